This design comes from an exercise in tuning for small area on the open sky130 flow, not from production work.
RTL that was checked went through simulation tests only; none was proved equivalent to the original.
The runs stand in the order in which they began. Some may have run side by side, so a run need not build on the results above it, and the first need not be the original design.
Some runs may be left out. An edit can pass the tests and still lose a function that they never use.
No functional check of the RTL was part of runs 1 and 3.
The clock cells of runs 9 to 15 come from the design's own scripts or RTL, not from TritonCTS.
The clock input has no modelled driver; a real chip could not lean on it and would need a root buffer or a full tree.

File: flow/design.v
module audio_clock_regeneration_packet (
	clk_pixel,
	clk_audio,
	reset,
	clk_audio_counter_wrap,
	header,
	sub
);
	parameter real VIDEO_RATE = 25.2E6;
	parameter signed [31:0] AUDIO_RATE = 48e3;
	input wire clk_pixel;
	input wire clk_audio;
	input wire reset;
	output reg clk_audio_counter_wrap;
	output wire [23:0] header;
	output wire [223:0] sub;
	function automatic signed [19:0] sv2v_cast_20_signed;
		input reg signed [19:0] inp;
		sv2v_cast_20_signed = inp;
	endfunction
	localparam [19:0] N = ((AUDIO_RATE % 125) == 0 ? sv2v_cast_20_signed((16 * AUDIO_RATE) / 125) : ((AUDIO_RATE % 225) == 0 ? sv2v_cast_20_signed((196 * AUDIO_RATE) / 225) : sv2v_cast_20_signed((AUDIO_RATE * 16) / 125)));
	localparam signed [31:0] CLK_AUDIO_COUNTER_WIDTH = $clog2(N / 128);
	function automatic [CLK_AUDIO_COUNTER_WIDTH - 1:0] sv2v_cast_C773D;
		input reg [CLK_AUDIO_COUNTER_WIDTH - 1:0] inp;
		sv2v_cast_C773D = inp;
	endfunction
	localparam [CLK_AUDIO_COUNTER_WIDTH - 1:0] CLK_AUDIO_COUNTER_END = sv2v_cast_C773D((N / 128) - 1);
	function automatic signed [CLK_AUDIO_COUNTER_WIDTH - 1:0] sv2v_cast_C773D_signed;
		input reg signed [CLK_AUDIO_COUNTER_WIDTH - 1:0] inp;
		sv2v_cast_C773D_signed = inp;
	endfunction
	reg [CLK_AUDIO_COUNTER_WIDTH - 1:0] clk_audio_counter;
	reg internal_clk_audio_counter_wrap;
	always @(posedge clk_audio)
		if (reset) begin
			clk_audio_counter <= sv2v_cast_C773D_signed(0);
			internal_clk_audio_counter_wrap <= 1'd0;
		end
		else if (clk_audio_counter == CLK_AUDIO_COUNTER_END) begin
			clk_audio_counter <= sv2v_cast_C773D_signed(0);
			internal_clk_audio_counter_wrap <= !internal_clk_audio_counter_wrap;
		end
		else
			clk_audio_counter <= clk_audio_counter + 1'd1;
	reg [1:0] clk_audio_counter_wrap_synchronizer_chain;
	always @(posedge clk_pixel) clk_audio_counter_wrap_synchronizer_chain <= reset ? 2'd0 : {internal_clk_audio_counter_wrap, clk_audio_counter_wrap_synchronizer_chain[1]};
	function automatic signed [31:0] sv2v_cast_32_signed;
		input reg signed [31:0] inp;
		sv2v_cast_32_signed = inp;
	endfunction
	localparam signed [31:0] CYCLE_TIME_STAMP_COUNTER_WIDTH = 18;
	reg [19:0] cycle_time_stamp;
	function automatic signed [CYCLE_TIME_STAMP_COUNTER_WIDTH - 1:0] sv2v_cast_CB977_signed;
		input reg signed [CYCLE_TIME_STAMP_COUNTER_WIDTH - 1:0] inp;
		sv2v_cast_CB977_signed = inp;
	endfunction
	reg [CYCLE_TIME_STAMP_COUNTER_WIDTH - 1:0] cycle_time_stamp_counter;
	function automatic signed [(20 - CYCLE_TIME_STAMP_COUNTER_WIDTH) - 1:0] sv2v_cast_3BF55_signed;
		input reg signed [(20 - CYCLE_TIME_STAMP_COUNTER_WIDTH) - 1:0] inp;
		sv2v_cast_3BF55_signed = inp;
	endfunction
	always @(posedge clk_pixel)
		if (reset) begin
			cycle_time_stamp_counter <= sv2v_cast_CB977_signed(0);
			cycle_time_stamp <= 20'd0;
			clk_audio_counter_wrap <= 1'b0;
		end
		else if (clk_audio_counter_wrap_synchronizer_chain[1] ^ clk_audio_counter_wrap_synchronizer_chain[0]) begin
			cycle_time_stamp_counter <= sv2v_cast_CB977_signed(0);
			cycle_time_stamp <= {sv2v_cast_3BF55_signed(0), cycle_time_stamp_counter + sv2v_cast_CB977_signed(1)};
			clk_audio_counter_wrap <= !clk_audio_counter_wrap;
		end
		else
			cycle_time_stamp_counter <= cycle_time_stamp_counter + sv2v_cast_CB977_signed(1);
	assign header = 24'h000001;
	genvar _gv_i_1;
	generate
		for (_gv_i_1 = 0; _gv_i_1 < 4; _gv_i_1 = _gv_i_1 + 1) begin : same_packet
			localparam i = _gv_i_1;
			assign sub[i * 56+:56] = {N[7:0], N[15:8], 4'd0, N[19:16], cycle_time_stamp[7:0], cycle_time_stamp[15:8], 4'd0, cycle_time_stamp[19:16], 8'd0};
		end
	endgenerate
endmodule
module audio_info_frame (
	header,
	sub
);
	parameter [2:0] AUDIO_CHANNEL_COUNT = 3'd1;
	parameter [7:0] CHANNEL_ALLOCATION = 8'h00;
	parameter [0:0] DOWN_MIX_INHIBITED = 1'b0;
	parameter [3:0] LEVEL_SHIFT_VALUE = 4'd0;
	parameter [1:0] LOW_FREQUENCY_EFFECTS_PLAYBACK_LEVEL = 2'b00;
	output wire [23:0] header;
	output wire [223:0] sub;
	localparam [3:0] AUDIO_CODING_TYPE = 4'd0;
	localparam [2:0] SAMPLING_FREQUENCY = 3'd0;
	localparam [1:0] SAMPLE_SIZE = 2'd0;
	localparam [4:0] LENGTH = 5'd10;
	localparam [7:0] VERSION = 8'd1;
	localparam [6:0] TYPE = 7'd4;
	assign header = {3'b000, LENGTH, VERSION, 1'b1, TYPE};
	wire [7:0] packet_bytes [27:0];
	assign packet_bytes[0] = 8'd1 + ~(((((((header[23:16] + header[15:8]) + header[7:0]) + packet_bytes[5]) + packet_bytes[4]) + packet_bytes[3]) + packet_bytes[2]) + packet_bytes[1]);
	assign packet_bytes[1] = {AUDIO_CODING_TYPE, 1'b0, AUDIO_CHANNEL_COUNT};
	assign packet_bytes[2] = {3'd0, SAMPLING_FREQUENCY, SAMPLE_SIZE};
	assign packet_bytes[3] = 8'd0;
	assign packet_bytes[4] = CHANNEL_ALLOCATION;
	assign packet_bytes[5] = {DOWN_MIX_INHIBITED, LEVEL_SHIFT_VALUE, 1'b0, LOW_FREQUENCY_EFFECTS_PLAYBACK_LEVEL};
	genvar _gv_i_1;
	generate
		for (_gv_i_1 = 6; _gv_i_1 < 28; _gv_i_1 = _gv_i_1 + 1) begin : pb_reserved
			localparam i = _gv_i_1;
			assign packet_bytes[i] = 8'd0;
		end
		for (_gv_i_1 = 0; _gv_i_1 < 4; _gv_i_1 = _gv_i_1 + 1) begin : pb_to_sub
			localparam i = _gv_i_1;
			assign sub[i * 56+:56] = {packet_bytes[6 + (i * 7)], packet_bytes[5 + (i * 7)], packet_bytes[4 + (i * 7)], packet_bytes[3 + (i * 7)], packet_bytes[2 + (i * 7)], packet_bytes[1 + (i * 7)], packet_bytes[0 + (i * 7)]};
		end
	endgenerate
endmodule
module audio_sample_packet (
	frame_counter,
	valid_bit,
	user_data_bit,
	audio_sample_word,
	audio_sample_word_present,
	header,
	sub
);
	parameter [0:0] GRADE = 1'b0;
	parameter [0:0] SAMPLE_WORD_TYPE = 1'b0;
	parameter [0:0] COPYRIGHT_NOT_ASSERTED = 1'b1;
	parameter [2:0] PRE_EMPHASIS = 3'b000;
	parameter [1:0] MODE = 2'b00;
	parameter [7:0] CATEGORY_CODE = 8'd0;
	parameter [3:0] SOURCE_NUMBER = 4'd0;
	parameter [3:0] SAMPLING_FREQUENCY = 4'b0000;
	parameter [1:0] CLOCK_ACCURACY = 2'b00;
	parameter [3:0] WORD_LENGTH = 0;
	parameter [3:0] ORIGINAL_SAMPLING_FREQUENCY = 4'b0000;
	parameter [0:0] LAYOUT = 1'b0;
	input wire [7:0] frame_counter;
	input wire [7:0] valid_bit;
	input wire [7:0] user_data_bit;
	input wire [191:0] audio_sample_word;
	input wire [3:0] audio_sample_word_present;
	output wire [23:0] header;
	output reg [223:0] sub;
	wire [3:0] CHANNEL_LEFT = 4'd1;
	wire [3:0] CHANNEL_RIGHT = 4'd2;
	localparam [7:0] CHANNEL_STATUS_LENGTH = 8'd192;
	wire [191:0] channel_status_left;
	assign channel_status_left = {152'd0, ORIGINAL_SAMPLING_FREQUENCY, WORD_LENGTH, 2'b00, CLOCK_ACCURACY, SAMPLING_FREQUENCY, CHANNEL_LEFT, SOURCE_NUMBER, CATEGORY_CODE, MODE, PRE_EMPHASIS, COPYRIGHT_NOT_ASSERTED, SAMPLE_WORD_TYPE, GRADE};
	wire [CHANNEL_STATUS_LENGTH - 1:0] channel_status_right;
	assign channel_status_right = {152'd0, ORIGINAL_SAMPLING_FREQUENCY, WORD_LENGTH, 2'b00, CLOCK_ACCURACY, SAMPLING_FREQUENCY, CHANNEL_RIGHT, SOURCE_NUMBER, CATEGORY_CODE, MODE, PRE_EMPHASIS, COPYRIGHT_NOT_ASSERTED, SAMPLE_WORD_TYPE, GRADE};
	assign header[19:12] = {7'b0000000, LAYOUT};
	assign header[7:0] = 8'd2;
	wire [1:0] parity_bit [3:0];
	reg [7:0] aligned_frame_counter [3:0];
	genvar _gv_i_1;
	function automatic [7:0] sv2v_cast_8;
		input reg [7:0] inp;
		sv2v_cast_8 = inp;
	endfunction
	generate
		for (_gv_i_1 = 0; _gv_i_1 < 4; _gv_i_1 = _gv_i_1 + 1) begin : sample_based_assign
			localparam i = _gv_i_1;
			always @(*) begin
				if (sv2v_cast_8(frame_counter + i) >= CHANNEL_STATUS_LENGTH)
					aligned_frame_counter[i] = sv2v_cast_8((frame_counter + i) - CHANNEL_STATUS_LENGTH);
				else
					aligned_frame_counter[i] = sv2v_cast_8(frame_counter + i);
			end
			assign header[20 + i] = (aligned_frame_counter[i] == 8'd0) && audio_sample_word_present[i];
			assign header[8 + i] = audio_sample_word_present[i];
			assign parity_bit[i][0] = ^{channel_status_left[aligned_frame_counter[i]], user_data_bit[i * 2], valid_bit[i * 2], audio_sample_word[(i * 2) * 24+:24]};
			assign parity_bit[i][1] = ^{channel_status_right[aligned_frame_counter[i]], user_data_bit[(i * 2) + 1], valid_bit[(i * 2) + 1], audio_sample_word[((i * 2) + 1) * 24+:24]};
			always @(*) begin
				if (audio_sample_word_present[i])
					sub[i * 56+:56] = {parity_bit[i][1], channel_status_right[aligned_frame_counter[i]], user_data_bit[(i * 2) + 1], valid_bit[(i * 2) + 1], parity_bit[i][0], channel_status_left[aligned_frame_counter[i]], user_data_bit[i * 2], valid_bit[i * 2], audio_sample_word[((i * 2) + 1) * 24+:24], audio_sample_word[(i * 2) * 24+:24]};
				else
					sub[i * 56+:56] = 56'd0;
			end
		end
	endgenerate
endmodule
module auxiliary_video_information_info_frame (
	header,
	sub
);
	parameter [1:0] VIDEO_FORMAT = 2'b00;
	parameter [0:0] ACTIVE_FORMAT_INFO_PRESENT = 1'b0;
	parameter [1:0] BAR_INFO = 2'b00;
	parameter [1:0] SCAN_INFO = 2'b00;
	parameter [1:0] COLORIMETRY = 2'b00;
	parameter [1:0] PICTURE_ASPECT_RATIO = 2'b00;
	parameter [3:0] ACTIVE_FORMAT_ASPECT_RATIO = 4'b1000;
	parameter [0:0] IT_CONTENT = 1'b0;
	parameter [2:0] EXTENDED_COLORIMETRY = 3'b000;
	parameter [1:0] RGB_QUANTIZATION_RANGE = 2'b00;
	parameter [1:0] NON_UNIFORM_PICTURE_SCALING = 2'b00;
	parameter signed [31:0] VIDEO_ID_CODE = 4;
	parameter [1:0] YCC_QUANTIZATION_RANGE = 2'b00;
	parameter [1:0] CONTENT_TYPE = 2'b00;
	parameter [3:0] PIXEL_REPETITION = 4'b0000;
	output wire [23:0] header;
	output wire [223:0] sub;
	localparam [4:0] LENGTH = 5'd13;
	localparam [7:0] VERSION = 8'd2;
	localparam [6:0] TYPE = 7'd2;
	assign header = {3'b000, LENGTH, VERSION, 1'b1, TYPE};
	wire [7:0] packet_bytes [27:0];
	assign packet_bytes[0] = 8'd1 + ~(((((((((((((((header[23:16] + header[15:8]) + header[7:0]) + packet_bytes[13]) + packet_bytes[12]) + packet_bytes[11]) + packet_bytes[10]) + packet_bytes[9]) + packet_bytes[8]) + packet_bytes[7]) + packet_bytes[6]) + packet_bytes[5]) + packet_bytes[4]) + packet_bytes[3]) + packet_bytes[2]) + packet_bytes[1]);
	assign packet_bytes[1] = {1'b0, VIDEO_FORMAT, ACTIVE_FORMAT_INFO_PRESENT, BAR_INFO, SCAN_INFO};
	assign packet_bytes[2] = {COLORIMETRY, PICTURE_ASPECT_RATIO, ACTIVE_FORMAT_ASPECT_RATIO};
	assign packet_bytes[3] = {IT_CONTENT, EXTENDED_COLORIMETRY, RGB_QUANTIZATION_RANGE, NON_UNIFORM_PICTURE_SCALING};
	function automatic signed [6:0] sv2v_cast_7_signed;
		input reg signed [6:0] inp;
		sv2v_cast_7_signed = inp;
	endfunction
	assign packet_bytes[4] = {1'b0, sv2v_cast_7_signed(VIDEO_ID_CODE)};
	assign packet_bytes[5] = {YCC_QUANTIZATION_RANGE, CONTENT_TYPE, PIXEL_REPETITION};
	genvar _gv_i_1;
	generate
		if (BAR_INFO != 2'b00) begin : genblk1
			assign packet_bytes[6] = 8'hff;
			assign packet_bytes[7] = 8'hff;
			assign packet_bytes[8] = 8'h00;
			assign packet_bytes[9] = 8'h00;
			assign packet_bytes[10] = 8'hff;
			assign packet_bytes[11] = 8'hff;
			assign packet_bytes[12] = 8'h00;
			assign packet_bytes[13] = 8'h00;
		end
		else begin : genblk1
			assign packet_bytes[6] = 8'h00;
			assign packet_bytes[7] = 8'h00;
			assign packet_bytes[8] = 8'h00;
			assign packet_bytes[9] = 8'h00;
			assign packet_bytes[10] = 8'h00;
			assign packet_bytes[11] = 8'h00;
			assign packet_bytes[12] = 8'h00;
			assign packet_bytes[13] = 8'h00;
		end
		for (_gv_i_1 = 14; _gv_i_1 < 28; _gv_i_1 = _gv_i_1 + 1) begin : pb_reserved
			localparam i = _gv_i_1;
			assign packet_bytes[i] = 8'd0;
		end
		for (_gv_i_1 = 0; _gv_i_1 < 4; _gv_i_1 = _gv_i_1 + 1) begin : pb_to_sub
			localparam i = _gv_i_1;
			assign sub[i * 56+:56] = {packet_bytes[6 + (i * 7)], packet_bytes[5 + (i * 7)], packet_bytes[4 + (i * 7)], packet_bytes[3 + (i * 7)], packet_bytes[2 + (i * 7)], packet_bytes[1 + (i * 7)], packet_bytes[0 + (i * 7)]};
		end
	endgenerate
endmodule
module source_product_description_info_frame (
	header,
	sub
);
	parameter [63:0] VENDOR_NAME = 0;
	parameter [127:0] PRODUCT_DESCRIPTION = 0;
	parameter [7:0] SOURCE_DEVICE_INFORMATION = 0;
	output wire [23:0] header;
	output wire [223:0] sub;
	localparam [4:0] LENGTH = 5'd25;
	localparam [7:0] VERSION = 8'd1;
	localparam [6:0] TYPE = 7'd3;
	assign header = {3'b000, LENGTH, VERSION, 1'b1, TYPE};
	wire [7:0] packet_bytes [27:0];
	assign packet_bytes[0] = 8'd1 + ~((((((((((((((((((((((((((header[23:16] + header[15:8]) + header[7:0]) + packet_bytes[24]) + packet_bytes[23]) + packet_bytes[22]) + packet_bytes[21]) + packet_bytes[20]) + packet_bytes[19]) + packet_bytes[18]) + packet_bytes[17]) + packet_bytes[16]) + packet_bytes[15]) + packet_bytes[14]) + packet_bytes[13]) + packet_bytes[12]) + packet_bytes[11]) + packet_bytes[10]) + packet_bytes[9]) + packet_bytes[8]) + packet_bytes[7]) + packet_bytes[6]) + packet_bytes[5]) + packet_bytes[4]) + packet_bytes[3]) + packet_bytes[2]) + packet_bytes[1]);
	wire signed [7:0] vendor_name [0:7];
	wire signed [7:0] product_description [0:15];
	genvar _gv_i_1;
	generate
		for (_gv_i_1 = 0; _gv_i_1 < 8; _gv_i_1 = _gv_i_1 + 1) begin : vendor_to_bytes
			localparam i = _gv_i_1;
			assign vendor_name[i] = VENDOR_NAME[((8 - i) * 8) - 1:(7 - i) * 8];
		end
		for (_gv_i_1 = 0; _gv_i_1 < 16; _gv_i_1 = _gv_i_1 + 1) begin : product_to_bytes
			localparam i = _gv_i_1;
			assign product_description[i] = PRODUCT_DESCRIPTION[((16 - i) * 8) - 1:(15 - i) * 8];
		end
		for (_gv_i_1 = 1; _gv_i_1 < 9; _gv_i_1 = _gv_i_1 + 1) begin : pb_vendor
			localparam i = _gv_i_1;
			assign packet_bytes[i] = (vendor_name[i - 1] == 8'h30 ? 8'h00 : vendor_name[i - 1]);
		end
		for (_gv_i_1 = 9; _gv_i_1 < LENGTH; _gv_i_1 = _gv_i_1 + 1) begin : pb_product
			localparam i = _gv_i_1;
			assign packet_bytes[i] = (product_description[i - 9] == 8'h30 ? 8'h00 : product_description[i - 9]);
		end
	endgenerate
	assign packet_bytes[LENGTH] = SOURCE_DEVICE_INFORMATION;
	generate
		for (_gv_i_1 = 26; _gv_i_1 < 28; _gv_i_1 = _gv_i_1 + 1) begin : pb_reserved
			localparam i = _gv_i_1;
			assign packet_bytes[i] = 8'd0;
		end
		for (_gv_i_1 = 0; _gv_i_1 < 4; _gv_i_1 = _gv_i_1 + 1) begin : pb_to_sub
			localparam i = _gv_i_1;
			assign sub[i * 56+:56] = {packet_bytes[6 + (i * 7)], packet_bytes[5 + (i * 7)], packet_bytes[4 + (i * 7)], packet_bytes[3 + (i * 7)], packet_bytes[2 + (i * 7)], packet_bytes[1 + (i * 7)], packet_bytes[0 + (i * 7)]};
		end
	endgenerate
endmodule
module packet_assembler (
	clk_pixel,
	reset,
	data_island_period,
	header,
	sub,
	packet_data,
	counter
);
	input wire clk_pixel;
	input wire reset;
	input wire data_island_period;
	input wire [23:0] header;
	input wire [223:0] sub;
	output wire [8:0] packet_data;
	output reg [4:0] counter;
	always @(posedge clk_pixel)
		if (reset)
			counter <= 5'd0;
		else if (data_island_period)
			counter <= counter + 5'd1;
	wire [5:0] counter_t2 = {counter, 1'b0};
	wire [5:0] counter_t2_p1 = {counter, 1'b1};
	reg [39:0] parity;
	wire [63:0] bch [3:0];
	assign bch[0] = {parity[0+:8], sub[0+:56]};
	assign bch[1] = {parity[8+:8], sub[56+:56]};
	assign bch[2] = {parity[16+:8], sub[112+:56]};
	assign bch[3] = {parity[24+:8], sub[168+:56]};
	wire [31:0] bch4 = {parity[32+:8], header};
	assign packet_data = {bch[3][counter_t2_p1], bch[2][counter_t2_p1], bch[1][counter_t2_p1], bch[0][counter_t2_p1], bch[3][counter_t2], bch[2][counter_t2], bch[1][counter_t2], bch[0][counter_t2], bch4[counter]};
	function automatic [7:0] next_ecc;
		input [7:0] ecc;
		input [7:0] next_bch_bit;
		next_ecc = (ecc >> 1) ^ (ecc[0] ^ next_bch_bit ? 8'b10000011 : 8'd0);
	endfunction
	wire [7:0] parity_next [4:0];
	wire [31:0] parity_next_next;
	genvar _gv_i_1;
	generate
		for (_gv_i_1 = 0; _gv_i_1 < 5; _gv_i_1 = _gv_i_1 + 1) begin : parity_calc
			localparam i = _gv_i_1;
			if (i == 4) begin : genblk1
				assign parity_next[i] = next_ecc(parity[i * 8+:8], header[counter]);
			end
			else begin : genblk1
				assign parity_next[i] = next_ecc(parity[i * 8+:8], sub[(i * 56) + counter_t2]);
				assign parity_next_next[i * 8+:8] = next_ecc(parity_next[i], sub[(i * 56) + counter_t2_p1]);
			end
		end
	endgenerate
	always @(posedge clk_pixel)
		if (reset)
			parity <= 40'h0000000000;
		else if (data_island_period) begin
			if (counter < 5'd28) begin
				parity[0+:32] <= parity_next_next;
				if (counter < 5'd24)
					parity[32+:8] <= parity_next[4];
			end
			else if (counter == 5'd31)
				parity <= 40'h0000000000;
		end
		else
			parity <= 40'h0000000000;
endmodule
module packet_picker (
	clk_pixel,
	clk_audio,
	reset,
	video_field_end,
	packet_enable,
	packet_pixel_counter,
	audio_sample_word,
	header,
	sub
);
	parameter signed [31:0] VIDEO_ID_CODE = 4;
	parameter real VIDEO_RATE = 0;
	parameter [0:0] IT_CONTENT = 1'b0;
	parameter signed [31:0] AUDIO_BIT_WIDTH = 0;
	parameter signed [31:0] AUDIO_RATE = 0;
	parameter [63:0] VENDOR_NAME = 0;
	parameter [127:0] PRODUCT_DESCRIPTION = 0;
	parameter [7:0] SOURCE_DEVICE_INFORMATION = 0;
	input wire clk_pixel;
	input wire clk_audio;
	input wire reset;
	input wire video_field_end;
	input wire packet_enable;
	input wire [4:0] packet_pixel_counter;
	input wire [(2 * AUDIO_BIT_WIDTH) - 1:0] audio_sample_word;
	output wire [23:0] header;
	output wire [223:0] sub;
	reg [7:0] packet_type;
	wire [23:0] headers [255:0];
	wire [223:0] subs [255:0];
	assign header = headers[packet_type];
	assign sub[0+:56] = subs[packet_type][0+:56];
	assign sub[56+:56] = subs[packet_type][56+:56];
	assign sub[112+:56] = subs[packet_type][112+:56];
	assign sub[168+:56] = subs[packet_type][168+:56];
	assign headers[0] = 24'h000000;
	assign subs[0][0+:56] = 56'd0;
	assign subs[0][56+:56] = 56'd0;
	assign subs[0][112+:56] = 56'd0;
	assign subs[0][168+:56] = 56'd0;
	genvar _gv_u;
	generate
		for (_gv_u = 3; _gv_u < 256; _gv_u = _gv_u + 1) begin : unused_packet_types
			if ((_gv_u < 130) || (_gv_u > 132)) begin : tie
				assign headers[_gv_u] = 24'd0;
				assign subs[_gv_u] = 224'd0;
			end
		end
	endgenerate
	wire clk_audio_counter_wrap;
	audio_clock_regeneration_packet #(
		.VIDEO_RATE(VIDEO_RATE),
		.AUDIO_RATE(AUDIO_RATE)
	) audio_clock_regeneration_packet(
		.clk_pixel(clk_pixel),
		.clk_audio(clk_audio),
		.reset(reset),
		.clk_audio_counter_wrap(clk_audio_counter_wrap),
		.header(headers[1]),
		.sub(subs[1])
	);
	localparam [3:0] SAMPLING_FREQUENCY = (AUDIO_RATE == 32000 ? 4'b0011 : (AUDIO_RATE == 44100 ? 4'b0000 : (AUDIO_RATE == 88200 ? 4'b1000 : (AUDIO_RATE == 176400 ? 4'b1100 : (AUDIO_RATE == 48000 ? 4'b0010 : (AUDIO_RATE == 96000 ? 4'b1010 : (AUDIO_RATE == 192000 ? 4'b1110 : 4'bxxxx)))))));
	localparam signed [31:0] AUDIO_BIT_WIDTH_COMPARATOR = (AUDIO_BIT_WIDTH < 20 ? 20 : (AUDIO_BIT_WIDTH == 20 ? 25 : (AUDIO_BIT_WIDTH < 24 ? 24 : (AUDIO_BIT_WIDTH == 24 ? 29 : -1))));
	function automatic signed [2:0] sv2v_cast_3_signed;
		input reg signed [2:0] inp;
		sv2v_cast_3_signed = inp;
	endfunction
	localparam [2:0] WORD_LENGTH = sv2v_cast_3_signed(AUDIO_BIT_WIDTH_COMPARATOR - AUDIO_BIT_WIDTH);
	localparam [0:0] WORD_LENGTH_LIMIT = (AUDIO_BIT_WIDTH <= 20 ? 1'b0 : 1'b1);
	reg [(2 * AUDIO_BIT_WIDTH) - 1:0] audio_sample_word_transfer;
	reg audio_sample_word_transfer_control;
	always @(posedge clk_audio) begin
		audio_sample_word_transfer <= audio_sample_word;
		audio_sample_word_transfer_control <= reset ? 1'd0 : !audio_sample_word_transfer_control;
	end
	reg [1:0] audio_sample_word_transfer_control_synchronizer_chain;
	always @(posedge clk_pixel) audio_sample_word_transfer_control_synchronizer_chain <= reset ? 2'd0 : {audio_sample_word_transfer_control, audio_sample_word_transfer_control_synchronizer_chain[1]};
	reg sample_buffer_current;
	reg [1:0] samples_remaining;
	reg [191:0] audio_sample_word_buffer [1:0];
	reg [(2 * AUDIO_BIT_WIDTH) - 1:0] audio_sample_word_transfer_mux;
	always @(*) begin
		if (audio_sample_word_transfer_control_synchronizer_chain[0] ^ audio_sample_word_transfer_control_synchronizer_chain[1])
			audio_sample_word_transfer_mux = audio_sample_word_transfer;
		else
			audio_sample_word_transfer_mux = {audio_sample_word_buffer[sample_buffer_current][(((samples_remaining * 2) + 1) * 24) + (23 >= (24 - AUDIO_BIT_WIDTH) ? 23 : (23 + (23 >= (24 - AUDIO_BIT_WIDTH) ? 0 + AUDIO_BIT_WIDTH : (24 - AUDIO_BIT_WIDTH) - 22)) - 1)-:(23 >= (24 - AUDIO_BIT_WIDTH) ? 0 + AUDIO_BIT_WIDTH : (24 - AUDIO_BIT_WIDTH) - 22)], audio_sample_word_buffer[sample_buffer_current][((samples_remaining * 2) * 24) + (23 >= (24 - AUDIO_BIT_WIDTH) ? 23 : (23 + (23 >= (24 - AUDIO_BIT_WIDTH) ? 0 + AUDIO_BIT_WIDTH : (24 - AUDIO_BIT_WIDTH) - 22)) - 1)-:(23 >= (24 - AUDIO_BIT_WIDTH) ? 0 + AUDIO_BIT_WIDTH : (24 - AUDIO_BIT_WIDTH) - 22)]};
	end
	reg sample_buffer_used;
	reg sample_buffer_ready;
	function automatic signed [(24 - AUDIO_BIT_WIDTH) - 1:0] sv2v_cast_C9FA5_signed;
		input reg signed [(24 - AUDIO_BIT_WIDTH) - 1:0] inp;
		sv2v_cast_C9FA5_signed = inp;
	endfunction
	always @(posedge clk_pixel) begin
		if (sample_buffer_used)
			sample_buffer_ready <= 1'b0;
		if (reset) begin
			samples_remaining <= 2'd0;
			sample_buffer_ready <= 1'b0;
			sample_buffer_current <= 1'b0;
		end
		else if (audio_sample_word_transfer_control_synchronizer_chain[0] ^ audio_sample_word_transfer_control_synchronizer_chain[1]) begin
			audio_sample_word_buffer[sample_buffer_current][(samples_remaining * 2) * 24+:24] <= {audio_sample_word_transfer_mux[0+:AUDIO_BIT_WIDTH], sv2v_cast_C9FA5_signed(0)};
			audio_sample_word_buffer[sample_buffer_current][((samples_remaining * 2) + 1) * 24+:24] <= {audio_sample_word_transfer_mux[AUDIO_BIT_WIDTH+:AUDIO_BIT_WIDTH], sv2v_cast_C9FA5_signed(0)};
			if (samples_remaining == 2'd3) begin
				samples_remaining <= 2'd0;
				sample_buffer_ready <= 1'b1;
				sample_buffer_current <= !sample_buffer_current;
			end
			else
				samples_remaining <= samples_remaining + 1'd1;
		end
	end
	reg [191:0] audio_sample_word_packet;
	reg [3:0] audio_sample_word_present_packet;
	reg [7:0] frame_counter;
	wire signed [31:0] k;
	always @(posedge clk_pixel)
		if (reset)
			frame_counter <= 8'd0;
		else if ((packet_pixel_counter == 5'd31) && (packet_type == 8'h02)) begin
			frame_counter = frame_counter + 8'd4;
			if (frame_counter >= 8'd192)
				frame_counter = frame_counter - 8'd192;
		end
	audio_sample_packet #(
		.SAMPLING_FREQUENCY(SAMPLING_FREQUENCY),
		.WORD_LENGTH({WORD_LENGTH[0], WORD_LENGTH[1], WORD_LENGTH[2], WORD_LENGTH_LIMIT})
	) audio_sample_packet(
		.frame_counter(frame_counter),
		.valid_bit(8'b00000000),
		.user_data_bit(8'b00000000),
		.audio_sample_word(audio_sample_word_packet),
		.audio_sample_word_present(audio_sample_word_present_packet),
		.header(headers[2]),
		.sub(subs[2])
	);
	function automatic signed [6:0] sv2v_cast_7_signed;
		input reg signed [6:0] inp;
		sv2v_cast_7_signed = inp;
	endfunction
	auxiliary_video_information_info_frame #(
		.VIDEO_ID_CODE(sv2v_cast_7_signed(VIDEO_ID_CODE)),
		.IT_CONTENT(IT_CONTENT)
	) auxiliary_video_information_info_frame(
		.header(headers[130]),
		.sub(subs[130])
	);
	source_product_description_info_frame #(
		.VENDOR_NAME(VENDOR_NAME),
		.PRODUCT_DESCRIPTION(PRODUCT_DESCRIPTION),
		.SOURCE_DEVICE_INFORMATION(SOURCE_DEVICE_INFORMATION)
	) source_product_description_info_frame(
		.header(headers[131]),
		.sub(subs[131])
	);
	audio_info_frame audio_info_frame(
		.header(headers[132]),
		.sub(subs[132])
	);
	reg audio_info_frame_sent;
	reg auxiliary_video_information_info_frame_sent;
	reg source_product_description_info_frame_sent;
	reg last_clk_audio_counter_wrap;
	always @(posedge clk_pixel) begin
		if (sample_buffer_used)
			sample_buffer_used <= 1'b0;
		if (reset) begin
			sample_buffer_used <= 1'b0;
			last_clk_audio_counter_wrap <= 1'b0;
		end
		if (reset || video_field_end) begin
			audio_info_frame_sent <= 1'b0;
			auxiliary_video_information_info_frame_sent <= 1'b0;
			source_product_description_info_frame_sent <= 1'b0;
			packet_type <= 8'd0;
		end
		else if (packet_enable) begin
			if (last_clk_audio_counter_wrap ^ clk_audio_counter_wrap) begin
				packet_type <= 8'd1;
				last_clk_audio_counter_wrap <= clk_audio_counter_wrap;
			end
			else if (sample_buffer_ready) begin
				packet_type <= 8'd2;
				audio_sample_word_packet <= audio_sample_word_buffer[!sample_buffer_current];
				audio_sample_word_present_packet <= 4'b1111;
				sample_buffer_used <= 1'b1;
			end
			else if (!audio_info_frame_sent) begin
				packet_type <= 8'h84;
				audio_info_frame_sent <= 1'b1;
			end
			else if (!auxiliary_video_information_info_frame_sent) begin
				packet_type <= 8'h82;
				auxiliary_video_information_info_frame_sent <= 1'b1;
			end
			else if (!source_product_description_info_frame_sent) begin
				packet_type <= 8'h83;
				source_product_description_info_frame_sent <= 1'b1;
			end
			else
				packet_type <= 8'd0;
		end
	end
endmodule
module tmds_channel (
	clk_pixel,
	video_data,
	data_island_data,
	control_data,
	mode,
	tmds
);
	parameter signed [31:0] CN = 0;
	input wire clk_pixel;
	input wire [7:0] video_data;
	input wire [3:0] data_island_data;
	input wire [1:0] control_data;
	input wire [2:0] mode;
	output reg [9:0] tmds;
	reg signed [4:0] acc;
	reg [8:0] q_m;
	reg [9:0] q_out;
	wire [9:0] video_coding;
	assign video_coding = q_out;
	reg [3:0] N1D;
	reg signed [4:0] N1q_m07;
	reg signed [4:0] N0q_m07;
	always @(*) begin
		N1D = ((((((video_data[0] + video_data[1]) + video_data[2]) + video_data[3]) + video_data[4]) + video_data[5]) + video_data[6]) + video_data[7];
		case (((((((q_m[0] + q_m[1]) + q_m[2]) + q_m[3]) + q_m[4]) + q_m[5]) + q_m[6]) + q_m[7])
			4'b0000: N1q_m07 = 5'sd0;
			4'b0001: N1q_m07 = 5'sd1;
			4'b0010: N1q_m07 = 5'sd2;
			4'b0011: N1q_m07 = 5'sd3;
			4'b0100: N1q_m07 = 5'sd4;
			4'b0101: N1q_m07 = 5'sd5;
			4'b0110: N1q_m07 = 5'sd6;
			4'b0111: N1q_m07 = 5'sd7;
			4'b1000: N1q_m07 = 5'sd8;
			default: N1q_m07 = 5'sd0;
		endcase
		N0q_m07 = 5'sd8 - N1q_m07;
	end
	reg signed [4:0] acc_add;
	integer i;
	always @(*) begin
		if ((N1D > 4'd4) || ((N1D == 4'd4) && (video_data[0] == 1'd0))) begin
			q_m[0] = video_data[0];
			for (i = 0; i < 7; i = i + 1)
				q_m[i + 1] = q_m[i] ~^ video_data[i + 1];
			q_m[8] = 1'b0;
		end
		else begin
			q_m[0] = video_data[0];
			for (i = 0; i < 7; i = i + 1)
				q_m[i + 1] = q_m[i] ^ video_data[i + 1];
			q_m[8] = 1'b1;
		end
		if ((acc == 5'sd0) || (N1q_m07 == N0q_m07)) begin
			if (q_m[8]) begin
				acc_add = N1q_m07 - N0q_m07;
				q_out = {~q_m[8], q_m[8], q_m[7:0]};
			end
			else begin
				acc_add = N0q_m07 - N1q_m07;
				q_out = {~q_m[8], q_m[8], ~q_m[7:0]};
			end
		end
		else if (((acc > 5'sd0) && (N1q_m07 > N0q_m07)) || ((acc < 5'sd0) && (N1q_m07 < N0q_m07))) begin
			q_out = {1'b1, q_m[8], ~q_m[7:0]};
			acc_add = (N0q_m07 - N1q_m07) + (q_m[8] ? 5'sd2 : 5'sd0);
		end
		else begin
			q_out = {1'b0, q_m[8], q_m[7:0]};
			acc_add = (N1q_m07 - N0q_m07) - (~q_m[8] ? 5'sd2 : 5'sd0);
		end
	end
	always @(posedge clk_pixel) acc <= (mode != 3'd1 ? 5'sd0 : acc + acc_add);
	reg [9:0] control_coding;
	always @(*) begin
		(* full_case, parallel_case *)
		case (control_data)
			2'b00: control_coding = 10'b1101010100;
			2'b01: control_coding = 10'b0010101011;
			2'b10: control_coding = 10'b0101010100;
			2'b11: control_coding = 10'b1010101011;
		endcase
	end
	reg [9:0] terc4_coding;
	always @(*) begin
		(* full_case, parallel_case *)
		case (data_island_data)
			4'b0000: terc4_coding = 10'b1010011100;
			4'b0001: terc4_coding = 10'b1001100011;
			4'b0010: terc4_coding = 10'b1011100100;
			4'b0011: terc4_coding = 10'b1011100010;
			4'b0100: terc4_coding = 10'b0101110001;
			4'b0101: terc4_coding = 10'b0100011110;
			4'b0110: terc4_coding = 10'b0110001110;
			4'b0111: terc4_coding = 10'b0100111100;
			4'b1000: terc4_coding = 10'b1011001100;
			4'b1001: terc4_coding = 10'b0100111001;
			4'b1010: terc4_coding = 10'b0110011100;
			4'b1011: terc4_coding = 10'b1011000110;
			4'b1100: terc4_coding = 10'b1010001110;
			4'b1101: terc4_coding = 10'b1001110001;
			4'b1110: terc4_coding = 10'b0101100011;
			4'b1111: terc4_coding = 10'b1011000011;
		endcase
	end
	wire [9:0] video_guard_band;
	generate
		if ((CN == 0) || (CN == 2)) begin : genblk1
			assign video_guard_band = 10'b1011001100;
		end
		else begin : genblk1
			assign video_guard_band = 10'b0100110011;
		end
	endgenerate
	wire [9:0] data_guard_band;
	generate
		if ((CN == 1) || (CN == 2)) begin : genblk2
			assign data_guard_band = 10'b0100110011;
		end
		else begin : genblk2
			assign data_guard_band = (control_data == 2'b00 ? 10'b1010001110 : (control_data == 2'b01 ? 10'b1001110001 : (control_data == 2'b10 ? 10'b0101100011 : 10'b1011000011)));
		end
	endgenerate
	always @(posedge clk_pixel)
		case (mode)
			3'd0: tmds <= control_coding;
			3'd1: tmds <= video_coding;
			3'd2: tmds <= video_guard_band;
			3'd3: tmds <= terc4_coding;
			3'd4: tmds <= data_guard_band;
		endcase
endmodule
module hdmi (
	clk_pixel,
	clk_audio,
	reset,
	rgb,
	audio_sample_word,
	tmds,
	cx,
	cy,
	frame_width,
	frame_height,
	screen_width,
	screen_height
);
	parameter signed [31:0] VIDEO_ID_CODE = 1;
	parameter [0:0] IT_CONTENT = 1'b1;
	parameter signed [31:0] BIT_WIDTH = (VIDEO_ID_CODE < 4 ? 10 : (VIDEO_ID_CODE == 4 ? 11 : 12));
	parameter signed [31:0] BIT_HEIGHT = (VIDEO_ID_CODE == 16 ? 11 : 10);
	parameter [0:0] DVI_OUTPUT = 1'b0;
	parameter real VIDEO_REFRESH_RATE = 59.94;
	parameter signed [31:0] AUDIO_RATE = 44100;
	parameter signed [31:0] AUDIO_BIT_WIDTH = 16;
	parameter [63:0] VENDOR_NAME = {"Unknown", 8'd0};
	parameter [127:0] PRODUCT_DESCRIPTION = {"FPGA", 96'd0};
	parameter [7:0] SOURCE_DEVICE_INFORMATION = 8'h00;
	parameter signed [31:0] START_X = 0;
	parameter signed [31:0] START_Y = 0;
	input wire clk_pixel;
	input wire clk_audio;
	input wire reset;
	input wire [23:0] rgb;
	input wire [(2 * AUDIO_BIT_WIDTH) - 1:0] audio_sample_word;
	output wire [29:0] tmds;
	output reg [BIT_WIDTH - 1:0] cx;
	output reg [BIT_HEIGHT - 1:0] cy;
	output wire [BIT_WIDTH - 1:0] frame_width;
	output wire [BIT_HEIGHT - 1:0] frame_height;
	output wire [BIT_WIDTH - 1:0] screen_width;
	output wire [BIT_HEIGHT - 1:0] screen_height;
	localparam signed [31:0] NUM_CHANNELS = 3;
	reg hsync;
	reg vsync;
	wire [BIT_WIDTH - 1:0] hsync_pulse_start;
	wire [BIT_WIDTH - 1:0] hsync_pulse_size;
	wire [BIT_HEIGHT - 1:0] vsync_pulse_start;
	wire [BIT_HEIGHT - 1:0] vsync_pulse_size;
	wire invert;
	generate
		case (VIDEO_ID_CODE)
			1: begin : genblk1
				assign frame_width = 800;
				assign frame_height = 525;
				assign screen_width = 640;
				assign screen_height = 480;
				assign hsync_pulse_start = 16;
				assign hsync_pulse_size = 96;
				assign vsync_pulse_start = 10;
				assign vsync_pulse_size = 2;
				assign invert = 1;
			end
			2, 3: begin : genblk1
				assign frame_width = 858;
				assign frame_height = 525;
				assign screen_width = 720;
				assign screen_height = 480;
				assign hsync_pulse_start = 16;
				assign hsync_pulse_size = 62;
				assign vsync_pulse_start = 9;
				assign vsync_pulse_size = 6;
				assign invert = 1;
			end
			4: begin : genblk1
				assign frame_width = 1650;
				assign frame_height = 750;
				assign screen_width = 1280;
				assign screen_height = 720;
				assign hsync_pulse_start = 110;
				assign hsync_pulse_size = 40;
				assign vsync_pulse_start = 5;
				assign vsync_pulse_size = 5;
				assign invert = 0;
			end
			16, 34: begin : genblk1
				assign frame_width = 2200;
				assign frame_height = 1125;
				assign screen_width = 1920;
				assign screen_height = 1080;
				assign hsync_pulse_start = 88;
				assign hsync_pulse_size = 44;
				assign vsync_pulse_start = 4;
				assign vsync_pulse_size = 5;
				assign invert = 0;
			end
			17, 18: begin : genblk1
				assign frame_width = 864;
				assign frame_height = 625;
				assign screen_width = 720;
				assign screen_height = 576;
				assign hsync_pulse_start = 12;
				assign hsync_pulse_size = 64;
				assign vsync_pulse_start = 5;
				assign vsync_pulse_size = 5;
				assign invert = 1;
			end
			19: begin : genblk1
				assign frame_width = 1980;
				assign frame_height = 750;
				assign screen_width = 1280;
				assign screen_height = 720;
				assign hsync_pulse_start = 440;
				assign hsync_pulse_size = 40;
				assign vsync_pulse_start = 5;
				assign vsync_pulse_size = 5;
				assign invert = 0;
			end
			95, 105, 97, 107: begin : genblk1
				assign frame_width = 4400;
				assign frame_height = 2250;
				assign screen_width = 3840;
				assign screen_height = 2160;
				assign hsync_pulse_start = 176;
				assign hsync_pulse_size = 88;
				assign vsync_pulse_start = 8;
				assign vsync_pulse_size = 10;
				assign invert = 0;
			end
		endcase
	endgenerate
	always @(*) begin
		hsync <= invert ^ ((cx >= (screen_width + hsync_pulse_start)) && (cx < ((screen_width + hsync_pulse_start) + hsync_pulse_size)));
		if (cy == (screen_height + vsync_pulse_start))
			vsync <= invert ^ (cx >= (screen_width + hsync_pulse_start));
		else if (cy == ((screen_height + vsync_pulse_start) + vsync_pulse_size))
			vsync <= invert ^ (cx < (screen_width + hsync_pulse_start));
		else
			vsync <= invert ^ ((cy >= (screen_height + vsync_pulse_start)) && (cy < ((screen_height + vsync_pulse_start) + vsync_pulse_size)));
	end
	localparam real VIDEO_RATE = (VIDEO_ID_CODE == 1 ? 25.2E6 : ((VIDEO_ID_CODE == 2) || (VIDEO_ID_CODE == 3) ? 27.027E6 : (VIDEO_ID_CODE == 4 ? 74.25E6 : (VIDEO_ID_CODE == 16 ? 148.5E6 : ((VIDEO_ID_CODE == 17) || (VIDEO_ID_CODE == 18) ? 27E6 : (VIDEO_ID_CODE == 19 ? 74.25E6 : (VIDEO_ID_CODE == 34 ? 74.25E6 : ((((VIDEO_ID_CODE == 95) || (VIDEO_ID_CODE == 105)) || (VIDEO_ID_CODE == 97)) || (VIDEO_ID_CODE == 107) ? 594E6 : 0)))))))) * ((VIDEO_REFRESH_RATE == 59.94) || (VIDEO_REFRESH_RATE == 29.97) ? 1000.0 / 1001.0 : 1);
	function automatic signed [BIT_WIDTH - 1:0] sv2v_cast_AA29A_signed;
		input reg signed [BIT_WIDTH - 1:0] inp;
		sv2v_cast_AA29A_signed = inp;
	endfunction
	function automatic signed [BIT_HEIGHT - 1:0] sv2v_cast_FE860_signed;
		input reg signed [BIT_HEIGHT - 1:0] inp;
		sv2v_cast_FE860_signed = inp;
	endfunction
	always @(posedge clk_pixel)
		if (reset) begin
			cx <= sv2v_cast_AA29A_signed(START_X);
			cy <= sv2v_cast_FE860_signed(START_Y);
		end
		else begin
			cx <= (cx == (frame_width - 1'b1) ? sv2v_cast_AA29A_signed(0) : cx + 1'b1);
			cy <= (cx == (frame_width - 1'b1) ? (cy == (frame_height - 1'b1) ? sv2v_cast_FE860_signed(0) : cy + 1'b1) : cy);
		end
	reg video_data_period;
	always @(posedge clk_pixel)
		if (reset)
			video_data_period <= 0;
		else
			video_data_period <= (cx < screen_width) && (cy < screen_height);
	reg [2:0] mode;
	reg [23:0] video_data;
	reg [5:0] control_data;
	reg [11:0] data_island_data;
	function automatic signed [4:0] sv2v_cast_5_signed;
		input reg signed [4:0] inp;
		sv2v_cast_5_signed = inp;
	endfunction
	function automatic [4:0] sv2v_cast_5;
		input reg [4:0] inp;
		sv2v_cast_5 = inp;
	endfunction
	generate
		if (!DVI_OUTPUT) begin : true_hdmi_output
			reg video_guard;
			reg video_preamble;
			always @(posedge clk_pixel)
				if (reset) begin
					video_guard <= 1;
					video_preamble <= 0;
				end
				else begin
					video_guard <= ((cx >= (frame_width - 2)) && (cx < frame_width)) && ((cy == (frame_height - 1)) || (cy < screen_height));
					video_preamble <= ((cx >= (frame_width - 10)) && (cx < (frame_width - 2))) && ((cy == (frame_height - 1)) || (cy < screen_height));
				end
			reg signed [31:0] max_num_packets_alongside;
			reg [4:0] num_packets_alongside;
			always @(*) begin
				max_num_packets_alongside = ((frame_width - screen_width) - 34) / 32;
				if (max_num_packets_alongside > 18)
					num_packets_alongside = 5'd18;
				else
					num_packets_alongside = sv2v_cast_5_signed(max_num_packets_alongside);
			end
			wire data_island_period_instantaneous;
			assign data_island_period_instantaneous = ((num_packets_alongside > 0) && (cx >= (screen_width + 10))) && (cx < ((screen_width + 10) + (num_packets_alongside * 32)));
			wire packet_enable;
			assign packet_enable = data_island_period_instantaneous && (sv2v_cast_5((cx + screen_width) + 22) == 5'd0);
			reg data_island_guard;
			reg data_island_preamble;
			reg data_island_period;
			always @(posedge clk_pixel)
				if (reset) begin
					data_island_guard <= 0;
					data_island_preamble <= 0;
					data_island_period <= 0;
				end
				else begin
					data_island_guard <= (num_packets_alongside > 0) && (((cx >= (screen_width + 8)) && (cx < (screen_width + 10))) || ((cx >= ((screen_width + 10) + (num_packets_alongside * 32))) && (cx < (((screen_width + 10) + (num_packets_alongside * 32)) + 2))));
					data_island_preamble <= ((num_packets_alongside > 0) && (cx >= screen_width)) && (cx < (screen_width + 8));
					data_island_period <= data_island_period_instantaneous;
				end
			wire [23:0] header;
			wire [223:0] sub;
			wire video_field_end;
			assign video_field_end = (cx == (screen_width - 1'b1)) && (cy == (screen_height - 1'b1));
			wire [4:0] packet_pixel_counter;
			packet_picker #(
				.VIDEO_ID_CODE(VIDEO_ID_CODE),
				.VIDEO_RATE(VIDEO_RATE),
				.IT_CONTENT(IT_CONTENT),
				.AUDIO_RATE(AUDIO_RATE),
				.AUDIO_BIT_WIDTH(AUDIO_BIT_WIDTH),
				.VENDOR_NAME(VENDOR_NAME),
				.PRODUCT_DESCRIPTION(PRODUCT_DESCRIPTION),
				.SOURCE_DEVICE_INFORMATION(SOURCE_DEVICE_INFORMATION)
			) packet_picker(
				.clk_pixel(clk_pixel),
				.clk_audio(clk_audio),
				.reset(reset),
				.video_field_end(video_field_end),
				.packet_enable(packet_enable),
				.packet_pixel_counter(packet_pixel_counter),
				.audio_sample_word(audio_sample_word),
				.header(header),
				.sub(sub)
			);
			wire [8:0] packet_data;
			packet_assembler packet_assembler(
				.clk_pixel(clk_pixel),
				.reset(reset),
				.data_island_period(data_island_period),
				.header(header),
				.sub(sub),
				.packet_data(packet_data),
				.counter(packet_pixel_counter)
			);
			always @(posedge clk_pixel)
				if (reset) begin
					mode <= 3'd2;
					video_data <= 24'd0;
					control_data <= 6'd0;
					data_island_data <= 12'd0;
				end
				else begin
					mode <= (data_island_guard ? 3'd4 : (data_island_period ? 3'd3 : (video_guard ? 3'd2 : (video_data_period ? 3'd1 : 3'd0))));
					video_data <= rgb;
					control_data <= {1'b0, data_island_preamble, 1'b0, video_preamble || data_island_preamble, vsync, hsync};
					data_island_data[11:4] <= packet_data[8:1];
					data_island_data[3] <= cx != 0;
					data_island_data[2] <= packet_data[0];
					data_island_data[1:0] <= {vsync, hsync};
				end
		end
		else begin : genblk2
			always @(posedge clk_pixel)
				if (reset) begin
					mode <= 3'd0;
					video_data <= 24'd0;
					control_data <= 6'd0;
				end
				else begin
					mode <= (video_data_period ? 3'd1 : 3'd0);
					video_data <= rgb;
					control_data <= {4'b0000, vsync, hsync};
				end
		end
	endgenerate
	genvar _gv_i_1;
	generate
		for (_gv_i_1 = 0; _gv_i_1 < NUM_CHANNELS; _gv_i_1 = _gv_i_1 + 1) begin : tmds_gen
			localparam i = _gv_i_1;
			tmds_channel #(.CN(i)) tmds_channel(
				.clk_pixel(clk_pixel),
				.video_data(video_data[(i * 8) + 7:i * 8]),
				.data_island_data(data_island_data[(i * 4) + 3:i * 4]),
				.control_data(control_data[(i * 2) + 1:i * 2]),
				.mode(mode),
				.tmds(tmds[i * 10+:10])
			);
		end
	endgenerate
endmodule
`timescale 1ns / 1ns
module hdmi_tmds_audio(
    input				clk_pixel,
    input				sys_nrst,
	input	[31 : 0]	hdmi_aud,
	output	[29:0]		tmds
);
	reg [15:0] audio_sample_l;
	reg [15:0] audio_sample_r;
	reg	[15:0]	sampling_clk;
	wire [31:0] audio_sample_word = {audio_sample_l, audio_sample_r};
	always @(posedge clk_pixel)begin
		if(!sys_nrst)begin
			audio_sample_l <= 16'd0;
			audio_sample_r <= 16'd0;
		end else if(sampling_clk >= 16'd3093)begin
			audio_sample_l <= hdmi_aud[16+:16];
			audio_sample_r <= hdmi_aud[16+:16];
		end
		sampling_clk <= (!sys_nrst || sampling_clk >= 16'd3093) ? 16'd0 : sampling_clk + 16'd1;
	end
	reg [23:0] rgb;
	wire [11:0] cx, frame_width, screen_width;
	wire [10:0] cy, frame_height, screen_height;
	always @(posedge clk_pixel)begin
		rgb <= {cx == 0 ? ~8'd0 : 8'd0, 
				cy == 0 ? ~8'd0 : 8'd0,
				cx == screen_width - 1'd1 || cy == screen_height - 1'd1 ? ~8'd0 : 8'd0
		};
	end
	hdmi#(
		.VIDEO_ID_CODE			(16),
		.VIDEO_REFRESH_RATE		(59.94),
		.AUDIO_RATE				(48000),
		.AUDIO_BIT_WIDTH		(16)
	)hdmi(
		.clk_pixel(clk_pixel),
		.clk_audio(clk_pixel),
		.reset(~sys_nrst),
		.rgb(rgb),
		.audio_sample_word(audio_sample_word),
		.tmds(tmds),
		.cx(cx),
		.cy(cy),
		.frame_width(frame_width),
		.frame_height(frame_height),
		.screen_width(screen_width),
		.screen_height(screen_height)
	);
endmodule
File: flow/run.sh
#!/bin/bash
# synth_recipe.tcl (not shown) runs the flow's synth.tcl, then flattens the netlist and writes it again
# the make line also repeats each setting of config.mk as NAME=value (left out here)
make -C /OpenROAD-flow-scripts/flow DESIGN_CONFIG=/design/flow/config.mk WORK_HOME=/design/flow/orfs CLKGATE_MAP_FILE= SYNTH_SCRIPT=/design/flow/synth_recipe.tcl finish
File: flow/config.mk
export PLATFORM = sky130hd
export DESIGN_NAME = hdmi_tmds_audio
export DESIGN_NICKNAME = hdmi_tmds_audio
export VERILOG_FILES = /design/flow/design.v
export SDC_FILE = /design/flow/constraint.sdc
export NUM_CORES = 4
export LEC_CHECK = 0
export CAP_MARGIN = 20
export CORE_MARGIN = 2
export CORE_UTILIZATION = 40
export SLEW_MARGIN = 20
File: flow/constraint.sdc
create_clock -name core_clock -period 6.7 [get_ports {clk_pixel}]
set_input_delay 1.3400 -clock core_clock [delete_from_list [all_inputs] [get_ports {clk_pixel}]]
set_output_delay 1.3400 -clock core_clock [all_outputs]
set_load 0.01 [all_outputs]
==> results_dict.tcl, run 1 <==
set metrics [dict create \
    worstPathRequired_ns 7.24 \
    setup_viol 0 \
    fp-row-count 120 \
    rr_worst_depth 11 \
    crit_fanout 16 \
    start_kind "flip-flop" \
    ctsHoldBuffers 0 \
    hold_violations 0 \
    path_class "flip-flop to flip-flop" \
    clk_path_buf_depth 3 \
    cts.sinks 828 \
    dieWidth_um 332 \
    maxSlewHeadroom 0.229 \
    postSynth.asyncResetShare 0 \
    clk_pin_slew_ns 0.06 \
    drt_iter0_markers 3914 \
    tightest_slew_ns 1.16 \
    skew_ns 0.0499 \
    detail-route-antenna-nets 0 \
    clkLatencyLatePin_ns 0.68 \
    cts_setup_buffers 0 \
    synth_edf_count 582 \
    ys_warn_count 17 \
    vias 30700 \
    max_freq_mhz 208 \
    synth_top_cell_by_area "edfxtp_1" \
    grt_overflow 0 \
    grt_pass1_wl_um 203000 \
    yosysUniqueCellTypes 95 \
    drive_gt1_frac 0.159 \
    wirelength_um 141000 \
    rsz0062_at_grt "no" \
    tns_ns 0 \
    routabilityCongestion 0.982 \
    worstSetupEndpointType "flip-flop" \
    viasPerCell 6.01 \
    status "timing/DRC/antenna clean" \
    area_growth_pct 11.3 \
    endpoint "hdmi.tmds_gen[2].tmds_channel.terc4_coding[7]" \
    cts_root_buf "clkbuf_16" \
    pin_count 64 \
    portBuffers 47 \
    grt_use_total 0.251 \
    cts_buffers 89 \
    coreArea_um2 107000 \
    drt_pre_antenna_iters 8 \
    crit_arrival_ns 5.34 \
    routedWlPerCell_um 27.7 \
    drc 0 \
    layout_commonest_cell "edfxtp_1" \
    ff2ff_setup_slack_ns 1.90 \
    yosys-top-cells-area "edfxtp_1 (41%), dfxtp_1 (11%), mux4_2 (6.0%)" \
    period_share 0.716 \
    maxCapViolCount 0 \
    h-tree-depth 3 \
    die_h_um 332 \
    grt_max_degree 69 \
    antenna_found_initial 4 \
    final_cell_mix "edfxtp_1 (582), nor2_1 (341), nand2_1 (304)" \
    mappedNetlistArea_um2 42900 \
    dieArea_um2 110000 \
    cts_tree "yes" \
    grt_pass1_vias 28800 \
    yosys_most_used_dff "edfxtp_1" \
    dp_hpwl_um 104000 \
    initial_core_util 0.402 \
    fin_nets 3738 \
    hold_class "flip-flop to flip-flop" \
    synth_seq_cells 828 \
    postCtsResizedCells 0 \
    postSynthAreaPerCell_um2 11.7 \
    fin_crit_ns 4.80 \
    synth_top_area_frac 0.407 \
    seq_area_frac_synth 0.522 \
    r2r-end "hdmi.tmds_gen[2].tmds_channel.terc4_coding[7]" \
    slew_viol_final 0 \
    synthCells 3666 \
]
sequential cells by signal, indices dropped and copies added (netlist names), 5 cells and up, named ones only:
| signal | flops |
|---|---|
| hdmi.true_hdmi_output.packet_assembler.parity | 40 |
| hdmi.tmds_gen.tmds_channel.acc | 12 |
| hdmi.true_hdmi_output.packet_picker.audio_sample_word_buffer | 368 |
| hdmi.cy | 11 |
| audio_sample_r | 16 |
| hdmi.true_hdmi_output.packet_assembler.counter | 5 |
| hdmi.cx | 12 |
| hdmi.true_hdmi_output.packet_picker.frame_counter | 6 |
| hdmi.tmds_gen.tmds_channel.terc4_coding | 30 |
| sampling_clk | 16 |
| hdmi.true_hdmi_output.packet_picker.audio_sample_word_packet | 184 |
| hdmi.tmds_gen.tmds_channel.tmds | 30 |
layout make-up:
cell class	count	area [um2]
fill	9738	59000
sequential	828	22400
multi-input combinational	2533	19300
clock buffer	128	2620
tap	1403	1760
timing repair buffer	115	1030
clock inverter	38	395
inverter	66	248
antenna	2	5.00
per-layer routing:
layer  up-vias  track usage  wire length [um]
li1      13600            -                 -
met1     15100        0.330             56300
met2      1667        0.390             63500
met3       357       0.0604             13800
met4         4        0.124              7910
met5         -            0                19
cells by family after synthesis:
kind of cell | Yosys count | synth area share
AO/OA/AOI/OAI | 752 | 0.114
XOR/XNOR | 260 | 0.0596
adder cells (fa/ha/maj) | 71 | 0.0212
buffers and inverters | 308 | 0.0302
flip-flops | 828 | 0.522
multiplexers | 449 | 0.145
other | 1 | 0.0000874
AND/OR/NAND/NOR | 997 | 0.108
stage by stage:
stage | area [um2] | instances | hold WS (ns) | worst slack [ns] | util
after floorplan | 43000 | 3669 | 0.331 | 0.00350 | -
after global placement | 44700 | 4945 | 0.335 | 2.01 | 0.419
after detailed placement | 44700 | 4945 | 0.339 | 2.06 | 0.419
after CTS | 47800 | 5111 | 0.351 | 2.03 | 0.447
after global routing | 47800 | 5111 | 0.359 | 1.64 | 0.447
final | 47800 | 5113 | 0.351 | 1.90 | 0.447
cells in the mapped netlist, types with 25 or more instances:
| master | number |
|---|---|
| nand2_1 | 304 |
| clkbuf_1 | 151 |
| edfxtp_1 | 582 |
| a221oi_1 | 25 |
| xnor2_1 | 173 |
| xor2_1 | 66 |
| o21a_1 | 26 |
| nand3_1 | 59 |
| a22oi_1 | 39 |
| nor2b_1 | 26 |
| a211oi_1 | 33 |
| a21oi_1 | 165 |
| ha_1 | 68 |
| inv_1 | 59 |
| and2_1 | 38 |
| mux2i_1 | 116 |
| nor3_1 | 55 |
| o21ai_0 | 174 |
| buf_2 | 54 |
| dfxtp_1 | 246 |
| o22ai_1 | 81 |
| mux4_2 | 114 |
| nor2_1 | 342 |
| a22o_1 | 37 |
| mux2_2 | 218 |
how the worst min path moves through the flow:
stage / from / to / cells after the start
after floorplan: audio_sample_r[15] / flip-flop / 0
after global placement: audio_sample_r[13] / flip-flop / 0
after detailed placement: audio_sample_r[7] / flip-flop / 0
after CTS: audio_sample_r[13] / flip-flop / 0
after global routing: audio_sample_r[8] / flip-flop / 0
final: audio_sample_r[7] / flip-flop / 0
critical path: stages (launching register included):
cell and delay, ns:
dfxtp_1 0.67, nor4b_4 0.92, a21oi_1 0.31, a21oi_1 0.20, o221ai_1 0.14, o211ai_1 0.30
a21oi_1 0.14, a311oi_1 0.91, ha_1 0.43, nor3_1 0.38, o21bai_1 0.18, mux2i_1 0.09
Power of run 1 is not shown: the default activity estimate is doubtful for this run.
==> run 2, diff against run 1 <==
==> flow/design.v (replaced) <==
`timescale 1ns / 1ns
module hdmi_tmds_audio(
	input				clk_pixel,
	input				sys_nrst,
	input	[31 : 0]	hdmi_aud,
	output	[29:0]		tmds
);
	wire rst = !sys_nrst;
	genvar g;
	function automatic [7:0] ecc_step;
		input [7:0] e;
		input b;
		ecc_step = (e >> 1) ^ ((e[0] ^ b) ? 8'b10000011 : 8'd0);
	endfunction
	function automatic [7:0] ecc56;
		input [55:0] d;
		integer k;
		reg [7:0] e;
		begin
			e = 8'd0;
			for (k = 0; k < 56; k = k + 1)
				e = ecc_step(e, d[k]);
			ecc56 = e;
		end
	endfunction
	function automatic [7:0] ecc24;
		input [23:0] d;
		integer k;
		reg [7:0] e;
		begin
			e = 8'd0;
			for (k = 0; k < 24; k = k + 1)
				e = ecc_step(e, d[k]);
			ecc24 = e;
		end
	endfunction
	localparam [19:0] ACR_N = 20'd6144;
	localparam [19:0] ACR_CTS = 20'd48;
	localparam [55:0] ACR_SUB = {ACR_N[7:0], ACR_N[15:8], 4'd0, ACR_N[19:16], ACR_CTS[7:0], ACR_CTS[15:8], 4'd0, ACR_CTS[19:16], 8'd0};
	localparam [63:0] ACR_BCH = {ecc56(ACR_SUB), ACR_SUB};
	localparam [23:0] ACR_HDR = 24'h000001;
	localparam [31:0] ACR_HBCH = {ecc24(ACR_HDR), ACR_HDR};
	localparam [23:0] ASP_HDR = 24'h000F02;
	localparam [31:0] ASP_HBCH = {ecc24(ASP_HDR), ASP_HDR};
	localparam [7:0] ASP_HB = ecc24(24'h100000);
	localparam [7:0] K_L = ecc56(56'd3 << 50);
	localparam [7:0] K_R = ecc56(56'd3 << 54);
	function automatic [7:0] ecc_step2;
		input [7:0] e;
		input b0;
		input b1;
		ecc_step2 = ecc_step(ecc_step(e, b0), b1);
	endfunction
	reg [11:0] px;
	reg [10:0] py;
	wire px_end = px == 12'd2199;
	always @(posedge clk_pixel)
		if (rst) begin
			px <= 12'd2198;
			py <= 11'd1124;
		end else begin
			px <= px_end ? 12'd0 : px + 12'd1;
			if (px_end)
				py <= (py == 11'd1124) ? 11'd0 : py + 11'd1;
		end
	wire active_line = py < 11'd1080;
	wire pre_line = active_line || (py == 11'd1124);
	wire v_data = active_line && (px < 12'd1920);
	wire v_guard = pre_line && (px >= 12'd2198);
	wire v_pre = pre_line && (px >= 12'd2190) && (px < 12'd2198);
	wire di_pre = (px >= 12'd1920) && (px < 12'd1928);
	wire di_guard = ((px >= 12'd1928) && (px < 12'd1930)) || ((px >= 12'd2154) && (px < 12'd2156));
	wire island = (px >= 12'd1930) && (px < 12'd2154);
	wire hsync = (px >= 12'd2007) && (px < 12'd2051);
	wire vsync = ((py == 11'd1084) && (px >= 12'd2007)) || ((py >= 11'd1085) && (py <= 11'd1088)) || ((py == 11'd1089) && (px < 12'd2007));
	reg [11:0] sc;
	reg [15:0] smp;
	always @(posedge clk_pixel)
		if (rst) begin
			sc <= 12'd0;
			smp <= 16'd0;
		end else if (sc == 12'd3093) begin
			sc <= 12'd0;
			smp <= hdmi_aud[31:16];
		end else
			sc <= sc + 12'd1;
	wire [4:0] c = px[4:0] + 5'd22;        
	wire slot_last = c == 5'd31;
	wire slot_start = slot_last && (px >= 12'd1929) && (px < 12'd2153);
	wire slot_end = slot_last && (px >= 12'd1961) && (px <= 12'd2153);
	reg [5:0] ac;
	reg acr_wrap;
	always @(posedge clk_pixel)
		if (rst) begin
			ac <= 6'd45;
			acr_wrap <= 1'b1;
		end else if (ac == 6'd47) begin
			ac <= 6'd0;
			acr_wrap <= !acr_wrap;
		end else
			ac <= ac + 6'd1;
	reg last_wrap;
	reg slot_acr;
	reg [5:0] fq;                           
	always @(posedge clk_pixel)
		if (rst) begin
			last_wrap <= 1'b0;
			fq <= 6'd0;
		end else begin
			if (slot_start) begin
				slot_acr <= acr_wrap ^ last_wrap;
				last_wrap <= acr_wrap;
			end
			if (slot_end && !slot_acr)
				fq <= (fq == 6'd47) ? 6'd0 : fq + 6'd1;
		end
	reg [15:0] smp_old;
	reg [1:0] sw;                           
	always @(posedge clk_pixel) begin
		if (px[4:0] == 5'd3)
			smp_old <= smp;
		if (px[4:0] == 5'd9)
			sw <= (sc == 12'd5) ? 2'd1 : (sc == 12'd4) ? 2'd2 : (sc == 12'd3) ? 2'd3 : 2'd0;
	end
	wire [3:0] use_new = {sw != 2'd0, (sw == 2'd1) || (sw == 2'd2), sw == 2'd1, 1'b0};
	wire samp_ph = (c[4:3] == 2'b10) || ((c[4] == 1'b0) && ((c[3:2] == 2'b01) || (c[3:2] == 2'b10)));
	wire par_lo = c[4:2] == 3'b001 || c[4:2] == 3'b010;    
	wire par_ph = (c == 5'd25) || (c == 5'd27);
	wire ecc_ph = c[4:2] == 3'b111;
	wire [2:0] bi = {c[2] ^ !c[4], c[1:0]};
	wire [1:0] b_old = {smp_old[{bi, 1'b1}], smp_old[{bi, 1'b0}]};
	wire [1:0] b_new = {smp[{bi, 1'b1}], smp[{bi, 1'b0}]};
	reg [7:0] e_old, e_new;
	reg p_old, p_new;
	wire [1:0] s_old = samp_ph ? b_old : {par_ph & p_old, 1'b0};
	wire [1:0] s_new = samp_ph ? b_new : {par_ph & p_new, 1'b0};
	always @(posedge clk_pixel) begin
		if (slot_last) begin
			e_old <= 8'd0;
			e_new <= 8'd0;
			p_old <= 1'b0;
			p_new <= 1'b0;
		end else begin
			if (!ecc_ph) begin
				e_old <= ecc_step2(e_old, s_old[0], s_old[1]);
				e_new <= ecc_step2(e_new, s_new[0], s_new[1]);
			end
			if (par_lo) begin
				p_old <= p_old ^ b_old[0] ^ b_old[1];
				p_new <= p_new ^ b_new[0] ^ b_new[1];
			end
		end
	end
	wire q0 = fq == 6'd0;
	wire q5 = fq == 6'd5;
	wire q68 = (fq == 6'd6) || (fq == 6'd8);
	wire [3:0] cs_l = {1'b0, q0, q68, q5};
	wire [3:0] cs_r = {1'b0, q0, q5 || q68, 1'b0};
	wire [2:0] ei = {c[1:0], 1'b0};
	wire [1:0] acr_bits = {ACR_BCH[{c, 1'b1}], ACR_BCH[{c, 1'b0}]};
	wire [3:0] sub_even, sub_odd;
	wire [1:0] e_old_b = {e_old[ei + 3'd1], e_old[ei]};
	wire [1:0] e_new_b = {e_new[ei + 3'd1], e_new[ei]};
	generate
		for (g = 0; g < 4; g = g + 1) begin : subpkt
			wire [7:0] k = (cs_l[g] ? K_L : 8'd0) ^ (cs_r[g] ? K_R : 8'd0);
			wire [1:0] base = use_new[g] ? (ecc_ph ? e_new_b : s_new) : (ecc_ph ? e_old_b : s_old);
			wire [1:0] corr = ((c == 5'd25) ? {2{cs_l[g]}} : 2'b00) ^ ((c == 5'd27) ? {2{cs_r[g]}} : 2'b00) ^ (ecc_ph ? {k[ei + 3'd1], k[ei]} : 2'b00);
			wire [1:0] bits = slot_acr ? acr_bits : base ^ corr;
			assign sub_even[g] = bits[0];
			assign sub_odd[g] = bits[1];
		end
	endgenerate
	wire hdr_bit = slot_acr ? ACR_HBCH[c] : (ASP_HBCH[c] ^ (q0 && ((c == 5'd20) || (c[4:3] == 2'b11 && ASP_HB[c[2:0]]))));
	wire [2:0] mode = di_guard ? 3'd4 : island ? 3'd3 : v_guard ? 3'd2 : v_data ? 3'd1 : 3'd0;
	wire [2:0] vbit = {px == 12'd0, py == 11'd0, (px == 12'd1919) || (py == 11'd1079)};
	reg [3:0] acc [0:2];
	reg [2:0] mode_r;
	reg [3:0] d_r [0:2];
	generate
		for (g = 0; g < 3; g = g + 1) begin : ch
			wire neg = acc[g][3];
			always @(posedge clk_pixel)
				acc[g] <= (mode != 3'd1) ? 4'd0 : neg ? acc[g] + (vbit[g] ? 4'd3 : 4'd5) : acc[g] - 4'd4;
		end
	endgenerate
	always @(posedge clk_pixel) begin
		mode_r <= mode;
		d_r[0] <= (mode == 3'd1) ? {2'b00, acc[0][3], vbit[0]} : {1'b1, hdr_bit || (mode == 3'd4), vsync, hsync};
		d_r[1] <= (mode == 3'd1) ? {2'b00, acc[1][3], vbit[1]} : (mode == 3'd0) ? {3'b000, v_pre || di_pre} : sub_even;
		d_r[2] <= (mode == 3'd1) ? {2'b00, acc[2][3], vbit[2]} : (mode == 3'd0) ? {3'b000, di_pre} : sub_odd;
	end
	function automatic [9:0] terc4;
		input [3:0] d;
		case (d)
			4'b0000: terc4 = 10'b1010011100;
			4'b0001: terc4 = 10'b1001100011;
			4'b0010: terc4 = 10'b1011100100;
			4'b0011: terc4 = 10'b1011100010;
			4'b0100: terc4 = 10'b0101110001;
			4'b0101: terc4 = 10'b0100011110;
			4'b0110: terc4 = 10'b0110001110;
			4'b0111: terc4 = 10'b0100111100;
			4'b1000: terc4 = 10'b1011001100;
			4'b1001: terc4 = 10'b0100111001;
			4'b1010: terc4 = 10'b0110011100;
			4'b1011: terc4 = 10'b1011000110;
			4'b1100: terc4 = 10'b1010001110;
			4'b1101: terc4 = 10'b1001110001;
			4'b1110: terc4 = 10'b0101100011;
			default: terc4 = 10'b1011000011;
		endcase
	endfunction
	function automatic [9:0] ctl;
		input [1:0] d;
		case (d)
			2'b00: ctl = 10'b1101010100;
			2'b01: ctl = 10'b0010101011;
			2'b10: ctl = 10'b0101010100;
			default: ctl = 10'b1010101011;
		endcase
	endfunction
	function automatic [9:0] vid;
		input [1:0] d;    
		case (d)
			2'b00: vid = 10'b0100000000;
			2'b01: vid = 10'b1000000000;
			2'b10: vid = 10'b1111111111;
			default: vid = 10'b0011111111;
		endcase
	endfunction
	function automatic [9:0] enc;
		input [2:0] m;
		input [3:0] d;
		input [9:0] vguard;
		input [9:0] dguard;
		case (m)
			3'd0: enc = ctl(d[1:0]);
			3'd1: enc = vid(d[1:0]);
			3'd2: enc = vguard;
			3'd3: enc = terc4(d);
			default: enc = dguard;
		endcase
	endfunction
	assign tmds[9:0] = enc(mode_r, d_r[0], 10'b1011001100, terc4(d_r[0]));
	assign tmds[19:10] = enc(mode_r, d_r[1], 10'b0100110011, 10'b0100110011);
	assign tmds[29:20] = enc(mode_r, d_r[2], 10'b1011001100, 10'b0100110011);
endmodule
==> results_dict.tcl, run 2 <==
set metrics [dict create \
    status "timing/DRC/antenna clean" \
    hp-start "smp[3]" \
    mappedNetlistArea_um2 8510 \
    cts_setup_buffers 0 \
    synth_edf_count 19 \
    fin_crit_ns 4.28 \
    slowest_delay_ns 0.58 \
    area_growth_pct 13.8 \
    detail-route-antenna-nets 0 \
    cpMaxStageDelayCell "clkdlybuf4s50_1" \
    portBuffers 47 \
    path_cells "inv_1 -> ha_1 -> nor2_1 -> a21oi_1 -> o22ai_1 -> a31oi_1 -> mux2i_1 -> o21ai_0 -> clkdlybuf4s50_1" \
    n_antenna_cell 0 \
    grt_pass1_wl_um 31000 \
    worstSetupEndpointType "output port" \
    max_freq_mhz 234 \
    fp-row-count 53 \
    slew_viol_final 0 \
    cts_root_buf "clkbuf_16" \
    tightest_slew_ns 0.950 \
    maxSlewHeadroom 0.358 \
    crit_fanout 8 \
    clk_pin_slew_ns 0.06 \
    wirelength_um 18300 \
    h-tree-depth 4 \
    dieWidth_um 150 \
    viasPerCell 5.33 \
    start_kind "flip-flop" \
    yosysMostFrequentCell "dfxtp_1" \
    utilization 0.462 \
    antenna_found_initial 0 \
    dp_hpwl_um 12800 \
    r2r-start "px[2]" \
    fin_nets 1089 \
    yosys_most_used_dff "dfxtp_1" \
    vias 6865 \
    crit_arrival_ns 2.94 \
    clk_path_buf_depth 2 \
    instances_no_fill 1289 \
    cts_buffers 17 \
    final_cell_mix "dfxtp_1 (110), nor2_1 (96), nand2_1 (76), o21ai_0 (76), a21oi_1 (53)" \
    path_class "flip-flop to output port" \
    drt_pre_antenna_iters 5 \
    dieArea_um2 22500 \
    pin_count 64 \
    ctsHoldBuffers 0 \
    hold_violations 0 \
    yosys-top-cells-area "dfxtp_1 (26%), ha_1 (7.5%), edfxtp_1 (6.7%)" \
    synthCells 993 \
    dp.cells 1257 \
    synth_top_cell_by_area "dfxtp_1" \
    rr_worst_depth 10 \
    initial_core_util 0.406 \
    synth_commonest_cells "dfxtp_1 (110), nor2_1 (96), nand2_1 (76), o21ai_0 (76), a21oi_1 (53)" \
    ys_warn_count 3 \
    cts.sinks 129 \
    setup_viol 0 \
    routabilityCongestion 0.836 \
    grt_max_degree 47 \
    worstPathRequired_ns 5.36 \
    rsz0062_at_grt "no" \
    hold_class "flip-flop to flip-flop" \
    skew_ns 0.0211 \
    tns_ns 0 \
    maxCapViolCount 0 \
    drc 0 \
    clkLatencyLatePin_ns 0.43 \
    drt_iter0_markers 353 \
    grt_use_total 0.168 \
    synth_top_area_frac 0.259 \
    grt_overflow 0 \
    coreArea_um2 21000 \
    drive_gt1_frac 0.0690 \
    grt_pass1_vias 6543 \
    postSynthAreaPerCell_um2 8.57 \
    synth_seq_cells 129 \
    seq_area_frac_synth 0.326 \
    yosysUniqueCellTypes 79 \
    postCtsResizedCells 0 \
    hold_depth 0 \
    cp-startpoint "d_r[2][0]" \
    period_share 0.638 \
    postSynth.asyncResetShare 0 \
    largestRegisters "smp: 16 flops, smp_old: 16 flops" \
    die_h_um 150 \
    routedWlPerCell_um 14.2 \
    cts_tree "yes" \
    layout_commonest_cell "dfxtp_1" \
]
## run 2: layout make-up
cell class / count / area, um2
fillers: 2093 / 11300
multi-input cells: 758 / 5330
flip-flops and latches: 129 / 2770
repair buffers: 52 / 508
clock buffers: 18 / 429
well taps: 275 / 344
inverters: 43 / 161
clock inverters: 14 / 140
## run 2: per-layer routing
metal,GRT usage,share of wire
met5,0,0
met4,0.0491,0.011
met3,0.0332,0.038
met2,0.269,0.45
met1,0.229,0.50
## run 2: stage by stage
| step | setup slack (ns) | hold slack [ns] | cell area [um2] |
|---|---|---|---|
| 3_3_place_gp | 2.91 | 0.441 | 9120 |
| 4_1_cts | 2.43 | 0.453 | 9690 |
| 5_1_grt | 2.28 | 0.465 | 9690 |
| 3_5_place_dp | 2.88 | 0.442 | 9120 |
| 2_1_floorplan | 3.11 | 0.425 | 8510 |
| 6_report | 2.42 | 0.451 | 9690 |
## run 2: cells by family after synthesis
logic type	count (synthesis)	synth area share
fa+ha+maj	54	0.0820
flops	129	0.326
compound gates	229	0.172
xor+xnor	74	0.0845
mux	51	0.0782
buf+inv	106	0.0485
simple gates	350	0.209
## run 2: worst paths after layout
| kind | to | slack, ns |
|---|---|---|
| max | tmds[24] | 2.42 |
| min | smp_old[3] | 0.45 |
| max reg2reg | d_r[1][2] | 2.82 |
| min reg2reg | smp_old[3] | 0.45 |
## run 2: worst max-delay path: cells and delay by family, from the launching register on
family,cells,cell delay [ns]
compound gates,4,0.66
fa+ha+maj,1,0.43
buf+inv,2,0.73
flops,1,0.49
mux,1,0.09
simple gates,1,0.11
Power of run 2 is not shown: the default activity estimate is doubtful for this run.
==> run 3, diff against run 2 <==
--- a/flow/design.v
+++ b/flow/design.v
@@ -51,78 +51,106 @@
 		input b1;
 		ecc_step2 = ecc_step(ecc_step(e, b0), b1);
 	endfunction
-	reg [11:0] px;
+	function automatic [11:0] lfsr12;
+		input integer n;
+		integer k;
+		reg [11:0] s;
+		begin
+			s = 12'd0;
+			for (k = 0; k < n; k = k + 1)
+				s = {s[10:0], ~(s[11] ^ s[5] ^ s[3] ^ s[0])};
+			lfsr12 = s;
+		end
+	endfunction
+	function automatic [5:0] lfsr6;
+		input integer n;
+		integer k;
+		reg [5:0] s;
+		begin
+			s = 6'd0;
+			for (k = 0; k < n; k = k + 1)
+				s = {s[4:0], ~(s[5] ^ s[4])};
+			lfsr6 = s;
+		end
+	endfunction
+	localparam [11:0] XO = 12'd22;
+	reg [11:0] qx;
 	reg [10:0] py;
-	wire px_end = px == 12'd2199;
+	wire qx_end = qx == 12'd2199 + XO;
 	always @(posedge clk_pixel)
 		if (rst) begin
-			px <= 12'd2198;
+			qx <= 12'd2198 + XO;
 			py <= 11'd1124;
 		end else begin
-			px <= px_end ? 12'd0 : px + 12'd1;
-			if (px_end)
+			qx <= qx_end ? XO : qx + 12'd1;
+			if (qx_end)
 				py <= (py == 11'd1124) ? 11'd0 : py + 11'd1;
 		end
 	wire active_line = py < 11'd1080;
 	wire pre_line = active_line || (py == 11'd1124);
-	wire v_data = active_line && (px < 12'd1920);
-	wire v_guard = pre_line && (px >= 12'd2198);
-	wire v_pre = pre_line && (px >= 12'd2190) && (px < 12'd2198);
-	wire di_pre = (px >= 12'd1920) && (px < 12'd1928);
-	wire di_guard = ((px >= 12'd1928) && (px < 12'd1930)) || ((px >= 12'd2154) && (px < 12'd2156));
-	wire island = (px >= 12'd1930) && (px < 12'd2154);
-	wire hsync = (px >= 12'd2007) && (px < 12'd2051);
-	wire vsync = ((py == 11'd1084) && (px >= 12'd2007)) || ((py >= 11'd1085) && (py <= 11'd1088)) || ((py == 11'd1089) && (px < 12'd2007));
+	wire v_data = active_line && (qx < 12'd1920 + XO);
+	wire v_guard = pre_line && (qx >= 12'd2198 + XO);
+	wire v_pre = pre_line && (qx >= 12'd2190 + XO) && (qx < 12'd2198 + XO);
+	wire di_pre = (qx >= 12'd1920 + XO) && (qx < 12'd1928 + XO);
+	wire di_guard = ((qx >= 12'd1928 + XO) && (qx < 12'd1930 + XO)) || ((qx >= 12'd2154 + XO) && (qx < 12'd2156 + XO));
+	wire island = (qx >= 12'd1930 + XO) && (qx < 12'd2154 + XO);
+	wire hsync = (qx >= 12'd2007 + XO) && (qx < 12'd2051 + XO);
+	wire vsync = ((py == 11'd1084) && (qx >= 12'd2007 + XO)) || ((py >= 11'd1085) && (py <= 11'd1088)) || ((py == 11'd1089) && (qx < 12'd2007 + XO));
+	localparam [11:0] SC_END = lfsr12(3093);
 	reg [11:0] sc;
 	reg [15:0] smp;
-	always @(posedge clk_pixel)
-		if (rst) begin
+	wire smp_take = sc == SC_END;
+	always @(posedge clk_pixel)
+		if (rst || smp_take)
 			sc <= 12'd0;
+		else
+			sc <= {sc[10:0], ~(sc[11] ^ sc[5] ^ sc[3] ^ sc[0])};
+	always @(posedge clk_pixel)
+		if (rst)
 			smp <= 16'd0;
-		end else if (sc == 12'd3093) begin
-			sc <= 12'd0;
+		else if (smp_take)
 			smp <= hdmi_aud[31:16];
-		end else
-			sc <= sc + 12'd1;
-	wire [4:0] c = px[4:0] + 5'd22;        
+	wire [4:0] c = qx[4:0];                
 	wire slot_last = c == 5'd31;
-	wire slot_start = slot_last && (px >= 12'd1929) && (px < 12'd2153);
-	wire slot_end = slot_last && (px >= 12'd1961) && (px <= 12'd2153);
+	wire slot_start = slot_last && (qx >= 12'd1929 + XO) && (qx < 12'd2153 + XO);
+	wire slot_end = slot_last && (qx >= 12'd1961 + XO) && (qx <= 12'd2153 + XO);
+	localparam [5:0] AC_END = lfsr6(47);
 	reg [5:0] ac;
-	reg acr_wrap;
-	always @(posedge clk_pixel)
-		if (rst) begin
-			ac <= 6'd45;
-			acr_wrap <= 1'b1;
-		end else if (ac == 6'd47) begin
+	reg acr_pend;
+	reg slot_acr;
+	wire ac_wrap = ac == AC_END;
+	always @(posedge clk_pixel) begin
+		if (rst)
+			ac <= lfsr6(45);
+		else if (ac_wrap)
 			ac <= 6'd0;
-			acr_wrap <= !acr_wrap;
-		end else
-			ac <= ac + 6'd1;
-	reg last_wrap;
-	reg slot_acr;
-	reg [5:0] fq;                           
-	always @(posedge clk_pixel)
-		if (rst) begin
-			last_wrap <= 1'b0;
+		else
+			ac <= {ac[4:0], ~(ac[5] ^ ac[4])};
+		if (rst)
+			acr_pend <= 1'b1;
+		else
+			acr_pend <= (acr_pend && !slot_start) ^ ac_wrap;
+		if (slot_start)
+			slot_acr <= acr_pend;
+	end
+	localparam [5:0] FQ_END = lfsr6(47);
+	reg [5:0] fq;
+	always @(posedge clk_pixel)
+		if (rst || (slot_end && !slot_acr && fq == FQ_END))
 			fq <= 6'd0;
-		end else begin
-			if (slot_start) begin
-				slot_acr <= acr_wrap ^ last_wrap;
-				last_wrap <= acr_wrap;
-			end
-			if (slot_end && !slot_acr)
-				fq <= (fq == 6'd47) ? 6'd0 : fq + 6'd1;
-		end
+		else if (slot_end && !slot_acr)
+			fq <= {fq[4:0], ~(fq[5] ^ fq[4])};
 	reg [15:0] smp_old;
-	reg [1:0] sw;                           
-	always @(posedge clk_pixel) begin
-		if (px[4:0] == 5'd3)
+	reg sw1, sw3;                           
+	always @(posedge clk_pixel) begin
+		if (c == 5'd3 + XO[4:0])
 			smp_old <= smp;
-		if (px[4:0] == 5'd9)
-			sw <= (sc == 12'd5) ? 2'd1 : (sc == 12'd4) ? 2'd2 : (sc == 12'd3) ? 2'd3 : 2'd0;
-	end
-	wire [3:0] use_new = {sw != 2'd0, (sw == 2'd1) || (sw == 2'd2), sw == 2'd1, 1'b0};
+		if (slot_last) begin
+			sw1 <= sc == lfsr12(5);
+			sw3 <= (sc == lfsr12(5)) || (sc == lfsr12(3));
+		end
+	end
+	wire [3:0] use_new = {sw3, sw1, sw1, 1'b0};
 	wire samp_ph = (c[4:3] == 2'b10) || ((c[4] == 1'b0) && ((c[3:2] == 2'b01) || (c[3:2] == 2'b10)));
 	wire par_lo = c[4:2] == 3'b001 || c[4:2] == 3'b010;    
 	wire par_ph = (c == 5'd25) || (c == 5'd27);
@@ -135,36 +163,32 @@
 	wire [1:0] s_old = samp_ph ? b_old : {par_ph & p_old, 1'b0};
 	wire [1:0] s_new = samp_ph ? b_new : {par_ph & p_new, 1'b0};
 	always @(posedge clk_pixel) begin
+		e_old <= ecc_ph ? {2'b00, e_old[7:2]} : ecc_step2(e_old, s_old[0], s_old[1]);
+		e_new <= ecc_ph ? {2'b00, e_new[7:2]} : ecc_step2(e_new, s_new[0], s_new[1]);
 		if (slot_last) begin
-			e_old <= 8'd0;
-			e_new <= 8'd0;
 			p_old <= 1'b0;
 			p_new <= 1'b0;
-		end else begin
-			if (!ecc_ph) begin
-				e_old <= ecc_step2(e_old, s_old[0], s_old[1]);
-				e_new <= ecc_step2(e_new, s_new[0], s_new[1]);
-			end
-			if (par_lo) begin
-				p_old <= p_old ^ b_old[0] ^ b_old[1];
-				p_new <= p_new ^ b_new[0] ^ b_new[1];
-			end
-		end
-	end
-	wire q0 = fq == 6'd0;
-	wire q5 = fq == 6'd5;
-	wire q68 = (fq == 6'd6) || (fq == 6'd8);
+		end else if (par_lo) begin
+			p_old <= p_old ^ b_old[0] ^ b_old[1];
+			p_new <= p_new ^ b_new[0] ^ b_new[1];
+		end
+	end
+	localparam [5:0] FQ0 = lfsr6(0);
+	localparam [5:0] FQ5 = lfsr6(5);
+	localparam [5:0] FQ6 = lfsr6(6);
+	localparam [5:0] FQ8 = lfsr6(8);
+	wire q0 = fq == FQ0;
+	wire q5 = fq == FQ5;
+	wire q68 = (fq == FQ6) || (fq == FQ8);
 	wire [3:0] cs_l = {1'b0, q0, q68, q5};
 	wire [3:0] cs_r = {1'b0, q0, q5 || q68, 1'b0};
 	wire [2:0] ei = {c[1:0], 1'b0};
 	wire [1:0] acr_bits = {ACR_BCH[{c, 1'b1}], ACR_BCH[{c, 1'b0}]};
 	wire [3:0] sub_even, sub_odd;
-	wire [1:0] e_old_b = {e_old[ei + 3'd1], e_old[ei]};
-	wire [1:0] e_new_b = {e_new[ei + 3'd1], e_new[ei]};
 	generate
 		for (g = 0; g < 4; g = g + 1) begin : subpkt
 			wire [7:0] k = (cs_l[g] ? K_L : 8'd0) ^ (cs_r[g] ? K_R : 8'd0);
-			wire [1:0] base = use_new[g] ? (ecc_ph ? e_new_b : s_new) : (ecc_ph ? e_old_b : s_old);
+			wire [1:0] base = use_new[g] ? (ecc_ph ? e_new[1:0] : s_new) : (ecc_ph ? e_old[1:0] : s_old);
 			wire [1:0] corr = ((c == 5'd25) ? {2{cs_l[g]}} : 2'b00) ^ ((c == 5'd27) ? {2{cs_r[g]}} : 2'b00) ^ (ecc_ph ? {k[ei + 3'd1], k[ei]} : 2'b00);
 			wire [1:0] bits = slot_acr ? acr_bits : base ^ corr;
 			assign sub_even[g] = bits[0];
@@ -173,7 +197,7 @@
 	endgenerate
 	wire hdr_bit = slot_acr ? ACR_HBCH[c] : (ASP_HBCH[c] ^ (q0 && ((c == 5'd20) || (c[4:3] == 2'b11 && ASP_HB[c[2:0]]))));
 	wire [2:0] mode = di_guard ? 3'd4 : island ? 3'd3 : v_guard ? 3'd2 : v_data ? 3'd1 : 3'd0;
-	wire [2:0] vbit = {px == 12'd0, py == 11'd0, (px == 12'd1919) || (py == 11'd1079)};
+	wire [2:0] vbit = {qx == XO, py == 11'd0, (qx == 12'd1919 + XO) || (py == 11'd1079)};
 	reg [3:0] acc [0:2];
 	reg [2:0] mode_r;
 	reg [3:0] d_r [0:2];
--- a/flow/config.mk
+++ b/flow/config.mk
@@ -5,6 +5,7 @@
 export SDC_FILE = /design/flow/constraint.sdc
 export NUM_CORES = 4
 export LEC_CHECK = 0
+export ABC_AREA = 1
 export CAP_MARGIN = 20
 export CORE_MARGIN = 2
 export CORE_UTILIZATION = 40
==> results_dict.tcl, run 3 <==
set metrics [dict create \
    cts_buffers 17 \
    dieWidth_um 144 \
    vias 6990 \
    worstPathRequired_ns 5.36 \
    r2r-start "qx[1]" \
    postSynthAreaPerCell_um2 7.03 \
    synth_top_area_frac 0.279 \
    final_cell_mix "nand2_1 (254), inv_1 (141), nor2_1 (120)" \
    postSynth.asyncResetShare 0 \
    grt_use_total 0.184 \
    synth_edf_count 19 \
    crit_arrival_ns 2.67 \
    detail-route-antenna-nets 0 \
    maxCapViolCount 0 \
    grt_pass1_vias 6410 \
    h-tree-depth 4 \
    initial_core_util 0.404 \
    clk_path_buf_depth 2 \
    yosys_most_used_dff "dfxtp_1" \
    ctsHoldBuffers 0 \
    utilization 0.469 \
    mappedNetlistArea_um2 7810 \
    layout_commonest_cell "nand2_1" \
    yosysMostFrequentCell "nand2_1" \
    yosys-top-cells-area "dfxtp_1 (28%), nand2_1 (12%), edfxtp_1 (7.3%)" \
    synth_seq_cells 128 \
    wirelength_um 18100 \
    hp-start "e_old[7]" \
    largestRegisters "smp: 16 flops, smp_old: 16 flops" \
    clk_pin_slew_ns 0.06 \
    slew_viol_final 0 \
    coreArea_um2 19300 \
    tns_ns 0 \
    area_growth_pct 16.1 \
    routedWlPerCell_um 12.7 \
    synthCells 1112 \
    portBuffers 47 \
    drive_gt1_frac 0.0745 \
    n_antenna_cell 0 \
    postCtsResizedCells 0 \
    routabilityCongestion 0.874 \
    cts_tree "yes" \
    dp_hpwl_um 13600 \
    ys_warn_count 3 \
    drt_pre_antenna_iters 5 \
    skew_ns 0.00720 \
    maxSlewHeadroom 0.507 \
    max_freq_mhz 249 \
    hold_class "flip-flop to flip-flop" \
    fp-row-count 51 \
    grt_pass1_wl_um 30600 \
    seq_area_frac_synth 0.352 \
    clkLatencyLatePin_ns 0.42 \
    synth_commonest_cells "nand2_1 (254), inv_1 (141), nor2_1 (121), dfxtp_1 (109), nand3_1 (89)" \
    rsz0062_at_grt "no" \
    cts_setup_buffers 0 \
    antenna_found_initial 0 \
    fin_crit_ns 4.01 \
    status "timing/DRC/antenna clean" \
    start_kind "flip-flop" \
    dieArea_um2 20700 \
    pin_count 64 \
    grt_max_degree 32 \
    grt_overflow 0 \
    cts_root_buf "clkbuf_16" \
    cts.sinks 128 \
    die_h_um 144 \
    viasPerCell 4.88 \
    setup_viol 0 \
    synth_top_cell_by_area "dfxtp_1" \
    path_class "flip-flop to output port" \
    yosysUniqueCellTypes 59 \
    fin_nets 1236 \
    tightest_slew_ns 0.739 \
    drc 0 \
    worstSetupEndpointType "output port" \
    crit_fanout 6 \
    cp-startpoint "mode_r[2]" \
    drt_iter0_markers 322 \
    period_share 0.599 \
    hold_violations 0 \
]
## run 3: path summary, 6_finish.rpt
kind	cells past startpoint	end	slack [ns]
worst min register to register	0	e_old[5]	0.33
worst min-delay path	0	e_old[5]	0.33
worst max-delay path	8	tmds[4]	2.69
worst max register to register	8	d_r[2][0]	3.77
## run 3: worst max-delay path, cell delays in order, from the launching register on
cell             delay [ns]
dfxtp_1                0.36
nor2_1                 0.25
inv_1                  0.15
nor2_1                 0.34
o21ai_0                0.19
o21ai_0                0.14
nor2_1                 0.07
a31oi_1                0.18
clkdlybuf4s50_1        0.57
## run 3: area by class of cell
type                       instances  area [um2]
fill                            1941       10300
timing repair buffer              49         485
inverter                         156         591
tap                              265         332
multi-input combinational        803        4340
sequential                       128        2750
clock buffer                      17         425
clock inverter                    15         148
## run 3: metrics by stage
step	hold WS [ns]	worst slack [ns]	cells	instance area (um2)
after detailed placement	0.313	3.13	1401	8500
after global placement	0.311	3.01	1401	8500
after global routing	0.337	2.42	1433	9070
after CTS	0.329	2.66	1433	9070
final	0.327	2.69	1433	9070
after floorplan	0.310	3.84	1112	7810
## run 3: cells by family after synthesis
family          Yosys count  synth area share
mux                       2           0.00256
flops                   128             0.352
fa+ha+maj                47            0.0781
simple gates            552             0.315
compound gates          178             0.132
xor+xnor                 24            0.0279
buf+inv                 181            0.0927
## run 3: routing by layer
| metal | global-route usage | wire length, um | vias up |
|---|---|---|---|
| met1 | 0.250 | 9150 | 3106 |
| met3 | 0.0300 | 637 | 17 |
| met2 | 0.298 | 8110 | 144 |
| met4 | 0.0635 | 231 | 0 |
| li1 | - | - | 3723 |
| met5 | 0 | 0 | - |
Power of run 3 is not shown: the default activity estimate is doubtful for this run.
==> run 4, diff against run 3 <==
--- a/flow/design.v
+++ b/flow/design.v
@@ -144,19 +144,20 @@
 	reg sw1, sw3;                           
 	always @(posedge clk_pixel) begin
 		if (c == 5'd3 + XO[4:0])
-			smp_old <= smp;
+			smp_old <= {smp[11:0], smp[15:12]};
+		else
+			smp_old <= {smp_old[1:0], smp_old[15:2]};
 		if (slot_last) begin
 			sw1 <= sc == lfsr12(5);
 			sw3 <= (sc == lfsr12(5)) || (sc == lfsr12(3));
 		end
 	end
-	wire [3:0] use_new = {sw3, sw1, sw1, 1'b0};
 	wire samp_ph = (c[4:3] == 2'b10) || ((c[4] == 1'b0) && ((c[3:2] == 2'b01) || (c[3:2] == 2'b10)));
 	wire par_lo = c[4:2] == 3'b001 || c[4:2] == 3'b010;    
 	wire par_ph = (c == 5'd25) || (c == 5'd27);
 	wire ecc_ph = c[4:2] == 3'b111;
 	wire [2:0] bi = {c[2] ^ !c[4], c[1:0]};
-	wire [1:0] b_old = {smp_old[{bi, 1'b1}], smp_old[{bi, 1'b0}]};
+	wire [1:0] b_old = c[4] ? smp_old[9:8] : smp_old[1:0];
 	wire [1:0] b_new = {smp[{bi, 1'b1}], smp[{bi, 1'b0}]};
 	reg [7:0] e_old, e_new;
 	reg p_old, p_new;
@@ -183,36 +184,48 @@
 	wire [3:0] cs_l = {1'b0, q0, q68, q5};
 	wire [3:0] cs_r = {1'b0, q0, q5 || q68, 1'b0};
 	wire [2:0] ei = {c[1:0], 1'b0};
+	wire [1:0] st_old = ecc_ph ? e_old[1:0] : s_old;
+	wire [1:0] st_new = ecc_ph ? e_new[1:0] : s_new;
+	wire [1:0] st12 = sw1 ? st_new : st_old;
+	wire [1:0] st3 = sw3 ? st_new : st_old;
+	wire [7:0] st = {st3, st12, st12, st_old};
+	wire [1:0] add_l = (c == 5'd25) ? 2'b11 : ecc_ph ? {K_L[ei + 3'd1], K_L[ei]} : 2'b00;
+	wire [1:0] add_r = (c == 5'd27) ? 2'b11 : ecc_ph ? {K_R[ei + 3'd1], K_R[ei]} : 2'b00;
 	wire [1:0] acr_bits = {ACR_BCH[{c, 1'b1}], ACR_BCH[{c, 1'b0}]};
 	wire [3:0] sub_even, sub_odd;
 	generate
 		for (g = 0; g < 4; g = g + 1) begin : subpkt
-			wire [7:0] k = (cs_l[g] ? K_L : 8'd0) ^ (cs_r[g] ? K_R : 8'd0);
-			wire [1:0] base = use_new[g] ? (ecc_ph ? e_new[1:0] : s_new) : (ecc_ph ? e_old[1:0] : s_old);
-			wire [1:0] corr = ((c == 5'd25) ? {2{cs_l[g]}} : 2'b00) ^ ((c == 5'd27) ? {2{cs_r[g]}} : 2'b00) ^ (ecc_ph ? {k[ei + 3'd1], k[ei]} : 2'b00);
-			wire [1:0] bits = slot_acr ? acr_bits : base ^ corr;
+			wire [1:0] bits = slot_acr ? acr_bits : st[2 * g +: 2] ^ (add_l & {2{cs_l[g]}}) ^ (add_r & {2{cs_r[g]}});
 			assign sub_even[g] = bits[0];
 			assign sub_odd[g] = bits[1];
 		end
 	endgenerate
 	wire hdr_bit = slot_acr ? ACR_HBCH[c] : (ASP_HBCH[c] ^ (q0 && ((c == 5'd20) || (c[4:3] == 2'b11 && ASP_HB[c[2:0]]))));
 	wire [2:0] mode = di_guard ? 3'd4 : island ? 3'd3 : v_guard ? 3'd2 : v_data ? 3'd1 : 3'd0;
-	wire [2:0] vbit = {qx == XO, py == 11'd0, (qx == 12'd1919 + XO) || (py == 11'd1079)};
-	reg [3:0] acc [0:2];
+	reg [3:0] dz;                           
+	reg [2:0] dn;                           
+	always @(posedge clk_pixel)
+		if (mode != 3'd1) begin
+			dz <= 4'd0;
+			dn <= 3'd0;
+		end else begin
+			dz <= (dz == 4'd8) ? 4'd0 : dz + 4'd1;
+			dn <= (dn == 3'd6) ? 3'd0 : dn + 3'd1;
+		end
+	wire neg_z = dz[0];
+	wire neg_n = (dn == 3'd1) || (dn == 3'd2) || (dn == 3'd4) || (dn == 3'd6);
+	wire line0 = py == 11'd0;
+	wire line1079 = py == 11'd1079;
+	wire [2:0] vbit = {qx == XO, line0, (qx == 12'd1919 + XO) || line1079};
+	wire [2:0] vneg = {neg_z, line0 ? neg_n : neg_z, line1079 ? neg_n : neg_z};
 	reg [2:0] mode_r;
-	reg [3:0] d_r [0:2];
-	generate
-		for (g = 0; g < 3; g = g + 1) begin : ch
-			wire neg = acc[g][3];
-			always @(posedge clk_pixel)
-				acc[g] <= (mode != 3'd1) ? 4'd0 : neg ? acc[g] + (vbit[g] ? 4'd3 : 4'd5) : acc[g] - 4'd4;
-		end
-	endgenerate
+	reg [2:0] d0_r;
+	reg [3:0] d1_r, d2_r;
 	always @(posedge clk_pixel) begin
 		mode_r <= mode;
-		d_r[0] <= (mode == 3'd1) ? {2'b00, acc[0][3], vbit[0]} : {1'b1, hdr_bit || (mode == 3'd4), vsync, hsync};
-		d_r[1] <= (mode == 3'd1) ? {2'b00, acc[1][3], vbit[1]} : (mode == 3'd0) ? {3'b000, v_pre || di_pre} : sub_even;
-		d_r[2] <= (mode == 3'd1) ? {2'b00, acc[2][3], vbit[2]} : (mode == 3'd0) ? {3'b000, di_pre} : sub_odd;
+		d0_r <= (mode == 3'd1) ? {1'b0, vneg[0], vbit[0]} : (mode == 3'd2) ? 3'b000 : {hdr_bit || (mode == 3'd4), vsync, hsync};
+		d1_r <= (mode == 3'd1) ? {2'b00, vneg[1], vbit[1]} : (mode == 3'd0) ? {3'b000, v_pre || di_pre} : sub_even;
+		d2_r <= (mode == 3'd1) ? {2'b00, vneg[2], vbit[2]} : (mode == 3'd0) ? {3'b000, di_pre} : (mode == 3'd2) ? 4'b1000 : sub_odd;
 	end
 	function automatic [9:0] terc4;
 		input [3:0] d;
@@ -266,7 +279,7 @@
 			default: enc = dguard;
 		endcase
 	endfunction
-	assign tmds[9:0] = enc(mode_r, d_r[0], 10'b1011001100, terc4(d_r[0]));
-	assign tmds[19:10] = enc(mode_r, d_r[1], 10'b0100110011, 10'b0100110011);
-	assign tmds[29:20] = enc(mode_r, d_r[2], 10'b1011001100, 10'b0100110011);
+	assign tmds[9:0] = (mode_r == 3'd0) ? ctl(d0_r[1:0]) : (mode_r == 3'd1) ? vid(d0_r[1:0]) : terc4({1'b1, d0_r});
+	assign tmds[19:10] = (mode_r == 3'd0) ? ctl(d1_r[1:0]) : (mode_r == 3'd1) ? vid(d1_r[1:0]) : (mode_r == 3'd3) ? terc4(d1_r) : 10'b0100110011;
+	assign tmds[29:20] = (mode_r == 3'd0) ? ctl(d2_r[1:0]) : (mode_r == 3'd1) ? vid(d2_r[1:0]) : (mode_r == 3'd4) ? 10'b0100110011 : terc4(d2_r);
 endmodule
--- a/flow/config.mk
+++ b/flow/config.mk
@@ -5,7 +5,6 @@
 export SDC_FILE = /design/flow/constraint.sdc
 export NUM_CORES = 4
 export LEC_CHECK = 0
-export ABC_AREA = 1
 export CAP_MARGIN = 20
 export CORE_MARGIN = 2
 export CORE_UTILIZATION = 40
==> results_dict.tcl, run 4 <==
set metrics [dict create \
    vias 5546 \
    ff2ff_setup_slack_ns 3.13 \
    seq_area_frac_synth 0.356 \
    drt_pre_antenna_iters 5 \
    tns_ns 0 \
    maxSlewHeadroom 0.456 \
    dieArea_um2 18400 \
    largestRegisters "smp: 16 flops, smp_old: 16 flops" \
    drive_gt1_frac 0.0780 \
    fp-row-count 48 \
    path_cells "nand3b_1 -> a31o_2 -> a21oi_1 -> nor2b_1 -> a21oi_1 -> clkdlybuf4s50_1" \
    path_class "flip-flop to output port" \
    postCtsResizedCells 0 \
    slowest_delay_ns 0.75 \
    hold_depth 0 \
    drt_iter0_markers 196 \
    grt_max_degree 55 \
    status "timing/DRC/antenna clean" \
    area_growth_pct 18.0 \
    mappedNetlistArea_um2 6950 \
    yosys_most_used_dff "dfxtp_1" \
    critical_path.top_delay_family "flip-flops" \
    routedWlPerCell_um 14.2 \
    cts_buffers 17 \
    dp_hpwl_um 11000 \
    max_freq_mhz 244 \
    hold_class "flip-flop to flip-flop" \
    die_h_um 136 \
    cts_setup_buffers 0 \
    cp_common_cell "a21oi_1" \
    synth_top_cell_by_area "dfxtp_1" \
    yosys-top-cells-area "dfxtp_1 (34%), ha_1 (6.8%), mux2i_1 (5.5%)" \
    grt_overflow 0 \
    hp-start "e_new[7]" \
    portBuffers 47 \
    period_share 0.611 \
    final_cell_mix "dfxtp_1 (119), nor2_1 (68), o21ai_0 (56)" \
    maxCapViolCount 0 \
    viasPerCell 5.18 \
    placed_area_um2 7560 \
    dieWidth_um 136 \
    utilization 0.479 \
    grt_pass1_vias 5227 \
    crit_arrival_ns 2.75 \
    antenna_found_initial 0 \
    routabilityCongestion 0.837 \
    h-tree-depth 4 \
    cts_root_buf "clkbuf_16" \
    cts_tree "yes" \
    clk_path_buf_depth 2 \
    detail-route-antenna-nets 0 \
    n_antenna_cell 0 \
    synth_commonest_cells "dfxtp_1 (119), nor2_1 (68), o21ai_0 (56), nand2_1 (53), a21oi_1 (49)" \
    cpMaxStageDelayCell "dfxtp_1" \
    ctsHoldBuffers 0 \
    rsz0062_at_grt "no" \
    slew_viol_final 0 \
    fin_crit_ns 4.09 \
    start_kind "flip-flop" \
    stdcell_area_um2 8200 \
    synth_edf_count 3 \
    worstPathRequired_ns 5.36 \
    drc 0 \
    synth_top_area_frac 0.343 \
    grt_pass1_wl_um 26100 \
    synth_seq_cells 122 \
    postSynthAreaPerCell_um2 8.64 \
    hold_violations 0 \
    wirelength_um 15300 \
    skew_ns 0.0146 \
    clkLatencyLatePin_ns 0.42 \
    yosysUniqueCellTypes 70 \
    path_buf_inv 1 \
    initial_core_util 0.406 \
    worstHoldEndpoint "e_new[5]" \
    pin_count 64 \
    ys_warn_count 1 \
    r2r-start "qx[1]" \
    setup_viol 0 \
    r2r-end "d1_r[2]" \
    fin_nets 906 \
    yosysMostFrequentCell "dfxtp_1" \
    rr_worst_depth 9 \
    crit_fanout 17 \
    postSynth.asyncResetShare 0 \
    worstSetupEndpointType "output port" \
    tightest_slew_ns 0.813 \
    layout_commonest_cell "dfxtp_1" \
    clk_pin_slew_ns 0.05 \
    grt_use_total 0.176 \
    cts.sinks 122 \
    synthCells 804 \
    coreArea_um2 17100 \
]
run 4: changes by cell type after synthesis, moves of 18 or more:
cell and change:
clkbuf_1 +21, inv_1 -108, mux2_2 +20, mux2i_1 +36, nand2_1 -201, nand3_1 -72, nor2_1 -53, nor2b_1 +35
o21ai_0 -18, xnor2_1 +20
run 4: metrics by stage:
step,setup slack [ns],instances,hold WS [ns]
2_1_floorplan,3.74,804,0.310
3_3_place_gp,3.01,1039,0.311
3_5_place_dp,3.07,1039,0.312
4_1_cts,2.58,1071,0.324
5_1_grt,2.35,1071,0.330
6_report,2.61,1071,0.321
run 4: final cells by class:
class,count,area [um2]
clock buffer,21,450
clock inverter,11,195
fill,1665,8910
inverter,34,128
multi-input combinational,607,4170
sequential,122,2470
tap,225,282
timing repair buffer,51,500
run 4: kinds of logic (layout without fill, tap and decap cells):
kind of cell,after synthesis,count (layout),synth area share
AOI/OAI and AO/OA,176,176,0.154
xor gates and xnor gates,52,52,0.0666
adders and majority gates,39,39,0.0713
buffers and inverters,75,117,0.0434
DFF,122,122,0.356
muxes,62,62,0.100
and+or+nand+nor,278,278,0.209
run 4: worst max-delay path by stage:
| stage | startpoint | end | cells after the start |
|---|---|---|---|
| 2_1_floorplan | d2_r[0] | tmds[26] | 8 |
| 3_3_place_gp | mode_r[0] | tmds[19] | 6 |
| 3_5_place_dp | mode_r[0] | tmds[19] | 6 |
| 4_1_cts | mode_r[0] | tmds[19] | 6 |
| 5_1_grt | d0_r[0] | tmds[5] | 6 |
| 6_report | mode_r[0] | tmds[19] | 6 |
run 4: per-layer routing:
| metal | part of all wire | vias to the layer above | track usage | routed length (um) |
|---|---|---|---|---|
| met4 | 0.013 | 0 | 0.0608 | 203 |
| met5 | 0 | - | 0 | 0 |
| met2 | 0.45 | 108 | 0.274 | 6870 |
| li1 | - | 2870 | - | - |
| met1 | 0.50 | 2551 | 0.238 | 7600 |
| met3 | 0.038 | 17 | 0.0449 | 584 |
Power of run 4 is not shown: the default activity estimate is doubtful for this run.
==> run 5, diff against run 4 <==
--- a/flow/config.mk
+++ b/flow/config.mk
@@ -8,4 +8,7 @@
 export CAP_MARGIN = 20
 export CORE_MARGIN = 2
 export CORE_UTILIZATION = 40
+export CTS_BUF_LIST = sky130_fd_sc_hd__clkbuf_4
+export CTS_CLUSTER_DIAMETER = 60
+export CTS_CLUSTER_SIZE = 30
 export SLEW_MARGIN = 20
==> results_dict.tcl, run 5 <==
set metrics [dict create \
    status "timing/DRC/antenna clean" \
    drive_gt1_frac 0.0804 \
    maxSlewHeadroom 0.458 \
    synth_top_area_frac 0.343 \
    slew_viol_final 0 \
    multi_input_area_um2 4170 \
    initial_core_util 0.406 \
    path_cells "nand3b_1 -> a31o_2 -> a21oi_1 -> nor2b_1 -> a21oi_1 -> clkdlybuf4s50_1" \
    fin_crit_ns 4.22 \
    mappedNetlistArea_um2 6950 \
    setup_viol 0 \
    vias 5602 \
    synth_seq_cells 122 \
    yosys_most_used_dff "dfxtp_1" \
    maxCapViolCount 0 \
    wirelength_um 15100 \
    grt_pass1_wl_um 25800 \
    drt_iter0_markers 191 \
    seq_area_frac_synth 0.356 \
    final_cell_mix "dfxtp_1 (119), nor2_1 (68), o21ai_0 (56)" \
    worstSetupEndpointType "output port" \
    cpMaxStageDelayCell "dfxtp_1" \
    synthSimpleGateAreaFrac 0.209 \
    path_buf_inv 1 \
    max_freq_mhz 237 \
    clk_path_buf_depth 2 \
    cts_root_buf "clkbuf_4" \
    dieWidth_um 136 \
    coreArea_um2 17100 \
    area_growth_pct 13.8 \
    synth.mux.area_fraction 0.100 \
    routedWlPerCell_um 14.1 \
    synth_top_family_by_area "simple AND/OR/NAND/NOR gates" \
    postSynth.asyncResetShare 0 \
    start_kind "flip-flop" \
    worstPathRequired_ns 5.36 \
    rsz0062_at_grt "no" \
    portBuffers 47 \
    cts_buffers 17 \
    ys_warn_count 1 \
    critical_path.top_delay_family "flip-flops" \
    cts_tree "yes" \
    yosysUniqueCellTypes 70 \
    tightest_slew_ns 0.811 \
    synthCells 804 \
    synth_xor_area_frac 0.0666 \
    grt_use_total 0.174 \
    antenna_found_initial 1 \
    clkLatencyLatePin_ns 0.55 \
    postSynthAreaPerCell_um2 8.64 \
    fp-row-count 48 \
    ctsHoldBuffers 0 \
    cts.sinks 122 \
    grt_overflow 0 \
    cts_setup_buffers 0 \
    slowest_delay_ns 0.77 \
    n_fill_cell 1710 \
    postCtsResizedCells 0 \
    hold_violations 0 \
    layout_commonest_cell "dfxtp_1" \
    path_class "flip-flop to output port" \
    dp_hpwl_um 11000 \
    synth_adder_area_share 0.0713 \
    synth_top_cell_by_area "dfxtp_1" \
    period_share 0.631 \
    hold_slack_ns 0.329 \
    crit_fanout 17 \
    skew_ns 0.0235 \
    yosys-top-cells-area "dfxtp_1 (34%), ha_1 (6.8%), mux2i_1 (5.5%)" \
    die_h_um 136 \
    drc 0 \
    synth_edf_count 3 \
    grt_pass1_vias 5250 \
    tns_ns 0 \
    synth_commonest_cells "dfxtp_1 (119), nor2_1 (68), o21ai_0 (56), nand2_1 (53), a21oi_1 (49)" \
    synth_compound_area_frac 0.154 \
    clk_pin_slew_ns 0.11 \
    crit_arrival_ns 2.88 \
    dieArea_um2 18400 \
    largestRegisters "smp: 16 flops, smp_old: 16 flops" \
    yosysMostFrequentCell "dfxtp_1" \
    routabilityCongestion 0.837 \
    detail-route-antenna-nets 0 \
    viasPerCell 5.23 \
    drt_pre_antenna_iters 5 \
    h-tree-depth 4 \
    hold_class "flip-flop to flip-flop" \
    seq_area_um2 2470 \
    pin_count 64 \
    grt_max_degree 55 \
    fin_nets 906 \
    cp_common_cell "a21oi_1" \
]
==> run 5: cell counts after synthesis <==
Identical to the previous run, type by type.
==> run 5: kinds of logic after synthesis <==
family,Yosys count
and+or+nand+nor,278
AOI/OAI and AO/OA,176
DFF,122
buffers and inverters,75
muxes,62
xor gates and xnor gates,52
adders and majority gates,39
==> run 5: per-layer routing <==
metal	track usage	up-vias	wire (um)
li1	-	2884	-
met1	0.233	2581	7400
met2	0.275	118	6870
met3	0.0325	19	576
met4	0.0694	0	269
met5	0	-	0
==> run 5: path summary, 6_finish.rpt <==
| kind | slack [ns] | startpoint | depth (start not counted) | endpoint |
|---|---|---|---|---|
| worst min register to register | 0.33 | e_new[7] | 0 | e_new[5] |
| worst max-delay path | 2.48 | mode_r[0] | 6 | tmds[19] |
| worst max register to register | 3.11 | qx[1] | 9 | d1_r[2] |
| worst min-delay path | 0.33 | e_new[7] | 0 | e_new[5] |
==> run 5: stage by stage <==
stage | setup WS [ns] | utilization | area, um2 | instances
after CTS | 2.42 | 0.462 | 7910 | 1071
final | 2.48 | 0.462 | 7910 | 1072
after floorplan | 3.74 | - | 6950 | 804
after global routing | 2.18 | 0.462 | 7910 | 1072
after detailed placement | 3.07 | 0.441 | 7560 | 1039
after global placement | 3.01 | 0.441 | 7560 | 1039
==> run 5: layout make-up <==
class	count	share of cell area
flip-flops and latches	122	0.313
clock buffers	20	0.0190
multi-input cells	607	0.528
diodes	1	0.000316
repair buffers	51	0.0633
inverters	34	0.0161
clock inverters	12	0.0252
well taps	225	0.0356
Power of run 5 is not shown: the default activity estimate is doubtful for this run.
==> run 6, diff against run 5 <==
==> flow/flow/run.sh (new file) <==
#!/bin/bash
# Own layout flow: the standard synthesis, then the combinational logic of
# that netlist re-mapped with a stronger ABC script (registers untouched), then
# the standard layout from floorplan to finish on the re-mapped netlist.
set -euo pipefail
here=$(pwd)
res=$here/orfs/results/$FLOW_PLATFORM/hdmi_tmds_audio/base
yosys_bin=$FLOW_HOME/../tools/install/yosys/bin/yosys
lib=$FLOW_HOME/platforms/$FLOW_PLATFORM/lib/sky130_fd_sc_hd__tt_025C_1v80.lib

bash standard.sh synth > $here/log_1_standard_synth.log 2>&1

cp $res/1_2_yosys.v $here/std_synth.v
LIB=$lib IN_V=$here/std_synth.v OUT_V=$here/resynth.v TOP=$FLOW_TOP \
  ABC_SCRIPT=$here/flow/resynth.abc DELAY_PS=$(awk "BEGIN{print int($FLOW_PERIOD_NS*1000)}") \
  $yosys_bin -c $here/flow/resynth.tcl > $here/log_2_resynth.log 2>&1
cp $here/resynth.v $res/1_2_yosys.v
rm -f $res/1_synth.odb $res/1_synth.sdc

bash standard.sh finish > $here/log_3_standard_layout.log 2>&1
==> flow/flow/resynth.abc (new file) <==
strash
&get -n
&deepsyn -T 20
&put
strash
&get -n
&dch -f
&nf -R 1000
&put
==> flow/flow/resynth.tcl (new file) <==
# Re-map the combinational logic of the standard synthesis netlist with ABC.
# Flip-flops are kept as black-box instances, so their names and cell types
# are exactly those of the standard synthesis.
set lib $::env(LIB)
yosys read_liberty -ignore_miss_func $lib
yosys read_verilog $::env(IN_V)
yosys hierarchy -top $::env(TOP)
foreach m [list dfxtp_1 dfxtp_2 dfxtp_4 edfxtp_1 dfrtp_1 dfrtp_2 dfrtp_4 dfstp_1 dfstp_2 dfstp_4 dfbbn_1 dfbbp_1 dfrtn_1 conb_1] {
  catch { yosys blackbox sky130_fd_sc_hd__$m }
}
yosys flatten
yosys opt -purge
set dont_use {}
foreach c {probe_p_8 probec_p_8 lpflow_*} { lappend dont_use -dont_use sky130_fd_sc_hd__$c }
yosys abc -liberty $lib -D $::env(DELAY_PS) -script $::env(ABC_SCRIPT) {*}$dont_use
yosys opt_clean -purge
# define every library cell again so that the checks know their pin directions
yosys read_liberty -lib -nooverwrite $lib
yosys hilomap -singleton -hicell sky130_fd_sc_hd__conb_1 HI -locell sky130_fd_sc_hd__conb_1 LO
yosys check -assert -mapped
yosys stat -liberty $lib
yosys write_verilog -noattr -nohex -nodec $::env(OUT_V)
==> flow/standard.sh (new file) <==
#!/bin/bash
# synth_recipe.tcl (not shown) runs the flow's synth.tcl, then flattens the netlist and writes it again
# the make line also repeats each setting of config.mk as NAME=value (left out here)
make -C /OpenROAD-flow-scripts/flow DESIGN_CONFIG=/design/flow/config.mk WORK_HOME=/design/flow/orfs CLKGATE_MAP_FILE= SYNTH_SCRIPT=/design/flow/synth_recipe.tcl "${@:-finish}"
--- a/flow/config.mk
+++ b/flow/config.mk
@@ -8,7 +8,7 @@
 export CAP_MARGIN = 20
 export CORE_MARGIN = 2
 export CORE_UTILIZATION = 40
-export CTS_BUF_LIST = sky130_fd_sc_hd__clkbuf_4
-export CTS_CLUSTER_DIAMETER = 60
-export CTS_CLUSTER_SIZE = 30
+export CTS_BUF_LIST = sky130_fd_sc_hd__clkbuf_8
+export CTS_CLUSTER_DIAMETER = 100
+export CTS_CLUSTER_SIZE = 40
 export SLEW_MARGIN = 20
removed: flow/run.sh
==> results_dict.tcl, run 6 <==
set metrics [dict create \
    grt_max_degree 38 \
    period_share 0.711 \
    drc 0 \
    clk_path_buf_depth 2 \
    cts_setup_buffers 0 \
    start_kind "flip-flop" \
    worstPathRequired_ns 5.36 \
    layout_commonest_cell "dfxtp_1" \
    grt_pass1_vias 4521 \
    ctsHoldBuffers 0 \
    cts_root_buf "clkbuf_8" \
    status "timing/DRC/antenna clean" \
    tightest_slew_ns 0.772 \
    hold_class "flip-flop to flip-flop" \
    die_h_um 121 \
    setup_viol 0 \
    path_class "flip-flop to output port" \
    detail-route-antenna-nets 0 \
    portBuffers 47 \
    vias 4805 \
    grt_use_total 0.179 \
    maxSlewHeadroom 0.485 \
    viasPerCell 5.49 \
    clkLatencyLatePin_ns 0.43 \
    tns_ns 0 \
    dp_hpwl_um 8960 \
    drt_pre_antenna_iters 5 \
    initial_core_util 0.411 \
    worstSetupEndpointType "output port" \
    mappedNetlistArea_um2 5440 \
    cts.sinks 122 \
    dieArea_um2 14500 \
    coreArea_um2 13200 \
    pin_count 64 \
    largestRegisters "smp: 16 flops, smp_old: 16 flops" \
    max_freq_mhz 210 \
    grt_overflow 0 \
    grt_pass1_wl_um 21300 \
    postSynthAreaPerCell_um2 8.77 \
    crit_fanout 10 \
    cts_buffers 17 \
    maxCapViolCount 0 \
    fp-row-count 42 \
    fin_nets 721 \
    area_growth_pct 21.5 \
    ys_warn_count 1 \
    drt_iter0_markers 400 \
    drive_gt1_frac 0.0457 \
    wirelength_um 12400 \
    antenna_found_initial 0 \
    skew_ns 0.0102 \
    routedWlPerCell_um 14.2 \
    rsz0062_at_grt "no" \
    routabilityCongestion 0.859 \
    cts_tree "yes" \
    slew_viol_final 0 \
    fin_crit_ns 4.76 \
    synthCells 620 \
    hold_violations 0 \
    clk_pin_slew_ns 0.07 \
    crit_arrival_ns 3.42 \
    postCtsResizedCells 0 \
    n_antenna_cell 0 \
    h-tree-depth 4 \
    dieWidth_um 121 \
    final_cell_mix "dfxtp_1 (119), nor2_1 (64), nand2_1 (62)" \
]
[run 6: area by class of cell]
class,count,area (um2)
fillers,1278,6640
repair buffers,48,478
clock inverters,10,148
flip-flops and latches,122,2470
well taps,176,220
multi-input cells,490,2960
inverters,8,30.0
clock buffers,22,303
[run 6: per-stage QoR]
| stage | std cells | instance area, um2 | worst slack (ns) | hold WS [ns] | util |
|---|---|---|---|---|---|
| global placement | 844 | 6140 | 2.52 | 0.310 | 0.464 |
| finish | 876 | 6610 | 1.94 | 0.328 | 0.499 |
| CTS | 876 | 6590 | 1.99 | 0.329 | 0.498 |
| detailed placement | 844 | 6140 | 2.48 | 0.312 | 0.464 |
| floorplan | 620 | 5440 | 3.09 | 0.310 | - |
| global route | 876 | 6610 | 1.64 | 0.333 | 0.499 |
[run 6: worst max-delay path, stage by stage, from the launching register on]
cell and delay [ns]:
dfxtp_1 0.50, nor2b_1 0.27, and2_0 0.25, o21ai_0 0.18, a21oi_1 0.20, or2_0 0.16, a21oi_1 0.07, o22ai_1 0.29
clkinv_1 0.18, a41oi_1 0.26, a31oi_1 0.12, clkdlybuf4s50_1 0.49
[run 6: worst paths after layout]
path              from        to  slack (ns)  cells after the start
max          mode_r[0]  tmds[17]        1.94                     11
min           e_old[5]  e_old[3]        0.33                      0
max reg2reg      qx[3]    py[10]        3.13                     15
min reg2reg   e_old[5]  e_old[3]        0.33                      0
[run 6: per-layer routing]
metal  global-route usage  share of wire
met3               0.0481          0.058
met1                0.227           0.45
met4               0.0741          0.026
met2                0.289           0.46
met5                    0              0
Power of run 6 is not shown: the default activity estimate is doubtful for this run.
==> run 7, diff against run 6 <==
--- a/flow/flow/run.sh
+++ b/flow/flow/run.sh
@@ -17,4 +17,8 @@
 cp $here/resynth.v $res/1_2_yosys.v
 rm -f $res/1_synth.odb $res/1_synth.sdc
 
-bash standard.sh finish > $here/log_3_standard_layout.log 2>&1
+# clock tree without dummy loads; the smallest buffer on the ports
+bash standard.sh \
+  "CTS_ARGS=-sink_clustering_enable -repair_clock_nets -dont_use_dummy_load -buf_list sky130_fd_sc_hd__clkbuf_8 -sink_clustering_size 40 -sink_clustering_max_diameter 100" \
+  "BUFFER_PORTS_ARGS=-buffer_cell sky130_fd_sc_hd__buf_1" \
+  finish > $here/log_3_standard_layout.log 2>&1
==> results_dict.tcl, run 7 <==
set metrics [dict create \
    portBuffers 47 \
    rr_worst_depth 15 \
    hp-start "e_new[6]" \
    slowest_delay_ns 0.49 \
    fin_nets 721 \
    clkLatencyLatePin_ns 0.43 \
    r2r-end "py[10]" \
    antenna_found_initial 0 \
    clk_pin_slew_ns 0.06 \
    mappedNetlistArea_um2 5440 \
    cp_common_cell "a21oi_1" \
    cts_tree "yes" \
    cts.sinks 122 \
    largestRegisters "smp: 16 flops, smp_old: 16 flops" \
    dieArea_um2 14500 \
    crit_arrival_ns 3.07 \
    area_growth_pct 12.1 \
    setup_viol 0 \
    fp-row-count 42 \
    worstHoldEndpoint "e_new[4]" \
    ff2ff_setup_slack_ns 3.13 \
    path_buf_inv 2 \
    cts_setup_buffers 0 \
    worstSetupEndpointType "output port" \
    h-tree-depth 4 \
    hold_depth 0 \
    drc 0 \
    layout_commonest_cell "dfxtp_1" \
    critical_path.top_delay_family "compound AO/OA/AOI/OAI gates" \
    path_class "flip-flop to output port" \
    drt_iter0_markers 381 \
    cts_root_buf "clkbuf_8" \
    postSynthAreaPerCell_um2 8.77 \
    start_kind "flip-flop" \
    r2r-start "qx[3]" \
    vias 4659 \
    detail-route-antenna-nets 0 \
    status "timing/DRC/antenna clean" \
    skew_ns 0.0237 \
    drive_gt1_frac 0.0307 \
    postCtsResizedCells 0 \
    cpMaxStageDelayCell "dfxtp_1" \
    period_share 0.658 \
    routedWlPerCell_um 14.3 \
    die_h_um 121 \
    path_cells "nor2b_1 -> and2_0 -> o21ai_0 -> a21oi_1 -> or2_0 -> a21oi_1 -> o22ai_1 -> clkinv_1 -> a41oi_1 -> a31oi_1 -> buf_1" \
    clk_path_buf_depth 2 \
    crit_fanout 10 \
    hold_violations 0 \
    maxCapViolCount 0 \
    ys_warn_count 1 \
    grt_pass1_vias 4428 \
    tightest_slew_ns 0.775 \
    dp_hpwl_um 8980 \
    dieWidth_um 121 \
    utilization 0.460 \
    routabilityCongestion 0.861 \
    max_freq_mhz 227 \
    coreArea_um2 13200 \
    drt_pre_antenna_iters 7 \
    slew_viol_final 0 \
    maxSlewHeadroom 0.483 \
    viasPerCell 5.41 \
    cts_buffers 17 \
    hold_class "flip-flop to flip-flop" \
    initial_core_util 0.411 \
    final_cell_mix "dfxtp_1 (119), nor2_1 (64), nand2_1 (62)" \
    wirelength_um 12300 \
    synthCells 620 \
    fin_crit_ns 4.41 \
    ctsHoldBuffers 0 \
    pin_count 64 \
    worstPathRequired_ns 5.36 \
    tns_ns 0 \
    n_antenna_cell 0 \
    grt_max_degree 38 \
    grt_overflow 0 \
    rsz0062_at_grt "no" \
    grt_use_total 0.175 \
    grt_pass1_wl_um 20800 \
]
[run 7: worst max-delay path by stage]
stage,endpoint,startpoint,slack (ns),cells past startpoint
after global routing,tmds[17],mode_r[0],2.06,11
after CTS,tmds[17],mode_r[0],2.31,11
after global placement,tmds[17],mode_r[0],2.89,11
after detailed placement,tmds[17],mode_r[0],2.79,11
after floorplan,tmds[17],mode_r[0],3.09,10
final,tmds[17],mode_r[0],2.29,11
[run 7: metrics by stage]
| step | hold WS (ns) | area (um2) | instances | worst slack, ns |
|---|---|---|---|---|
| 2_1_floorplan | 0.310 | 5440 | 620 | 3.09 |
| 3_3_place_gp | 0.311 | 5850 | 844 | 2.89 |
| 3_5_place_dp | 0.314 | 5850 | 844 | 2.79 |
| 4_1_cts | 0.327 | 6080 | 861 | 2.31 |
| 5_1_grt | 0.337 | 6100 | 861 | 2.06 |
| 6_report | 0.324 | 6100 | 861 | 2.29 |
[run 7: area by class of cell]
class,instances,area [um2]
Multi-Input combinational cell,490,2960
Sequential cell,122,2470
Fill cell,1328,7150
Timing Repair Buffer,48,184
Clock buffer,17,234
Tap cell,176,220
Inverter,8,30.0
[run 7: worst reg2reg max path: stages (launching register included)]
cell and delay [ns]:
dfxtp_1 0.66, nor2b_1 0.17, nand2_1 0.16, clkinv_1 0.11, nor3_1 0.33, nand2_1 0.18
nand2_1 0.15, nor2_1 0.06, and3_1 0.32, and3_1 0.29, and3_1 0.22, and2_0 0.22
and3_1 0.23, nand2_1 0.11, xor2_1 0.15, o21ai_0 0.08
[run 7: layer usage]
metal,track usage,up-vias,part of all wire
li1,-,2386,-
met1,0.221,2117,0.48
met2,0.288,139,0.46
met3,0.0420,17,0.050
met4,0.0690,0,0.013
met5,0,-,0
Power of run 7 is not shown: the default activity estimate is doubtful for this run.
==> run 8, diff against run 7 <==
--- a/flow/design.v
+++ b/flow/design.v
@@ -74,20 +74,21 @@
 		end
 	endfunction
 	localparam [11:0] XO = 12'd22;
+	localparam [10:0] YO = 11'd0;
 	reg [11:0] qx;
 	reg [10:0] py;
 	wire qx_end = qx == 12'd2199 + XO;
 	always @(posedge clk_pixel)
 		if (rst) begin
 			qx <= 12'd2198 + XO;
-			py <= 11'd1124;
+			py <= 11'd1124 + YO;
 		end else begin
 			qx <= qx_end ? XO : qx + 12'd1;
 			if (qx_end)
-				py <= (py == 11'd1124) ? 11'd0 : py + 11'd1;
-		end
-	wire active_line = py < 11'd1080;
-	wire pre_line = active_line || (py == 11'd1124);
+				py <= (py == 11'd1124 + YO) ? YO : py + 11'd1;
+		end
+	wire active_line = (py >= YO) && (py < 11'd1080 + YO);
+	wire pre_line = active_line || (py == 11'd1124 + YO);
 	wire v_data = active_line && (qx < 12'd1920 + XO);
 	wire v_guard = pre_line && (qx >= 12'd2198 + XO);
 	wire v_pre = pre_line && (qx >= 12'd2190 + XO) && (qx < 12'd2198 + XO);
@@ -95,7 +96,7 @@
 	wire di_guard = ((qx >= 12'd1928 + XO) && (qx < 12'd1930 + XO)) || ((qx >= 12'd2154 + XO) && (qx < 12'd2156 + XO));
 	wire island = (qx >= 12'd1930 + XO) && (qx < 12'd2154 + XO);
 	wire hsync = (qx >= 12'd2007 + XO) && (qx < 12'd2051 + XO);
-	wire vsync = ((py == 11'd1084) && (qx >= 12'd2007 + XO)) || ((py >= 11'd1085) && (py <= 11'd1088)) || ((py == 11'd1089) && (qx < 12'd2007 + XO));
+	wire vsync = ((py == 11'd1084 + YO) && (qx >= 12'd2007 + XO)) || ((py >= 11'd1085 + YO) && (py <= 11'd1088 + YO)) || ((py == 11'd1089 + YO) && (qx < 12'd2007 + XO));
 	localparam [11:0] SC_END = lfsr12(3093);
 	reg [11:0] sc;
 	reg [15:0] smp;
@@ -114,18 +115,15 @@
 	wire slot_last = c == 5'd31;
 	wire slot_start = slot_last && (qx >= 12'd1929 + XO) && (qx < 12'd2153 + XO);
 	wire slot_end = slot_last && (qx >= 12'd1961 + XO) && (qx <= 12'd2153 + XO);
-	localparam [5:0] AC_END = lfsr6(47);
-	reg [5:0] ac;
+	reg [2:0] ac;
 	reg acr_pend;
 	reg slot_acr;
-	wire ac_wrap = ac == AC_END;
+	wire ac_wrap = (ac == 3'd0) && (qx[2:0] == 3'd6);       
 	always @(posedge clk_pixel) begin
 		if (rst)
-			ac <= lfsr6(45);
-		else if (ac_wrap)
-			ac <= 6'd0;
-		else
-			ac <= {ac[4:0], ~(ac[5] ^ ac[4])};
+			ac <= 3'd0;
+		else if (qx[2:0] == 3'd3)
+			ac <= (ac == 3'd5) ? 3'd0 : ac + 3'd1;
 		if (rst)
 			acr_pend <= 1'b1;
 		else
@@ -161,11 +159,11 @@
 	wire [1:0] b_new = {smp[{bi, 1'b1}], smp[{bi, 1'b0}]};
 	reg [7:0] e_old, e_new;
 	reg p_old, p_new;
-	wire [1:0] s_old = samp_ph ? b_old : {par_ph & p_old, 1'b0};
-	wire [1:0] s_new = samp_ph ? b_new : {par_ph & p_new, 1'b0};
-	always @(posedge clk_pixel) begin
-		e_old <= ecc_ph ? {2'b00, e_old[7:2]} : ecc_step2(e_old, s_old[0], s_old[1]);
-		e_new <= ecc_ph ? {2'b00, e_new[7:2]} : ecc_step2(e_new, s_new[0], s_new[1]);
+	wire [1:0] s_old = samp_ph ? b_old : ecc_ph ? e_old[1:0] : {par_ph & p_old, 1'b0};
+	wire [1:0] s_new = samp_ph ? b_new : ecc_ph ? e_new[1:0] : {par_ph & p_new, 1'b0};
+	always @(posedge clk_pixel) begin
+		e_old <= ecc_step2(e_old, s_old[0], s_old[1]);
+		e_new <= ecc_step2(e_new, s_new[0], s_new[1]);
 		if (slot_last) begin
 			p_old <= 1'b0;
 			p_new <= 1'b0;
@@ -184,8 +182,8 @@
 	wire [3:0] cs_l = {1'b0, q0, q68, q5};
 	wire [3:0] cs_r = {1'b0, q0, q5 || q68, 1'b0};
 	wire [2:0] ei = {c[1:0], 1'b0};
-	wire [1:0] st_old = ecc_ph ? e_old[1:0] : s_old;
-	wire [1:0] st_new = ecc_ph ? e_new[1:0] : s_new;
+	wire [1:0] st_old = s_old;
+	wire [1:0] st_new = s_new;
 	wire [1:0] st12 = sw1 ? st_new : st_old;
 	wire [1:0] st3 = sw3 ? st_new : st_old;
 	wire [7:0] st = {st3, st12, st12, st_old};
@@ -214,8 +212,8 @@
 		end
 	wire neg_z = dz[0];
 	wire neg_n = (dn == 3'd1) || (dn == 3'd2) || (dn == 3'd4) || (dn == 3'd6);
-	wire line0 = py == 11'd0;
-	wire line1079 = py == 11'd1079;
+	wire line0 = py == YO;
+	wire line1079 = py == 11'd1079 + YO;
 	wire [2:0] vbit = {qx == XO, line0, (qx == 12'd1919 + XO) || line1079};
 	wire [2:0] vneg = {neg_z, line0 ? neg_n : neg_z, line1079 ? neg_n : neg_z};
 	reg [2:0] mode_r;
==> results_dict.tcl, run 8 <==
set metrics [dict create \
    status "timing/DRC/antenna clean" \
    detail-route-antenna-nets 0 \
    crit_arrival_ns 3.04 \
    grt_use_total 0.184 \
    grt_pass1_vias 4417 \
    routabilityCongestion 0.900 \
    largestRegisters "smp: 16 flops, smp_old: 16 flops" \
    cts.sinks 119 \
    synthCells 604 \
    post-place-ws_ns 2.79 \
    h-tree-depth 4 \
    area_growth_pct 12.0 \
    clkLatencyLatePin_ns 0.43 \
    n_antenna_cell 0 \
    fin_ws_ns 2.32 \
    r2r-start "qx[9]" \
    utilization 0.455 \
    worstSetupEndpointType "output port" \
    cpMaxStageDelayCell "nor2_1" \
    grt_max_degree 35 \
    multi_input_area_um2 2870 \
    wirelength_um 12500 \
    fp-row-count 42 \
    cts_setup_buffers 0 \
    n_fill_cell 1298 \
    period_share 0.654 \
    crit_fanout 14 \
    seq_area_um2 2410 \
    grt_overflow 0 \
    final_cell_mix "dfxtp_1 (116), nand2_1 (67), nor2_1 (56)" \
    cts_buffers 17 \
    grt_pass1_wl_um 21200 \
    cp-startpoint "mode_r[1]" \
    layout_commonest_cell "dfxtp_1" \
    fin_nets 705 \
    die_h_um 119 \
    worstPathRequired_ns 5.36 \
    tightest_slew_ns 1.02 \
    tns_ns 0 \
    initial_core_util 0.406 \
    postSynthAreaPerCell_um2 8.80 \
    vias 4723 \
    setup_viol 0 \
    viasPerCell 5.59 \
    clk_pin_slew_ns 0.06 \
    slew_viol_final 0 \
    maxCapViolCount 0 \
    drt_pre_antenna_iters 5 \
    hold_class "flip-flop to flip-flop" \
    hold_slack_ns 0.321 \
    fin_crit_ns 4.38 \
    maxSlewHeadroom 0.320 \
    slowest_delay_ns 0.65 \
    ctsHoldBuffers 0 \
    mappedNetlistArea_um2 5320 \
    postCtsResizedCells 0 \
    routedWlPerCell_um 14.8 \
    coreArea_um2 13100 \
    cts_tree "yes" \
    skew_ns 0.0166 \
    start_kind "flip-flop" \
    dp_hpwl_um 9250 \
    clk_path_buf_depth 2 \
    cts_root_buf "clkbuf_8" \
    dieWidth_um 119 \
    pin_count 64 \
    drc 0 \
    hp-start "e_new[4]" \
    path_cells "nor2_1 -> and2_0 -> a22oi_1 -> nand2b_1 -> a21o_1 -> o21a_1 -> o21ai_0 -> o31ai_1 -> buf_1" \
    dieArea_um2 14200 \
    portBuffers 47 \
    rsz0062_at_grt "no" \
    ys_warn_count 1 \
    antenna_found_initial 0 \
    hold_violations 0 \
    drt_iter0_markers 376 \
    max_freq_mhz 228 \
    path_class "flip-flop to output port" \
    drive_gt1_frac 0.0284 \
]
## run 8: worst max-delay path: cells and delay by family (launching register included)
family / cells / cell delay (ns)
and+or+nand+nor: 3 / 1.30
AOI/OAI and AO/OA: 5 / 0.81
DFF: 1 / 0.35
buffers and inverters: 1 / 0.17
## run 8: area by class of cell
type / count / area share
sequential: 119 / 0.405
tap: 176 / 0.0370
clock buffer: 17 / 0.0393
timing repair buffer: 48 / 0.0309
multi-input combinational: 476 / 0.482
inverter: 9 / 0.00567
## run 8: routing by layer
metal / track usage / wire, um
met1: 0.235 / 5790
met2: 0.288 / 5740
met3: 0.0522 / 718
met4: 0.0841 / 292
met5: 0 / 0
## run 8: path summary, 6_finish.rpt
path	end	slack, ns	cells after the start
setup reg to reg	py[10]	3.51	12
hold / removal	e_new[2]	0.32	0
setup / recovery	tmds[1]	2.32	9
hold reg to reg	e_new[2]	0.32	0
## run 8: per-stage QoR
| step | area, um2 | cells |
|---|---|---|
| final | 5960 | 845 |
| after global routing | 5960 | 845 |
| after CTS | 5960 | 845 |
| after detailed placement | 5720 | 828 |
| after global placement | 5720 | 828 |
| after floorplan | 5320 | 604 |
Power of run 8 is not shown: the default activity estimate is doubtful for this run.
==> run 9, diff against run 8 <==
--- a/flow/flow/run.sh
+++ b/flow/flow/run.sh
@@ -17,8 +17,8 @@
 cp $here/resynth.v $res/1_2_yosys.v
 rm -f $res/1_synth.odb $res/1_synth.sdc
 
-# clock tree without dummy loads; the smallest buffer on the ports
+# own clock tree (flow/mycts.tcl); the smallest buffer on the ports
 bash standard.sh \
-  "CTS_ARGS=-sink_clustering_enable -repair_clock_nets -dont_use_dummy_load -buf_list sky130_fd_sc_hd__clkbuf_8 -sink_clustering_size 40 -sink_clustering_max_diameter 100" \
+  "PRE_CTS_TCL=$here/flow/mycts.tcl" \
   "BUFFER_PORTS_ARGS=-buffer_cell sky130_fd_sc_hd__buf_1" \
   finish > $here/log_3_standard_layout.log 2>&1
==> flow/flow/mycts.tcl (new file) <==
# Sourced by ORFS's CTS step before clock_tree_synthesis (PRE_CTS_TCL): build
# a two-level clock tree here (port -> root buffer -> 8 leaf buffers, each
# leaf driving the flip-flops of one eighth of the placement) and let the
# step's own clock_tree_synthesis call only mark the clock as propagated.
source [file join [file dirname [info script]] mytree.tcl]
my_clock_tree 8 sky130_fd_sc_hd__clkbuf_8 sky130_fd_sc_hd__clkbuf_8
rename clock_tree_synthesis tritoncts_not_used
proc clock_tree_synthesis { args } {
  set_propagated_clock [all_clocks]
  puts "clock tree built by flow/mycts.tcl"
}
==> flow/flow/mytree.tcl (new file) <==
# Manual clock tree: the clock port drives NLEAF leaf buffers, each driving
# the flip-flops of one region of the placement (split at coordinate medians).
proc my_clock_tree { nleaf bufname {rootname ""} } {
  set block [ord::get_db_block]
  set db [ord::get_db]
  set clknet [$block findNet clk_pixel]
  set master [$db findMaster $bufname]
  set sinks {}
  foreach it [$clknet getITerms] {
    set inst [$it getInst]
    set loc [$inst getLocation]
    lappend sinks [list $it [lindex $loc 0] [lindex $loc 1]]
  }
  # recursive median split, alternating x and y
  set groups [list $sinks]
  set axis 1
  while {[llength $groups] < $nleaf} {
    set new {}
    foreach g $groups {
      set s [lsort -integer -index $axis $g]
      set h [expr {[llength $s] / 2}]
      lappend new [lrange $s 0 [expr {$h - 1}]] [lrange $s $h end]
    }
    set groups $new
    set axis [expr {3 - $axis}]
  }
  set src $clknet
  if {$rootname ne ""} {
    # a root buffer between the port and the leaves, at the centre of the sinks
    set rx 0; set ry 0
    foreach e $sinks { set rx [expr {$rx + [lindex $e 1]}]; set ry [expr {$ry + [lindex $e 2]}] }
    set root [odb::dbInst_create $block [$db findMaster $rootname] "clkroot"]
    set src [odb::dbNet_create $block "clknet_root"]
    $src setSigType CLOCK
    [$root findITerm A] connect $clknet
    [$root findITerm X] connect $src
    $root setLocation [expr {$rx / [llength $sinks]}] [expr {$ry / [llength $sinks]}]
    $root setPlacementStatus PLACED
  }
  set i 0
  foreach g $groups {
    set sx 0; set sy 0
    foreach e $g { set sx [expr {$sx + [lindex $e 1]}]; set sy [expr {$sy + [lindex $e 2]}] }
    set n [llength $g]
    set inst [odb::dbInst_create $block $master "clkleaf_$i"]
    set net [odb::dbNet_create $block "clknet_leaf_$i"]
    $net setSigType CLOCK
    [$inst findITerm A] connect $src
    [$inst findITerm X] connect $net
    foreach e $g { set it [lindex $e 0]; $it disconnect; $it connect $net }
    $inst setLocation [expr {$sx / $n}] [expr {$sy / $n}]
    $inst setPlacementStatus PLACED
    incr i
  }
  puts "my_clock_tree: $nleaf leaves of $bufname"
}
==> results_dict.tcl, run 9 <==
set metrics [dict create \
    status "timing/DRC/antenna clean" \
    seq_area_um2 2410 \
    grt_pass1_wl_um 21000 \
    clkLatencyLatePin_ns 0.38 \
    layout_commonest_cell "dfxtp_1" \
    dp_hpwl_um 9250 \
    n_antenna_cell 0 \
    dieWidth_um 119 \
    hold_violations 0 \
    viasPerCell 5.58 \
    initial_core_util 0.406 \
    fin_nets 697 \
    drt_pre_antenna_iters 5 \
    worstSetupEndpointType "output port" \
    detail-route-antenna-nets 0 \
    ff2ff_setup_slack_ns 3.49 \
    drc 0 \
    slew_viol_final 0 \
    area_growth_pct 9.98 \
    antenna_found_initial 0 \
    dieArea_um2 14200 \
    grt_max_degree 35 \
    clk_pin_slew_ns 0.09 \
    grt_use_total 0.171 \
    maxCapViolCount 0 \
    path_cells "nor2_1 -> and2_0 -> a22oi_1 -> nand2b_1 -> a21o_1 -> o21a_1 -> o21ai_0 -> o31ai_1 -> buf_1" \
    vias 4668 \
    setup_viol 0 \
    portBuffers 47 \
    grt_pass1_vias 4337 \
    skew_ns 0.0107 \
    routabilityCongestion 0.900 \
    wirelength_um 12400 \
    n_fill_cell 1302 \
    cp-startpoint "mode_r[1]" \
    hold_class "flip-flop to flip-flop" \
    placed_area_um2 5720 \
    mappedNetlistArea_um2 5320 \
    largestRegisters "smp: 16 flops, smp_old: 16 flops" \
    grt_overflow 0 \
    start_kind "flip-flop" \
    ctsHoldBuffers 0 \
    r2r-end "py[10]" \
    pin_count 64 \
    crit_fanout 14 \
    worstPathRequired_ns 5.36 \
    max_freq_mhz 229 \
    postSynthAreaPerCell_um2 8.80 \
    path_class "flip-flop to output port" \
    period_share 0.652 \
    tns_ns 0 \
    r2r-start "qx[9]" \
    fin_crit_ns 4.37 \
    cpMaxStageDelayCell "nor2_1" \
    ys_warn_count 1 \
    postCtsResizedCells 0 \
    final_cell_mix "dfxtp_1 (116), nand2_1 (67), nor2_1 (56)" \
    multi_input_area_um2 2870 \
    fp-row-count 42 \
    rr_worst_depth 12 \
    drt_iter0_markers 361 \
    routedWlPerCell_um 14.8 \
    die_h_um 119 \
    synthCells 604 \
    tightest_slew_ns 1.02 \
    coreArea_um2 13100 \
    slowest_delay_ns 0.65 \
    stdcell_area_um2 5850 \
    cts_setup_buffers 0 \
    endpoint "tmds[1]" \
    rsz0062_at_grt "no" \
    maxSlewHeadroom 0.320 \
    drive_gt1_frac 0.0166 \
    crit_arrival_ns 3.03 \
]
-- run 9: per-stage QoR --
step | utilization | setup slack (ns) | hold slack [ns] | std cells
floorplan | - | 3.02 | 0.310 | 604
global placement | 0.437 | 2.85 | 0.312 | 828
detailed placement | 0.437 | 2.79 | 0.313 | 828
CTS | 0.447 | 2.33 | 0.336 | 837
global route | 0.447 | 1.98 | 0.350 | 837
finish | 0.447 | 2.33 | 0.332 | 837
-- run 9: how the worst min path moves through the flow --
stage	startpoint	endpoint	slack, ns	cells past startpoint
6_report	e_old[7]	e_old[5]	0.33	0
2_1_floorplan	e_new[4]	e_new[2]	0.31	0
4_1_cts	e_old[7]	e_old[5]	0.34	0
5_1_grt	e_old[7]	e_old[5]	0.35	0
3_3_place_gp	e_new[6]	e_new[4]	0.31	0
3_5_place_dp	e_old[7]	e_old[5]	0.31	0
-- run 9: cell type report --
class                      count  area share
multi-input combinational    476       0.491
inverter                       9     0.00578
sequential                   119       0.413
tap                          176      0.0377
buffer                         9      0.0212
timing repair buffer          48      0.0315
-- run 9: worst max-delay path, delay by kind of cell (launching register included) --
family,cells,cell delay [ns]
AND/OR/NAND/NOR,3,1.30
AO/OA/AOI/OAI,5,0.81
flip-flops,1,0.37
buffers and inverters,1,0.17
-- run 9: layer usage --
metal / track usage / share of wire / vias to the layer above / wire length, um
li1: - / - / 2359 / -
met1: 0.234 / 0.46 / 2145 / 5760
met2: 0.288 / 0.45 / 140 / 5620
met3: 0.0206 / 0.055 / 24 / 685
met4: 0.0394 / 0.026 / 0 / 327
met5: 0 / 0 / - / 0
Power of run 9 is not shown: the default activity estimate is doubtful for this run.
==> run 10, diff against run 9 <==
--- a/flow/design.v
+++ b/flow/design.v
@@ -74,21 +74,20 @@
 		end
 	endfunction
 	localparam [11:0] XO = 12'd22;
-	localparam [10:0] YO = 11'd0;
 	reg [11:0] qx;
 	reg [10:0] py;
 	wire qx_end = qx == 12'd2199 + XO;
 	always @(posedge clk_pixel)
 		if (rst) begin
 			qx <= 12'd2198 + XO;
-			py <= 11'd1124 + YO;
+			py <= 11'd1124;
 		end else begin
 			qx <= qx_end ? XO : qx + 12'd1;
 			if (qx_end)
-				py <= (py == 11'd1124 + YO) ? YO : py + 11'd1;
-		end
-	wire active_line = (py >= YO) && (py < 11'd1080 + YO);
-	wire pre_line = active_line || (py == 11'd1124 + YO);
+				py <= (py == 11'd1124) ? 11'd0 : py + 11'd1;
+		end
+	wire active_line = py < 11'd1080;
+	wire pre_line = active_line || (py == 11'd1124);
 	wire v_data = active_line && (qx < 12'd1920 + XO);
 	wire v_guard = pre_line && (qx >= 12'd2198 + XO);
 	wire v_pre = pre_line && (qx >= 12'd2190 + XO) && (qx < 12'd2198 + XO);
@@ -96,7 +95,7 @@
 	wire di_guard = ((qx >= 12'd1928 + XO) && (qx < 12'd1930 + XO)) || ((qx >= 12'd2154 + XO) && (qx < 12'd2156 + XO));
 	wire island = (qx >= 12'd1930 + XO) && (qx < 12'd2154 + XO);
 	wire hsync = (qx >= 12'd2007 + XO) && (qx < 12'd2051 + XO);
-	wire vsync = ((py == 11'd1084 + YO) && (qx >= 12'd2007 + XO)) || ((py >= 11'd1085 + YO) && (py <= 11'd1088 + YO)) || ((py == 11'd1089 + YO) && (qx < 12'd2007 + XO));
+	wire vsync = ((py == 11'd1084) && (qx >= 12'd2007 + XO)) || ((py >= 11'd1085) && (py <= 11'd1088)) || ((py == 11'd1089) && (qx < 12'd2007 + XO));
 	localparam [11:0] SC_END = lfsr12(3093);
 	reg [11:0] sc;
 	reg [15:0] smp;
@@ -159,11 +158,11 @@
 	wire [1:0] b_new = {smp[{bi, 1'b1}], smp[{bi, 1'b0}]};
 	reg [7:0] e_old, e_new;
 	reg p_old, p_new;
-	wire [1:0] s_old = samp_ph ? b_old : ecc_ph ? e_old[1:0] : {par_ph & p_old, 1'b0};
-	wire [1:0] s_new = samp_ph ? b_new : ecc_ph ? e_new[1:0] : {par_ph & p_new, 1'b0};
-	always @(posedge clk_pixel) begin
-		e_old <= ecc_step2(e_old, s_old[0], s_old[1]);
-		e_new <= ecc_step2(e_new, s_new[0], s_new[1]);
+	wire [1:0] s_old = samp_ph ? b_old : {par_ph & p_old, 1'b0};
+	wire [1:0] s_new = samp_ph ? b_new : {par_ph & p_new, 1'b0};
+	always @(posedge clk_pixel) begin
+		e_old <= ecc_ph ? {2'b00, e_old[7:2]} : ecc_step2(e_old, s_old[0], s_old[1]);
+		e_new <= ecc_ph ? {2'b00, e_new[7:2]} : ecc_step2(e_new, s_new[0], s_new[1]);
 		if (slot_last) begin
 			p_old <= 1'b0;
 			p_new <= 1'b0;
@@ -182,8 +181,8 @@
 	wire [3:0] cs_l = {1'b0, q0, q68, q5};
 	wire [3:0] cs_r = {1'b0, q0, q5 || q68, 1'b0};
 	wire [2:0] ei = {c[1:0], 1'b0};
-	wire [1:0] st_old = s_old;
-	wire [1:0] st_new = s_new;
+	wire [1:0] st_old = ecc_ph ? e_old[1:0] : s_old;
+	wire [1:0] st_new = ecc_ph ? e_new[1:0] : s_new;
 	wire [1:0] st12 = sw1 ? st_new : st_old;
 	wire [1:0] st3 = sw3 ? st_new : st_old;
 	wire [7:0] st = {st3, st12, st12, st_old};
@@ -212,8 +211,8 @@
 		end
 	wire neg_z = dz[0];
 	wire neg_n = (dn == 3'd1) || (dn == 3'd2) || (dn == 3'd4) || (dn == 3'd6);
-	wire line0 = py == YO;
-	wire line1079 = py == 11'd1079 + YO;
+	wire line0 = py == 11'd0;
+	wire line1079 = py == 11'd1079;
 	wire [2:0] vbit = {qx == XO, line0, (qx == 12'd1919 + XO) || line1079};
 	wire [2:0] vneg = {neg_z, line0 ? neg_n : neg_z, line1079 ? neg_n : neg_z};
 	reg [2:0] mode_r;
==> results_dict.tcl, run 10 <==
set metrics [dict create \
    wirelength_um 12100 \
    routedWlPerCell_um 14.3 \
    initial_core_util 0.405 \
    setup_viol 0 \
    grt_pass1_wl_um 20400 \
    drc 0 \
    portBuffers 47 \
    hold_depth 0 \
    worstSetupEndpointType "output port" \
    grt_use_total 0.165 \
    maxCapViolCount 0 \
    detail-route-antenna-nets 0 \
    pin_count 64 \
    crit_arrival_ns 2.70 \
    period_share 0.602 \
    vias 4623 \
    final_cell_mix "dfxtp_1 (116), nor2_1 (73), a21oi_1 (62)" \
    die_h_um 119 \
    drive_gt1_frac 0.0180 \
    largestRegisters "smp: 16 flops, smp_old: 16 flops" \
    postCtsResizedCells 0 \
    fp-row-count 42 \
    hold_class "flip-flop to flip-flop" \
    area_growth_pct 10.2 \
    max_freq_mhz 248 \
    tightest_slew_ns 0.871 \
    cts_setup_buffers 0 \
    antenna_found_initial 0 \
    fin_nets 703 \
    status "timing/DRC/antenna clean" \
    ctsHoldBuffers 0 \
    crit_fanout 13 \
    clkLatencyLatePin_ns 0.38 \
    slew_viol_final 0 \
    ys_warn_count 1 \
    hold_violations 0 \
    fin_crit_ns 4.04 \
    worstPathRequired_ns 5.36 \
    rr_worst_depth 9 \
    mappedNetlistArea_um2 5320 \
    postSynthAreaPerCell_um2 8.72 \
    grt_overflow 0 \
    grt_pass1_vias 4386 \
    dieWidth_um 119 \
    drt_iter0_markers 350 \
    layout_commonest_cell "dfxtp_1" \
    start_kind "flip-flop" \
    skew_ns 0.0186 \
    dp_hpwl_um 8940 \
    tns_ns 0 \
    drt_pre_antenna_iters 5 \
    dieArea_um2 14200 \
    grt_max_degree 35 \
    synthCells 610 \
    n_antenna_cell 0 \
    rsz0062_at_grt "no" \
    utilization 0.446 \
    coreArea_um2 13100 \
    routabilityCongestion 0.856 \
    viasPerCell 5.48 \
    maxSlewHeadroom 0.418 \
    clk_pin_slew_ns 0.09 \
    path_class "flip-flop to output port" \
]
-- run 10: stage by stage --
step	setup WS, ns	instance area [um2]	hold slack, ns	std cells
finish	2.66	5860	0.326	843
global route	2.41	5860	0.339	843
CTS	2.68	5850	0.330	843
detailed placement	3.09	5730	0.314	834
global placement	3.20	5730	0.313	834
floorplan	3.28	5320	0.310	610
-- run 10: path summary, 6_finish.rpt --
check / from / to / slack [ns]
max reg2reg: qx[0] / py[10] / 3.21
min reg2reg: e_old[5] / e_old[3] / 0.33
max: d2_r[0] / tmds[24] / 2.66
min: e_old[5] / e_old[3] / 0.33
-- run 10: critical path: stages (launching register included) --
cell and delay, ns:
dfxtp_1 0.56, nor2_1 0.15, xor2_1 0.30, nand2_1 0.12
o21ai_0 0.21, a21boi_0 0.42, a211o_1 0.19, o21ai_0 0.07
a21oi_1 0.13, buf_1 0.16
-- run 10: layout make-up --
class / count / area (um2)
fillers: 1321 / 7280
flip-flops and latches: 119 / 2410
inverters: 10 / 37.5
repair buffers: 48 / 184
plain buffers: 9 / 124
well taps: 176 / 220
multi-input cells: 481 / 2880
-- run 10: metal layers --
metal / share of wire / up-vias / GRT usage
met3: 0.049 / 21 / 0.0148
met5: 0 / - / 0
li1: - / 2336 / -
met4: 0.024 / 0 / 0.0338
met2: 0.47 / 126 / 0.307
met1: 0.46 / 2140 / 0.209
Power of run 10 is not shown: the default activity estimate is doubtful for this run.
==> run 11, diff against run 10 <==
--- a/flow/flow/run.sh
+++ b/flow/flow/run.sh
@@ -1,7 +1,14 @@
 #!/bin/bash
-# Own layout flow: the standard synthesis, then the combinational logic of
-# that netlist re-mapped with a stronger ABC script (registers untouched), then
-# the standard layout from floorplan to finish on the re-mapped netlist.
+# Own layout flow:
+#  1. the standard synthesis (standard.sh synth);
+#  2. the combinational logic of that netlist re-mapped by ABC with a stronger
+#     script (flow/resynth.tcl, flow/resynth.abc); the flip-flops stay the
+#     standard synthesis's instances, names and cell types;
+#  3. the standard layout from floorplan to finish on the re-mapped
+#     netlist, with two changes: the clock tree is built by flow/mycts.tcl
+#     (port -> one root buffer -> 8 leaf buffers) instead of TritonCTS, and
+#     the port buffers are buf_1.
+# Each tool's full output goes to a log_*.log file in the work folder.
 set -euo pipefail
 here=$(pwd)
 res=$here/orfs/results/$FLOW_PLATFORM/hdmi_tmds_audio/base
--- a/flow/config.mk
+++ b/flow/config.mk
@@ -8,7 +8,4 @@
 export CAP_MARGIN = 20
 export CORE_MARGIN = 2
 export CORE_UTILIZATION = 40
-export CTS_BUF_LIST = sky130_fd_sc_hd__clkbuf_8
-export CTS_CLUSTER_DIAMETER = 100
-export CTS_CLUSTER_SIZE = 40
 export SLEW_MARGIN = 20
==> results_dict.tcl, run 11 <==
set metrics [dict create \
    rr_worst_depth 9 \
    postCtsResizedCells 0 \
    n_fill_cell 1321 \
    largestRegisters "smp: 16 flops, smp_old: 16 flops" \
    pin_count 64 \
    wirelength_um 12100 \
    start_kind "flip-flop" \
    period_share 0.602 \
    slew_viol_final 0 \
    path_class "flip-flop to output port" \
    final_cell_mix "dfxtp_1 (116), nor2_1 (73), a21oi_1 (62)" \
    routedWlPerCell_um 14.3 \
    antenna_found_initial 0 \
    cp_common_cell "o21ai_0" \
    clkLatencyLatePin_ns 0.38 \
    drt_iter0_markers 350 \
    postSynthAreaPerCell_um2 8.72 \
    ys_warn_count 1 \
    synthCells 610 \
    dp_hpwl_um 8940 \
    cts_setup_buffers 0 \
    dieArea_um2 14200 \
    grt_overflow 0 \
    dieWidth_um 119 \
    tns_ns 0 \
    setup_viol 0 \
    fin_nets 703 \
    worstPathRequired_ns 5.36 \
    die_h_um 119 \
    viasPerCell 5.48 \
    ctsHoldBuffers 0 \
    crit_fanout 13 \
    worstSetupEndpointType "output port" \
    grt_use_total 0.165 \
    rsz0062_at_grt "no" \
    status "timing/DRC/antenna clean" \
    detail-route-antenna-nets 0 \
    critical_path.top_delay_family "compound AO/OA/AOI/OAI gates" \
    n_antenna_cell 0 \
    grt_pass1_vias 4386 \
    grt_pass1_wl_um 20400 \
    grt_max_degree 35 \
    initial_core_util 0.405 \
    max_freq_mhz 248 \
    layout_commonest_cell "dfxtp_1" \
    path_cells "nor2_1 -> xor2_1 -> nand2_1 -> o21ai_0 -> a21boi_0 -> a211o_1 -> o21ai_0 -> a21oi_1 -> buf_1" \
    cpMaxStageDelayCell "dfxtp_1" \
    mappedNetlistArea_um2 5320 \
    drc 0 \
    fp-row-count 42 \
    maxCapViolCount 0 \
    hold_depth 0 \
    path_buf_inv 1 \
    vias 4623 \
    area_growth_pct 10.2 \
    coreArea_um2 13100 \
    routabilityCongestion 0.856 \
    tightest_slew_ns 0.871 \
    crit_arrival_ns 2.70 \
    cp.depth 9 \
    fin_crit_ns 4.04 \
    hold_class "flip-flop to flip-flop" \
    slowest_delay_ns 0.56 \
    drt_pre_antenna_iters 5 \
    clk_pin_slew_ns 0.09 \
    drive_gt1_frac 0.0180 \
    hold_violations 0 \
    maxSlewHeadroom 0.418 \
    portBuffers 47 \
    skew_ns 0.0186 \
]
## run 11: per-stage QoR
step                setup slack [ns]  instances  instance area (um2)  hold slack [ns]  utilization
floorplan                       3.28        610                 5320            0.310            -
global placement                3.20        834                 5730            0.313        0.436
detailed placement              3.09        834                 5730            0.314        0.436
CTS                             2.68        843                 5850            0.330        0.446
global route                    2.41        843                 5860            0.339        0.446
finish                          2.66        843                 5860            0.326        0.446
## run 11: path summary, 6_finish.rpt
path	slack (ns)	from	end
setup / recovery	2.66	d2_r[0]	tmds[24]
setup reg to reg	3.21	qx[0]	py[10]
hold reg to reg	0.33	e_old[5]	e_old[3]
hold / removal	0.33	e_old[5]	e_old[3]
## run 11: layer usage
layer,up-vias,global-route usage,part of all wire
li1,2336,-,-
met1,2140,0.209,0.46
met2,126,0.307,0.47
met3,21,0.0148,0.049
met4,0,0.0338,0.024
met5,-,0,0
## run 11: cell type report
class                           instances  area [um2]  share of cell area
Multi-Input combinational cell        481        2880               0.492
Sequential cell                       119        2410               0.412
Tap cell                              176         220              0.0376
Timing Repair Buffer                   48         184              0.0314
Buffer                                  9         124              0.0211
Inverter                               10        37.5             0.00640
Power of run 11 is not shown: the default activity estimate is doubtful for this run.
==> run 12, diff against run 11 <==
--- a/flow/design.v
+++ b/flow/design.v
@@ -199,51 +199,47 @@
 	endgenerate
 	wire hdr_bit = slot_acr ? ACR_HBCH[c] : (ASP_HBCH[c] ^ (q0 && ((c == 5'd20) || (c[4:3] == 2'b11 && ASP_HB[c[2:0]]))));
 	wire [2:0] mode = di_guard ? 3'd4 : island ? 3'd3 : v_guard ? 3'd2 : v_data ? 3'd1 : 3'd0;
-	reg [3:0] dz;                           
-	reg [2:0] dn;                           
-	always @(posedge clk_pixel)
-		if (mode != 3'd1) begin
-			dz <= 4'd0;
-			dn <= 3'd0;
-		end else begin
-			dz <= (dz == 4'd8) ? 4'd0 : dz + 4'd1;
-			dn <= (dn == 3'd6) ? 3'd0 : dn + 3'd1;
-		end
+	reg [2:0] mode_r;
+	reg [2:0] d0_r;
+	reg [3:0] d1_r, d2_r;
+	reg [1:0] dzl;
+	wire [3:0] dz = {d2_r[3:2], dzl};       
+	wire [2:0] dn = {d0_r[2], d1_r[3:2]};   
+	wire [3:0] dz_next = (dz == 4'd8) ? 4'd0 : dz + 4'd1;
+	wire [2:0] dn_next = (dn == 3'd6) ? 3'd0 : dn + 3'd1;
 	wire neg_z = dz[0];
 	wire neg_n = (dn == 3'd1) || (dn == 3'd2) || (dn == 3'd4) || (dn == 3'd6);
 	wire line0 = py == 11'd0;
 	wire line1079 = py == 11'd1079;
 	wire [2:0] vbit = {qx == XO, line0, (qx == 12'd1919 + XO) || line1079};
 	wire [2:0] vneg = {neg_z, line0 ? neg_n : neg_z, line1079 ? neg_n : neg_z};
-	reg [2:0] mode_r;
-	reg [2:0] d0_r;
-	reg [3:0] d1_r, d2_r;
 	always @(posedge clk_pixel) begin
 		mode_r <= mode;
-		d0_r <= (mode == 3'd1) ? {1'b0, vneg[0], vbit[0]} : (mode == 3'd2) ? 3'b000 : {hdr_bit || (mode == 3'd4), vsync, hsync};
-		d1_r <= (mode == 3'd1) ? {2'b00, vneg[1], vbit[1]} : (mode == 3'd0) ? {3'b000, v_pre || di_pre} : sub_even;
-		d2_r <= (mode == 3'd1) ? {2'b00, vneg[2], vbit[2]} : (mode == 3'd0) ? {3'b000, di_pre} : (mode == 3'd2) ? 4'b1000 : sub_odd;
-	end
+		dzl <= (mode == 3'd1) ? dz_next[1:0] : 2'd0;
+		d0_r <= (mode == 3'd1) ? {dn_next[2], vneg[0], vbit[0]} : (mode == 3'd2) ? 3'b000 : {hdr_bit || (mode == 3'd4), vsync, hsync};
+		d1_r <= (mode == 3'd1) ? {dn_next[1:0], vneg[1], vbit[1]} : (mode == 3'd0) ? {3'b000, v_pre || di_pre} : (mode == 3'd2) ? 4'b0000 : sub_even;
+		d2_r <= (mode == 3'd1) ? {dz_next[3:2], vneg[2], vbit[2]} : (mode == 3'd0) ? {3'b000, di_pre} : (mode == 3'd2) ? 4'b0000 : sub_odd;
+	end
+	localparam [159:0] TERC4 = {
+		10'b1011000011,
+		10'b0101100011,
+		10'b1001110001,
+		10'b1010001110,
+		10'b1011000110,
+		10'b0110011100,
+		10'b0100111001,
+		10'b1011001100,
+		10'b0100111100,
+		10'b0110001110,
+		10'b0100011110,
+		10'b0101110001,
+		10'b1011100010,
+		10'b1011100100,
+		10'b1001100011,
+		10'b1010011100};
 	function automatic [9:0] terc4;
 		input [3:0] d;
-		case (d)
-			4'b0000: terc4 = 10'b1010011100;
-			4'b0001: terc4 = 10'b1001100011;
-			4'b0010: terc4 = 10'b1011100100;
-			4'b0011: terc4 = 10'b1011100010;
-			4'b0100: terc4 = 10'b0101110001;
-			4'b0101: terc4 = 10'b0100011110;
-			4'b0110: terc4 = 10'b0110001110;
-			4'b0111: terc4 = 10'b0100111100;
-			4'b1000: terc4 = 10'b1011001100;
-			4'b1001: terc4 = 10'b0100111001;
-			4'b1010: terc4 = 10'b0110011100;
-			4'b1011: terc4 = 10'b1011000110;
-			4'b1100: terc4 = 10'b1010001110;
-			4'b1101: terc4 = 10'b1001110001;
-			4'b1110: terc4 = 10'b0101100011;
-			default: terc4 = 10'b1011000011;
-		endcase
+		terc4 = TERC4[10 * d +: 10];
 	endfunction
 	function automatic [9:0] ctl;
 		input [1:0] d;
@@ -278,5 +274,5 @@
 	endfunction
 	assign tmds[9:0] = (mode_r == 3'd0) ? ctl(d0_r[1:0]) : (mode_r == 3'd1) ? vid(d0_r[1:0]) : terc4({1'b1, d0_r});
 	assign tmds[19:10] = (mode_r == 3'd0) ? ctl(d1_r[1:0]) : (mode_r == 3'd1) ? vid(d1_r[1:0]) : (mode_r == 3'd3) ? terc4(d1_r) : 10'b0100110011;
-	assign tmds[29:20] = (mode_r == 3'd0) ? ctl(d2_r[1:0]) : (mode_r == 3'd1) ? vid(d2_r[1:0]) : (mode_r == 3'd4) ? 10'b0100110011 : terc4(d2_r);
+	assign tmds[29:20] = (mode_r == 3'd0) ? ctl(d2_r[1:0]) : (mode_r == 3'd1) ? vid(d2_r[1:0]) : (mode_r == 3'd2) ? 10'b1011001100 : (mode_r == 3'd4) ? 10'b0100110011 : terc4(d2_r);
 endmodule
==> results_dict.tcl, run 12 <==
set metrics [dict create \
    routabilityCongestion 0.893 \
    fin_nets 701 \
    setup_viol 0 \
    n_antenna_cell 0 \
    seq_area_um2 2310 \
    routedWlPerCell_um 14.4 \
    detail-route-antenna-nets 0 \
    drive_gt1_frac 0.0180 \
    hold_slack_ns 0.332 \
    dieWidth_um 118 \
    drt_pre_antenna_iters 5 \
    hp-start "e_new[7]" \
    crit_arrival_ns 3.57 \
    hold_class "flip-flop to flip-flop" \
    clk_pin_slew_ns 0.10 \
    skew_ns 0.0154 \
    status "timing/DRC/antenna clean" \
    fp-row-count 41 \
    coreArea_um2 12700 \
    grt_pass1_wl_um 20100 \
    area_growth_pct 10.2 \
    tns_ns 0 \
    n_fill_cell 1311 \
    vias 4592 \
    ys_warn_count 1 \
    pin_count 64 \
    path_class "flip-flop to output port" \
    worstSetupEndpointType "output port" \
    rsz0062_at_grt "no" \
    ctsHoldBuffers 0 \
    period_share 0.733 \
    viasPerCell 5.49 \
    grt_use_total 0.165 \
    drc 0 \
    fin_crit_ns 4.91 \
    maxSlewHeadroom 0.273 \
    postCtsResizedCells 0 \
    largestRegisters "smp: 16 flops, smp_old: 16 flops" \
    grt_overflow 0 \
    final_cell_mix "dfxtp_1 (111), nor2_1 (70), nand2_1 (65)" \
    slew_viol_final 0 \
    max_freq_mhz 204 \
    hold_violations 0 \
    worstPathRequired_ns 5.36 \
    cp-startpoint "mode_r[1]" \
    mappedNetlistArea_um2 5230 \
    postSynthAreaPerCell_um2 8.62 \
    synthCells 607 \
    layout_commonest_cell "dfxtp_1" \
    portBuffers 47 \
    dp_hpwl_um 8880 \
    multi_input_area_um2 2890 \
    die_h_um 118 \
    cts_setup_buffers 0 \
    wirelength_um 12000 \
    maxCapViolCount 0 \
    initial_core_util 0.411 \
    tightest_slew_ns 1.06 \
    start_kind "flip-flop" \
    clkLatencyLatePin_ns 0.39 \
    antenna_found_initial 0 \
    dieArea_um2 14000 \
    r2r-start "qx[2]" \
    drt_iter0_markers 381 \
    crit_fanout 13 \
    grt_pass1_vias 4168 \
    grt_max_degree 35 \
]
run 12: area by class of cell:
type                    instances  share of cell area
plain buffers                   9              0.0215
inverters                       9             0.00586
multi-input cells             484               0.501
flip-flops and latches        114               0.401
well taps                     172              0.0373
repair buffers                 49              0.0332
run 12: worst max-delay path, stage by stage, from the launching register on:
cell and delay [ns]:
dfxtp_1 0.39, nor2_1 0.62, nand3_1 0.19, nand2_1 0.14, a21o_1 0.15, nor2_1 0.08
nor3_1 0.31, o32a_1 0.27, nor2_1 0.08, a21o_1 0.20, a21oi_1 0.19, nand2_1 0.10
nor2_1 0.15, nor2_1 0.05, nor2_1 0.09, buf_1 0.17
run 12: worst paths after layout:
kind / to / slack [ns] / cells after the start
worst max-delay path: tmds[12] / 1.79 / 15
worst min-delay path: e_new[5] / 0.33 / 0
worst max register to register: d2_r[3] / 3.46 / 7
worst min register to register: e_new[5] / 0.33 / 0
run 12: metal layers:
metal	global-route usage	vias up	wire, um
met4	0.0201	0	157
li1	-	2330	-
met2	0.283	93	5500
met1	0.231	2155	5840
met5	0	-	0
met3	0.0150	14	535
run 12: metrics by stage:
step / setup WS (ns) / utilization / cells / area, um2
after floorplan: 2.71 / - / 607 / 5230
after global placement: 2.34 / 0.443 / 828 / 5640
after detailed placement: 2.25 / 0.443 / 828 / 5640
after CTS: 1.80 / 0.453 / 837 / 5760
after global routing: 1.48 / 0.453 / 837 / 5770
final: 1.79 / 0.453 / 837 / 5770
Power of run 12 is not shown: the default activity estimate is doubtful for this run.
==> run 13, diff against run 12 <==
==> flow/flow/resynth.abc (replaced) <==
strash
&get -n
&deepsyn -T 20
&put
strash
&get -n
&dch -f
&nf -R 1000
&put
mfs3 -ae -R 4 -H 6
==> results_dict.tcl, run 13 <==
set metrics [dict create \
    postSynthAreaPerCell_um2 8.51 \
    grt_pass1_wl_um 19500 \
    start_kind "flip-flop" \
    fp-row-count 41 \
    drt_iter0_markers 301 \
    mappedNetlistArea_um2 5190 \
    fin_crit_ns 4.29 \
    worstSetupEndpointType "output port" \
    ys_warn_count 1 \
    routedWlPerCell_um 13.9 \
    grt_overflow 0 \
    drive_gt1_frac 0.0180 \
    cpMaxStageDelayCell "nor2_1" \
    synthCells 610 \
    n_antenna_cell 0 \
    detail-route-antenna-nets 0 \
    routabilityCongestion 0.875 \
    maxSlewHeadroom 0.359 \
    tns_ns 0 \
    status "timing/DRC/antenna clean" \
    post-place-ws_ns 2.82 \
    vias 4559 \
    setup_viol 0 \
    maxCapViolCount 0 \
    pin_count 64 \
    hold_violations 0 \
    slew_viol_final 0 \
    worstPathRequired_ns 5.36 \
    largestRegisters "smp: 16 flops, smp_old: 16 flops" \
    dp_hpwl_um 8730 \
    n_fill_cell 1298 \
    path_cells "nor2_1 -> clkinv_1 -> nor2_1 -> a21oi_1 -> a21oi_1 -> a21oi_1 -> a21oi_1 -> nor2_1 -> buf_1" \
    portBuffers 47 \
    antenna_found_initial 0 \
    fin_nets 704 \
    crit_arrival_ns 2.95 \
    hp-start "e_old[6]" \
    max_freq_mhz 233 \
    multi_input_area_um2 2820 \
    rr_worst_depth 12 \
    cts_setup_buffers 0 \
    drt_pre_antenna_iters 5 \
    final_cell_mix "dfxtp_1 (111), nand2_1 (71), nor2_1 (66)" \
    placed_area_um2 5600 \
    wirelength_um 11700 \
    layout_commonest_cell "dfxtp_1" \
    dieWidth_um 118 \
    grt_use_total 0.159 \
    cp_common_cell "a21oi_1" \
    drc 0 \
    clkLatencyLatePin_ns 0.39 \
    grt_pass1_vias 4208 \
    ctsHoldBuffers 0 \
    clk_pin_slew_ns 0.10 \
    initial_core_util 0.410 \
    ff2ff_setup_slack_ns 2.93 \
    fin_ws_ns 2.41 \
    r2r-start "qx[2]" \
    hold_class "flip-flop to flip-flop" \
    hold_depth 0 \
    tightest_slew_ns 0.958 \
    r2r-end "py[10]" \
    area_growth_pct 10.3 \
    path_class "flip-flop to output port" \
    dieArea_um2 13900 \
    period_share 0.640 \
    viasPerCell 5.43 \
    grt_max_degree 36 \
    worstHoldEndpoint "e_old[4]" \
    stdcell_area_um2 5730 \
    crit_fanout 16 \
    coreArea_um2 12700 \
    postCtsResizedCells 0 \
    skew_ns 0.0154 \
    rsz0062_at_grt "no" \
    slowest_delay_ns 0.76 \
    die_h_um 118 \
    seq_area_um2 2310 \
]
run 13: changes by cell type in the layout (fill, tap and decap cells not counted), moves of 4 or more:
cell      before  now
nor3_1        19   30
a21oi_1       52   42
clkinv_1       9   17
nand2_1       65   71
o31ai_1        7    2
or2_0          7    2
a211oi_1       6    2
nor2_1        70   66
o21ai_0       33   37
xor2_1        21   17
run 13: how the worst max path moves through the flow:
stage                     depth (start not counted)      start       to  slack (ns)
final                                             9  mode_r[2]  tmds[4]        2.41
after global routing                              9  mode_r[2]  tmds[4]        2.08
after CTS                                         9  mode_r[2]  tmds[4]        2.37
after detailed placement                          9  mode_r[2]  tmds[4]        2.82
after global placement                            9  mode_r[2]  tmds[4]        2.87
after floorplan                                   8  mode_r[2]  tmds[4]        3.26
run 13: cell type report:
cell class                 instances  share of cell area
buffer                             9              0.0216
sequential                       114               0.404
tap                              172              0.0376
timing repair buffer              49              0.0334
multi-input combinational        479               0.492
inverter                          17              0.0111
run 13: metal layers:
metal  up-vias  share of wire  track usage
li1       2334              -            -
met1      2070           0.49        0.220
met2       134           0.44        0.267
met3        21          0.044       0.0150
met4         0          0.027       0.0437
met5         -              0            0
run 13: metrics by stage:
step                hold slack (ns)  std cells  utilization
floorplan                     0.310        610            -
global placement              0.311        831        0.442
detailed placement            0.312        831        0.442
CTS                           0.333        840        0.452
global route                  0.340        840        0.452
finish                        0.333        840        0.452
run 13: critical path: cells and delay by family, from the launching register on:
kind                   cells  cell delay, ns
and+or+nand+nor            3            1.06
buffers and inverters      2            0.57
AOI/OAI and AO/OA          4            0.57
DFF                        1            0.37
Power of run 13 is not shown: the default activity estimate is doubtful for this run.
==> run 14, diff against run 13 <==
--- a/flow/design.v
+++ b/flow/design.v
@@ -51,15 +51,15 @@
 		input b1;
 		ecc_step2 = ecc_step(ecc_step(e, b0), b1);
 	endfunction
-	function automatic [11:0] lfsr12;
+	function automatic [10:0] lfsr11;
 		input integer n;
 		integer k;
-		reg [11:0] s;
-		begin
-			s = 12'd0;
+		reg [10:0] s;
+		begin
+			s = 11'd0;
 			for (k = 0; k < n; k = k + 1)
-				s = {s[10:0], ~(s[11] ^ s[5] ^ s[3] ^ s[0])};
-			lfsr12 = s;
+				s = {s[9:0], ~(s[10] ^ s[8])};
+			lfsr11 = s;
 		end
 	endfunction
 	function automatic [5:0] lfsr6;
@@ -96,15 +96,16 @@
 	wire island = (qx >= 12'd1930 + XO) && (qx < 12'd2154 + XO);
 	wire hsync = (qx >= 12'd2007 + XO) && (qx < 12'd2051 + XO);
 	wire vsync = ((py == 11'd1084) && (qx >= 12'd2007 + XO)) || ((py >= 11'd1085) && (py <= 11'd1088)) || ((py == 11'd1089) && (qx < 12'd2007 + XO));
-	localparam [11:0] SC_END = lfsr12(3093);
-	reg [11:0] sc;
+	localparam [10:0] SC_END = lfsr11(1546);
+	reg [10:0] sc;
 	reg [15:0] smp;
-	wire smp_take = sc == SC_END;
-	always @(posedge clk_pixel)
-		if (rst || smp_take)
-			sc <= 12'd0;
+	wire sc_wrap = sc == SC_END;
+	wire smp_take = sc_wrap && qx[0];
+	always @(posedge clk_pixel)
+		if (rst || sc_wrap)
+			sc <= 11'd0;
 		else
-			sc <= {sc[10:0], ~(sc[11] ^ sc[5] ^ sc[3] ^ sc[0])};
+			sc <= {sc[9:0], ~(sc[10] ^ sc[8])};
 	always @(posedge clk_pixel)
 		if (rst)
 			smp <= 16'd0;
@@ -145,8 +146,8 @@
 		else
 			smp_old <= {smp_old[1:0], smp_old[15:2]};
 		if (slot_last) begin
-			sw1 <= sc == lfsr12(5);
-			sw3 <= (sc == lfsr12(5)) || (sc == lfsr12(3));
+			sw1 <= sc == lfsr11(5);
+			sw3 <= (sc == lfsr11(5)) || (sc == lfsr11(3));
 		end
 	end
 	wire samp_ph = (c[4:3] == 2'b10) || ((c[4] == 1'b0) && ((c[3:2] == 2'b01) || (c[3:2] == 2'b10)));
==> results_dict.tcl, run 14 <==
set metrics [dict create \
    rr_worst_depth 12 \
    synthCells 611 \
    largestRegisters "smp: 16 flops, smp_old: 16 flops, qx: 12 flops" \
    drive_gt1_frac 0.0179 \
    routabilityCongestion 0.862 \
    dieWidth_um 118 \
    clkLatencyLatePin_ns 0.37 \
    path_buf_inv 1 \
    rsz0062_at_grt "no" \
    maxCapViolCount 0 \
    grt_pass1_vias 4285 \
    maxSlewHeadroom 0.340 \
    routedWlPerCell_um 13.9 \
    cpMaxStageDelayCell "and2_0" \
    tightest_slew_ns 0.986 \
    grt_use_total 0.163 \
    die_h_um 118 \
    grt_pass1_wl_um 19900 \
    grt_overflow 0 \
    fp-row-count 41 \
    vias 4615 \
    area_growth_pct 10.4 \
    status "timing/DRC/antenna clean" \
    hold_violations 0 \
    cp.depth 9 \
    dp_hpwl_um 8690 \
    fin_nets 706 \
    dieArea_um2 13800 \
    path_class "flip-flop to output port" \
    period_share 0.613 \
    hold_class "flip-flop to flip-flop" \
    cts_setup_buffers 0 \
    ff2ff_setup_slack_ns 3.28 \
    coreArea_um2 12600 \
    cp_common_cell "o21ai_0" \
    worstPathRequired_ns 5.36 \
    skew_ns 0.00945 \
    slew_viol_final 0 \
    path_cells "nor2_1 -> and2_0 -> a22oi_1 -> nand3_1 -> o21ai_0 -> a31o_1 -> o21ai_0 -> a22o_1 -> buf_1" \
    drc 0 \
    clk_pin_slew_ns 0.09 \
    final_cell_mix "dfxtp_1 (110), nand2_1 (74), nor2_1 (64)" \
    postCtsResizedCells 0 \
    ys_warn_count 1 \
    drt_pre_antenna_iters 5 \
    antenna_found_initial 0 \
    layout_commonest_cell "dfxtp_1" \
    n_antenna_cell 0 \
    grt_max_degree 24 \
    detail-route-antenna-nets 0 \
    critical_path.top_delay_family "simple AND/OR/NAND/NOR gates" \
    max_freq_mhz 243 \
    ctsHoldBuffers 0 \
    tns_ns 0 \
    pin_count 64 \
    worstSetupEndpointType "output port" \
    initial_core_util 0.409 \
    viasPerCell 5.48 \
    postSynthAreaPerCell_um2 8.45 \
    drt_iter0_markers 348 \
    wirelength_um 11700 \
    portBuffers 47 \
    hold_depth 0 \
    mappedNetlistArea_um2 5160 \
    crit_fanout 10 \
    fin_crit_ns 4.11 \
    slowest_delay_ns 0.41 \
    setup_viol 0 \
    start_kind "flip-flop" \
    crit_arrival_ns 2.77 \
]
run 14: final timing paths:
path / from / to
min: e_new[7] / e_new[5]
max: mode_r[2] / tmds[4]
min reg2reg: e_new[7] / e_new[5]
max reg2reg: qx[0] / d1_r[2]
run 14: metal layers:
metal  GRT usage  vias to the layer above  routed length (um)
li1            -                     2364                   -
met1       0.225                     2107                5500
met2       0.279                      125                5260
met3      0.0199                       19                 691
met4      0.0286                        0                 214
met5           0                        -                   0
run 14: stage by stage:
stage | hold slack, ns | utilization | std cells | worst slack (ns) | area (um2)
after floorplan | 0.310 | - | 611 | 3.02 | 5160
after global placement | 0.313 | 0.441 | 832 | 2.76 | 5570
after detailed placement | 0.312 | 0.442 | 833 | 3.01 | 5580
after CTS | 0.333 | 0.452 | 842 | 2.59 | 5700
after global routing | 0.344 | 0.452 | 842 | 2.31 | 5700
final | 0.332 | 0.452 | 842 | 2.59 | 5700
run 14: cell type report:
cell class	instances	area [um2]
multi-input cells	480	2800
fillers	1280	6920
inverters	18	67.6
plain buffers	9	124
repair buffers	50	199
well taps	172	215
flip-flops and latches	113	2290
run 14: worst register-to-register path, stage by stage, from the launching register on:
cell,delay (ns)
dfxtp_1,0.61
nand2_1,0.39
nand2_1,0.35
clkinv_1,0.20
a222oi_1,0.30
nand2_1,0.15
a21oi_1,0.31
a21boi_0,0.41
nand2_1,0.09
o21ai_0,0.16
xnor2_1,0.11
o21ai_0,0.13
o21ai_0,0.09
Power of run 14 is not shown: the default activity estimate is doubtful for this run.
==> run 15, diff against run 14 <==
==> flow/flow/run.sh (replaced) <==
#!/bin/bash
# Own layout flow:
#  1. the standard synthesis (standard.sh synth);
#  2. the combinational logic of that netlist re-mapped by ABC with a stronger
#     script (flow/resynth.tcl, flow/resynth.abc); the flip-flops stay the
#     standard synthesis's instances, names and cell types.  ABC's &deepsyn is
#     randomised, so the re-mapping runs with 8 seeds and the smallest
#     netlist is kept;
#  3. the standard layout from floorplan to finish on the re-mapped
#     netlist, with two changes: the clock tree is built by flow/mycts.tcl
#     (port -> one root buffer -> 8 leaf buffers) instead of TritonCTS, and
#     the port buffers are buf_1.
# Each tool's full output goes to a log_*.log file in the work folder.
set -euo pipefail
here=$(pwd)
res=$here/orfs/results/$FLOW_PLATFORM/hdmi_tmds_audio/base
yosys_bin=$FLOW_HOME/../tools/install/yosys/bin/yosys
lib=$FLOW_HOME/platforms/$FLOW_PLATFORM/lib/sky130_fd_sc_hd__tt_025C_1v80.lib
delay_ps=$(awk "BEGIN{print int($FLOW_PERIOD_NS*1000)}")

bash standard.sh synth > $here/log_1_standard_synth.log 2>&1
cp $res/1_2_yosys.v $here/std_synth.v

resynth() {
  local s=$1
  sed "s/&deepsyn -T 20/&deepsyn -T 20 -S $s/" $here/flow/resynth.abc > $here/resynth_$s.abc
  LIB=$lib IN_V=$here/std_synth.v OUT_V=$here/resynth_$s.v TOP=$FLOW_TOP \
    ABC_SCRIPT=$here/resynth_$s.abc DELAY_PS=$delay_ps \
    $yosys_bin -c $here/flow/resynth.tcl > $here/log_2_resynth_$s.log 2>&1 || rm -f $here/resynth_$s.v
}
for s in 0 1 2 3; do resynth $s & done
wait
for s in 4 5 6 7; do resynth $s & done
wait
best=""
best_area=""
for s in 0 1 2 3 4 5 6 7; do
  [[ -f $here/resynth_$s.v ]] || continue
  a=$(grep -i "chip area for module" $here/log_2_resynth_$s.log | tail -1 | awk '{print $NF}')
  if [[ -z "$best" ]] || awk "BEGIN{exit !($a < $best_area)}"; then best=$s; best_area=$a; fi
done
[[ -n "$best" ]]
echo "re-mapped netlist: seed $best, area $best_area" > $here/log_2_resynth_choice.log
cp $here/resynth_$best.v $res/1_2_yosys.v
rm -f $res/1_synth.odb $res/1_synth.sdc

# own clock tree (flow/mycts.tcl); the smallest buffer on the ports
bash standard.sh \
  "PRE_CTS_TCL=$here/flow/mycts.tcl" \
  "BUFFER_PORTS_ARGS=-buffer_cell sky130_fd_sc_hd__buf_1" \
  finish > $here/log_3_standard_layout.log 2>&1
--- a/flow/flow/mytree.tcl
+++ b/flow/flow/mytree.tcl
@@ -1,4 +1,5 @@
-# Manual clock tree: the clock port drives NLEAF leaf buffers, each driving
+# Manual clock tree: the clock port drives a root buffer (or, without one, the
+# leaves directly), which drives NLEAF leaf buffers, each driving
 # the flip-flops of one region of the placement (split at coordinate medians).
 proc my_clock_tree { nleaf bufname {rootname ""} } {
   set block [ord::get_db_block]
==> results_dict.tcl, run 15 <==
set metrics [dict create \
    cts_setup_buffers 0 \
    n_fill_cell 1299 \
    routedWlPerCell_um 14.3 \
    drt_pre_antenna_iters 6 \
    antenna_found_initial 0 \
    utilization 0.450 \
    die_h_um 117 \
    detail-route-antenna-nets 0 \
    coreArea_um2 12500 \
    slew_viol_final 0 \
    cpMaxStageDelayCell "nor2_1" \
    path_class "flip-flop to output port" \
    worstPathRequired_ns 5.36 \
    fin_crit_ns 4.77 \
    synthCells 594 \
    tns_ns 0 \
    status "timing/DRC/antenna clean" \
    worstHoldEndpoint "e_new[2]" \
    critical_path.top_delay_family "simple AND/OR/NAND/NOR gates" \
    grt_pass1_wl_um 20100 \
    pin_count 64 \
    largestRegisters "smp: 16 flops, smp_old: 16 flops, qx: 12 flops" \
    portBuffers 47 \
    r2r-end "d1_r[1]" \
    ff2ff_setup_slack_ns 2.99 \
    multi_input_area_um2 2760 \
    fp-row-count 41 \
    fin_nets 689 \
    crit_arrival_ns 3.43 \
    grt_max_degree 25 \
    tightest_slew_ns 1.00 \
    grt_overflow 0 \
    clkLatencyLatePin_ns 0.38 \
    clk_pin_slew_ns 0.08 \
    ys_warn_count 1 \
    n_antenna_cell 0 \
    layout_commonest_cell "dfxtp_1" \
    path_buf_inv 1 \
    start_kind "flip-flop" \
    vias 4612 \
    dieArea_um2 13600 \
    setup_viol 0 \
    path_cells "nor2_1 -> nand2_1 -> o22ai_1 -> nor2_1 -> a21oi_1 -> a21oi_1 -> o21ai_0 -> nand3_1 -> o31ai_1 -> nor3_1 -> nor2_1 -> a22o_1 -> buf_1" \
    slowest_delay_ns 0.56 \
    rsz0062_at_grt "no" \
    drc 0 \
    period_share 0.713 \
    routabilityCongestion 0.860 \
    dieWidth_um 117 \
    mappedNetlistArea_um2 5080 \
    skew_ns 0.0164 \
    maxSlewHeadroom 0.331 \
    drt_iter0_markers 318 \
    hp-start "e_new[4]" \
    crit_fanout 11 \
    hold_violations 0 \
    cp_common_cell "nor2_1" \
    postCtsResizedCells 0 \
    drive_gt1_frac 0.0199 \
    final_cell_mix "dfxtp_1 (110), nor2_1 (73), nand2_1 (51)" \
    seq_area_um2 2290 \
    r2r-start "qx[0]" \
    area_growth_pct 10.8 \
    grt_use_total 0.174 \
    ctsHoldBuffers 0 \
    hold_class "flip-flop to flip-flop" \
    viasPerCell 5.59 \
    grt_pass1_vias 4273 \
    max_freq_mhz 209 \
    postSynthAreaPerCell_um2 8.55 \
    worstSetupEndpointType "output port" \
    rr_worst_depth 13 \
    initial_core_util 0.406 \
    maxCapViolCount 0 \
    dp_hpwl_um 8740 \
    hold_depth 0 \
    wirelength_um 11800 \
]
[run 15: area by class of cell]
| class | count | share of cell area |
|---|---|---|
| well taps | 172 | 0.0382 |
| multi-input cells | 471 | 0.491 |
| inverters | 10 | 0.00667 |
| plain buffers | 9 | 0.0220 |
| flip-flops and latches | 113 | 0.407 |
| repair buffers | 50 | 0.0353 |
[run 15: worst max path at each step]
stage / startpoint / endpoint / slack [ns] / cells past startpoint
4_1_cts: mode_r[1] / tmds[17] / 1.99 / 13
5_1_grt: mode_r[1] / tmds[17] / 1.58 / 13
2_1_floorplan: mode_r[1] / tmds[6] / 2.53 / 11
3_3_place_gp: mode_r[1] / tmds[17] / 2.55 / 13
6_report: mode_r[1] / tmds[17] / 1.93 / 13
3_5_place_dp: mode_r[1] / tmds[17] / 2.43 / 13
[run 15: through the flow]
stage                     std cells  setup slack [ns]  cell area [um2]  hold WS [ns]
final                           825              1.93             5630         0.323
after global placement          816              2.55             5500         0.310
after detailed placement        816              2.43             5500         0.312
after floorplan                 594              2.53             5080         0.310
after global routing            825              1.58             5630         0.333
after CTS                       825              1.99             5620         0.326
[run 15: routing by layer]
metal  GRT usage  up-vias  share of wire
li1            -     2304              -
met1       0.226     2153           0.46
met2       0.324      139           0.48
met3      0.0145       16          0.046
met4      0.0212        0          0.014
met5           0        -              0
Power of run 15 is not shown: the default activity estimate is doubtful for this run.

-- afterwards: timing with drivers on the ports --
In the flow no input, the clock included, has a driving cell. The finished layouts below were timed again as built, in two steps. Step 1 sets driving cells, clkbuf_16 on the clock port and buf_2 on the other inputs (assumed; they add their load-dependent delay and slew). Step 2, shift: input delay + t, output delay - t, t = (earliest + latest rising clock arrival at the registers) / 2. This alone moves slack from input paths to output paths. Slacks: ideal ports / drivers / drivers and shift; pairs: ideal ports / drivers.
run | shift t [ns] | slack for setup (ns) | clock arrival spread, ns
run 1 | 0.726 | 1.902 / 1.902 / 1.902 | 0.053 / 0.052
run 2 | 0.463 | 2.424 / 2.383 / 2.822 | 0.022 / 0.022
run 3 | 0.463 | 2.689 / 2.646 / 3.109 | 0.008 / 0.008
run 4 | 0.459 | 2.608 / 2.568 / 3.026 | 0.015 / 0.015
run 5 | 0.568 | 2.476 / 2.443 / 3.011 | 0.024 / 0.023
run 6 | 0.461 | 1.936 / 1.900 / 2.361 | 0.012 / 0.012
run 7 | 0.453 | 2.290 / 2.258 / 2.711 | 0.024 / 0.024
run 8 | 0.460 | 2.316 / 2.282 / 2.742 | 0.016 / 0.017
run 9 | 0.408 | 2.333 / 2.303 / 2.711 | 0.011 / 0.011
run 10 | 0.405 | 2.663 / 2.633 / 3.038 | 0.019 / 0.019
run 11 | 0.405 | 2.663 / 2.633 / 3.038 | 0.019 / 0.019
run 12 | 0.413 | 1.788 / 1.756 / 2.169 | 0.016 / 0.016
run 13 | 0.410 | 2.412 / 2.381 / 2.791 | 0.016 / 0.016
run 14 | 0.399 | 2.590 / 2.561 / 2.959 | 0.011 / 0.011
run 15 | 0.399 | 1.925 / 1.896 / 2.295 | 0.018 / 0.018
After both steps every run listed still meets setup and hold.
